Context: an optimization exercise on an open-source flow, tuned for small area. The choices shown serve that exercise and are no tape-out recipe.
At most, simulation tests tie the RTL to the original design; equivalence was not proved.
The runs stand in the order in which they began. Some may have run side by side, so a run need not build on the results above it, and the first need not be the original design.
Not every run is shown, and edits may drop behaviour that the tests do not exercise.
Function not checked in run 2: the RTL went through the layout flow alone.
No activity file was given, so power comes from the tool's default toggle rates. No driver is modelled on the clock port, so clocking that relies on it looks cheaper here than on a real chip.

==> flow/config.mk <==
export PLATFORM = sky130hd
export DESIGN_NAME = edabk_uart_tx
export DESIGN_NICKNAME = edabk_uart_tx
export VERILOG_FILES = /design/flow/design.v
export SDC_FILE = /design/flow/constraint.sdc
export NUM_CORES = 8
export LEC_CHECK = 0
export CAP_MARGIN = 20
export CORE_MARGIN = 2
export CORE_UTILIZATION = 30
export PLACE_DENSITY = 0.5
export SLEW_MARGIN = 50
==> flow/constraint.sdc <==
create_clock -name core_clock -period 10.0 [get_ports {clk}]
set_input_delay 2.0000 -clock core_clock [delete_from_list [all_inputs] [get_ports {clk}]]
set_output_delay 2.0000 -clock core_clock [all_outputs]
set_load 0.01 [all_outputs]
==> flow/design.v <==
module baud_generator #(
  parameter CLK_FREQ   = 100000000                              ,  
  parameter CLK_DIV    = 8                               ,  
  parameter BAUDRATE   = 9600                              ,  
  parameter BAUD_WIDTH = $clog2(CLK_FREQ/(2 * CLK_DIV * 1200))         
)
(
  input        clk     ,  
  input        reset_n ,  
  input  [2:0] baudrate,  
  output reg   bclk    ,  
  output       bclk_rise  
);
  reg [BAUD_WIDTH-1:0] divisor;  
  wire                 tick   ;  
  reg [BAUD_WIDTH-1:0] count  ;  
  always @(baudrate) begin : divisor_select
    case (baudrate)
      3'b000 : begin
        divisor = 100000000/(2 * CLK_DIV * 1200) - 1;
      end
      3'b001 : begin
        divisor = 100000000/(2 * CLK_DIV * 2400) - 1;
      end
      3'b010 : begin
        divisor = 100000000/(2 * CLK_DIV * 4800) - 1;
      end
      3'b011 : begin
        divisor = 100000000/(2 * CLK_DIV * 9600) - 1;
      end
      3'b100 : begin
        divisor = 100000000/(2 * CLK_DIV * 19200) - 1;
      end
      3'b101 : begin
        divisor = 100000000/(2 * CLK_DIV * 38400) - 1;
      end
      3'b110 : begin
        divisor = 100000000/(2 * CLK_DIV * 57600) - 1;
      end
      3'b111 : begin
        divisor = 100000000/(2 * CLK_DIV * 115200) - 1;
      end
      default : begin
        divisor = 0;
      end
    endcase
  end : divisor_select
  assign tick = (divisor == count);
  assign bclk_rise = tick & ~bclk;
  always @(posedge clk, negedge reset_n) begin : count_process
    if (~reset_n) begin
      count <= 0;
    end
    else begin
      count <= (tick == 0) ? count + 1 : 0;
    end
  end : count_process
  always @(posedge clk, negedge reset_n) begin : bclk_assignment
    if (~reset_n) begin
      bclk <= 0;
    end
    else begin
      bclk <= (tick == 0) ? bclk : ~bclk;
    end
  end : bclk_assignment
endmodule
module edabk_io_fifo #(
  parameter DATA_WIDTH    = 8                            ,  
  parameter ADDRESS_WIDTH = 8                       
)
(
  input                   clk       ,   
  input                   reset_n   ,   
  input                   write     ,   
  input                   read      ,   
  input                   flush     ,   
  input  [DATA_WIDTH-1:0] write_data,   
  output [DATA_WIDTH-1:0] read_data ,   
  output reg              empty     ,   
  output reg              full          
);
  reg  [DATA_WIDTH-1:0]    fifo         [0:2**ADDRESS_WIDTH-1];  
  reg  [ADDRESS_WIDTH-1:0] write_ptr                          ;  
  reg  [ADDRESS_WIDTH-1:0] read_ptr                           ;  
  wire                     write_enable                       ;  
  wire                     read_enable                        ;  
  assign write_enable = (write & (~full));  
  assign read_enable  = (read & (~empty));  
  always @(posedge clk, negedge reset_n) begin : full_assignment
    if(~reset_n) begin
      full <= 0;
    end else begin
      if (flush) begin
        full <= 0;
      end
      else if ((((read_ptr == write_ptr + 1) || ((read_ptr == 0) && (write_ptr == 2**ADDRESS_WIDTH - 1))) && write_enable && (~read_enable)) || 
                (full & (~read_enable))) begin
        full <= 1;
      end
      else begin
        full <= 0;
      end
    end
  end
  always @(posedge clk, negedge reset_n) begin : empty_assignment
    if(~reset_n) begin
      empty <= 1;
    end else begin
      if (flush) begin
        empty <= 1;
      end
      else if ((((write_ptr == read_ptr + 1) || ((write_ptr == 0) && (read_ptr == 2**ADDRESS_WIDTH - 1))) && read_enable && (~write_enable)) || 
                (empty & (~write_enable))) begin
        empty <= 1;
      end
      else begin
        empty <= 0;
      end
    end
  end
  always @(posedge clk, negedge reset_n) begin : write_pointer
    if(~reset_n) begin
      write_ptr <= {ADDRESS_WIDTH{1'b1}};
    end else begin
      if (flush) begin
        write_ptr <= {ADDRESS_WIDTH{1'b1}};
      end
      else if (write_enable) begin
        write_ptr <= write_ptr + 1;
      end
      else begin
        write_ptr <= write_ptr;
      end
    end
  end
  always @(posedge clk, negedge reset_n) begin : read_pointer
    if(~reset_n) begin
      read_ptr <= {ADDRESS_WIDTH{1'b1}};
    end else begin
      if (flush) begin
        read_ptr <= {ADDRESS_WIDTH{1'b1}};
      end
      else if (read_enable) begin
        read_ptr <= read_ptr + 1;
      end
      else begin
        read_ptr <= read_ptr;
      end
    end
  end
  always @(posedge clk, negedge reset_n) begin : update_data_fifo
    if(~reset_n) begin
      for (int i = 0; i < 2**ADDRESS_WIDTH; i++) begin
        fifo[i] <= 0;
      end
    end else begin
      if (flush) begin
        for (int i = 0; i < 2**ADDRESS_WIDTH; i++) begin
          fifo[i] <= 0;
        end
      end
      else if (write_enable) begin
        fifo[write_ptr] <= write_data;
      end
      else if (read_enable) begin
        fifo[read_ptr] <= 0;
      end
      else begin
        for (int i = 0; i < 2**ADDRESS_WIDTH; i++) begin
          fifo[i] <= fifo[i];
        end
      end
    end
  end
  assign read_data = fifo[read_ptr];
endmodule
module edabk_transmitter_controller #(
  parameter CLK_FREQ    = 100000000                              ,  
  parameter CLK_DIV     = 8                               ,  
  parameter BAUDRATE    = 9600                              ,  
  parameter DATA_WIDTH  = 8                            ,  
  parameter COUNT_WIDTH = $clog2(DATA_WIDTH + 4)                        
)
(
  input      clk    ,   
  input      bclk_en,   
  input      reset_n,   
  input      start  ,   
  input      parity ,   
  input      done   ,   
  output reg shift  ,   
  output reg load   ,   
  output reg clear  ,   
  output reg finish ,   
  output     busy       
);
  localparam IDLE     = 2'b00,
             TRANSMIT = 2'b01,
             WAIT     = 2'b10;
  reg [1:0]             current_state;  
  reg [COUNT_WIDTH-1:0] data_count   ;  
  reg [COUNT_WIDTH-1:0] count_to     ;  
  assign busy = (current_state != IDLE);
  always @(posedge clk, negedge reset_n) begin : clocked_block
    if(~reset_n) begin
      current_state <= IDLE;
      data_count    <= 0   ;
      count_to      <= 0   ;
    end else if (bclk_en) begin
      case (current_state)
        IDLE : begin
          if (start) begin
            current_state <= TRANSMIT;
            data_count    <= 0;
            count_to      <= (parity == 1) ? DATA_WIDTH + 3 : DATA_WIDTH + 2;
          end
        end
        TRANSMIT : begin
          if (data_count == count_to) begin
            current_state <= IDLE;
          end
          else begin
            current_state <= WAIT;
            data_count    <= data_count + 1;
          end
        end
        WAIT : begin
          if (done == 1) begin
            current_state <= TRANSMIT;
          end
        end
        default : begin
          current_state <= IDLE;
        end
      endcase
    end
  end
  always @(*) begin : output_block
    shift  = 1'b0;
    load   = 1'b0;
    clear  = 1'b1;
    finish = 1'b0;
    case (current_state)
      IDLE : begin
        if (start) begin
          load  = 1'b1;
          clear = 1'b0;
        end
      end
      TRANSMIT : begin
        if (data_count == count_to) begin
          finish = 1'b1;
        end
        else begin
          clear = 1'b0;
        end
      end
      WAIT : begin
        shift = done;
        clear = 1'b0;
      end
      default : begin
      end
    endcase
  end
endmodule
module edabk_transmitter_datapath #(
  parameter CLK_FREQ    = 100000000                              ,  
  parameter CLK_DIV     = 8                               ,  
  parameter BAUDRATE    = 9600                              ,  
  parameter DATA_WIDTH  = 8                            ,  
  parameter COUNT_WIDTH = $clog2(CLK_DIV)                               
)
(
  input                   clk    ,   
  input                   bclk_en,   
  input                   reset_n,   
  input  [DATA_WIDTH-1:0] tx_in  ,   
  input                   parity ,   
  input                   shift  ,   
  input                   load   ,   
  input                   clear  ,   
  output                  done   ,   
  output                  tx_out     
);
  wire [DATA_WIDTH+1:0]    data_in;  
  reg  [DATA_WIDTH+1:0]    datareg;  
  reg  [COUNT_WIDTH-1:0]   count  ;  
  always @(posedge clk, negedge reset_n) begin : data_shift_reg
    if(~reset_n) begin
      datareg <= {(DATA_WIDTH+1){1'b1}};
    end else if (bclk_en) begin
      if (clear) begin
        datareg <= {(DATA_WIDTH+1){1'b1}};
      end
      else if (load) begin
        datareg[DATA_WIDTH:0] <= {tx_in, 1'b0};
        datareg[DATA_WIDTH+1] <= (parity == 1) ? ~(^tx_in) : 1'b1;
      end
      else if (shift) begin
        datareg <= {1'b1, datareg[DATA_WIDTH+1:1]};
      end
      else begin
        datareg <= datareg;
      end
    end
  end
  assign tx_out = datareg[0];
  assign done   = (count == CLK_DIV - 1);
  always @(posedge clk, negedge reset_n) begin : counter_block
    if(~reset_n) begin
      count <= 0;
    end else if (bclk_en) begin
      count <= (load | clear | (count == CLK_DIV - 1)) ? 0 : count + 1;
    end
  end
endmodule
module edabk_transmitter #(
  parameter CLK_FREQ    = 100000000                              ,  
  parameter CLK_DIV     = 8                               ,  
  parameter BAUDRATE    = 9600                              ,  
  parameter DATA_WIDTH  = 8                               
)
(
  input                   clk    ,   
  input                   bclk_en,   
  input                   reset_n,   
  input                   start  ,   
  input                   parity ,   
  input  [DATA_WIDTH-1:0] tx_in  ,   
  output                  tx_out ,   
  output                  finish ,   
  output                  busy       
);
  wire done ,
       shift,
       load ,
       clear;
  edabk_transmitter_controller uart_transmitter_controller (
    .clk    (clk    ),
    .bclk_en(bclk_en),
    .reset_n(reset_n),
    .start  (start  ),
    .parity (parity ),
    .done   (done   ),
    .shift  (shift  ),
    .load   (load   ),
    .clear  (clear  ),
    .finish (finish ),
    .busy   (busy   ) 
  );
  edabk_transmitter_datapath uart_transmitter_datapath (
    .clk    (clk    ),
    .bclk_en(bclk_en),
    .reset_n(reset_n),
    .tx_in  (tx_in  ),
    .parity (parity ),
    .shift  (shift  ),
    .load   (load   ),
    .clear  (clear  ),
    .done   (done   ),
    .tx_out (tx_out ) 
  );
endmodule
module edabk_uart_tx #(
  parameter DATA_WIDTH    = 8        ,  
  parameter ADDRESS_WIDTH = 8   
)
(
  input                   clk       ,   
  input                   reset_n   ,   
  input  [2:0]            baudrate  ,   
  input                   parity    ,   
  input                   write     ,   
  input  [DATA_WIDTH-1:0] write_data,   
  input                   flush     ,   
  output                  tx_out    ,   
  output                  tx_busy   ,   
  output                  fifo_empty,   
  output                  fifo_full     
);
  wire                  bclk     ;  
  wire                  bclk_en  ;  
  wire                  pop      ;  
  wire [DATA_WIDTH-1:0] fifo_head;  
  wire                  finish   ;  
  assign pop = bclk_en & (~tx_busy) & (~fifo_empty);
  baud_generator baud_generator (
    .clk      (clk      ),
    .reset_n  (reset_n  ),
    .baudrate (baudrate ),
    .bclk     (bclk     ),
    .bclk_rise(bclk_en  )
  );
  edabk_io_fifo #(
    .DATA_WIDTH   (DATA_WIDTH   ),
    .ADDRESS_WIDTH(ADDRESS_WIDTH)
  ) uart_io_fifo (
    .clk       (clk       ),
    .reset_n   (reset_n   ),
    .write     (write     ),
    .read      (pop       ),
    .flush     (flush     ),
    .write_data(write_data),
    .read_data (fifo_head ),
    .empty     (fifo_empty),
    .full      (fifo_full )
  );
  edabk_transmitter #(
    .DATA_WIDTH(DATA_WIDTH)
  ) uart_transmitter (
    .clk    (clk        ),
    .bclk_en(bclk_en    ),
    .reset_n(reset_n    ),
    .start  (~fifo_empty),
    .parity (parity     ),
    .tx_in  (fifo_head  ),
    .tx_out (tx_out     ),
    .finish (finish     ),
    .busy   (tx_busy    )
  );
endmodule
==> flow/run.sh <==
#!/bin/bash
# synth_recipe.tcl (not shown) runs the flow's synth.tcl, then flattens the netlist and writes it again
# the make line also repeats each setting of config.mk as NAME=value (left out here)
make -C /OpenROAD-flow-scripts/flow DESIGN_CONFIG=/design/flow/config.mk WORK_HOME=/design/flow/orfs CLKGATE_MAP_FILE= SYNTH_SCRIPT=/design/flow/synth_recipe.tcl finish
==> results of run 1 <==
cells in the final DEF, fill, tap and decap left out, types with 66 or more instances in the layout:
cell type	synthesis	layout
o22ai_1	100	79
buf_12	0	98
nand2_1	178	174
mux2_2	2074	2074
clkbuf_1	447	70
o21ai_0	75	66
o21ai_4	0	82
nand4_1	98	98
diode_2	0	203
dfrtp_1	2075	2071
nand3_1	93	90
a21oi_1	340	333
nor3_1	106	82
nor2_4	1	66
clkbuf_16	0	280
nor2_2	3	82
a32oi_1	176	162
a22oi_1	552	524
buf_4	20	750
a22o_1	104	102
o21ai_2	191	115
nor2_1	313	169
through the flow:
step	worst slack (ns)	utilization, %	power (uW)	cell area (sq um)
2_1_floorplan	4.322	-	10460	99290
3_3_place_gp	0.7905	33.52	11920	110500
3_5_place_dp	1.367	34.79	12040	114700
4_1_cts	2.241	37.54	22310	123800
5_1_grt	1.999	37.73	22810	124400
6_report	1.947	37.84	22530	124800
worst max-delay path, cell delays in order:
cell             delay (ns)
clkdlybuf4s50_1        0.85
inv_1                  0.24
ha_1                   0.34
nand2_1                0.15
o21ai_0                0.20
xnor2_1                0.29
nand4_1                0.15
nor4_2                 0.23
buf_4                  0.26
nand2b_1               0.28
or3_1                  0.58
nor2_4                 0.48
buf_8                  0.25
buf_12                 0.21
nand2_1                0.43
buf_4                  0.33
o21ai_2                0.64
buf_4                  0.51
mux2_2                 0.39
worst max path at each step:
stage / startpoint / end / slack (ns) / depth (start not counted)
4_1_cts: uart_io_fifo.read_ptr[6] / flip-flop / 2.24 / 18
3_3_place_gp: baudrate[0] / uart_io_fifo.fifo[39][2] / 0.79 / 16
2_1_floorplan: baudrate[0] / uart_io_fifo.fifo[198][0] / 4.32 / 15
6_report: baudrate[0] / uart_io_fifo.fifo[27][7] / 1.95 / 19
5_1_grt: baudrate[0] / uart_io_fifo.fifo[27][6] / 2.00 / 19
3_5_place_dp: baudrate[0] / uart_io_fifo.fifo[27][6] / 1.37 / 19
kinds of logic (layout without fill, tap and decap cells):
| kind of cell | after synthesis | count (layout) |
|---|---|---|
| muxes | 2120 | 2120 |
| DFF | 2101 | 2101 |
| AOI/OAI and AO/OA | 1853 | 1853 |
| and+or+nand+nor | 1063 | 1063 |
| buffers and inverters | 696 | 1547 |
| xor gates and xnor gates | 52 | 52 |
| adders and majority gates | 19 | 19 |
| other | 0 | 203 |
sequential cells by signal (all words and copies together) (netlist names), 2 cells and up:
signal / flops
uart_io_fifo.fifo: 2048
baud_generator.count: 13
uart_transmitter.uart_transmitter_datapath.datareg: 10
uart_io_fifo.read_ptr: 8
uart_io_fifo.write_ptr: 8
uart_transmitter.uart_transmitter_controller.data_count: 4
uart_transmitter.uart_transmitter_datapath.count: 3
uart_transmitter.uart_transmitter_controller.count_to: 2
uart_transmitter.uart_transmitter_controller.current_state: 2
routing by layer:
metal	wire, um	share of wire, %	global-route usage [%]	up-vias
met3	133800	14	31.38	3204
met2	350000	38	69.70	10100
li1	-	-	-	31530
met1	338600	37	61.65	51870
met5	1011	0.11	0.9217	-
met4	103600	11	50.67	58
layout make-up:
cell class / instances / share of cell area [%]
inverters: 17 / 0.05314
flip-flops and latches: 2101 / 42.18
well taps: 4366 / 4.378
repair buffers: 1040 / 8.322
multi-input cells: 5107 / 37.40
diodes: 203 / 0.4071
clock inverters: 85 / 0.8332
clock buffers: 405 / 6.432
power groups by stage:
stage	Combinational, uW	Clock (uW)	Sequential [uW]
2_1_floorplan	1070	0	9390
3_3_place_gp	2270	0	9650
3_5_place_dp	2370	0	9670
4_1_cts	2370	10400	9520
5_1_grt	2480	10700	9580
6_report	2510	10400	9570
==> metrics.cfg, run 1 <==
[yosys]
syn-num-nets=7939
synth_xor_area_share_pct=0.4864
ys_top_cells_by_area=dfrtp_1 52%, mux2_2 24%, a22oi_1 4.2%
synth_area_sq_mm=0.09929
synthSimpleGateAreaFrac_pct=5.489
synth_top_family_by_area=multiplexers
synth_compound_area_share_pct=13.80
syn_inst=7904
synth_top_area_cell=dfrtp_1
synth_mux_area_share_pct=23.99
synth_seq_cells=2101
avgSynthCellArea_sq_um=12.56
synth_seq_area_share_pct=52.99
synthDistinctLibCells=103
synth_top_cell_area_share_pct=52.30
synth_fa_ha_area_share_pct=0.2394
yosysMostFrequentCell=dfrtp_1
synth_commonest_cells=2075 x dfrtp_1, 2074 x mux2_2, 552 x a22oi_1, 447 x clkbuf_1, 340 x a21oi_1
yosysWarnings=5
synth_edf_count=0
async_flop_share_pct=100.0
synth_flop_cell=dfrtp_1

[timing]
fmax_mhz=124.2
hold_ws_ns=0.4766
maxSlewViolCount=0
setup_viol=0
worst_slew_pin_slew_ns=0.9125
clock_skew_ns=0.05506
relSlewSlack_pct=38.52
rsz0062_at_grt=no
setup_tns_ns=0
finalCritPeriodShare_pct=80.53
final_hold_viol_count=0
post-route-min-period_ns=8.053

[setup_path]
criticalPathCategory=primary input to flip-flop
endpoint_kind=flip-flop
r2r_cells=18
worst_setup_path_start_kind=primary input
cp.required_ns=10.85
ff2ff_setup_slack_ns=2.17
cp_data_arrival_time_ns=8.90
r2r_start=uart_io_fifo.read_ptr[6]
path_max_fanout=15

[finish]
area_delta_synth_final_pct=25.69
drive_above_1_share_pct=47.82
multi_input_area_sq_mm=0.04666
regArea_sq_mm=0.05264
layout.cells.non_filler=13320
finalNetCount=8577
fill_cells=31550

[detailed_routing]
wl_per_cell_um=69.57
vias_per_cell=7.263
drtIter0Drc=17050
drt_pass1_iterations=8
drc=0
drt-total-wl_um=927000
ant_nets=0
route.vias.total=96770

[global_routing]
grt_max_degree=94
grt_pass1_vias=85860
grt_pass1_wl_um=1128000
grt_usage_pct=54.16
antenna_found_initial=218
overflow=0

[cts]
cts_hold_buf=0
cts_tree=yes
cts-root-buf=clkbuf_16
insertion_delay_ns=0.99
clockBufferDepth=4
cts_sinks=2101
htree_levels=5
cts_buffers=275
cts.repair.resized=0
clk_pin_slew_ns=0.06
cts_setup_buffers=0

[power]
vdd_drop_max_uv=119.7
pwr-share-seq_pct=42.5
swShare_pct=29.46
internal_power_uw=15890
switchingPower_uw=6636
pwr-share-clk_pct=46.4
combPwrFrac_pct=11.1
power_leakage_uw=0.05549
pwr_density_cell_mw_per_mm2=180.5

[floorplanning]
fp.dieArea_sq_mm=0.3356
core_area_sq_mm=0.3297
row_count=211
ios=20
die_h_um=579.3
die_x_um=579.3
start_util_pct=30.11

[job]
drv_cap=0

[placed_design]
gp_congestion=1.135
placed_cells=12600
portBuffers=19
dp_hpwl_um=675600

[worst_hold_path]
hold_path_depth=2
min_path_type=flip-flop to flip-flop

[outcome]
status=timing/DRC/antenna clean

==> run 2: changes to the inputs <==
==> flow/design.v (replaced) <==
module baud_generator #(
  parameter CLK_FREQ   = 100000000                              ,  
  parameter CLK_DIV    = 8                               ,  
  parameter BAUDRATE   = 9600                              ,  
  parameter BAUD_WIDTH = $clog2(CLK_FREQ/(2 * CLK_DIV * 1200))         
)
(
  input        clk     ,  
  input        reset_n ,  
  input  [2:0] baudrate,  
  output reg   bclk    ,  
  output       bclk_rise  
);
  reg [BAUD_WIDTH-1:0] divisor;  
  wire                 tick   ;  
  reg [BAUD_WIDTH-1:0] count  ;  
  always @(baudrate) begin : divisor_select
    case (baudrate)
      3'b000 : begin
        divisor = 100000000/(2 * CLK_DIV * 1200) - 1;
      end
      3'b001 : begin
        divisor = 100000000/(2 * CLK_DIV * 2400) - 1;
      end
      3'b010 : begin
        divisor = 100000000/(2 * CLK_DIV * 4800) - 1;
      end
      3'b011 : begin
        divisor = 100000000/(2 * CLK_DIV * 9600) - 1;
      end
      3'b100 : begin
        divisor = 100000000/(2 * CLK_DIV * 19200) - 1;
      end
      3'b101 : begin
        divisor = 100000000/(2 * CLK_DIV * 38400) - 1;
      end
      3'b110 : begin
        divisor = 100000000/(2 * CLK_DIV * 57600) - 1;
      end
      3'b111 : begin
        divisor = 100000000/(2 * CLK_DIV * 115200) - 1;
      end
      default : begin
        divisor = 0;
      end
    endcase
  end : divisor_select
  assign tick = (divisor == count);
  assign bclk_rise = tick & ~bclk;
  always @(posedge clk, negedge reset_n) begin : count_process
    if (~reset_n) begin
      count <= 0;
    end
    else begin
      count <= (tick == 0) ? count + 1 : 0;
    end
  end : count_process
  always @(posedge clk, negedge reset_n) begin : bclk_assignment
    if (~reset_n) begin
      bclk <= 0;
    end
    else begin
      bclk <= (tick == 0) ? bclk : ~bclk;
    end
  end : bclk_assignment
endmodule
module edabk_uart_tx #(
  parameter DATA_WIDTH    = 8        ,  
  parameter ADDRESS_WIDTH = 8   
)
(
  input                   clk       ,   
  input                   reset_n   ,   
  input  [2:0]            baudrate  ,   
  input                   parity    ,   
  input                   write     ,   
  input  [DATA_WIDTH-1:0] write_data,   
  input                   flush     ,   
  output                  tx_out    ,   
  output                  tx_busy   ,   
  output                  fifo_empty,   
  output                  fifo_full     
);
  localparam PH = 4;              
  localparam NS = 1 << PH;        
  localparam NR = 1 << (ADDRESS_WIDTH - PH);  
  localparam DL = NS - 1;         
  wire bclk   ;  
  wire bclk_en;  
  baud_generator baud_generator (
    .clk      (clk      ),
    .reset_n  (reset_n  ),
    .baudrate (baudrate ),
    .bclk     (bclk     ),
    .bclk_rise(bclk_en  )
  );
  reg  [ADDRESS_WIDTH-1:0] wp   ;  
  reg  [ADDRESS_WIDTH-1:0] rp   ;  
  reg  [ADDRESS_WIDTH-1:0] ip   ;  
  reg  [PH-1:0]            ph   ;  
  reg                      empty;
  reg                      full ;
  reg                      busy ;
  wire we  = write & ~full & ~flush;        
  wire pop = bclk_en & ~busy & ~empty;      
  assign fifo_empty = empty;
  assign fifo_full  = full;
  assign tx_busy    = busy;
  always @(posedge clk, negedge reset_n) begin : flags
    if (~reset_n) begin
      full  <= 1'b0;
      empty <= 1'b1;
    end else if (flush) begin
      full  <= 1'b0;
      empty <= 1'b1;
    end else begin
      full  <= ((rp == wp + 1'b1) & we & ~pop) | (full & ~pop);
      empty <= ((wp == rp + 1'b1) & pop & ~we) | (empty & ~we);
    end
  end
  reg  [DATA_WIDTH-1:0] dly [0:DL-1];  
  reg  [DL-1:0]         dv          ;  
  reg  [PH-1:0]         osel        ;  
  integer               k           ;
  always @(*) begin : oldest
    osel = 0;
    for (k = 0; k < DL; k = k + 1)
      if (dv[k]) osel = k;
  end
  wire                  pend = (ip != wp);              
  wire                  ins  = (ph == ip[PH-1:0]) & (pend | we);
  wire [DATA_WIDTH-1:0] din  = pend ? dly[osel] : write_data;
  always @(posedge clk) begin : delay_line
    dly[0] <= write_data;
    for (k = 1; k < DL; k = k + 1)
      dly[k] <= dly[k-1];
  end
  always @(posedge clk, negedge reset_n) begin : delay_valid
    if (~reset_n) begin
      dv <= 0;
    end else begin
      dv[0] <= we & ~(ins & ~pend);
      for (k = 1; k < DL; k = k + 1)
        dv[k] <= dv[k-1] & ~(ins & pend & (osel == k - 1)) & ~flush;
    end
  end
  always @(posedge clk, negedge reset_n) begin : pointers
    if (~reset_n) begin
      wp <= 0;
      rp <= 0;
      ip <= 0;
      ph <= 0;
    end else begin
      ph <= ph + 1'b1;
      if (flush) begin
        wp <= 0;
        rp <= 0;
        ip <= 0;
      end else begin
        wp <= wp + we;
        rp <= rp + pop;
        ip <= ip + ins;
      end
    end
  end
  wire [DATA_WIDTH-1:0] rin [0:NR-1];  
  genvar r;
  generate
    for (r = 0; r < NR; r = r + 1) begin : ring
      reg [NS*DATA_WIDTH-1:0] q;
      assign rin[r] = (ins && ip[ADDRESS_WIDTH-1:PH] == r) ? din : q[NS*DATA_WIDTH-1 -: DATA_WIDTH];
      always @(posedge clk) begin
        q <= {q[(NS-1)*DATA_WIDTH-1:0], rin[r]};
      end
    end
  endgenerate
  reg [DATA_WIDTH-1:0] head;  
  reg [6:0]            step;  
  reg                  pf  ;  
  always @(posedge clk) begin : head_register
    if (~busy & empty & we)
      head <= write_data;
    else if (~busy & ~empty & (ph == rp[PH-1:0]))
      head <= rin[rp[ADDRESS_WIDTH-1:PH]];
  end
  always @(posedge clk, negedge reset_n) begin : busy_flag
    if (~reset_n) begin
      busy <= 1'b0;
    end else if (bclk_en) begin
      if (~busy)
        busy <= ~empty;
      else if (step == (pf ? 7'd88 : 7'd80))
        busy <= 1'b0;
    end
  end
  always @(posedge clk) begin : frame_counter
    if (bclk_en) begin
      if (~busy) begin
        step <= 0;
        pf   <= parity;
      end else begin
        step <= step + 1'b1;
      end
    end
  end
  reg tx;
  always @(*) begin : serial_out
    case (step[6:3])
      4'd0    : tx = 1'b0;
      4'd1    : tx = head[0];
      4'd2    : tx = head[1];
      4'd3    : tx = head[2];
      4'd4    : tx = head[3];
      4'd5    : tx = head[4];
      4'd6    : tx = head[5];
      4'd7    : tx = head[6];
      4'd8    : tx = head[7];
      4'd9    : tx = ~pf | ~(^head);
      default : tx = 1'b1;
    endcase
  end
  assign tx_out = ~busy | tx;
endmodule
==> run 2 against run 1 <==
  * Die area down 46%
  * Cell count down 54%
  * Clock power down 27%
==> metrics.cfg, run 2 <==
[finish]
layout.cells.non_filler=6168
fin_util_pct=35.72
layout.cells.most_common_list=2168 x dfxtp_1, 196 x clkbuf_16, 163 x nand2_1
largest_reg_flops=2048
drive_above_1_share_pct=11.59
finalNetCount=3694
largestRegisters=ring.q: 2048 flops, dly: 120 flops, dv: 15 flops
final_common_cell=dfxtp_1
area_delta_synth_final_pct=18.59
regMostFlops=ring.q

[placed_design]
gp_congestion=0.8977
placed_cells=5803
portBuffers=19
dp_hpwl_um=70290

[outcome]
status=timing/DRC/antenna clean

[detailed_routing]
drt-total-wl_um=103600
wl_per_cell_um=16.80
drt_pass1_iterations=7
route.vias.total=24360
drtIter0Drc=1529
drc=0
ant_nets=0
vias_per_cell=3.949

[yosys]
synth_area_sq_mm=0.05293
synth_mux_area_share_pct=0.7233
yosysWarnings=3
yosysMostFrequentCell=dfxtp_1
ys_top_cells_by_area=dfxtp_1 82%, dfrtp_1 2.8%, nand2_1 1.2%
synth_top_family_by_area=simple AND/OR/NAND/NOR gates
synth_fa_ha_area_share_pct=0.4255
synth_compound_area_share_pct=5.335
synth_commonest_cells=2168 x dfxtp_1, 164 x nand2_1, 114 x nor2_1, 107 x o21ai_0, 84 x nand3_1
synth_top_area_cell=dfxtp_1
synth_top_cell_area_share_pct=81.99
synth_xor_area_share_pct=1.307
syn_inst=3501
synth_seq_area_share_pct=85.74
avgSynthCellArea_sq_um=15.12
synth_seq_cells=2244
synthDistinctLibCells=88
synth_edf_count=16
syn-num-nets=3535
async_flop_share_pct=2.674
synthSimpleGateAreaFrac_pct=5.394
synth_flop_cell=dfxtp_1

[cts]
insertion_delay_ns=0.82
cts_hold_buf=0
clockBufferDepth=3
cts_buffers=195
cts_setup_buffers=0
cts.repair.resized=0
htree_levels=4
cts_sinks=2244
cts-root-buf=clkbuf_16
clk_pin_slew_ns=0.06
cts_tree=yes

[timing]
post-route-min-period_ns=5.546
maxSlewViolCount=0
final_hold_viol_count=0
relSlewSlack_pct=47.65
hold_ws_ns=0.2810
fmax_mhz=180.3
clock_skew_ns=0.05762
worst_slew_pin_slew_ns=0.7771
setup_viol=0
finalCritPeriodShare_pct=55.46
setup_tns_ns=0
rsz0062_at_grt=no

[setup_path]
r2r_cells=11
endpoint_kind=flip-flop
r2r_end=head[5]
cp_data_arrival_time_ns=6.20
cp-endpoint=rp[4]
criticalPathCategory=primary input to flip-flop
path_max_fanout=15
crit_start=baudrate[0]
worst_setup_path_start_kind=primary input
cp.required_ns=10.65
r2r_start=dv[8]
ff2ff_setup_slack_ns=5.37

[global_routing]
grt_usage_pct=11.51
grt_pass1_vias=23260
grt_max_degree=61
antenna_found_initial=5
overflow=0
grt_pass1_wl_um=152300

[worst_hold_path]
min_path_type=flip-flop to flip-flop

[power]
vdd_drop_max_uv=161.1
pwr_density_cell_mw_per_mm2=271.0
power_leakage_uw=0.02477

[job]
drv_cap=0

[floorplanning]
ios=20
fp.dieArea_sq_mm=0.1798
die_h_um=424.1
die_x_um=424.1
core_area_sq_mm=0.1757
row_count=154
start_util_pct=30.12

==> run 2: changes by cell type after synthesis, sizes merged, moves of 281 or more <==
cell	previous run	this run
a22oi	553	26
clkbuf	447	67
dfxtp	0	2168
a21oi	340	59
mux2	2074	8
dfrtp	2075	59
==> run 2: final cells by class <==
type | instances | area [sq um]
fill | 16720 | 113000
sequential | 2244 | 45390
multi-input combinational | 1117 | 7171
clock buffer | 282 | 5698
tap | 2340 | 2928
clock inverter | 78 | 949.7
timing repair buffer | 53 | 444.2
inverter | 49 | 183.9
antenna | 5 | 12.51
==> run 2: kinds of logic (layout without fill, tap and decap cells) <==
| group | after synthesis | in the layout |
|---|---|---|
| AOI/OAI and AO/OA | 405 | 405 |
| xor gates and xnor gates | 79 | 79 |
| adders and majority gates | 18 | 18 |
| buffers and inverters | 140 | 462 |
| DFF | 2244 | 2244 |
| muxes | 36 | 36 |
| other | 0 | 5 |
| and+or+nand+nor | 579 | 579 |
==> run 2: where the power goes <==
group | internal [uW] | total [uW] | leakage (uW) | switching [uW]
clock network | 4390 | 7540 | 0.00329 | 3150
logic | 125 | 371 | 0.00301 | 245
registers | 9030 | 9100 | 0.0185 | 73.8
total | 13500 | 17000 | 0.0248 | 3470
==> run 2: worst min path at each step <==
stage	start	end	slack, ns	cells after the start
after global routing	ring[7].q[77]	ring[7].q[85]	0.29	0
after detailed placement	ring[2].q[31]	ring[2].q[39]	0.31	0
after CTS	ring[9].q[93]	ring[9].q[101]	0.29	0
after floorplan	ring[0].q[92]	ring[0].q[100]	0.31	0
final	ring[7].q[77]	ring[7].q[85]	0.28	0
after global placement	ring[15].q[50]	ring[15].q[58]	0.31	0
==> run 2: worst max-delay path, cell delays in order <==
cell	delay, ns
clkdlybuf4s50_1	0.72
inv_1	0.20
ha_1	0.34
a2111oi_0	0.58
a221oi_1	0.20
a21oi_1	0.13
nor4b_2	0.22
buf_4	0.26
nand2b_1	0.19
nor3_1	0.47
ha_1	0.33
ha_1	0.24
nand3_1	0.10
xor2_1	0.16
nor2_1	0.05
==> run 2: layer usage <==
layer  GRT usage, %  part of all wire (%)
met5              0                 0.013
met4          4.662                   3.2
met3          2.616                   4.6
met2          16.94                    42
met1          16.23                    50
==> run 2: metrics by stage <==
| stage | cell area [sq um] | worst slack [ns] | total power [uW] |
|---|---|---|---|
| final | 62780 | 4.454 | 17010 |
| after global routing | 62760 | 4.136 | 17640 |
| after CTS | 62740 | 4.524 | 17250 |
| after detailed placement | 56100 | 3.659 | 9668 |
| after global placement | 55950 | 3.559 | 9666 |
| after floorplan | 52930 | 4.712 | 9473 |
==> run 3: changes to the inputs <==
--- a/flow/design.v
+++ b/flow/design.v
@@ -82,8 +82,9 @@
   output                  fifo_full     
 );
-  localparam PH = 4;              
-  localparam NS = 1 << PH;        
-  localparam NR = 1 << (ADDRESS_WIDTH - PH);  
-  localparam DL = NS - 1;         
+  localparam NS = 1 << ADDRESS_WIDTH;   
+  localparam PB = 3;                    
+  localparam NP = NS >> PB;             
+  localparam TB = 6;                    
+  localparam DL = (1 << PB) - 1;        
   wire bclk   ;  
   wire bclk_en;  
@@ -95,8 +96,7 @@
     .bclk_rise(bclk_en  )
   );
-  reg  [ADDRESS_WIDTH-1:0] wp   ;  
-  reg  [ADDRESS_WIDTH-1:0] rp   ;  
-  reg  [ADDRESS_WIDTH-1:0] ip   ;  
-  reg  [PH-1:0]            ph   ;  
+  reg  [ADDRESS_WIDTH-1:0] wd   ;  
+  reg  [ADDRESS_WIDTH-1:0] rd   ;  
+  reg  [ADDRESS_WIDTH-1:0] id   ;  
   reg                      empty;
   reg                      full ;
@@ -115,11 +115,11 @@
       empty <= 1'b1;
     end else begin
-      full  <= ((rp == wp + 1'b1) & we & ~pop) | (full & ~pop);
-      empty <= ((wp == rp + 1'b1) & pop & ~we) | (empty & ~we);
+      full  <= ((wd == rd + 1'b1) & we & ~pop) | (full & ~pop);
+      empty <= ((rd == wd + 1'b1) & pop & ~we) | (empty & ~we);
     end
   end
   reg  [DATA_WIDTH-1:0] dly [0:DL-1];  
   reg  [DL-1:0]         dv          ;  
-  reg  [PH-1:0]         osel        ;  
+  reg  [PB-1:0]         osel        ;  
   integer               k           ;
   always @(*) begin : oldest
@@ -128,6 +128,6 @@
       if (dv[k]) osel = k;
   end
-  wire                  pend = (ip != wp);              
-  wire                  ins  = (ph == ip[PH-1:0]) & (pend | we);
+  wire                  pend = (id != wd);                      
+  wire                  ins  = (id[PB-1:0] == 0) & (pend | we);  
   wire [DATA_WIDTH-1:0] din  = pend ? dly[osel] : write_data;
   always @(posedge clk) begin : delay_line
@@ -147,32 +147,35 @@
   always @(posedge clk, negedge reset_n) begin : pointers
     if (~reset_n) begin
-      wp <= 0;
-      rp <= 0;
-      ip <= 0;
-      ph <= 0;
+      wd <= 0;
+      rd <= 0;
+      id <= 0;
+    end else if (flush) begin
+      wd <= 0;
+      rd <= 0;
+      id <= 0;
     end else begin
-      ph <= ph + 1'b1;
-      if (flush) begin
-        wp <= 0;
-        rp <= 0;
-        ip <= 0;
-      end else begin
-        wp <= wp + we;
-        rp <= rp + pop;
-        ip <= ip + ins;
-      end
-    end
-  end
-  wire [DATA_WIDTH-1:0] rin [0:NR-1];  
-  genvar r;
+      wd <= we  ? wd : wd + 1'b1;
+      rd <= pop ? rd : rd + 1'b1;
+      id <= ins ? id : id + 1'b1;
+    end
+  end
+  reg  [NS*DATA_WIDTH-1:0] ring;            
+  wire [NS*DATA_WIDTH-1:0] ring_in;         
+  wire [DATA_WIDTH-1:0]    pin  [0:NP-1];   
+  genvar p;
   generate
-    for (r = 0; r < NR; r = r + 1) begin : ring
-      reg [NS*DATA_WIDTH-1:0] q;
-      assign rin[r] = (ins && ip[ADDRESS_WIDTH-1:PH] == r) ? din : q[NS*DATA_WIDTH-1 -: DATA_WIDTH];
-      always @(posedge clk) begin
-        q <= {q[(NS-1)*DATA_WIDTH-1:0], rin[r]};
-      end
+    for (p = 0; p < NP; p = p + 1) begin : port
+      wire [DATA_WIDTH-1:0] prev = ring[((p << PB) + NS - 1) % NS * DATA_WIDTH +: DATA_WIDTH];
+      assign pin[p] = (ins && id[ADDRESS_WIDTH-1:PB] == p) ? din : prev;
+      assign ring_in[(p << PB) * DATA_WIDTH +: DATA_WIDTH] = pin[p];
+      assign ring_in[((p << PB) + 1) * DATA_WIDTH +: ((1 << PB) - 1) * DATA_WIDTH] =
+             ring[(p << PB) * DATA_WIDTH +: ((1 << PB) - 1) * DATA_WIDTH];
     end
   endgenerate
+  always @(posedge clk) begin : ring_shift
+    ring <= ring_in;
+  end
+  wire [DATA_WIDTH-1:0] tap = pin[{rd[ADDRESS_WIDTH-1:TB], {(TB-PB){1'b0}}}];
+  wire                  at_tap = (rd[TB-1:0] == 0);
   reg [DATA_WIDTH-1:0] head;  
   reg [6:0]            step;  
@@ -181,6 +184,6 @@
     if (~busy & empty & we)
       head <= write_data;
-    else if (~busy & ~empty & (ph == rp[PH-1:0]))
-      head <= rin[rp[ADDRESS_WIDTH-1:PH]];
+    else if (~busy & ~empty & at_tap)
+      head <= tap;
   end
   always @(posedge clk, negedge reset_n) begin : busy_flag
==> flow/flow/run.sh (new file) <==
#!/bin/bash
export CTS_ARGS="-sink_clustering_enable -repair_clock_nets -sink_clustering_size 35 -sink_clustering_max_diameter 70 -buf_list sky130_fd_sc_hd__clkbuf_16 -dont_use_dummy_load"
bash standard.sh > standard.log 2>&1
==> flow/standard.sh (new file) <==
#!/bin/bash
# synth_recipe.tcl (not shown) runs the flow's synth.tcl, then flattens the netlist and writes it again
# the make line also repeats each setting of config.mk as NAME=value (left out here)
make -C /OpenROAD-flow-scripts/flow DESIGN_CONFIG=/design/flow/config.mk WORK_HOME=/design/flow/orfs CLKGATE_MAP_FILE= SYNTH_SCRIPT=/design/flow/synth_recipe.tcl "${@:-finish}"
--- a/flow/config.mk
+++ b/flow/config.mk
@@ -8,5 +8,5 @@
 export CAP_MARGIN = 20
 export CORE_MARGIN = 2
-export CORE_UTILIZATION = 30
-export PLACE_DENSITY = 0.5
+export CORE_UTILIZATION = 50
+export PLACE_DENSITY = 0.6
 export SLEW_MARGIN = 50
removed: flow/run.sh
==> run 3 against run 2 <==
  * Still clean
  * Synthesized cell count decreased by 9.9%
  * Non-clock buffer count shrank 17
  * Hold slack got worse by 0.0094 ns
  * Critical path depth shrank 5
  * Sequential power increased by 3.8%
  * Combinational power grew to 2.7 times the previous value
  * Die area fell by 43%
  * Maximum frequency up 14%
  * Clock power decreased by about 50%
  * Flip-flop and latch count is 76 lower
  * Final area decreased by 14%
  * Cell count is 27% lower
==> metrics.cfg, run 3 <==
[timing]
setup_viol=0
fmax_mhz=206.4
final_hold_viol_count=0
relSlewSlack_pct=53.83
fin_ws_ns=5.156
worst_slew_pin_slew_ns=0.6909
setup_tns_ns=0
post-route-min-period_ns=4.844
maxSlewViolCount=0
rsz0062_at_grt=no
finalCritPeriodShare_pct=48.44
clock_skew_ns=0.06397

[outcome]
status=timing/DRC/antenna clean

[setup_path]
endpoint_kind=flip-flop
path_max_fanout=15
r2r_start=id[6]
criticalPathCategory=primary input to flip-flop
cp.required_ns=10.51
ff2ff_setup_slack_ns=6.61
r2r_end=head[1]
worst_setup_path_start_kind=primary input
r2r_cells=8
cp_data_arrival_time_ns=5.36

[yosys]
synth_commonest_cells=2104 x dfxtp_1, 211 x nand2_1, 150 x o21ai_0, 92 x mux2_2, 60 x clkbuf_1
yosysMostFrequentCell=dfxtp_1
ys_top_cells_by_area=dfxtp_1 84%, dfrtp_1 2.3%, mux2_2 2.1%
synth_edf_count=16
synth_seq_cells=2168
syn-num-nets=3187
avgSynthCellArea_sq_um=15.89
async_flop_share_pct=2.214
synth_top_cell_area_share_pct=83.99
synth_top_area_cell=dfxtp_1
synth_flop_cell=dfxtp_1
synth_seq_area_share_pct=87.34
synth_area_sq_mm=0.05015
yosysWarnings=3
syn_inst=3156
synthDistinctLibCells=72

[cts]
cts_tree=yes
cts_buffers=81
insertion_delay_ns=0.68
cts_sinks=2168
cts-root-buf=clkbuf_16
htree_levels=3
clk_pin_slew_ns=0.11
clockBufferDepth=3
cts.repair.resized=0
cts_hold_buf=0
cts_setup_buffers=0

[global_routing]
grt_pass1_wl_um=122500
grt_max_degree=49
grt_usage_pct=15.64
grt_pass1_vias=20610
overflow=0
antenna_found_initial=12

[worst_hold_path]
hold_path_end=ring[671]
hold_path_depth=0
holdCritStartpoint=ring[663]
min_path_type=flip-flop to flip-flop

[floorplanning]
die_x_um=320.7
start_util_pct=50.30
core_area_sq_mm=0.09971
fp.dieArea_sq_mm=0.1029
row_count=116
die_h_um=320.7
ios=20

[power]
combPwrFrac_pct=7.2
pwr-share-clk_pct=26.5
vdd_drop_max_uv=149.1
swShare_pct=22.81
pwr_density_cell_mw_per_mm2=264.1
power_leakage_uw=0.02141
switchingPower_uw=3251
internal_power_uw=11000
total_power_uw=14250
pwr-share-seq_pct=66.3

[finish]
largest_reg_flops=2048
finalNetCount=3224
layout.cells.non_filler=4491
drive_above_1_share_pct=7.897
largestRegisters=ring: 2048 flops, dly: 56 flops, baud_generator.count: 13 flops
regMostFlops=ring
layout.cells.most_common_list=2104 x dfxtp_1, 210 x nand2_1, 150 x o21ai_0
fin_util_pct=54.12
area_delta_synth_final_pct=7.609
final_common_cell=dfxtp_1

[detailed_routing]
drt-total-wl_um=79290
drc=0
route.vias.total=20320
drt_pass1_iterations=5
vias_per_cell=4.524
drtIter0Drc=1370
ant_nets=0
wl_per_cell_um=17.65

[placed_design]
gp_congestion=0.8068
portBuffers=19
dpl_worst_slack_ns=4.504
dp_hpwl_um=47170
placed_cells=4407

[job]
drv_cap=0

-- run 3: kinds of logic (layout without fill, tap and decap cells) --
logic type | after synthesis | count (layout) | share of synthesized area, %
flip-flops | 2168 | 2168 | 87.34
AND/OR/NAND/NOR | 422 | 422 | 4.069
AO/OA/AOI/OAI | 237 | 237 | 2.859
multiplexers | 135 | 135 | 3.051
buffers and inverters | 107 | 142 | 0.9281
XOR/XNOR | 72 | 72 | 1.377
adder cells (fa/ha/maj) | 15 | 15 | 0.3742
other | 0 | 2 | 0
-- run 3: cell type report --
cell class                      count  area, sq um
Inverter                           25        93.84
Clock buffer                       81         2027
Sequential cell                  2168        43810
Antenna cell                        2        5.005
Timing Repair Buffer               36        314.1
Fill cell                        7885        45740
Multi-Input combinational cell    881         6097
Tap cell                         1298         1624
-- run 3: worst max-delay path by stage --
stage,to,cells past startpoint,slack [ns],from
global placement,busy,10,4.51,baudrate[0]
detailed placement,busy,10,4.50,baudrate[0]
global route,busy,10,4.88,baudrate[0]
finish,busy,10,5.16,baudrate[0]
CTS,busy,10,5.17,baudrate[0]
floorplan,busy,10,5.88,baudrate[0]
-- run 3: critical path, stage by stage --
cell,delay (ns)
clkdlybuf4s50_1,0.67
inv_1,0.17
ha_1,0.21
or2_2,0.29
nand3_1,0.09
nor4bb_1,0.42
and4_1,0.62
nand2_1,0.18
or4_1,0.52
a21o_1,0.18
-- run 3: power by group through the flow --
stage / Clock [uW] / Combinational, uW / Sequential (uW)
2_1_floorplan: 0 / 507 / 9530
3_3_place_gp: 0 / 1020 / 9650
6_report: 3780 / 1020 / 9450
4_1_cts: 3900 / 1040 / 9460
5_1_grt: 4210 / 1090 / 9510
3_5_place_dp: 0 / 1030 / 9640
-- run 3: through the flow --
stage / hold WS [ns] / area [sq um]
finish: 0.2716 / 53970
global route: 0.2603 / 53960
CTS: 0.2678 / 53930
detailed placement: 0.3121 / 51900
global placement: 0.3096 / 51780
floorplan: 0.3096 / 50150
-- run 3: routing by layer --
metal,track usage (%),part of all wire (%),up-vias
li1,-,-,10110
met1,23.06,50,9770
met2,23.87,43,319
met3,2.317,4.2,114
met4,4.799,2.3,2
met5,0,0.016,-
==> run 4: changes to the inputs <==
==> flow/flow/run.sh (replaced) <==
#!/bin/bash
# Layout flow: the standard flow (standard.sh) with three changes.
#  1. Synthesis runs the standard flow's own synthesis script (synth_recipe.tcl, which sources ORFS's
#     synth.tcl), but ABC maps the logic with an area-oriented script (flow/abc_area.script)
#     instead of ORFS's delay-oriented one. Flip-flops are mapped by dfflibmap before ABC runs,
#     so the registers (names, count, cell types) are those of the standard synthesis.
#  2. Clock tree synthesis clusters up to 35 sinks within 70 um on clkbuf_16 and inserts no
#     dummy loads.
#  3. Ports are buffered with buf_1.
# Each tool's output goes to a log of its own: synth.log (synthesis), standard.log (the rest);
# ORFS's per-step logs are under orfs/logs.
set -euo pipefail
here=$(pwd)

# abc wrapper: swap the mapping script, drop the delay target
cat > synth_area.tcl <<EOT
proc abc {args} {
  set i [lsearch -exact \$args -script]
  if { \$i >= 0 } { set args [lreplace \$args [expr {\$i + 1}] [expr {\$i + 1}] $here/flow/abc_area.script] }
  set j [lsearch -exact \$args -D]
  if { \$j >= 0 } { set args [lreplace \$args \$j [expr {\$j + 1}]] }
  yosys abc {*}\$args
}
EOT
cat synth_recipe.tcl >> synth_area.tcl

make -C "$FLOW_HOME" DESIGN_CONFIG="$here/config.mk" WORK_HOME="$here/orfs" CLKGATE_MAP_FILE= \
  SYNTH_SCRIPT="$here/synth_area.tcl" synth > synth.log 2>&1

export CTS_ARGS="-sink_clustering_enable -repair_clock_nets -sink_clustering_size 35 -sink_clustering_max_diameter 70 -buf_list sky130_fd_sc_hd__clkbuf_16 -dont_use_dummy_load"
export BUFFER_PORTS_ARGS="-buffer_cell sky130_fd_sc_hd__buf_1"
bash standard.sh > standard.log 2>&1
==> flow/flow/abc_area.script (new file) <==
strash
dc2
dch -f
amap -m
topo
==> run 4 against run 3 <==
  * Critical endpoint is now head[0]
  * Total power is 0.54% higher
  * Die area is 2.7% lower
  * Global-route usage hardly changed
  * Sequential share of layout area is 1.7 points higher
  * Synthesized cell count is 0.92% higher
  * Highest routed layer is now met4
  * Core utilization is 0.56 points higher
  * Still clean
  * Wire length is 1.8% lower
  * Clock-buffer cell count stayed put
==> metrics.cfg, run 4 <==
[outcome]
status=timing/DRC/antenna clean

[cts]
cts-root-buf=clkbuf_16
cts_buffers=81
htree_levels=3
cts_tree=yes
cts_setup_buffers=0
cts_hold_buf=0
clockBufferDepth=3
clk_pin_slew_ns=0.12
cts.repair.resized=0
insertion_delay_ns=0.69
cts_sinks=2168

[setup_path]
crit_top_cell=clkinv_1
path_max_fanout=16
criticalPathCategory=flip-flop to flip-flop
crit_chain=clkinv_1 -> a221o_1 -> nor4_1 -> buf_4 -> clkinv_1 -> o211ai_1 -> clkinv_1 -> nand2_1 -> nor2_2 -> nor2_1 -> a21oi_1 -> and3_1 -> a2111oi_0 -> o31ai_1
endpoint_kind=flip-flop
cpPeakStageDelay_ns=0.59
cp_slowest_cell=dfrtp_1
worst_setup_path_start_kind=flip-flop
cp.required_ns=10.38
cp_data_arrival_time_ns=5.74

[yosys]
ys_top_cells_by_area=dfxtp_1 86%, a21oi_1 2.9%, nor2_1 2.8%
synth_area_sq_mm=0.04879
synth_seq_cells=2168
async_flop_share_pct=2.214
synth_top_area_cell=dfxtp_1
syn-num-nets=3216
synth_edf_count=16
synth_seq_area_share_pct=89.77
synth_commonest_cells=2104 x dfxtp_1, 359 x nor2_1, 285 x a21oi_1, 88 x clkinv_1, 47 x dfrtp_1
synthDistinctLibCells=39
synth_top_cell_area_share_pct=86.32
yosysWarnings=3
syn_inst=3185
yosysMostFrequentCell=dfxtp_1
synth_flop_cell=dfxtp_1
avgSynthCellArea_sq_um=15.32

[timing]
clock_skew_ns=0.07528
post-route-min-period_ns=5.363
relSlewSlack_pct=50.99
rsz0062_at_grt=no
setup_viol=0
finalCritPeriodShare_pct=53.63
final_hold_viol_count=0
setup_tns_ns=0
fmax_mhz=186.5
worst_slew_pin_slew_ns=0.7351
maxSlewViolCount=0

[job]
drv_cap=0

[floorplanning]
fp.dieArea_sq_mm=0.1001
die_h_um=316.4
start_util_pct=50.46
die_x_um=316.4
ios=20
row_count=114
core_area_sq_mm=0.09671

[finish]
fin_util_pct=54.69
antenna-diode-count=0
finalNetCount=3355
drive_above_1_share_pct=4.244
area_delta_synth_final_pct=8.388
layout.cells.non_filler=4598
regMostFlops=ring
largestRegisters=ring: 2048 flops, dly: 56 flops, baud_generator.count: 13 flops
final_common_cell=dfxtp_1
largest_reg_flops=2048
fill_cells=7913
layout.cells.most_common_list=2104 x dfxtp_1, 350 x nor2_1, 285 x a21oi_1
fin_area_sq_mm=0.05289

[global_routing]
antenna_found_initial=3
overflow=0
grt_pass1_wl_um=120500
grt_max_degree=49
grt_usage_pct=15.69
grt_pass1_vias=21130

[detailed_routing]
route.vias.total=21200
drtIter0Drc=1259
ant_nets=0
vias_per_cell=4.611
drc=0
drt-total-wl_um=77880
drt_pass1_iterations=5
wl_per_cell_um=16.94

[power]
pwr_density_cell_mw_per_mm2=270.9
power_leakage_uw=0.02082
vdd_drop_max_uv=197.3

[placed_design]
place_area_sq_mm=0.05084
portBuffers=19
gp_congestion=0.8710
dp_hpwl_um=46330
placed_cells=4517

[worst_hold_path]
min_path_type=flip-flop to flip-flop

[run 4: cell types whose count changed after synthesis, sizes merged, moves of 22 or more]
cell / previous run / this run
nor2: 60 / 359
a21oi: 19 / 285
nand2: 211 / 41
o21ai: 150 / 25
mux2: 112 / 0
clkinv: 0 / 88
clkbuf: 60 / 0
xnor2: 47 / 0
o22ai: 0 / 41
inv: 25 / 0
xor2: 25 / 0
buf: 22 / 0
mux2i: 22 / 0
[run 4: where the power goes]
group | switching [uW] | internal [uW] | leakage (uW) | total [uW]
Sequential | 213 | 9410 | 0.0179 | 9620
Clock | 2310 | 1470 | 0.000998 | 3780
Combinational | 725 | 208 | 0.00197 | 933
[run 4: cell type report]
class                   instances  area (sq um)  area share (%)
clock buffers                  81          2027           3.833
multi-input cells             929          4752           8.985
inverters                      88         330.3          0.6246
well taps                    1276          1597           3.019
flip-flops and latches       2168         43800           82.82
repair buffers                 56         377.9          0.7145
[run 4: worst max-delay path: cells and delay by family, from the launching register on]
family          cells  cell delay (ns)
buf+inv             4             1.36
compound gates      5             1.66
simple gates        5             1.47
flops               1             0.59
[run 4: kinds of logic (layout without fill, tap and decap cells)]
logic type / count (synthesis) / in the layout / share of synthesized area, %
AND/OR/NAND/NOR: 478 / 478 / 3.982
flip-flops: 2168 / 2168 / 89.77
AO/OA/AOI/OAI: 436 / 436 / 5.185
buffers and inverters: 88 / 225 / 0.6770
adder cells (fa/ha/maj): 15 / 15 / 0.3846
[run 4: worst paths after layout]
path,start,endpoint,slack [ns],depth (start not counted)
min reg2reg,ring[1034],ring[1042],0.28,0
max in group asynchronous,reset_n,rd[5],8.22,2
min,ring[1034],ring[1042],0.28,0
max reg2reg,id[3],head[0],4.64,14
min in group asynchronous,reset_n,baud_generator.count[5],1.38,2
max,id[3],head[0],4.64,14
[run 4: stage by stage]
step | setup WS, ns | hold slack (ns) | power [uW]
floorplan | 4.329 | 0.3096 | 10130
global placement | 4.003 | 0.3095 | 10730
detailed placement | 3.962 | 0.3121 | 10750
CTS | 4.622 | 0.2636 | 14480
global route | 4.120 | 0.2750 | 14880
finish | 4.637 | 0.2786 | 14330
[run 4: metal layers]
metal	track usage (%)	part of all wire [%]	vias to the layer above
met5	0	0	-
met4	5.157	3.1	0
met3	2.675	3.6	140
met2	24.90	44	304
met1	21.99	49	10200
li1	-	-	10560
==> run 5: changes to the inputs <==
--- a/flow/design.v
+++ b/flow/design.v
@@ -85,5 +85,4 @@
   localparam PB = 3;                    
   localparam NP = NS >> PB;             
-  localparam TB = 6;                    
   localparam DL = (1 << PB) - 1;        
   wire bclk   ;  
@@ -128,5 +127,5 @@
       if (dv[k]) osel = k;
   end
-  wire                  pend = (id != wd);                      
+  wire                  pend = |dv;                             
   wire                  ins  = (id[PB-1:0] == 0) & (pend | we);  
   wire [DATA_WIDTH-1:0] din  = pend ? dly[osel] : write_data;
@@ -167,5 +166,5 @@
     for (p = 0; p < NP; p = p + 1) begin : port
       wire [DATA_WIDTH-1:0] prev = ring[((p << PB) + NS - 1) % NS * DATA_WIDTH +: DATA_WIDTH];
-      assign pin[p] = (ins && id[ADDRESS_WIDTH-1:PB] == p) ? din : prev;
+      assign pin[p] = ~((ins && id[ADDRESS_WIDTH-1:PB] == p) ? (p % 2 ? din : ~din) : prev);
       assign ring_in[(p << PB) * DATA_WIDTH +: DATA_WIDTH] = pin[p];
       assign ring_in[((p << PB) + 1) * DATA_WIDTH +: ((1 << PB) - 1) * DATA_WIDTH] =
@@ -176,13 +175,15 @@
     ring <= ring_in;
   end
-  wire [DATA_WIDTH-1:0] tap = pin[{rd[ADDRESS_WIDTH-1:TB], {(TB-PB){1'b0}}}];
-  wire                  at_tap = (rd[TB-1:0] == 0);
+  wire [DATA_WIDTH-1:0] tap    = pin[0];
+  wire                  at_tap = (rd == 0);
   reg [DATA_WIDTH-1:0] head;  
   reg [6:0]            step;  
   reg                  pf  ;  
+  reg                  pbit;  
+  wire hfree = ~busy | (step[6:3] >= 4'd9);
   always @(posedge clk) begin : head_register
-    if (~busy & empty & we)
+    if (hfree & empty & we)
       head <= write_data;
-    else if (~busy & ~empty & at_tap)
+    else if (hfree & ~empty & at_tap)
       head <= tap;
   end
@@ -202,4 +203,5 @@
         step <= 0;
         pf   <= parity;
+        pbit <= ~parity | ~(^head);
       end else begin
         step <= step + 1'b1;
@@ -219,5 +221,5 @@
       4'd7    : tx = head[6];
       4'd8    : tx = head[7];
-      4'd9    : tx = ~pf | ~(^head);
+      4'd9    : tx = pbit;
       default : tx = 1'b1;
     endcase
==> run 5 against run 4 <==
  * Sequential power shrank 1%
  * Register-to-register slack gained 1.1 ns
  * Critical endpoint is now rd[5]
  * Global-route usage grew 0.092 points
  * Sequential share of layout area grew 1.4 points
  * Critical path depth grew 2
  * Core utilization is essentially flat
  * Clock power shrank 2%
  * Non-clock buffer count shrank 12
  * Total power shrank 2.6%
  * Cell count shrank 6.1%
  * Critical path type is now primary input to flip-flop
  * First-iteration DRC count grew 8.1%
==> metrics.cfg, run 5 <==
[detailed_routing]
route.vias.total=20160
drc=0
vias_per_cell=4.670
drtIter0Drc=1361
drt-total-wl_um=77620
wl_per_cell_um=17.98
ant_nets=0
drt_pass1_iterations=6

[setup_path]
path_max_fanout=13
endpoint_kind=flip-flop
r2r_cells=13
cpPeakStageDelay_ns=0.38
crit_chain=buf_1 -> clkinv_1 -> ha_1 -> nand2_1 -> o21ai_0 -> nand2_1 -> o21ai_0 -> a221o_1 -> nor4_2 -> buf_4 -> clkinv_1 -> nor2_2 -> nand2_1 -> nor2_1 -> nand2_1 -> o22ai_1
crit_top_cell=nand2_1
cp_data_arrival_time_ns=5.33
cp_slowest_cell=nor2_2
cp.required_ns=10.51
crit_start=baudrate[0]
ff2ff_setup_slack_ns=5.73
r2r_start=dv[6]
worst_setup_path_start_kind=primary input
cp-endpoint=rd[5]
criticalPathCategory=primary input to flip-flop
r2r_end=head[6]

[global_routing]
antenna_found_initial=2
grt_max_degree=49
grt_pass1_vias=19930
grt_usage_pct=15.78
overflow=0
grt_pass1_wl_um=118000

[finish]
fill_cells=7411
regMostFlops=ring
drive_above_1_share_pct=4.423
layout.cells.non_filler=4317
antenna-diode-count=0
finalNetCount=3085
largest_reg_flops=2048
final_common_cell=dfxtp_1
area_delta_synth_final_pct=8.339
largestRegisters=ring: 2048 flops, dly: 56 flops, baud_generator.count: 13 flops
layout.cells.most_common_list=2104 x dfxtp_1, 289 x o22ai_1, 113 x clkinv_1

[cts]
cts.repair.resized=0
clk_pin_slew_ns=0.12
cts_sinks=2169
insertion_delay_ns=0.68
cts_buffers=78
cts-root-buf=clkbuf_16
cts_tree=yes
cts_setup_buffers=0
htree_levels=3
clockBufferDepth=3
cts_hold_buf=0

[placed_design]
portBuffers=19
dp_hpwl_um=44690
gp_congestion=0.7996
placed_cells=4239

[yosys]
synth_flop_cell=dfxtp_1
synth_top_cell_area_share_pct=87.64
yosysMostFrequentCell=dfxtp_1
yosysWarnings=3
synth_seq_cells=2169
syn_inst=2930
synth_seq_area_share_pct=91.21
syn-num-nets=2961
synth_top_area_cell=dfxtp_1
avgSynthCellArea_sq_um=16.40
ys_top_cells_by_area=dfxtp_1 88%, o22ai_1 3.8%, dfrtp_1 2.4%
async_flop_share_pct=2.213
synth_commonest_cells=2104 x dfxtp_1, 289 x o22ai_1, 115 x clkinv_1, 107 x nor2_1
synth_area_sq_mm=0.04806
synthDistinctLibCells=40
synth_edf_count=17

[outcome]
status=timing/DRC/antenna clean

[timing]
final_hold_viol_count=0
clock_skew_ns=0.09883
finalCritPeriodShare_pct=48.12
setup_tns_ns=0
rsz0062_at_grt=no
setup_viol=0
post-route-min-period_ns=4.812
relSlewSlack_pct=54.33
maxSlewViolCount=0
worst_slew_pin_slew_ns=0.6825
fmax_mhz=207.8
hold_ws_ns=0.2691

[floorplanning]
die_x_um=314.0
fp.dieArea_sq_mm=0.09861
start_util_pct=50.51
die_h_um=314.0
ios=20
row_count=113
core_area_sq_mm=0.09515

[worst_hold_path]
min_path_type=flip-flop to flip-flop

[power]
pwr_density_cell_mw_per_mm2=268.0
power_leakage_uw=0.02026
vdd_drop_max_uv=146.0

[job]
drv_cap=0

-- run 5: cell types whose count changed after synthesis, sizes merged, moves of 6 or more --
cell,delta
and3,-9
o2111ai,-6
or3,+8
a2111oi,-7
o22ai,+248
o32ai,+7
a21oi,-258
a221oi,-9
nand2,+6
nor2,-252
a211oi,+11
clkinv,+27
nand4,-9
-- run 5: logic make-up (layout without fill, tap and decap cells) --
kind of cell	count (synthesis)	count (layout)	synth area share [%]
flops	2169	2169	91.21
compound gates	417	417	5.597
simple gates	214	214	1.908
buf+inv	115	237	0.8982
fa+ha+maj	15	15	0.3905
-- run 5: layer usage --
metal  part of all wire (%)  up-vias  global-route usage, %
met3                    3.4      127                  2.536
met4                    2.5        0                  4.458
met2                     44      335                  24.09
li1                       -     9943                      -
met5                      0        -                      0
met1                     50     9755                  23.35
-- run 5: through the flow --
step / area [sq um] / setup slack, ns / util [%] / total power, uW
global route: 52070 / 4.764 / 54.72 / 14430
global placement: 50040 / 4.405 / 52.59 / 10410
CTS: 52050 / 4.948 / 54.70 / 14070
detailed placement: 50100 / 4.340 / 52.65 / 10410
finish: 52070 / 5.188 / 54.72 / 13950
floorplan: 48060 / 4.409 / - / 9850
-- run 5: worst min-delay path by stage --
| stage | start | to | slack (ns) | cells after the start |
|---|---|---|---|---|
| finish | ring[1576] | ring[1584] | 0.27 | 0 |
| global route | ring[240] | ring[248] | 0.26 | 0 |
| CTS | ring[240] | ring[248] | 0.27 | 0 |
| detailed placement | ring[92] | ring[100] | 0.31 | 0 |
| global placement | ring[1048] | ring[1056] | 0.31 | 0 |
| floorplan | ring[992] | ring[1000] | 0.31 | 0 |
-- run 5: critical path, delay by kind of cell --
| family | cells | cell delay (ns) |
|---|---|---|
| simple gates | 7 | 1.47 |
| buf+inv | 4 | 0.90 |
| compound gates | 4 | 0.66 |
| fa+ha+maj | 1 | 0.27 |
-- run 5: area by class of cell --
| cell class | instances | area, sq um | area share, % |
|---|---|---|---|
| Inverter | 115 | 432.9 | 0.8315 |
| Clock buffer | 78 | 1952 | 3.749 |
| Sequential cell | 2169 | 43830 | 84.19 |
| Timing Repair Buffer | 44 | 269.0 | 0.5167 |
| Tap cell | 1265 | 1583 | 3.040 |
| Multi-Input combinational cell | 646 | 3998 | 7.678 |
-- run 5: report_power, final --
part	total [uW]	internal, uW	switching (uW)
logic	752	176	575
clock network	3720	1420	2310
registers	9480	9280	201
==> run 6: changes to the inputs <==
--- a/flow/config.mk
+++ b/flow/config.mk
@@ -6,7 +6,7 @@
 export NUM_CORES = 8
 export LEC_CHECK = 0
-export CAP_MARGIN = 20
+export CAP_MARGIN = 10
 export CORE_MARGIN = 2
 export CORE_UTILIZATION = 50
 export PLACE_DENSITY = 0.6
-export SLEW_MARGIN = 50
+export SLEW_MARGIN = 10
==> run 6 against run 5 <==
  * Via count fell by 0.29%
  * Sequential power about the same
  * Flip-flop and latch count unchanged
  * Final area shrank 0.23%
  * Maximum frequency down 14%
  * Total power down 0.45%
  * Register-to-register slack got worse by 1.3 ns
  * Die area stayed put
  * Largest power group unchanged
  * Highest routed layer unchanged
==> metrics.cfg, run 6 <==
[cts]
cts-root-buf=clkbuf_16
cts_hold_buf=0
htree_levels=3
cts.repair.resized=0
cts_sinks=2169
insertion_delay_ns=0.68
clockBufferDepth=3
cts_buffers=76
cts_tree=yes
clk_pin_slew_ns=0.12
cts_setup_buffers=0

[finish]
area_delta_synth_final_pct=8.086
drive_above_1_share_pct=3.609
regMostFlops=ring
layout.cells.most_common_list=2104 x dfxtp_1, 289 x o22ai_1, 115 x clkinv_1
antenna-diode-count=0
largest_reg_flops=2048
finalNetCount=3081
final_common_cell=dfxtp_1
largestRegisters=ring: 2048 flops, dly: 56 flops, baud_generator.count: 13 flops

[yosys]
synthDistinctLibCells=40
synth_top_cell_area_share_pct=87.64
synth_area_sq_mm=0.04806
synth_xor_area_share_pct=0
synth_fa_ha_area_share_pct=0.3905
synth_top_area_cell=dfxtp_1
synth_seq_area_share_pct=91.21
synth_commonest_cells=2104 x dfxtp_1, 289 x o22ai_1, 115 x clkinv_1, 107 x nor2_1
synth_top_family_by_area=compound AO/OA/AOI/OAI gates
synthSimpleGateAreaFrac_pct=1.908
syn_inst=2930
async_flop_share_pct=2.213
yosysWarnings=3
synth_seq_cells=2169
syn-num-nets=2961
ys_top_cells_by_area=dfxtp_1 88%, o22ai_1 3.8%, dfrtp_1 2.4%
avgSynthCellArea_sq_um=16.40
synth_edf_count=17
synth_flop_cell=dfxtp_1
yosysMostFrequentCell=dfxtp_1
synth_compound_area_share_pct=5.597
synth_mux_area_share_pct=0

[floorplanning]
die_h_um=314.0
fp.dieArea_sq_mm=0.09861
start_util_pct=50.51
row_count=113
core_area_sq_mm=0.09515
ios=20
die_x_um=314.0

[timing]
rsz0062_at_grt=no
fmax_mhz=179.3
maxSlewViolCount=0
finalCritPeriodShare_pct=55.79
setup_tns_ns=0
final_hold_viol_count=0
post-route-min-period_ns=5.579
relSlewSlack_pct=20.37
hold_ws_ns=0.2834
clock_skew_ns=0.08189
worst_slew_pin_slew_ns=1.195
setup_viol=0

[global_routing]
antenna_found_initial=0
grt_usage_pct=15.77
overflow=0
grt_max_degree=49
grt_pass1_wl_um=118300
grt_pass1_vias=19950

[detailed_routing]
vias_per_cell=4.661
drt_pass1_iterations=5
route.vias.total=20100
wl_per_cell_um=17.95
drc=0
drt-total-wl_um=77430
ant_nets=0
drtIter0Drc=1391

[setup_path]
crit_chain=clkinv_1 -> nand3_1 -> nor2_1 -> clkinv_1 -> nor2_1 -> buf_4 -> clkinv_1 -> o21ai_0 -> clkinv_1 -> nand2_1 -> nor2_1 -> clkinv_1 -> o22ai_1
cpPeakStageDelay_ns=0.86
cp.required_ns=10.49
worst_setup_path_start_kind=flip-flop
endpoint_kind=flip-flop
criticalPathCategory=flip-flop to flip-flop
cp_data_arrival_time_ns=6.07
crit_top_cell=clkinv_1
path_max_fanout=16
cp_slowest_cell=nand2_1

[power]
vdd_drop_max_uv=133.8
total_power_uw=13890
power_leakage_uw=0.02022
pwr_density_cell_mw_per_mm2=267.4

[placed_design]
dp_hpwl_um=44460
portBuffers=19
gp_congestion=0.7996

[job]
drv_cap=0

[outcome]
status=timing/DRC/antenna clean

[worst_hold_path]
min_path_type=flip-flop to flip-flop

## run 6: routing by layer
layer | vias to the layer above | track usage [%] | wire, um
met3 | 132 | 2.016 | 2384
met2 | 302 | 24.24 | 33760
met5 | - | 0 | 0
li1 | 9921 | - | -
met4 | 0 | 4.937 | 2140
met1 | 9747 | 23.33 | 39150
## run 6: cell families (layout without fill, tap and decap cells)
logic type,count (synthesis),after routing
flip-flops,2169,2169
adder cells (fa/ha/maj),15,15
AND/OR/NAND/NOR,214,214
buffers and inverters,115,233
AO/OA/AOI/OAI,417,417
## run 6: through the flow
| step | utilization [%] | instance area [sq um] | setup slack [ns] | cells |
|---|---|---|---|---|
| 2_1_floorplan | - | 48060 | 4.409 | 2930 |
| 6_report | 54.59 | 51950 | 4.421 | 4313 |
| 5_1_grt | 54.59 | 51950 | 3.880 | 4313 |
| 4_1_cts | 54.59 | 51950 | 4.435 | 4313 |
| 3_3_place_gp | 52.59 | 50040 | 4.405 | 4237 |
| 3_5_place_dp | 52.59 | 50040 | 4.344 | 4237 |
## run 6: layout make-up
cell class / instances / area, sq um
well taps: 1265 / 1583
multi-input cells: 646 / 3951
fillers: 7428 / 43210
repair buffers: 42 / 245.2
inverters: 115 / 431.7
clock buffers: 76 / 1902
flip-flops and latches: 2169 / 43830
## run 6: worst max-delay path, delay by kind of cell, from the launching register on
kind	cells	cell delay (ns)
simple gates	5	2.10
flops	1	0.56
buf+inv	6	2.03
compound gates	2	0.73
## run 6: worst paths after layout
path | slack, ns | from | end | cells past startpoint
min in group asynchronous | 1.45 | reset_n | id[1] | 2
hold reg to reg | 0.28 | ring[1163] | ring[1171] | 0
setup / recovery | 4.42 | dv[6] | ring[1732] | 13
hold / removal | 0.28 | ring[1163] | ring[1171] | 0
setup reg to reg | 4.42 | dv[6] | ring[1732] | 13
max in group asynchronous | 8.05 | reset_n | baud_generator.count[7] | 2
## run 6: where the power goes
group	leakage [uW]	total (uW)	internal, uW	switching, uW
Clock	0.000937	3680	1380	2300
Combinational	0.00116	736	170	565
Sequential	0.0181	9480	9280	199
Total	0.0202	13900	10800	3060
==> run 7: changes to the inputs <==
--- a/flow/config.mk
+++ b/flow/config.mk
@@ -6,7 +6,7 @@
 export NUM_CORES = 8
 export LEC_CHECK = 0
-export CAP_MARGIN = 10
+export CAP_MARGIN = 0
 export CORE_MARGIN = 2
 export CORE_UTILIZATION = 50
 export PLACE_DENSITY = 0.6
-export SLEW_MARGIN = 10
+export SLEW_MARGIN = 0
==> run 7 against run 6 <==
  * Wire length about the same
  * Still clean on timing, DRC and antenna
  * Worst setup slack improved by 0.022 ns
  * First-iteration DRC count increased by 6.8%
  * Critical path depth unchanged
  * Via count decreased by 0.14%
  * Register-to-register slack improved by 0.02 ns
  * Total power about the same
  * Combinational power about the same
  * Die area unchanged
==> metrics.cfg, run 7 <==
[floorplanning]
die_x_um=314.0
start_util_pct=50.51
row_count=113
ios=20
core_area_sq_mm=0.09515
die_h_um=314.0
fp.dieArea_sq_mm=0.09861

[finish]
drive_above_1_share_pct=3.641
antenna-diode-count=0
largestRegisters=ring: 2048 flops, dly: 56 flops, baud_generator.count: 13 flops
largest_reg_flops=2048
regMostFlops=ring
layout.cells.most_common_list=2104 x dfxtp_1, 289 x o22ai_1, 115 x clkinv_1
final_common_cell=dfxtp_1
finalNetCount=3082
area_delta_synth_final_pct=8.097

[power]
combPwrFrac_pct=5.3
switchingPower_uw=3060
swShare_pct=22.03
power_leakage_uw=0.02022
total_power_uw=13890
pwr-share-clk_pct=26.5
vdd_drop_max_uv=134.0
pwr_density_cell_mw_per_mm2=267.4
internal_power_uw=10830
pwr-share-seq_pct=68.2

[yosys]
async_flop_share_pct=2.213
yosysWarnings=3
ys_top_cells_by_area=dfxtp_1 88%, o22ai_1 3.8%, dfrtp_1 2.4%
synth_top_area_cell=dfxtp_1
synth_seq_cells=2169
synth_commonest_cells=2104 x dfxtp_1, 289 x o22ai_1, 115 x clkinv_1, 107 x nor2_1
avgSynthCellArea_sq_um=16.40
synth_top_cell_area_share_pct=87.64
synth_flop_cell=dfxtp_1
synthDistinctLibCells=40
syn_inst=2930
synth_seq_area_share_pct=91.21
syn-num-nets=2961
synth_area_sq_mm=0.04806
synth_edf_count=17
yosysMostFrequentCell=dfxtp_1

[setup_path]
endpoint_kind=flip-flop
crit_chain=clkinv_1 -> nand3_1 -> nor2_1 -> clkinv_1 -> nor2_1 -> buf_4 -> clkinv_1 -> o21ai_0 -> clkinv_1 -> nand2_1 -> nor2_1 -> clkinv_1 -> o22ai_1
path_max_fanout=16
cpPeakStageDelay_ns=0.86
cp_data_arrival_time_ns=6.01
critical_path_buf_inv_count=6
cp_slowest_cell=nand2_1
crit_family=simple AND/OR/NAND/NOR gates
criticalPathCategory=flip-flop to flip-flop
worst_setup_path_start_kind=flip-flop
crit_top_cell=clkinv_1
cp.required_ns=10.46

[timing]
fmax_mhz=180.0
relSlewSlack_pct=19.50
final_hold_viol_count=0
rsz0062_at_grt=no
setup_viol=0
setup_tns_ns=0
post-route-min-period_ns=5.557
maxSlewViolCount=0
clock_skew_ns=0.08084
finalCritPeriodShare_pct=55.57
worst_slew_pin_slew_ns=1.207

[global_routing]
antenna_found_initial=0
grt_usage_pct=15.77
overflow=0
grt_max_degree=49
grt_pass1_vias=19950
grt_pass1_wl_um=118300

[placed_design]
gp_congestion=0.7996
dp_hpwl_um=44460
portBuffers=19

[detailed_routing]
drt_pass1_iterations=5
vias_per_cell=4.653
route.vias.total=20070
drtIter0Drc=1486
drc=0
wl_per_cell_um=17.96
drt-total-wl_um=77460
ant_nets=0

[cts]
cts-root-buf=clkbuf_16
clockBufferDepth=3
cts_sinks=2169
cts_setup_buffers=0
insertion_delay_ns=0.68
htree_levels=3
cts_buffers=76
cts_tree=yes
cts_hold_buf=0
clk_pin_slew_ns=0.12
cts.repair.resized=0

[job]
drv_cap=0

[outcome]
status=timing/DRC/antenna clean

[worst_hold_path]
min_path_type=flip-flop to flip-flop

-- run 7: cell counts after synthesis --
Identical to the previous run, type by type.
-- run 7: worst paths after layout --
check	slack, ns	end	cells after the start	start
max	4.44	ring[1605]	13	dv[6]
min	0.28	ring[1171]	0	ring[1163]
max reg2reg	4.44	ring[1605]	13	dv[6]
min reg2reg	0.28	ring[1171]	0	ring[1163]
max in group asynchronous	8.03	baud_generator.count[7]	2	reset_n
min in group asynchronous	1.45	id[1]	2	reset_n
-- run 7: kinds of logic after synthesis --
logic type | after synthesis | share of synthesized area [%]
buffers and inverters | 115 | 0.8982
and+or+nand+nor | 214 | 1.908
adders and majority gates | 15 | 0.3905
DFF | 2169 | 91.21
AOI/OAI and AO/OA | 417 | 5.597
-- run 7: area by class of cell --
type / instances / area, sq um
repair buffers: 43 / 250.2
well taps: 1265 / 1583
fillers: 7430 / 43200
multi-input cells: 646 / 3951
inverters: 115 / 431.7
flip-flops and latches: 2169 / 43830
clock buffers: 76 / 1902
-- run 7: routing by layer --
layer | GRT usage [%] | vias to the layer above | share of wire [%]
met5 | 0 | - | 0
met4 | 4.937 | 0 | 2.7
met3 | 2.016 | 124 | 3.0
met2 | 24.24 | 282 | 44
met1 | 23.33 | 9750 | 51
li1 | - | 9918 | -
-- run 7: power groups by stage --
stage	clock network [uW]	logic, uW	registers (uW)
floorplan	0	283	9570
detailed placement	0	744	9660
finish	3680	734	9480
global route	4060	768	9540
CTS	3780	749	9490
global placement	0	738	9670
-- run 7: per-stage QoR --
step / instances / util (%) / instance area (sq um) / hold WS (ns) / worst slack, ns
floorplan: 2930 / - / 48060 / 0.3096 / 4.409
global placement: 4237 / 52.59 / 50040 / 0.3098 / 4.405
CTS: 4313 / 54.59 / 51950 / 0.2908 / 4.435
global route: 4314 / 54.60 / 51950 / 0.2828 / 3.880
detailed placement: 4237 / 52.59 / 50040 / 0.3121 / 4.344
finish: 4314 / 54.60 / 51950 / 0.2833 / 4.443
==> run 8: changes to the inputs <==
--- a/flow/flow/run.sh
+++ b/flow/flow/run.sh
@@ -28,5 +28,5 @@
   SYNTH_SCRIPT="$here/synth_area.tcl" synth > synth.log 2>&1
 
-export CTS_ARGS="-sink_clustering_enable -repair_clock_nets -sink_clustering_size 35 -sink_clustering_max_diameter 70 -buf_list sky130_fd_sc_hd__clkbuf_16 -dont_use_dummy_load"
+export CTS_ARGS="-sink_clustering_enable -repair_clock_nets -sink_clustering_size 35 -sink_clustering_max_diameter 70 -buf_list {sky130_fd_sc_hd__clkbuf_8 sky130_fd_sc_hd__clkbuf_16} -sink_clustering_buffer sky130_fd_sc_hd__clkbuf_16 -dont_use_dummy_load"
 export BUFFER_PORTS_ARGS="-buffer_cell sky130_fd_sc_hd__buf_1"
 bash standard.sh > standard.log 2>&1
--- a/flow/config.mk
+++ b/flow/config.mk
@@ -6,7 +6,7 @@
 export NUM_CORES = 8
 export LEC_CHECK = 0
-export CAP_MARGIN = 0
+export CAP_MARGIN = 10
 export CORE_MARGIN = 2
 export CORE_UTILIZATION = 50
 export PLACE_DENSITY = 0.6
-export SLEW_MARGIN = 0
+export SLEW_MARGIN = 10
==> run 8 against run 7 <==
  * Non-clock buffer count fell by 1
  * Maximum frequency decreased by 0.40%
  * First-iteration DRC count down 6.4%
  * Final area about the same
  * Synthesized area unchanged
  * Clock skew is 0.0010 ns higher
  * Hold slack barely moved
  * Highest routed layer unchanged
==> metrics.cfg, run 8 <==
[global_routing]
gr-max-usage-layer=met2
grt_usage_pct=15.77
grt_util_met2_pct=24.24
grt_pass1_vias=19950
grt_pass1_wl_um=118300
met3_usage_pct=2.016
overflow=0
grt_max_degree=49
antenna_found_initial=0
use_met1_pct=23.33

[floorplanning]
die_h_um=314.0
die_x_um=314.0
row_count=113
start_util_pct=50.51
core_area_sq_mm=0.09515
ios=20
fp.dieArea_sq_mm=0.09861

[yosys]
ys_top_cells_by_area=dfxtp_1 88%, o22ai_1 3.8%, dfrtp_1 2.4%
syn_inst=2930
synth_seq_area_share_pct=91.21
yosysMostFrequentCell=dfxtp_1
synth_top_area_cell=dfxtp_1
avgSynthCellArea_sq_um=16.40
async_flop_share_pct=2.213
syn-num-nets=2961
synthDistinctLibCells=40
yosysWarnings=3
synth_seq_cells=2169
synth_edf_count=17
synth_flop_cell=dfxtp_1
synth_top_cell_area_share_pct=87.64
synth_commonest_cells=2104 x dfxtp_1, 289 x o22ai_1, 115 x clkinv_1, 107 x nor2_1
synth_area_sq_mm=0.04806

[placed_design]
dp_hpwl_um=44460
portBuffers=19
dpl_worst_slack_ns=4.344
gp_congestion=0.7996

[timing]
finalCritPeriodShare_pct=55.79
post-route-min-period_ns=5.579
fmax_mhz=179.3
clock_skew_ns=0.08189
hold_ws_ns=0.2834
rsz0062_at_grt=no
setup_viol=0
relSlewSlack_pct=20.37
final_hold_viol_count=0
maxSlewViolCount=0
fin_ws_ns=4.421
setup_tns_ns=0
worst_slew_pin_slew_ns=1.195

[cts]
insertion_delay_ns=0.68
cts-root-buf=clkbuf_16
clockBufferDepth=3
cts_buffers=76
cts_hold_buf=0
htree_levels=3
clk_pin_slew_ns=0.12
cts.repair.resized=0
cts_setup_buffers=0
cts_sinks=2169
cts_tree=yes

[finish]
regArea_sq_mm=0.04383
final_common_cell=dfxtp_1
largestRegisters=ring: 2048 flops, dly: 56 flops, baud_generator.count: 13 flops
finalNetCount=3081
layout.cells.most_common_list=2104 x dfxtp_1, 289 x o22ai_1, 115 x clkinv_1
fin_util_pct=54.59
antenna-diode-count=0
area_delta_synth_final_pct=8.086
drive_above_1_share_pct=3.609
multi_input_area_sq_mm=0.003951
regMostFlops=ring
largest_reg_flops=2048
fill_cells=7428

[setup_path]
r2r_cells=13
criticalPathCategory=flip-flop to flip-flop
r2r_end=ring[1732]
path_max_fanout=16
ff2ff_setup_slack_ns=4.42
cp_data_arrival_time_ns=6.07
r2r_start=dv[6]
cp.required_ns=10.49
worst_setup_path_start_kind=flip-flop
endpoint_kind=flip-flop

[detailed_routing]
drtIter0Drc=1391
route.vias.total=20100
wl_per_cell_um=17.95
drt-total-wl_um=77430
drc=0
drt_pass1_iterations=5
vias_per_cell=4.661
ant_nets=0

[power]
vdd_drop_max_uv=133.8
power_leakage_uw=0.02022
pwr_density_cell_mw_per_mm2=267.4

[job]
drv_cap=0

[worst_hold_path]
holdCritStartpoint=ring[1163]
hold_path_depth=0
hold_path_end=ring[1171]
min_path_type=flip-flop to flip-flop

[outcome]
status=timing/DRC/antenna clean

[run 8: cell counts after synthesis]
Identical to the previous run, type by type.
[run 8: kinds of logic (layout without fill, tap and decap cells)]
group / after synthesis / count (layout) / share of synthesized area (%)
buffers and inverters: 115 / 233 / 0.8982
AO/OA/AOI/OAI: 417 / 417 / 5.597
flip-flops: 2169 / 2169 / 91.21
adder cells (fa/ha/maj): 15 / 15 / 0.3905
AND/OR/NAND/NOR: 214 / 214 / 1.908
[run 8: how the worst max path moves through the flow]
| stage | from | to | slack [ns] | cells after the start |
|---|---|---|---|---|
| 6_report | dv[6] | ring[1732] | 4.42 | 13 |
| 5_1_grt | dv[6] | ring[1607] | 3.88 | 13 |
| 4_1_cts | dv[6] | ring[1607] | 4.43 | 13 |
| 3_5_place_dp | baudrate[0] | rd[1] | 4.34 | 17 |
| 3_3_place_gp | baudrate[0] | rd[2] | 4.40 | 17 |
| 2_1_floorplan | baudrate[0] | rd[2] | 4.41 | 15 |
[run 8: per-layer routing]
| metal | share of wire (%) | routed length [um] |
|---|---|---|
| met1 | 51 | 39150 |
| met5 | 0 | 0 |
| met2 | 44 | 33760 |
| met3 | 3.1 | 2384 |
| met4 | 2.8 | 2140 |
[run 8: area by class of cell]
class | count | share of cell area (%)
multi-input cells | 646 | 7.607
well taps | 1265 | 3.047
clock buffers | 76 | 3.661
flip-flops and latches | 2169 | 84.38
inverters | 115 | 0.8310
repair buffers | 42 | 0.4721
[run 8: power breakdown]
part	switching [uW]	internal, uW	total (uW)
combinational	565	170	736
clock	2300	1380	3680
sequential	199	9280	9480
[run 8: per-stage QoR]
step                      area [sq um]  instances  power (uW)
after global placement           50040       4237       10410
after detailed placement         50040       4237       10400
after global routing             51950       4313       14370
after CTS                        51950       4313       14010
final                            51950       4313       13890
after floorplan                  48060       2930        9850
[run 8: critical path: stages, from the launching register on]
cell	delay [ns]
dfrtp_1	0.56
clkinv_1	0.14
nand3_1	0.09
nor2_1	0.58
clkinv_1	0.45
nor2_1	0.18
buf_4	0.28
clkinv_1	0.63
o21ai_0	0.62
clkinv_1	0.27
nand2_1	0.86
nor2_1	0.39
clkinv_1	0.26
o22ai_1	0.11
==> run 9: changes to the inputs <==
--- a/flow/flow/run.sh
+++ b/flow/flow/run.sh
@@ -28,5 +28,5 @@
   SYNTH_SCRIPT="$here/synth_area.tcl" synth > synth.log 2>&1
 
-export CTS_ARGS="-sink_clustering_enable -repair_clock_nets -sink_clustering_size 35 -sink_clustering_max_diameter 70 -buf_list {sky130_fd_sc_hd__clkbuf_8 sky130_fd_sc_hd__clkbuf_16} -sink_clustering_buffer sky130_fd_sc_hd__clkbuf_16 -dont_use_dummy_load"
+export CTS_ARGS="-sink_clustering_enable -repair_clock_nets -sink_clustering_size 35 -sink_clustering_max_diameter 70 -buf_list sky130_fd_sc_hd__clkbuf_16 -dont_use_dummy_load"
 export BUFFER_PORTS_ARGS="-buffer_cell sky130_fd_sc_hd__buf_1"
 bash standard.sh > standard.log 2>&1
--- a/flow/config.mk
+++ b/flow/config.mk
@@ -9,4 +9,5 @@
 export CORE_MARGIN = 2
 export CORE_UTILIZATION = 50
+export GPL_TIMING_DRIVEN = 0
 export PLACE_DENSITY = 0.6
 export SLEW_MARGIN = 10
==> run 9 against run 8 <==
  * Still clean
  * Total power is 0.96% higher
  * Core utilization is 0.28 points higher
  * Global-route usage is 0.58 points lower
  * Clock power is 1% higher
  * Worst setup slack worse by 1.1 ns
  * Non-clock buffer count is 1 lower
  * Final area is 0.52% higher
  * Flip-flop and latch count stayed put
  * Cell count hardly changed
  * First-iteration DRC count is 1.9% lower
  * Wire length is 3.5% lower
  * Via count is 0.37% higher
==> metrics.cfg, run 9 <==
[outcome]
status=timing/DRC/antenna clean

[finish]
drive_above_1_share_pct=3.967
largestRegisters=ring: 2048 flops, dly: 56 flops, baud_generator.count: 13 flops
layout.cells.most_common_list=2104 x dfxtp_1, 289 x o22ai_1, 107 x clkinv_1
finalNetCount=3083
antenna-diode-count=0
regMostFlops=ring
largest_reg_flops=2048
area_delta_synth_final_pct=8.649
final_common_cell=dfxtp_1
fin_area_sq_mm=0.05222

[cts]
cts.repair.resized=0
htree_levels=3
cts_hold_buf=0
cts_sinks=2169
cts-root-buf=clkbuf_16
insertion_delay_ns=0.67
clockBufferDepth=3
cts_buffers=79
cts_tree=yes
cts_setup_buffers=0
clk_pin_slew_ns=0.10

[timing]
rsz0062_at_grt=no
setup_viol=0
fin_ws_ns=3.370
worst_slew_pin_slew_ns=1.278
maxSlewViolCount=0
final_hold_viol_count=0
clock_skew_ns=0.08440
relSlewSlack_pct=14.11
fmax_mhz=150.8
post-route-min-period_ns=6.630
finalCritPeriodShare_pct=66.30

[yosys]
synth_seq_cells=2169
synth_seq_area_share_pct=91.21
synthSimpleGateAreaFrac_pct=1.908
synth_top_cell_area_share_pct=87.64
yosysMostFrequentCell=dfxtp_1
synthDistinctLibCells=40
synth_flop_cell=dfxtp_1
syn-num-nets=2961
synth_edf_count=17
synth_compound_area_share_pct=5.597
synth_fa_ha_area_share_pct=0.3905
synth_area_sq_mm=0.04806
synth_top_area_cell=dfxtp_1
ys_top_cells_by_area=dfxtp_1 88%, o22ai_1 3.8%, dfrtp_1 2.4%
avgSynthCellArea_sq_um=16.40
synth_top_family_by_area=compound AO/OA/AOI/OAI gates
async_flop_share_pct=2.213
synth_commonest_cells=2104 x dfxtp_1, 289 x o22ai_1, 115 x clkinv_1, 107 x nor2_1
synth_xor_area_share_pct=0
synth_mux_area_share_pct=0
syn_inst=2930
yosysWarnings=3

[power]
power_leakage_uw=0.02034
pwr_density_cell_mw_per_mm2=268.6
vdd_drop_max_uv=134.3

[detailed_routing]
route.vias.total=20180
ant_nets=0
drt_pass1_iterations=6
vias_per_cell=4.676
drtIter0Drc=1365
drt-total-wl_um=74710
wl_per_cell_um=17.31
drc=0

[setup_path]
cp.required_ns=10.44
cp_data_arrival_time_ns=7.07
crit_chain=clkinv_1 -> nand3_1 -> nor2_1 -> clkinv_1 -> nor2_2 -> clkinv_1 -> o32ai_4 -> buf_8 -> clkinv_2 -> o22ai_1 -> nand2_1 -> o21ai_0
path_max_fanout=16
critical_path_buf_inv_count=5
endpoint_kind=flip-flop
worst_setup_path_start_kind=flip-flop
cp_slowest_cell=clkinv_1
crit_family=buffers and inverters
crit_top_cell=clkinv_1
criticalPathCategory=flip-flop to flip-flop
cpPeakStageDelay_ns=0.97

[floorplanning]
die_x_um=314.0
ios=20
fp.dieArea_sq_mm=0.09861
row_count=113
die_h_um=314.0
core_area_sq_mm=0.09515
start_util_pct=50.51

[worst_hold_path]
min_path_type=flip-flop to flip-flop

[placed_design]
dpl_worst_slack_ns=3.394
dp_hpwl_um=45210
portBuffers=19
place_area_sq_mm=0.05023
gp_congestion=0.7877

[global_routing]
grt_pass1_vias=19870
grt_max_degree=36
grt_usage_pct=15.19
grt_pass1_wl_um=115000
overflow=0
antenna_found_initial=0

[job]
drv_cap=0

## run 9: cell counts after synthesis
No cell type changed its count.
## run 9: cells by family after synthesis
group / Yosys count
DFF: 2169
buffers and inverters: 115
AOI/OAI and AO/OA: 417
and+or+nand+nor: 214
adders and majority gates: 15
## run 9: final timing paths
path | from | depth (start not counted) | endpoint | slack (ns)
max reg2reg | dv[6] | 12 | head[3] | 3.37
min | ring[210] | 0 | ring[218] | 0.27
min reg2reg | ring[210] | 0 | ring[218] | 0.27
max | dv[6] | 12 | head[3] | 3.37
max in group asynchronous | reset_n | 2 | baud_generator.count[4] | 8.16
min in group asynchronous | reset_n | 1 | full | 1.31
## run 9: power by group
part	internal, uW	switching (uW)
clock	1430	2300
combinational	227	603
sequential	9280	186
## run 9: final cells by class
type	count	area (sq um)
Clock buffer	79	1977
Fill cell	7392	42940
Inverter	115	441.7
Multi-Input combinational cell	646	3954
Sequential cell	2169	43830
Tap cell	1265	1583
Timing Repair Buffer	41	427.9
## run 9: per-stage QoR
| stage | util (%) | power [uW] | cells | setup TNS, ns | hold slack [ns] |
|---|---|---|---|---|---|
| floorplan | - | 9850 | 2930 | 0 | 0.3096 |
| finish | 54.88 | 14020 | 4315 | 0 | 0.2678 |
| CTS | 54.87 | 14160 | 4314 | 0 | 0.2646 |
| global placement | 52.25 | 10340 | 4214 | -165.88 | 0.3095 |
| detailed placement | 52.79 | 10490 | 4235 | 0 | 0.3121 |
| global route | 54.88 | 14530 | 4315 | 0 | 0.2627 |
## run 9: layer usage
layer	track usage, %	wire length (um)	vias to the layer above
li1	-	-	9927
met1	21.90	37050	9771
met2	23.36	32900	342
met3	2.661	2530	136
met4	4.948	2232	0
met5	0	0	-
==> run 10: changes to the inputs <==
--- a/flow/config.mk
+++ b/flow/config.mk
@@ -9,4 +9,5 @@
 export CORE_MARGIN = 2
 export CORE_UTILIZATION = 50
+export GPL_ROUTABILITY_DRIVEN = 0
 export GPL_TIMING_DRIVEN = 0
 export PLACE_DENSITY = 0.6
==> run 10 against run 9 <==
  * Still clean
  * Sequential share of layout area rose by 0.093 points
  * Core utilization shrank 0.060 points
  * Via count is 1.2% higher
  * Cell count fell by 0.12%
  * Maximum frequency decreased by 6.2%
  * Total power is 0.21% lower
  * Clock skew is 0.018 ns lower
  * Global-route usage increased by 0.079 points
  * Non-clock buffer count down 4
  * Largest power group unchanged
==> metrics.cfg, run 10 <==
[yosys]
synth_fa_ha_area_share_pct=0.3905
synth_top_cell_area_share_pct=87.64
synth_mux_area_share_pct=0
synth_area_sq_mm=0.04806
synth_top_family_by_area=compound AO/OA/AOI/OAI gates
synthSimpleGateAreaFrac_pct=1.908
synth_edf_count=17
async_flop_share_pct=2.213
synth_commonest_cells=2104 x dfxtp_1, 289 x o22ai_1, 115 x clkinv_1, 107 x nor2_1
synth_xor_area_share_pct=0
synthDistinctLibCells=40
syn-num-nets=2961
synth_top_area_cell=dfxtp_1
yosysMostFrequentCell=dfxtp_1
synth_seq_cells=2169
synth_compound_area_share_pct=5.597
ys_top_cells_by_area=dfxtp_1 88%, o22ai_1 3.8%, dfrtp_1 2.4%
avgSynthCellArea_sq_um=16.40
yosysWarnings=3
synth_seq_area_share_pct=91.21
synth_flop_cell=dfxtp_1
syn_inst=2930

[cts]
cts_sinks=2169
htree_levels=3
cts_hold_buf=0
cts_tree=yes
clockBufferDepth=3
cts.repair.resized=0
cts_setup_buffers=0
insertion_delay_ns=0.64
cts-root-buf=clkbuf_16
clk_pin_slew_ns=0.11
cts_buffers=78

[detailed_routing]
drc=0
drtIter0Drc=1485
ant_nets=0
wl_per_cell_um=17.45
vias_per_cell=4.738
route.vias.total=20420
drt-total-wl_um=75230
drt_pass1_iterations=6

[power]
power_leakage_uw=0.02030
pwr_density_cell_mw_per_mm2=268.3
vdd_drop_max_uv=128.3
total_power_uw=13990

[floorplanning]
core_area_sq_mm=0.09515
fp.dieArea_sq_mm=0.09861
ios=20
start_util_pct=50.51
die_x_um=314.0
die_h_um=314.0
row_count=113

[placed_design]
portBuffers=19
dp_hpwl_um=44940
dpl_worst_slack_ns=3.059
place_area_sq_mm=0.05020

[outcome]
status=timing/DRC/antenna clean

[finish]
fin_util_pct=54.82
final_common_cell=dfxtp_1
largestRegisters=ring: 2048 flops, dly: 56 flops, baud_generator.count: 13 flops
layout.cells.most_common_list=2104 x dfxtp_1, 289 x o22ai_1, 107 x clkinv_1
finalNetCount=3078
fill_cells=7384
antenna-diode-count=0
drive_above_1_share_pct=3.842
area_delta_synth_final_pct=8.529
regMostFlops=ring
largest_reg_flops=2048
fin_area_sq_mm=0.05216

[global_routing]
grt_pass1_wl_um=116400
grt_usage_pct=15.26
antenna_found_initial=0
overflow=0
grt_max_degree=36
grt_pass1_vias=20030

[timing]
setup_tns_ns=0
clock_skew_ns=0.06600
finalCritPeriodShare_pct=70.67
worst_slew_pin_slew_ns=1.171
relSlewSlack_pct=21.95
fmax_mhz=141.5
maxSlewViolCount=0
post-route-min-period_ns=7.067
rsz0062_at_grt=no
fin_ws_ns=2.933
setup_viol=0
final_hold_viol_count=0

[job]
drv_cap=0

[setup_path]
criticalPathCategory=flip-flop to flip-flop
worst_setup_path_start_kind=flip-flop
cp_data_arrival_time_ns=7.41
ff2ff_setup_slack_ns=2.93
path_max_fanout=16
cp.required_ns=10.34
endpoint_kind=flip-flop

[worst_hold_path]
min_path_type=flip-flop to flip-flop

-- run 10: path summary, 6_finish.rpt --
check | start | cells past startpoint | end
max | dv[6] | 13 | head[1]
max reg2reg | dv[6] | 13 | head[1]
min in group asynchronous | reset_n | 1 | dv[2]
min | ring[1701] | 0 | ring[1709]
max in group asynchronous | reset_n | 2 | id[2]
min reg2reg | ring[1701] | 0 | ring[1709]
-- run 10: per-layer routing --
metal | global-route usage (%) | vias to the layer above | share of wire [%]
met2 | 23.61 | 371 | 44
met5 | 0 | - | 0
met3 | 1.950 | 161 | 3.1
met4 | 4.980 | 0 | 2.9
li1 | - | 9926 | -
met1 | 22.39 | 9962 | 50
-- run 10: area by class of cell --
| cell class | count | area, sq um | share of cell area (%) |
|---|---|---|---|
| clock buffers | 78 | 1952 | 3.742 |
| inverters | 115 | 441.7 | 0.8468 |
| multi-input cells | 646 | 3959 | 7.590 |
| flip-flops and latches | 2169 | 43830 | 84.04 |
| well taps | 1265 | 1583 | 3.035 |
| repair buffers | 37 | 390.4 | 0.7484 |
-- run 10: kinds of logic after synthesis --
| logic type | count (synthesis) |
|---|---|
| buffers and inverters | 115 |
| AOI/OAI and AO/OA | 417 |
| DFF | 2169 |
| and+or+nand+nor | 214 |
| adders and majority gates | 15 |
-- run 10: critical path, cell delays in order, from the launching register on --
cell and delay [ns]:
dfrtp_1 0.57, clkinv_1 0.16, nand3_1 0.10, nor2_1 0.60
clkinv_1 0.53, nor2_2 0.92, clkinv_1 0.99, o21ai_0 0.76
or2_0 0.95, nor2_1 0.40, clkinv_1 0.25, o22ai_1 0.22
nand2_1 0.14, o21ai_0 0.18
-- run 10: metrics by stage --
step | instances | hold WS [ns]
6_report | 4310 | 0.2505
2_1_floorplan | 2930 | 0.3096
5_1_grt | 4310 | 0.2637
3_5_place_dp | 4232 | 0.3121
4_1_cts | 4310 | 0.2590
3_3_place_gp | 4214 | 0.3098
-- run 10: where the power goes --
part / leakage [uW] / switching (uW) / internal [uW]
registers: 0.0181 / 192 / 9280
clock network: 0.000961 / 2290 / 1420
logic: 0.00122 / 599 / 218
==> run 11: changes to the inputs <==
--- a/flow/flow/run.sh
+++ b/flow/flow/run.sh
@@ -28,5 +28,5 @@
   SYNTH_SCRIPT="$here/synth_area.tcl" synth > synth.log 2>&1
 
-export CTS_ARGS="-sink_clustering_enable -repair_clock_nets -sink_clustering_size 35 -sink_clustering_max_diameter 70 -buf_list sky130_fd_sc_hd__clkbuf_16 -dont_use_dummy_load"
+export CTS_ARGS="-sink_clustering_enable -repair_clock_nets -sink_clustering_size 38 -sink_clustering_max_diameter 70 -buf_list sky130_fd_sc_hd__clkbuf_16 -dont_use_dummy_load"
 export BUFFER_PORTS_ARGS="-buffer_cell sky130_fd_sc_hd__buf_1"
 bash standard.sh > standard.log 2>&1
--- a/flow/config.mk
+++ b/flow/config.mk
@@ -9,6 +9,4 @@
 export CORE_MARGIN = 2
 export CORE_UTILIZATION = 50
-export GPL_ROUTABILITY_DRIVEN = 0
-export GPL_TIMING_DRIVEN = 0
-export PLACE_DENSITY = 0.6
+export PLACE_DENSITY = 0.5
 export SLEW_MARGIN = 10
==> run 11 against run 10 <==
  * Still clean on timing, DRC and antenna
  * Synthesized cell count is the same
  * Combinational power shrank 12%
  * Via count shrank 2.5%
  * Global-route usage grew 1.4 points
  * Clock skew grew 0.038 ns
  * Worst setup slack gained 1.8 ns
  * Clock-buffer cell count grew 1
  * First-iteration DRC count shrank 8.6%
  * Critical path type unchanged
  * Critical endpoint is now ring[1024]
==> metrics.cfg, run 11 <==
[outcome]
status=timing/DRC/antenna clean

[global_routing]
antenna_found_initial=4
overflow=0
grt_pass1_vias=19380
grt_usage_pct=16.69
grt_max_degree=49
grt_pass1_wl_um=122000

[floorplanning]
core_area_sq_mm=0.09515
die_h_um=314.0
fp.dieArea_sq_mm=0.09861
die_x_um=314.0
start_util_pct=50.51
row_count=113
ios=20

[cts]
cts.repair.resized=0
cts_setup_buffers=0
cts_hold_buf=0
cts_sinks=2169
cts-root-buf=clkbuf_16
cts_tree=yes
clk_pin_slew_ns=0.12
htree_levels=3
cts_buffers=79
clockBufferDepth=3
insertion_delay_ns=0.70

[yosys]
syn_inst=2930
yosysWarnings=3
synth_area_sq_mm=0.04806
synth_flop_cell=dfxtp_1
synth_commonest_cells=2104 x dfxtp_1, 289 x o22ai_1, 115 x clkinv_1, 107 x nor2_1
avgSynthCellArea_sq_um=16.40
synth_seq_cells=2169
ys_top_cells_by_area=dfxtp_1 88%, o22ai_1 3.8%, dfrtp_1 2.4%
synth_edf_count=17
synth_seq_area_share_pct=91.21
syn-num-nets=2961
async_flop_share_pct=2.213
yosysMostFrequentCell=dfxtp_1
synthDistinctLibCells=40
synth_top_cell_area_share_pct=87.64
synth_top_area_cell=dfxtp_1

[timing]
setup_viol=0
post-route-min-period_ns=5.289
maxSlewViolCount=0
finalCritPeriodShare_pct=52.89
clock_skew_ns=0.1043
relSlewSlack_pct=24.56
rsz0062_at_grt=no
worst_slew_pin_slew_ns=1.127
setup_tns_ns=0
fmax_mhz=189.1
final_hold_viol_count=0

[power]
total_power_uw=13980
vdd_drop_max_uv=171.8
internal_power_uw=10880
swShare_pct=22.15
power_leakage_uw=0.02027
pwr_density_cell_mw_per_mm2=268.6
pwr-share-seq_pct=68.0
pwr-share-clk_pct=26.9
combPwrFrac_pct=5.1
switchingPower_uw=3096

[detailed_routing]
wl_per_cell_um=19.01
vias_per_cell=4.608
drt-total-wl_um=82130
drtIter0Drc=1358
route.vias.total=19910
drt_pass1_iterations=6
drc=0
ant_nets=0

[worst_hold_path]
min_path_type=flip-flop to flip-flop

[setup_path]
endpoint_kind=flip-flop
cp.required_ns=10.50
crit_chain=nor2_1 -> nand3_1 -> nor2_1 -> clkinv_1 -> nor2_1 -> buf_4 -> clkinv_1 -> o21ai_0 -> clkinv_1 -> nand2_1 -> buf_4 -> nor2_1 -> clkinv_1 -> o22ai_1
cp_slowest_cell=o21ai_0
cpPeakStageDelay_ns=0.70
path_max_fanout=16
criticalPathCategory=flip-flop to flip-flop
worst_setup_path_start_kind=flip-flop
cp_data_arrival_time_ns=5.79

[finish]
drive_above_1_share_pct=3.831
area_delta_synth_final_pct=8.300
regMostFlops=ring
largest_reg_flops=2048
finalNetCount=3087
fill_cells=7706
final_common_cell=dfxtp_1
layout.cells.most_common_list=2104 x dfxtp_1, 289 x o22ai_1, 115 x clkinv_1
largestRegisters=ring: 2048 flops, dly: 56 flops, baud_generator.count: 13 flops

[placed_design]
dp_hpwl_um=48920
portBuffers=19
gp_congestion=0.8115

[job]
drv_cap=0

[run 11: cell counts after synthesis]
Identical to the previous run, type by type.
[run 11: area by class of cell]
type	instances	area (sq um)	share of cell area, %
antenna	1	2.502	0.004808
timing repair buffer	45	267.8	0.5144
sequential	2169	43830	84.22
tap	1265	1583	3.041
clock buffer	79	1977	3.798
multi-input combinational	646	3954	7.596
inverter	115	431.7	0.8293
[run 11: logic make-up (layout without fill, tap and decap cells)]
family          Yosys count  in the layout  share of synthesized area (%)
simple gates            214            214                          1.908
buf+inv                 115            239                         0.8982
compound gates          417            417                          5.597
flops                  2169           2169                          91.21
other cells               0              1                              0
fa+ha+maj                15             15                         0.3905
[run 11: routing by layer]
metal | GRT usage, % | wire length (um) | up-vias
met3 | 2.780 | 2636 | 131
li1 | - | - | 9928
met5 | 0 | 12 | -
met2 | 24.88 | 34970 | 279
met1 | 24.81 | 42020 | 9567
met4 | 5.524 | 2492 | 2
[run 11: path summary, 6_finish.rpt]
| path | slack, ns | startpoint | to | depth (start not counted) |
|---|---|---|---|---|
| max | 4.71 | dv[5] | ring[1024] | 14 |
| min | 0.24 | ring[1901] | ring[1909] | 0 |
| max reg2reg | 4.71 | dv[5] | ring[1024] | 14 |
| min reg2reg | 0.24 | ring[1901] | ring[1909] | 0 |
| max in group asynchronous | 8.01 | reset_n | rd[2] | 2 |
| min in group asynchronous | 1.46 | reset_n | dv[5] | 2 |
[run 11: power groups by stage]
stage / clock network [uW] / registers, uW / logic (uW)
after global routing: 4200 / 9560 / 758
after detailed placement: 0 / 9690 / 737
after CTS: 3890 / 9510 / 740
final: 3760 / 9500 / 719
after floorplan: 0 / 9570 / 283
after global placement: 0 / 9700 / 726
[run 11: through the flow]
stage | hold WS, ns | setup WS (ns) | instances | cell area (sq um) | utilization [%]
after floorplan | 0.3096 | 4.409 | 2930 | 48060 | -
after global placement | 0.3095 | 3.732 | 4240 | 50070 | 52.62
after detailed placement | 0.3121 | 4.254 | 4240 | 50070 | 52.62
after CTS | 0.2485 | 4.752 | 4319 | 52050 | 54.70
after global routing | 0.2420 | 4.351 | 4319 | 52050 | 54.70
final | 0.2436 | 4.711 | 4320 | 52050 | 54.70
[run 11: critical path: cells and delay by family (launching register included)]
kind,cells,cell delay (ns)
flops,1,0.42
compound gates,2,0.90
buf+inv,6,2.23
simple gates,6,1.54
==> run 12: changes to the inputs <==
--- a/flow/config.mk
+++ b/flow/config.mk
@@ -8,5 +8,5 @@
 export CAP_MARGIN = 10
 export CORE_MARGIN = 2
-export CORE_UTILIZATION = 50
-export PLACE_DENSITY = 0.5
+export CORE_UTILIZATION = 40
+export PLACE_DENSITY = 0.45
 export SLEW_MARGIN = 10
==> run 12 against run 11 <==
  * Clock power increased by 13%
  * Via count increased by 2.1%
  * Worst setup slack got worse by 0.079 ns
  * Global-route usage decreased by 2.9 points
  * Synthesized area unchanged
  * Core utilization decreased by 10 points
  * Clock-buffer cell count increased by 22
  * Critical path depth decreased by 6
  * Sequential power about the same
  * Wire length increased by 2.4%
  * Maximum frequency decreased by 1.5%
  * Cell count increased by 8.6%
  * Largest cell class unchanged
  * Highest routed layer is now met4
==> metrics.cfg, run 12 <==
[outcome]
status=timing/DRC/antenna clean

[placed_design]
gp_congestion=0.7675
dp_hpwl_um=47470
dpl_worst_slack_ns=3.757
place_area_sq_mm=0.05051
portBuffers=19

[yosys]
async_flop_share_pct=2.213
avgSynthCellArea_sq_um=16.40
ys_top_cells_by_area=dfxtp_1 88%, o22ai_1 3.8%, dfrtp_1 2.4%
synth_seq_area_share_pct=91.21
synth_edf_count=17
synth_flop_cell=dfxtp_1
synth_top_cell_area_share_pct=87.64
syn_inst=2930
synth_area_sq_mm=0.04806
synth_commonest_cells=2104 x dfxtp_1, 289 x o22ai_1, 115 x clkinv_1, 107 x nor2_1
syn-num-nets=2961
synth_seq_cells=2169
synth_top_area_cell=dfxtp_1
yosysMostFrequentCell=dfxtp_1
yosysWarnings=3
synthDistinctLibCells=40

[finish]
regMostFlops=ring
area_delta_synth_final_pct=10.36
finalNetCount=3110
final_common_cell=dfxtp_1
largestRegisters=ring: 2048 flops, dly: 56 flops, baud_generator.count: 13 flops
drive_above_1_share_pct=4.517
layout.cells.most_common_list=2104 x dfxtp_1, 289 x o22ai_1, 115 x clkinv_1
largest_reg_flops=2048
fin_area_sq_mm=0.05304

[cts]
cts_tree=yes
htree_levels=3
cts_setup_buffers=0
clk_pin_slew_ns=0.12
cts.repair.resized=0
clockBufferDepth=3
insertion_delay_ns=0.74
cts_hold_buf=0
cts_buffers=101
cts_sinks=2169
cts-root-buf=clkbuf_16

[detailed_routing]
route.vias.total=20320
drt-total-wl_um=84090
ant_nets=0
drtIter0Drc=1087
vias_per_cell=4.331
drc=0
wl_per_cell_um=17.93
drt_pass1_iterations=5

[floorplanning]
row_count=127
ios=20
die_h_um=350.6
die_x_um=350.6
start_util_pct=40.22
core_area_sq_mm=0.1195
fp.dieArea_sq_mm=0.1229

[power]
vdd_drop_max_uv=147.1
power_leakage_uw=0.02055
total_power_uw=14480
pwr_density_cell_mw_per_mm2=273.0

[setup_path]
criticalPathCategory=primary input to flip-flop
path_max_fanout=16
cp.required_ns=10.59
cp_data_arrival_time_ns=5.96
endpoint_kind=flip-flop
r2r_cells=12
worst_setup_path_start_kind=primary input

[global_routing]
antenna_found_initial=6
grt_max_degree=49
grt_pass1_vias=20580
overflow=0
grt_usage_pct=13.80
grt_pass1_wl_um=127300

[timing]
setup_tns_ns=0
setup_viol=0
finalCritPeriodShare_pct=53.68
fin_ws_ns=4.632
fmax_mhz=186.3
relSlewSlack_pct=15.62
rsz0062_at_grt=no
clock_skew_ns=0.1320
post-route-min-period_ns=5.368
maxSlewViolCount=0
worst_slew_pin_slew_ns=1.261
final_hold_viol_count=0

[worst_hold_path]
hold_path_depth=0
min_path_type=flip-flop to flip-flop

[job]
drv_cap=0

[run 12: cell counts after synthesis]
Identical to the previous run, type by type.
[run 12: metal layers]
layer  GRT usage, %  part of all wire, %  vias up
met4          4.213                  2.5        0
met5              0                    0        -
li1               -                    -     9994
met3          2.539                  3.9      144
met1          19.73                   50     9858
met2          21.26                   44      320
[run 12: cell type report]
| cell class | count | area, sq um |
|---|---|---|
| multi-input cells | 646 | 3951 |
| inverters | 115 | 431.7 |
| flip-flops and latches | 2169 | 43830 |
| diodes | 2 | 5.005 |
| repair buffers | 46 | 275.3 |
| fillers | 10600 | 66450 |
| clock buffers | 101 | 2527 |
| well taps | 1612 | 2017 |
[run 12: cells by family after synthesis]
family	count (synthesis)	share of synthesized area, %
adders and majority gates	15	0.3905
and+or+nand+nor	214	1.908
DFF	2169	91.21
buffers and inverters	115	0.8982
AOI/OAI and AO/OA	417	5.597
[run 12: per-stage QoR]
step / utilization (%) / hold slack [ns] / std cells
2_1_floorplan: - / 0.3096 / 2930
3_3_place_gp: 42.27 / 0.3098 / 4588
3_5_place_dp: 42.27 / 0.3121 / 4588
4_1_cts: 44.38 / 0.2690 / 4689
5_1_grt: 44.38 / 0.2709 / 4689
6_report: 44.39 / 0.2708 / 4691
[run 12: worst max-delay path, cell delays in order]
cell,delay (ns)
buf_1,0.30
nor3_1,0.56
o21ai_0,0.36
or2_1,0.32
buf_4,0.21
nor2_1,0.98
clkinv_1,0.76
o22ai_1,0.44
[run 12: final timing paths]
kind                            from                       to  slack, ns
min                        ring[689]                ring[697]       0.27
max                            flush                ring[771]       4.63
min in group asynchronous    reset_n                    id[0]       1.40
max in group asynchronous    reset_n  baud_generator.count[6]       8.03
min reg2reg                ring[689]                ring[697]       0.27
max reg2reg                    dv[6]                ring[771]       5.03
[run 12: report_power, final]
part	switching, uW	leakage (uW)	total [uW]	internal (uW)
registers	202	0.0181	9480	9280
clock network	2420	0.00124	4230	1800
logic	602	0.00118	772	170
total	3230	0.0205	14500	11200
==> run 13: changes to the inputs <==
--- a/flow/flow/run.sh
+++ b/flow/flow/run.sh
@@ -28,5 +28,5 @@
   SYNTH_SCRIPT="$here/synth_area.tcl" synth > synth.log 2>&1
 
-export CTS_ARGS="-sink_clustering_enable -repair_clock_nets -sink_clustering_size 38 -sink_clustering_max_diameter 70 -buf_list sky130_fd_sc_hd__clkbuf_16 -dont_use_dummy_load"
+export CTS_ARGS="-sink_clustering_enable -repair_clock_nets -sink_clustering_size 35 -sink_clustering_max_diameter 70 -buf_list sky130_fd_sc_hd__clkbuf_16 -dont_use_dummy_load"
 export BUFFER_PORTS_ARGS="-buffer_cell sky130_fd_sc_hd__buf_1"
 bash standard.sh > standard.log 2>&1
--- a/flow/config.mk
+++ b/flow/config.mk
@@ -9,4 +9,4 @@
 export CORE_MARGIN = 2
 export CORE_UTILIZATION = 40
-export PLACE_DENSITY = 0.45
+export PLACE_DENSITY = 0.55
 export SLEW_MARGIN = 10
==> run 13 against run 12 <==
  * Die area unchanged
  * Clock power decreased by 11%
  * Hold slack improved by 0.016 ns
  * First-iteration DRC count increased by 40%
  * Worst setup slack got worse by 0.067 ns
  * Highest routed layer unchanged
  * Core utilization decreased by 0.48 points
  * Largest power group unchanged
  * Largest cell class unchanged
  * Total power decreased by 3.5%
  * Still clean
  * Synthesized area unchanged
==> metrics.cfg, run 13 <==
[outcome]
status=timing/DRC/antenna clean

[worst_hold_path]
holdCritStartpoint=ring[277]
min_path_type=flip-flop to flip-flop
hold_path_depth=0
hold_path_end=ring[285]

[global_routing]
grt_pass1_vias=18880
grt_pass1_wl_um=114900
overflow=0
grt_usage_pct=12.51
antenna_found_initial=4
grt_max_degree=49

[setup_path]
r2r_end=ring[1735]
endpoint_kind=flip-flop
cp.required_ns=10.48
path_max_fanout=16
r2r_start=dv[5]
worst_setup_path_start_kind=flip-flop
r2r_cells=13
ff2ff_setup_slack_ns=4.56
cp_data_arrival_time_ns=5.91
criticalPathCategory=flip-flop to flip-flop

[floorplanning]
start_util_pct=40.22
fp.dieArea_sq_mm=0.1229
row_count=127
core_area_sq_mm=0.1195
die_x_um=350.6
die_h_um=350.6
ios=20

[timing]
worst_slew_pin_slew_ns=1.101
post-route-min-period_ns=5.435
finalCritPeriodShare_pct=54.35
relSlewSlack_pct=26.42
clock_skew_ns=0.07276
maxSlewViolCount=0
hold_ws_ns=0.2870
setup_viol=0
fmax_mhz=184.0
setup_tns_ns=0
final_hold_viol_count=0
rsz0062_at_grt=no

[cts]
htree_levels=3
cts_tree=yes
cts_buffers=79
clockBufferDepth=3
cts_hold_buf=0
clk_pin_slew_ns=0.12
cts.repair.resized=0
cts_sinks=2169
insertion_delay_ns=0.68
cts_setup_buffers=0
cts-root-buf=clkbuf_16

[detailed_routing]
wl_per_cell_um=16.45
route.vias.total=19870
drt-total-wl_um=76760
drt_pass1_iterations=7
drtIter0Drc=1523
vias_per_cell=4.259
ant_nets=0
drc=0

[finish]
final_common_cell=dfxtp_1
fill_cells=10640
area_delta_synth_final_pct=9.167
regMostFlops=ring
largestRegisters=ring: 2048 flops, dly: 56 flops, baud_generator.count: 13 flops
largest_reg_flops=2048
finalNetCount=3085
drive_above_1_share_pct=3.735
layout.cells.non_filler=4665
layout.cells.most_common_list=2104 x dfxtp_1, 289 x o22ai_1, 115 x clkinv_1

[yosys]
yosysWarnings=3
syn_inst=2930
synth_seq_cells=2169
synth_edf_count=17
synthDistinctLibCells=40
synth_area_sq_mm=0.04806
synth_top_cell_area_share_pct=87.64
synth_top_area_cell=dfxtp_1
synth_seq_area_share_pct=91.21
async_flop_share_pct=2.213
yosysMostFrequentCell=dfxtp_1
synth_flop_cell=dfxtp_1
synth_commonest_cells=2104 x dfxtp_1, 289 x o22ai_1, 115 x clkinv_1, 107 x nor2_1
ys_top_cells_by_area=dfxtp_1 88%, o22ai_1 3.8%, dfrtp_1 2.4%
syn-num-nets=2961
avgSynthCellArea_sq_um=16.40

[placed_design]
dp_hpwl_um=43430
placed_cells=4585
gp_congestion=0.7688
portBuffers=19

[job]
drv_cap=0

[power]
pwr_density_cell_mw_per_mm2=266.3
power_leakage_uw=0.02026
vdd_drop_max_uv=137.8

run 13: worst max-delay path by stage:
| stage | from | end | slack, ns | cells after the start |
|---|---|---|---|---|
| after detailed placement | flush | head[0] | 4.33 | 10 |
| after global routing | dv[5] | ring[1735] | 4.05 | 13 |
| after CTS | dv[6] | ring[1735] | 4.58 | 13 |
| after global placement | flush | head[7] | 4.46 | 10 |
| after floorplan | baudrate[0] | rd[2] | 4.41 | 15 |
| final | dv[5] | ring[1735] | 4.56 | 13 |
run 13: final cells by class:
cell class / count / area [sq um] / area share (%)
Antenna cell: 1 / 2.502 / 0.004770
Inverter: 115 / 431.7 / 0.8228
Multi-Input combinational cell: 646 / 3951 / 7.531
Sequential cell: 2169 / 43830 / 83.55
Tap cell: 1612 / 2017 / 3.844
Clock buffer: 79 / 1977 / 3.768
Timing Repair Buffer: 43 / 252.7 / 0.4817
run 13: metrics by stage:
| stage | total power (uW) | worst slack (ns) | utilization (%) | cell area (sq um) |
|---|---|---|---|---|
| after floorplan | 9850 | 4.409 | - | 48060 |
| after global placement | 10420 | 4.457 | 42.25 | 50490 |
| after detailed placement | 10420 | 4.327 | 42.25 | 50490 |
| after CTS | 14140 | 4.577 | 43.90 | 52460 |
| after global routing | 14510 | 4.048 | 43.90 | 52460 |
| final | 13970 | 4.565 | 43.91 | 52470 |
run 13: logic make-up (layout without fill, tap and decap cells):
kind of cell / Yosys count / count (layout) / synth area share (%)
buffers and inverters: 115 / 237 / 0.8982
AND/OR/NAND/NOR: 214 / 214 / 1.908
adder cells (fa/ha/maj): 15 / 15 / 0.3905
AO/OA/AOI/OAI: 417 / 417 / 5.597
flip-flops: 2169 / 2169 / 91.21
other: 0 / 1 / 0
run 13: worst max-delay path, cell delays in order (launching register included):
cell and delay [ns]:
dfrtp_1 0.40, nor2_1 0.22, nand3_1 0.13, nor2_1 0.53
clkinv_1 0.44, nor2_1 0.17, buf_4 0.29, clkinv_1 0.68
o21ai_0 0.59, clkinv_1 0.23, nand2_1 0.85, nor2_1 0.36
clkinv_1 0.25, o22ai_1 0.11
run 13: routing by layer:
layer	part of all wire (%)	vias to the layer above	wire length, um	track usage (%)
li1	-	9932	-	-
met1	52	9571	39790	18.65
met2	41	243	31830	18.21
met3	3.8	123	2919	2.418
met4	2.9	0	2219	3.994
met5	0	-	0	0
run 13: power by group:
| part | total [uW] | internal, uW | switching [uW] | leakage [uW] |
|---|---|---|---|---|
| Clock | 3750 | 1430 | 2320 | 0.000974 |
| Combinational | 751 | 170 | 581 | 0.00116 |
| Sequential | 9470 | 9280 | 191 | 0.0181 |
==> run 14: changes to the inputs <==
--- a/flow/config.mk
+++ b/flow/config.mk
@@ -8,5 +8,5 @@
 export CAP_MARGIN = 10
 export CORE_MARGIN = 2
-export CORE_UTILIZATION = 40
-export PLACE_DENSITY = 0.55
+export CORE_UTILIZATION = 60
+export PLACE_DENSITY = 0.65
 export SLEW_MARGIN = 10
==> run 14 against run 13 <==
  * Still clean
  * Wire length is 1.1% higher
  * Synthesized area stayed put
  * Clock-buffer cell count is 6 lower
  * Critical path depth is 1 lower
  * Clock power is 4% lower
  * Worst setup slack worse by 0.17 ns
  * Global-route usage is 6.5 points higher
  * Non-clock buffer count is 1 higher
  * Combinational power is 2% lower
  * Synthesized cell count stayed put
  * Clock skew is 0.0039 ns higher
  * Core utilization is 21 points higher
==> metrics.cfg, run 14 <==
[timing]
setup_viol=0
fin_ws_ns=4.392
post-route-min-period_ns=5.608
setup_tns_ns=0
clock_skew_ns=0.07666
finalCritPeriodShare_pct=56.08
relSlewSlack_pct=22.59
fmax_mhz=178.3
rsz0062_at_grt=no
maxSlewViolCount=0
final_hold_viol_count=0
worst_slew_pin_slew_ns=1.149

[finish]
regMostFlops=ring
area_delta_synth_final_pct=7.402
fin_area_sq_mm=0.05162
multi_input_area_sq_mm=0.003951
final_common_cell=dfxtp_1
layout.cells.most_common_list=2104 x dfxtp_1, 289 x o22ai_1, 115 x clkinv_1
largest_reg_flops=2048
regArea_sq_mm=0.04383
largestRegisters=ring: 2048 flops, dly: 56 flops, baud_generator.count: 13 flops
antenna-diode-count=0
fill_cells=5606
drive_above_1_share_pct=3.577
finalNetCount=3080
layout.cells.non_filler=4097

[cts]
cts_buffers=73
htree_levels=3
insertion_delay_ns=0.63
clk_pin_slew_ns=0.12
clockBufferDepth=3
cts_setup_buffers=0
cts_hold_buf=0
cts-root-buf=clkbuf_16
cts_sinks=2169
cts.repair.resized=0
cts_tree=yes

[floorplanning]
fp.dieArea_sq_mm=0.08238
ios=20
row_count=103
core_area_sq_mm=0.07913
die_x_um=287.0
die_h_um=287.0
start_util_pct=60.74

[placed_design]
placed_cells=4024
place_area_sq_mm=0.04979
portBuffers=19
dp_hpwl_um=45270
dpl_worst_slack_ns=4.335
gp_congestion=0.8014

[yosys]
synth_commonest_cells=2104 x dfxtp_1, 289 x o22ai_1, 115 x clkinv_1, 107 x nor2_1
yosysMostFrequentCell=dfxtp_1
avgSynthCellArea_sq_um=16.40
synth_xor_area_share_pct=0
ys_top_cells_by_area=dfxtp_1 88%, o22ai_1 3.8%, dfrtp_1 2.4%
yosysWarnings=3
synth_area_sq_mm=0.04806
synth_flop_cell=dfxtp_1
synth_seq_cells=2169
synth_top_family_by_area=compound AO/OA/AOI/OAI gates
synth_fa_ha_area_share_pct=0.3905
synth_compound_area_share_pct=5.597
syn_inst=2930
synthSimpleGateAreaFrac_pct=1.908
synth_mux_area_share_pct=0
async_flop_share_pct=2.213
synth_edf_count=17
synthDistinctLibCells=40
synth_top_cell_area_share_pct=87.64
synth_seq_area_share_pct=91.21
synth_top_area_cell=dfxtp_1
syn-num-nets=2961

[setup_path]
endpoint_kind=flip-flop
cp_slowest_cell=nand2_1
criticalPathCategory=flip-flop to flip-flop
crit_chain=nor2_1 -> nand3_1 -> nor2_1 -> clkinv_1 -> nor2_1 -> clkinv_1 -> o21ai_0 -> clkinv_1 -> nand2_1 -> nor2_1 -> clkinv_1 -> o22ai_1
worst_setup_path_start_kind=flip-flop
cp.required_ns=10.49
cp_data_arrival_time_ns=6.10
path_max_fanout=16
cpPeakStageDelay_ns=0.80

[detailed_routing]
ant_nets=0
drt-total-wl_um=77600
drc=0
wl_per_cell_um=18.94
drtIter0Drc=1279
drt_pass1_iterations=5
route.vias.total=20140
vias_per_cell=4.915

[global_routing]
antenna_found_initial=2
grt_max_degree=49
grt_pass1_vias=20040
grt_pass1_wl_um=118400
grt_usage_pct=19.04
overflow=0

[outcome]
status=timing/DRC/antenna clean

[worst_hold_path]
min_path_type=flip-flop to flip-flop

[power]
pwr_density_cell_mw_per_mm2=267.8
vdd_drop_max_uv=169.3
total_power_uw=13820
power_leakage_uw=0.02019

[job]
drv_cap=0

==> run 14: kinds of logic (layout without fill, tap and decap cells) <==
| kind of cell | count (synthesis) | after routing |
|---|---|---|
| buffers and inverters | 115 | 232 |
| AOI/OAI and AO/OA | 417 | 417 |
| and+or+nand+nor | 214 | 214 |
| adders and majority gates | 15 | 15 |
| DFF | 2169 | 2169 |
==> run 14: critical path, delay by kind of cell, from the launching register on <==
family	cells	cell delay, ns
buffers and inverters	4	1.75
DFF	1	0.42
AOI/OAI and AO/OA	2	0.80
and+or+nand+nor	6	2.49
==> run 14: stage by stage <==
step	hold WS [ns]	util [%]
after CTS	0.3108	65.23
after detailed placement	0.3121	62.92
after floorplan	0.3096	-
after global placement	0.3098	62.92
after global routing	0.3194	65.23
final	0.3151	65.23
==> run 14: worst paths after layout <==
kind / startpoint / endpoint / slack [ns] / depth (start not counted)
setup / recovery: dv[5] / ring[1799] / 4.39 / 12
hold / removal: ring[501] / ring[509] / 0.32 / 0
setup reg to reg: dv[5] / ring[1799] / 4.39 / 12
hold reg to reg: ring[501] / ring[509] / 0.32 / 0
max in group asynchronous: reset_n / baud_generator.count[5] / 8.01 / 2
min in group asynchronous: reset_n / dv[0] / 1.48 / 2
==> run 14: power by group <==
| part | internal, uW | switching, uW |
|---|---|---|
| combinational | 169 | 564 |
| clock | 1330 | 2270 |
| sequential | 9280 | 205 |
==> run 14: cell type report <==
cell class,count,share of cell area (%)
multi-input combinational,646,7.655
timing repair buffer,44,0.5042
tap,1050,2.545
inverter,115,0.8363
sequential,2169,84.92
clock buffer,73,3.539
==> run 14: per-layer routing <==
| metal | vias to the layer above | global-route usage [%] | wire length [um] |
|---|---|---|---|
| li1 | 9923 | - | - |
| met1 | 9818 | 28.49 | 39340 |
| met2 | 282 | 29.29 | 33980 |
| met3 | 113 | 2.548 | 2505 |
| met4 | 2 | 5.443 | 1755 |
| met5 | - | 0 | 13 |
==> run 15: changes to the inputs <==
--- a/flow/design.v
+++ b/flow/design.v
@@ -199,12 +199,10 @@
   end
   always @(posedge clk) begin : frame_counter
-    if (bclk_en) begin
-      if (~busy) begin
-        step <= 0;
-        pf   <= parity;
-        pbit <= ~parity | ~(^head);
-      end else begin
-        step <= step + 1'b1;
-      end
+    step <= (bclk_en & ~busy) ? 7'd0 : step + (bclk_en & busy);
+  end
+  always @(posedge clk) begin : frame_setup
+    if (bclk_en & ~busy) begin
+      pf   <= parity;
+      pbit <= ~parity | ~(^head);
     end
   end
==> run 15 against run 14 <==
  * Flip-flop and latch count unchanged
  * Synthesized area about the same
  * Die area about the same
  * Core utilization down 0.057 points
  * Clock-buffer cell count up 1
  * Largest cell class unchanged
  * Sequential share of layout area down 0.062 points
  * Critical endpoint is now rd[2]
  * Clock power about the same
  * Non-clock buffer count down 4
  * Clock skew down 0.0065 ns
  * Highest routed layer is now met4
  * Total power about the same
  * Wire length down 3.0%
  * Via count down 0.47%
==> metrics.cfg, run 15 <==
[cts]
cts.repair.resized=0
cts_sinks=2169
clk_pin_slew_ns=0.11
cts_tree=yes
insertion_delay_ns=0.66
clockBufferDepth=3
htree_levels=3
cts_buffers=74
cts_setup_buffers=0
cts_hold_buf=0
cts-root-buf=clkbuf_16

[yosys]
yosysMostFrequentCell=dfxtp_1
synth_top_family_by_area=compound AO/OA/AOI/OAI gates
syn-num-nets=2964
avgSynthCellArea_sq_um=16.37
synth_mux_area_share_pct=0
synthDistinctLibCells=38
yosysWarnings=3
synthSimpleGateAreaFrac_pct=1.967
synth_seq_cells=2169
syn_inst=2933
synth_flop_cell=dfxtp_1
synth_edf_count=10
synth_commonest_cells=2111 x dfxtp_1, 293 x o22ai_1, 119 x clkinv_1, 104 x nor2_1, 47 x dfrtp_1
synth_seq_area_share_pct=91.14
async_flop_share_pct=2.213
synth_xor_area_share_pct=0.01824
ys_top_cells_by_area=dfxtp_1 88%, o22ai_1 3.8%, dfrtp_1 2.4%
synth_fa_ha_area_share_pct=0.3909
synth_area_sq_mm=0.04802
synth_top_cell_area_share_pct=88.01
synth_top_area_cell=dfxtp_1
synth_compound_area_share_pct=5.553

[floorplanning]
ios=20
die_x_um=286.9
core_area_sq_mm=0.07913
start_util_pct=60.68
fp.dieArea_sq_mm=0.08231
die_h_um=286.9
row_count=103

[finish]
layout.cells.most_common_list=2111 x dfxtp_1, 293 x o22ai_1, 114 x clkinv_1
layout.cells.non_filler=4098
final_common_cell=dfxtp_1
regMostFlops=ring
fill_cells=5615
finalNetCount=3080
largestRegisters=ring: 2048 flops, dly: 56 flops, baud_generator.count: 13 flops
fin_area_sq_mm=0.05157
largest_reg_flops=2048
drive_above_1_share_pct=3.643
area_delta_synth_final_pct=7.403

[power]
total_power_uw=13810
vdd_drop_max_uv=182.6
pwr_density_cell_mw_per_mm2=267.8
swShare_pct=22.01
power_leakage_uw=0.02017
pwr-share-clk_pct=26.3
switchingPower_uw=3040
internal_power_uw=10770
combPwrFrac_pct=5.3
pwr-share-seq_pct=68.4

[timing]
maxSlewViolCount=0
finalCritPeriodShare_pct=56.31
setup_tns_ns=0
rsz0062_at_grt=no
final_hold_viol_count=0
fmax_mhz=177.6
setup_viol=0
relSlewSlack_pct=23.02
clock_skew_ns=0.07021
worst_slew_pin_slew_ns=1.152
hold_ws_ns=0.2925
post-route-min-period_ns=5.631

[worst_hold_path]
min_path_type=flip-flop to flip-flop

[placed_design]
dp_hpwl_um=42150
portBuffers=19
place_area_sq_mm=0.04972
placed_cells=4023
gp_congestion=0.7814

[setup_path]
worst_setup_path_start_kind=primary input
endpoint_kind=flip-flop
criticalPathCategory=primary input to flip-flop
cp.required_ns=10.45
path_max_fanout=15
cp_data_arrival_time_ns=6.08

[global_routing]
grt_pass1_wl_um=113800
overflow=0
grt_max_degree=49
antenna_found_initial=0
grt_pass1_vias=19670
grt_usage_pct=18.32

[outcome]
status=timing/DRC/antenna clean

[detailed_routing]
wl_per_cell_um=18.36
drtIter0Drc=1163
drt_pass1_iterations=5
route.vias.total=20040
drc=0
drt-total-wl_um=75250
vias_per_cell=4.891
ant_nets=0

[job]
drv_cap=0

## run 15: cell count changes in the layout (fill, tap and decap cells not counted), moves of 7 or more
cell / change
dfxtp_1: +7
edfxtp_1: -7
nand2_1: -10
nand3_1: -7
nand4_1: +15
nor3_1: +8
or3_1: -7
## run 15: cells by family after synthesis
kind of cell | count (synthesis)
AND/OR/NAND/NOR | 213
XOR/XNOR | 1
buffers and inverters | 119
AO/OA/AOI/OAI | 416
adder cells (fa/ha/maj) | 15
flip-flops | 2169
## run 15: path summary, 6_finish.rpt
| path | start | end | slack (ns) | depth (start not counted) |
|---|---|---|---|---|
| worst min register to register | ring[1934] | ring[1942] | 0.29 | 0 |
| worst max-delay path | baudrate[1] | rd[2] | 4.37 | 15 |
| max in group asynchronous | reset_n | baud_generator.count[10] | 8.02 | 2 |
| worst min-delay path | ring[1934] | ring[1942] | 0.29 | 0 |
| min in group asynchronous | reset_n | id[7] | 1.46 | 2 |
| worst max register to register | dv[2] | head[6] | 5.17 | 15 |
## run 15: layout make-up
cell class	count	area (sq um)	area share (%)
multi-input cells	645	3964	7.686
inverters	119	446.7	0.8661
clock buffers	74	1852	3.591
diodes	1	2.502	0.004852
repair buffers	40	230.2	0.4464
well taps	1050	1314	2.547
flip-flops and latches	2169	43760	84.86
## run 15: routing by layer
layer,share of wire [%],routed length (um),global-route usage (%)
met1,49,36680,26.31
met2,45,33530,28.52
met3,3.6,2709,3.183
met4,3.1,2332,5.964
met5,0,0,0
## run 15: power groups by stage
stage	registers, uW	clock network [uW]	logic, uW
floorplan	9550	0	269
global route	9510	4000	759
global placement	9630	0	740
detailed placement	9630	0	740
finish	9450	3630	739
CTS	9460	3720	745
## run 15: worst max-delay path, stage by stage
cell and delay [ns]:
buf_1 0.21, clkinv_1 0.19, ha_1 0.24, o22ai_1 0.17
a21oi_1 0.10, a2111o_1 0.29, a2111oi_0 0.39, nand4b_1 0.17
nor4_2 0.15, buf_4 0.24, nand2_1 0.12, nor2_1 0.53
clkinv_1 0.27, o21ai_0 0.81, o22ai_1 0.21
## run 15: through the flow
step | util [%] | setup slack (ns)
finish | 65.18 | 4.369
global route | 65.17 | 3.943
CTS | 65.17 | 4.423
detailed placement | 62.83 | 3.804
global placement | 62.83 | 3.792
floorplan | - | 3.928
==> run 16: changes to the inputs <==
--- a/flow/flow/run.sh
+++ b/flow/flow/run.sh
@@ -28,5 +28,5 @@
   SYNTH_SCRIPT="$here/synth_area.tcl" synth > synth.log 2>&1
 
-export CTS_ARGS="-sink_clustering_enable -repair_clock_nets -sink_clustering_size 35 -sink_clustering_max_diameter 70 -buf_list sky130_fd_sc_hd__clkbuf_16 -dont_use_dummy_load"
+export CTS_ARGS="-sink_clustering_enable -repair_clock_nets -sink_clustering_size 35 -sink_clustering_max_diameter 85 -buf_list sky130_fd_sc_hd__clkbuf_16 -dont_use_dummy_load"
 export BUFFER_PORTS_ARGS="-buffer_cell sky130_fd_sc_hd__buf_1"
 bash standard.sh > standard.log 2>&1
==> run 16 against run 15 <==
  * Critical endpoint unchanged
  * Synthesized area is the same
  * Die area did not move
  * Non-clock buffer count did not move
  * Total power is 0.22% lower
  * Sequential share of layout area about the same
==> metrics.cfg, run 16 <==
[setup_path]
crit_chain=buf_1 -> clkinv_1 -> ha_1 -> o22ai_1 -> a21oi_1 -> a2111o_1 -> a2111oi_0 -> nand4b_1 -> nor4_2 -> buf_4 -> nand2_1 -> nor2_1 -> clkinv_1 -> o21ai_0 -> o22ai_1
r2r_cells=15
critical_path_buf_inv_count=4
cpPeakStageDelay_ns=0.81
worst_setup_path_start_kind=primary input
cp.required_ns=10.43
ff2ff_setup_slack_ns=5.16
criticalPathCategory=primary input to flip-flop
path_max_fanout=15
cp_slowest_cell=o21ai_0
r2r_start=dv[2]
cp_data_arrival_time_ns=6.03
r2r_end=head[6]
endpoint_kind=flip-flop
crit_family=compound AO/OA/AOI/OAI gates

[yosys]
synth_commonest_cells=2111 x dfxtp_1, 293 x o22ai_1, 119 x clkinv_1, 104 x nor2_1, 47 x dfrtp_1
synth_seq_area_share_pct=91.14
syn-num-nets=2964
synth_seq_cells=2169
ys_top_cells_by_area=dfxtp_1 88%, o22ai_1 3.8%, dfrtp_1 2.4%
synth_edf_count=10
avgSynthCellArea_sq_um=16.37
synth_area_sq_mm=0.04802
synth_flop_cell=dfxtp_1
synthDistinctLibCells=38
yosysMostFrequentCell=dfxtp_1
async_flop_share_pct=2.213
yosysWarnings=3
synth_top_cell_area_share_pct=88.01
synth_top_area_cell=dfxtp_1
syn_inst=2933

[detailed_routing]
vias_per_cell=4.902
drt-total-wl_um=75110
drc=0
drt_pass1_iterations=5
wl_per_cell_um=18.33
drtIter0Drc=1223
route.vias.total=20080
ant_nets=0

[floorplanning]
ios=20
fp.dieArea_sq_mm=0.08231
die_h_um=286.9
row_count=103
die_x_um=286.9
start_util_pct=60.68
core_area_sq_mm=0.07913

[placed_design]
portBuffers=19
dp_hpwl_um=42150
gp_congestion=0.7814

[finish]
largestRegisters=ring: 2048 flops, dly: 56 flops, baud_generator.count: 13 flops
drive_above_1_share_pct=3.611
finalNetCount=3079
fill_cells=5616
layout.cells.most_common_list=2111 x dfxtp_1, 293 x o22ai_1, 114 x clkinv_1
fin_util_pct=65.14
final_common_cell=dfxtp_1
area_delta_synth_final_pct=7.351
regMostFlops=ring
largest_reg_flops=2048

[power]
vdd_drop_max_uv=199.0
pwr_density_cell_mw_per_mm2=267.4
power_leakage_uw=0.02016
total_power_uw=13780

[timing]
setup_tns_ns=0
maxSlewViolCount=0
clock_skew_ns=0.07485
setup_viol=0
relSlewSlack_pct=24.20
rsz0062_at_grt=no
hold_ws_ns=0.2771
fmax_mhz=178.5
final_hold_viol_count=0
finalCritPeriodShare_pct=56.02
post-route-min-period_ns=5.602
worst_slew_pin_slew_ns=1.134

[cts]
cts_setup_buffers=0
cts_tree=yes
clockBufferDepth=3
insertion_delay_ns=0.66
cts.repair.resized=0
cts_buffers=73
clk_pin_slew_ns=0.12
cts_hold_buf=0
cts-root-buf=clkbuf_16
cts_sinks=2169
htree_levels=3

[global_routing]
grt_max_degree=49
overflow=0
grt_usage_pct=18.29
grt_pass1_wl_um=113700
grt_pass1_vias=19560
antenna_found_initial=1

[worst_hold_path]
hold_path_depth=0
min_path_type=flip-flop to flip-flop
hold_path_end=ring[284]
holdCritStartpoint=ring[276]

[outcome]
status=timing/DRC/antenna clean

[job]
drv_cap=0

==> run 16: per-stage QoR <==
stage               instances  setup WS, ns  cell area (sq um)
floorplan                2933         3.928              48020
global placement         4023         3.792              49720
detailed placement       4023         3.804              49720
CTS                      4096         4.416              51540
global route             4096         3.943              51540
finish                   4097         4.398              51550
==> run 16: worst max path at each step <==
stage	startpoint	to	cells past startpoint
6_report	baudrate[1]	rd[2]	15
5_1_grt	baudrate[1]	rd[4]	15
4_1_cts	baudrate[1]	rd[2]	15
3_5_place_dp	baudrate[1]	rd[2]	15
3_3_place_gp	baudrate[1]	rd[2]	15
2_1_floorplan	baudrate[1]	rd[2]	13
==> run 16: cells by family (layout without fill, tap and decap cells) <==
kind of cell	Yosys count	after routing	share of synthesized area, %
xor gates and xnor gates	1	1	0.01824
DFF	2169	2169	91.14
buffers and inverters	119	232	0.9302
adders and majority gates	15	15	0.3909
and+or+nand+nor	213	213	1.967
other	0	1	0
AOI/OAI and AO/OA	416	416	5.553
==> run 16: routing by layer <==
| metal | vias to the layer above | track usage [%] | wire length, um |
|---|---|---|---|
| li1 | 9929 | - | - |
| met1 | 9679 | 26.55 | 36770 |
| met2 | 349 | 28.66 | 33640 |
| met3 | 127 | 2.563 | 2644 |
| met4 | 0 | 5.898 | 2054 |
| met5 | - | 0 | 0 |
==> run 16: layout make-up <==
class / count / area [sq um] / share of cell area [%]
diodes: 1 / 2.502 / 0.004855
well taps: 1050 / 1314 / 2.549
repair buffers: 40 / 230.2 / 0.4466
multi-input cells: 645 / 3964 / 7.690
flip-flops and latches: 2169 / 43760 / 84.90
inverters: 119 / 446.7 / 0.8665
clock buffers: 73 / 1827 / 3.544
==> run 16: power by group <==
part           switching, uW  total (uW)  internal [uW]
combinational            576         734            158
clock                   2260        3600           1330
sequential               185        9450           9270
total                   3030       13800          10800
==> run 17: changes to the inputs <==
--- a/flow/flow/run.sh
+++ b/flow/flow/run.sh
@@ -28,5 +28,5 @@
   SYNTH_SCRIPT="$here/synth_area.tcl" synth > synth.log 2>&1
 
-export CTS_ARGS="-sink_clustering_enable -repair_clock_nets -sink_clustering_size 35 -sink_clustering_max_diameter 85 -buf_list sky130_fd_sc_hd__clkbuf_16 -dont_use_dummy_load"
+export CTS_ARGS="-sink_clustering_enable -repair_clock_nets -sink_clustering_size 36 -sink_clustering_max_diameter 75 -buf_list sky130_fd_sc_hd__clkbuf_16 -dont_use_dummy_load"
 export BUFFER_PORTS_ARGS="-buffer_cell sky130_fd_sc_hd__buf_1"
 bash standard.sh > standard.log 2>&1
==> run 17 against run 16 <==
  * Still clean
  * Clock-buffer cell count did not move
  * Wire length fell by 0.50%
  * Register-to-register slack improved by 0.03 ns
  * Hold slack improved by 0.0075 ns
  * Total power fell by 0.10%
  * Flip-flop and latch count did not move
  * Combinational power barely moved
  * Via count fell by 0.31%
  * Sequential share of layout area barely moved
  * Maximum frequency barely moved
  * Core utilization barely moved
  * Critical endpoint unchanged
  * Largest power group unchanged
==> metrics.cfg, run 17 <==
[finish]
largest_reg_flops=2048
layout.cells.most_common_list=2111 x dfxtp_1, 293 x o22ai_1, 114 x clkinv_1
finalNetCount=3079
regMostFlops=ring
largestRegisters=ring: 2048 flops, dly: 56 flops, baud_generator.count: 13 flops
drive_above_1_share_pct=3.611
area_delta_synth_final_pct=7.356
fill_cells=5603
final_common_cell=dfxtp_1
fin_util_pct=65.15

[yosys]
yosysMostFrequentCell=dfxtp_1
synthDistinctLibCells=38
avgSynthCellArea_sq_um=16.37
synthSimpleGateAreaFrac_pct=1.967
synth_edf_count=10
synth_fa_ha_area_share_pct=0.3909
syn_inst=2933
synth_flop_cell=dfxtp_1
yosysWarnings=3
syn-num-nets=2964
synth_top_area_cell=dfxtp_1
synth_compound_area_share_pct=5.553
synth_top_cell_area_share_pct=88.01
synth_commonest_cells=2111 x dfxtp_1, 293 x o22ai_1, 119 x clkinv_1, 104 x nor2_1, 47 x dfrtp_1
synth_area_sq_mm=0.04802
synth_xor_area_share_pct=0.01824
synth_mux_area_share_pct=0
synth_seq_cells=2169
synth_seq_area_share_pct=91.14
async_flop_share_pct=2.213
synth_top_family_by_area=compound AO/OA/AOI/OAI gates
ys_top_cells_by_area=dfxtp_1 88%, o22ai_1 3.8%, dfrtp_1 2.4%

[worst_hold_path]
hold_path_depth=0
min_path_type=flip-flop to flip-flop
hold_path_end=ring[760]
holdCritStartpoint=ring[752]

[floorplanning]
core_area_sq_mm=0.07913
fp.dieArea_sq_mm=0.08231
die_x_um=286.9
start_util_pct=60.68
die_h_um=286.9
row_count=103
ios=20

[global_routing]
grt_pass1_vias=19560
overflow=0
grt_usage_pct=18.26
grt_pass1_wl_um=113400
antenna_found_initial=1
grt_max_degree=49

[setup_path]
path_max_fanout=15
r2r_start=dv[2]
endpoint_kind=flip-flop
r2r_end=head[6]
cp.required_ns=10.43
worst_setup_path_start_kind=primary input
crit_chain=buf_1 -> clkinv_1 -> ha_1 -> o22ai_1 -> a21oi_1 -> a2111o_1 -> a2111oi_0 -> nand4b_1 -> nor4_2 -> buf_4 -> nand2_1 -> nor2_1 -> clkinv_1 -> o21ai_0 -> o22ai_1
cpPeakStageDelay_ns=0.81
r2r_cells=15
critical_path_buf_inv_count=4
cp_slowest_cell=o21ai_0
crit_family=compound AO/OA/AOI/OAI gates
cp_data_arrival_time_ns=6.03
ff2ff_setup_slack_ns=5.19
criticalPathCategory=primary input to flip-flop

[power]
vdd_drop_max_uv=206.7
pwr_density_cell_mw_per_mm2=267.1
power_leakage_uw=0.02016

[placed_design]
gp_congestion=0.7814
dp_hpwl_um=42150
portBuffers=19

[job]
drv_cap=0

[cts]
cts_setup_buffers=0
cts-root-buf=clkbuf_16
cts.repair.resized=0
clockBufferDepth=3
cts_sinks=2169
cts_tree=yes
clk_pin_slew_ns=0.12
cts_hold_buf=0
htree_levels=3
insertion_delay_ns=0.66
cts_buffers=73

[timing]
worst_slew_pin_slew_ns=1.157
post-route-min-period_ns=5.600
setup_viol=0
relSlewSlack_pct=22.71
maxSlewViolCount=0
clock_skew_ns=0.06875
rsz0062_at_grt=no
fmax_mhz=178.6
final_hold_viol_count=0
finalCritPeriodShare_pct=56.00
setup_tns_ns=0

[detailed_routing]
drt-total-wl_um=74730
drt_pass1_iterations=5
route.vias.total=20020
vias_per_cell=4.886
ant_nets=0
drc=0
drtIter0Drc=1229
wl_per_cell_um=18.24

[outcome]
status=timing/DRC/antenna clean

==> run 17: cell types whose count changed in the layout (fill, tap and decap cells not counted), sizes merged <==
| cell | change |
|---|---|
| diode | +1 |
==> run 17: layout make-up <==
type                            instances  area [sq um]  share of cell area, %
Inverter                              119         446.7                 0.8665
Multi-Input combinational cell        645          3964                  7.689
Antenna cell                            2         5.005               0.009709
Sequential cell                      2169         43760                  84.90
Clock buffer                           73          1827                  3.544
Tap cell                             1050          1314                  2.549
Timing Repair Buffer                   40         230.2                 0.4466
==> run 17: worst max-delay path by stage <==
stage                           start     to  slack (ns)  depth (start not counted)
after global routing      baudrate[1]  rd[4]        3.94                         15
after CTS                 baudrate[1]  rd[2]        4.41                         15
final                     baudrate[1]  rd[2]        4.40                         15
after global placement    baudrate[1]  rd[2]        3.79                         15
after floorplan           baudrate[1]  rd[2]        3.93                         13
after detailed placement  baudrate[1]  rd[2]        3.80                         15
==> run 17: worst register-to-register path, delay by kind of cell, from the launching register on <==
kind | cells | cell delay, ns
compound gates | 7 | 1.34
buf+inv | 5 | 1.88
flops | 1 | 0.41
simple gates | 3 | 0.98
==> run 17: power by group <==
part | internal, uW | switching [uW] | total, uW
Sequential | 9270 | 185 | 9450
Clock | 1330 | 2250 | 3590
Combinational | 159 | 572 | 731
Total | 10800 | 3010 | 13800
==> run 17: metrics by stage <==
step	cell area [sq um]	worst slack, ns	hold slack, ns	cells	total power [uW]
floorplan	48020	3.928	0.3096	2933	9821
global placement	49720	3.792	0.3096	4023	10370
detailed placement	49720	3.804	0.3121	4023	10370
CTS	51540	4.414	0.2882	4096	13890
global route	51540	3.939	0.2998	4096	14230
finish	51550	4.400	0.2846	4098	13770
==> run 17: cells by family after synthesis <==
| kind of cell | after synthesis |
|---|---|
| AOI/OAI and AO/OA | 416 |
| xor gates and xnor gates | 1 |
| adders and majority gates | 15 |
| buffers and inverters | 119 |
| DFF | 2169 |
| and+or+nand+nor | 213 |
==> run 17: layer usage <==
layer / part of all wire, % / global-route usage [%]
met5: 0 / 0
met4: 2.8 / 5.742
met3: 3.8 / 2.960
met2: 45 / 28.42
met1: 49 / 26.46
==> run 18: changes to the inputs <==
--- a/flow/flow/run.sh
+++ b/flow/flow/run.sh
@@ -28,5 +28,5 @@
   SYNTH_SCRIPT="$here/synth_area.tcl" synth > synth.log 2>&1
 
-export CTS_ARGS="-sink_clustering_enable -repair_clock_nets -sink_clustering_size 36 -sink_clustering_max_diameter 75 -buf_list sky130_fd_sc_hd__clkbuf_16 -dont_use_dummy_load"
+export CTS_ARGS="-sink_clustering_enable -repair_clock_nets -sink_clustering_size 36 -sink_clustering_max_diameter 75 -apply_ndr full -buf_list sky130_fd_sc_hd__clkbuf_16 -dont_use_dummy_load"
 export BUFFER_PORTS_ARGS="-buffer_cell sky130_fd_sc_hd__buf_1"
 bash standard.sh > standard.log 2>&1
==> run 18 against run 17 <==
  * Die area is the same
  * Maximum frequency did not move
  * Non-clock buffer count is the same
  * Critical endpoint unchanged
  * Wire length did not move
  * First-iteration DRC count did not move
  * Synthesized cell count is the same
==> metrics.cfg, run 18 <==
[outcome]
status=timing/DRC/antenna clean

[yosys]
synth_top_cell_area_share_pct=88.01
syn_inst=2933
yosysMostFrequentCell=dfxtp_1
synth_flop_cell=dfxtp_1
async_flop_share_pct=2.213
avgSynthCellArea_sq_um=16.37
synth_seq_cells=2169
yosysWarnings=3
synthDistinctLibCells=38
synth_commonest_cells=2111 x dfxtp_1, 293 x o22ai_1, 119 x clkinv_1, 104 x nor2_1, 47 x dfrtp_1
ys_top_cells_by_area=dfxtp_1 88%, o22ai_1 3.8%, dfrtp_1 2.4%
synth_edf_count=10
synth_seq_area_share_pct=91.14
synth_area_sq_mm=0.04802
synth_top_area_cell=dfxtp_1
syn-num-nets=2964

[floorplanning]
start_util_pct=60.68
core_area_sq_mm=0.07913
ios=20
die_h_um=286.9
fp.dieArea_sq_mm=0.08231
die_x_um=286.9
row_count=103

[timing]
setup_tns_ns=0
relSlewSlack_pct=22.71
fmax_mhz=178.6
setup_viol=0
maxSlewViolCount=0
final_hold_viol_count=0
finalCritPeriodShare_pct=56.00
worst_slew_pin_slew_ns=1.157
rsz0062_at_grt=no
post-route-min-period_ns=5.600
clock_skew_ns=0.06875

[placed_design]
dp_hpwl_um=42150
gp_congestion=0.7814
portBuffers=19

[setup_path]
cp_data_arrival_time_ns=6.03
endpoint_kind=flip-flop
criticalPathCategory=primary input to flip-flop
path_max_fanout=15
cpPeakStageDelay_ns=0.81
cp_slowest_cell=o21ai_0
crit_chain=buf_1 -> clkinv_1 -> ha_1 -> o22ai_1 -> a21oi_1 -> a2111o_1 -> a2111oi_0 -> nand4b_1 -> nor4_2 -> buf_4 -> nand2_1 -> nor2_1 -> clkinv_1 -> o21ai_0 -> o22ai_1
worst_setup_path_start_kind=primary input
cp.required_ns=10.43

[power]
internal_power_uw=10760
pwr_density_cell_mw_per_mm2=267.1
pwr-share-clk_pct=26.0
total_power_uw=13770
swShare_pct=21.87
combPwrFrac_pct=5.3
switchingPower_uw=3011
power_leakage_uw=0.02016
pwr-share-seq_pct=68.6
vdd_drop_max_uv=206.7

[detailed_routing]
drc=0
drt-total-wl_um=74730
route.vias.total=20020
drtIter0Drc=1229
vias_per_cell=4.886
wl_per_cell_um=18.24
drt_pass1_iterations=5
ant_nets=0

[finish]
largest_reg_flops=2048
finalNetCount=3079
regMostFlops=ring
drive_above_1_share_pct=3.611
fin_util_pct=65.15
largestRegisters=ring: 2048 flops, dly: 56 flops, baud_generator.count: 13 flops
final_common_cell=dfxtp_1
area_delta_synth_final_pct=7.356
layout.cells.most_common_list=2111 x dfxtp_1, 293 x o22ai_1, 114 x clkinv_1

[cts]
insertion_delay_ns=0.66
cts.repair.resized=0
cts_tree=yes
cts-root-buf=clkbuf_16
cts_sinks=2169
clockBufferDepth=3
cts_setup_buffers=0
cts_buffers=73
cts_hold_buf=0
clk_pin_slew_ns=0.12
htree_levels=3

[global_routing]
grt_max_degree=49
overflow=0
grt_pass1_wl_um=113400
grt_usage_pct=18.26
antenna_found_initial=1
grt_pass1_vias=19560

[worst_hold_path]
min_path_type=flip-flop to flip-flop

[job]
drv_cap=0

==> run 18: cell counts in the layout (fill, tap and decap cells not counted) <==
No cell type changed its count.
==> run 18: final timing paths <==
path | from | to | slack [ns] | depth (start not counted)
setup / recovery | baudrate[1] | rd[2] | 4.40 | 15
hold / removal | ring[752] | ring[760] | 0.28 | 0
setup reg to reg | dv[2] | head[6] | 5.19 | 15
hold reg to reg | ring[752] | ring[760] | 0.28 | 0
max in group asynchronous | reset_n | baud_generator.count[10] | 8.03 | 2
min in group asynchronous | reset_n | id[1] | 1.47 | 2
==> run 18: layout make-up <==
| class | count | area [sq um] |
|---|---|---|
| clock buffers | 73 | 1827 |
| diodes | 2 | 5.005 |
| repair buffers | 40 | 230.2 |
| multi-input cells | 645 | 3964 |
| well taps | 1050 | 1314 |
| inverters | 119 | 446.7 |
| flip-flops and latches | 2169 | 43760 |
| fillers | 5603 | 27580 |
==> run 18: metal layers <==
metal	track usage [%]	vias to the layer above	wire length [um]
li1	-	9926	-
met3	2.960	126	2827
met2	28.42	310	33460
met1	26.46	9659	36350
met4	5.742	0	2091
met5	0	-	0
==> run 18: logic make-up (layout without fill, tap and decap cells) <==
| kind of cell | Yosys count | after routing | synth area share, % |
|---|---|---|---|
| AOI/OAI and AO/OA | 416 | 416 | 5.553 |
| xor gates and xnor gates | 1 | 1 | 0.01824 |
| adders and majority gates | 15 | 15 | 0.3909 |
| buffers and inverters | 119 | 232 | 0.9302 |
| DFF | 2169 | 2169 | 91.14 |
| other | 0 | 2 | 0 |
| and+or+nand+nor | 213 | 213 | 1.967 |
==> run 18: power groups by stage <==
stage               Sequential [uW]  Combinational [uW]  Clock (uW)
floorplan                      9550                 269           0
global placement               9630                 740           0
detailed placement             9630                 740           0
CTS                            9460                 745        3690
global route                   9510                 759        3970
finish                         9450                 731        3590
==> run 18: per-stage QoR <==
step / hold WS [ns] / setup slack [ns] / instances / instance area, sq um
final: 0.2846 / 4.400 / 4098 / 51550
after global routing: 0.2998 / 3.939 / 4096 / 51540
after CTS: 0.2882 / 4.414 / 4096 / 51540
after detailed placement: 0.3121 / 3.804 / 4023 / 49720
after global placement: 0.3096 / 3.792 / 4023 / 49720
after floorplan: 0.3096 / 3.928 / 2933 / 48020
==> run 18: worst max-delay path, delay by kind of cell <==
family,cells,cell delay [ns]
adders and majority gates,1,0.23
buffers and inverters,4,0.91
and+or+nand+nor,4,0.97
AOI/OAI and AO/OA,6,1.93

-- static timing again, ports no longer ideal --
Ports are ideal in the flow. The routed layouts listed here were re-timed in OpenROAD.
Step 1: set_driving_cell puts a clkbuf_16 on clk and a buf_2 on each other input, an assumption about the parent block.
Step 2 times the ports against the registers' clock, not the clock port: input delays grow and output delays shrink by t, the midpoint of the rising clock arrivals with the driver on.
Three values: no drivers, after step 1, after step 2; two values: the first two.
run	shift t [ns]	slack for setup (ns)	latest minus earliest clock arrival (ns)
run 1	1.093	1.947 / 1.980 / 0.887	0.061 / 0.062
run 2	0.865	4.454 / 4.506 / 3.640	0.058 / 0.059
run 3	0.698	5.156 / 5.186 / 4.488	0.091 / 0.091
run 4	0.701	4.637 / 4.637 / 3.981	0.102 / 0.102
run 5	0.691	5.188 / 5.221 / 4.530	0.100 / 0.100
run 6	0.700	4.421 / 4.421 / 4.346	0.083 / 0.084
run 7	0.700	4.443 / 4.443 / 4.332	0.085 / 0.084
run 8	0.700	4.421 / 4.421 / 4.346	0.083 / 0.084
run 9	0.691	3.370 / 3.370 / 3.370	0.106 / 0.106
run 10	0.688	2.933 / 2.933 / 2.933	0.085 / 0.085
run 11	0.706	4.711 / 4.711 / 4.241	0.110 / 0.110
run 12	0.733	4.632 / 4.655 / 3.922	0.140 / 0.140
run 13	0.713	4.565 / 4.565 / 4.286	0.073 / 0.073
run 14	0.673	4.392 / 4.392 / 4.300	0.099 / 0.100
run 15	0.678	4.369 / 4.409 / 3.731	0.094 / 0.095
run 16	0.683	4.398 / 4.438 / 3.755	0.076 / 0.076
run 17	0.676	4.400 / 4.440 / 3.764	0.092 / 0.092
run 18	0.676	4.400 / 4.440 / 3.764	0.092 / 0.092
After both steps setup and hold are still met in every run listed. The setup slack of run 1, which loses most, moves by +0.033 ns with the drivers and by -1.060 ns with both steps.
